This is an optimization exercise on Yosys and OpenROAD, whose aim is small area, not a production implementation. Function was checked by simulation only, so behaviour that the tests miss may differ from the original. The runs stand in the order in which they began. Some may have run side by side, so a run need not build on the results above it, and the first need not be the original design. Not every run is shown, and edits may drop behaviour that the tests do not exercise. Power and IR drop assume default switching activity.

===== flow/run.sh =====
#!/bin/bash
# synth_recipe.tcl (not shown) runs the flow's synth.tcl, then flattens the netlist and writes it again
# the make line also repeats each setting of config.mk as NAME=value (left out here)
make -C /OpenROAD-flow-scripts/flow DESIGN_CONFIG=/design/flow/config.mk WORK_HOME=/design/flow/orfs CLKGATE_MAP_FILE= SYNTH_SCRIPT=/design/flow/synth_recipe.tcl finish

===== flow/config.mk =====
export PLATFORM = sky130hd
export DESIGN_NAME = Full_Connect
export DESIGN_NICKNAME = Full_Connect
export VERILOG_FILES = /design/flow/design.v
export SDC_FILE = /design/flow/constraint.sdc
export NUM_CORES = 4
export LEC_CHECK = 0
export CAP_MARGIN = 20
export CORE_MARGIN = 2
export CORE_UTILIZATION = 40
export SLEW_MARGIN = 20

===== flow/constraint.sdc =====
create_clock -name core_clock -period 6.0 [get_ports {clk}]
set_input_delay 1.2000 -clock core_clock [delete_from_list [all_inputs] [get_ports {clk}]]
set_output_delay 1.2000 -clock core_clock [all_outputs]
set_load 0.01 [all_outputs]

===== flow/design.v =====
`timescale 1ns / 1ps
module Vector_Mult#(
parameter BITWIDTH = 8,
parameter LENGTH = 16
    )
    (
    input clk,
    input rstn,
    input ena,
    input [LENGTH*BITWIDTH-1:0] in_data,
    input [LENGTH*BITWIDTH-1:0] in_weight,
    output reg [LENGTH*BITWIDTH*2-1:0] out_data
    );
wire signed [BITWIDTH:0] in_data_signed[LENGTH-1:0];
wire signed [BITWIDTH-1:0] in_weight_signed[LENGTH-1:0];
genvar l;
for ( l = 0; l < LENGTH; l = l + 1 ) begin
assign in_data_signed[l] = { 1'b0, in_data[l*BITWIDTH +: BITWIDTH] };
assign in_weight_signed[l] = in_weight[l*BITWIDTH +: BITWIDTH];
end
integer i;
always@( posedge clk or negedge rstn ) begin
if ( !rstn ) begin
	out_data <= '0;
end
else if ( !ena ) begin
	out_data <= '0;
end
else begin
	for ( i = 0; i < LENGTH; i = i + 1 ) begin
		out_data[i*2*BITWIDTH +: 2*BITWIDTH] <= in_data_signed[i] * in_weight_signed[i];
	end
end
end
endmodule
`timescale 1ns / 1ps
module Vector_Adder#(
parameter BITWIDTH_IN = 16,
parameter BITWIDTH_OUT = 24,
parameter LENGTH = 4
    )
    (
    input clk,
    input rstn,
    input ena,
    input [LENGTH*BITWIDTH_IN-1:0] in_data,
    output [LENGTH*BITWIDTH_OUT-1:0] out_data
    );
reg signed [BITWIDTH_OUT-1:0] c_reg [LENGTH-1:0];
wire signed [BITWIDTH_IN-1:0] in_signed [LENGTH-1:0];
genvar l;
for ( l = 0; l < LENGTH; l = l + 1 ) begin
assign in_signed[l] = in_data[l*BITWIDTH_IN +: BITWIDTH_IN];
assign out_data[l*BITWIDTH_OUT +: BITWIDTH_OUT] = c_reg[l];
end
integer i;
always@( posedge clk or negedge rstn ) begin
if ( !rstn ) begin
    for ( i = 0; i < LENGTH; i = i + 1 ) begin
        c_reg[i] <= '0;
    end
end
else if ( ena ) begin
    for ( i = 0; i < LENGTH; i = i + 1 ) begin
        c_reg[i] <= in_signed[i] + c_reg[i];
    end
end
else begin
    for ( i = 0; i < LENGTH; i = i + 1 ) begin
        c_reg[i] <= in_signed[i];
    end
end
end
endmodule
module Vector_ADD_BIAS#(
parameter BITWIDTH_BIAS = 8,
parameter BITWIDTH_DATA = 24,
parameter LENGTH = 4
)
(
    input clk,
    input rstn,
    input ena,
    input [ LENGTH*BITWIDTH_DATA - 1 : 0 ] data_in,
    input [ LENGTH*BITWIDTH_BIAS - 1 : 0 ] bias,
    output reg [ LENGTH*BITWIDTH_DATA - 1 : 0 ] result
);
wire signed [ BITWIDTH_DATA - 1 : 0 ] data_signed [ LENGTH - 1 : 0 ];
wire signed [ BITWIDTH_BIAS - 1 : 0 ] bias_signed [ LENGTH - 1 : 0 ];
genvar l;
for ( l = 0; l < LENGTH; l = l + 1 ) begin
assign data_signed[l] = data_in[l*BITWIDTH_DATA +: BITWIDTH_DATA];
assign bias_signed[l] = bias[l*BITWIDTH_BIAS +: BITWIDTH_BIAS];
end
integer i;
always@ ( posedge clk or negedge rstn ) begin
if ( !rstn ) begin
    result <= '0;
end
else if ( ena ) begin
for ( i = 0; i < LENGTH; i = i + 1 ) begin
    result[i*BITWIDTH_DATA +: BITWIDTH_DATA] <= bias_signed[i] + data_signed[i];
end
end
end
endmodule
module Vector_RELU#(
parameter BITWIDTH = 8,
parameter LENGTH = 1,
parameter THRESSHOLD = 0
)
(
    input clk,
    input rstn,
    input ena,
    input [LENGTH*BITWIDTH-1:0] in_data,
    output [LENGTH*BITWIDTH-1:0] out_data
 );
reg [BITWIDTH - 1:0] c_reg [LENGTH - 1:0];
wire signed [BITWIDTH - 1:0] in_signed [LENGTH - 1:0];
genvar l;
for ( l = 0; l < LENGTH; l = l + 1 ) begin
assign in_signed[l] = in_data[l*BITWIDTH +: BITWIDTH];
assign out_data[l*BITWIDTH +: BITWIDTH] = c_reg[l];
end
integer i;
always@( posedge clk or negedge rstn ) begin
if ( !rstn ) begin
    for ( i = 0; i < LENGTH; i = i + 1 ) begin
        c_reg[i] <= '0;
    end
end
else if ( ena ) begin
	for ( i = 0; i < LENGTH; i = i + 1 ) begin
		if ( in_signed[i] > THRESSHOLD ) begin
		  c_reg[i] <= in_signed[i];
		end
		else begin
		  c_reg[i] <= 0;
		end
	end
end
end
endmodule
module Rescale #(
parameter BITWIDTH_IN = 24,
parameter BITWIDTH_OUT =  8,
parameter SCALE1 = 199,
parameter SCALE2 = 156,
parameter SCALE3 = 164,
parameter BITWIDTH_SCALE = 8,
parameter BITWIDTH_RIGHT_SHIFT = 16
)
(
input clk,
input rstn,
input ena,
input [ 2-1 : 0 ] select,
input [ BITWIDTH_IN - 1 : 0 ] in_data,
output [ BITWIDTH_OUT - 1 : 0 ] result
);
localparam LO = BITWIDTH_RIGHT_SHIFT - 1;
localparam HI = BITWIDTH_RIGHT_SHIFT + BITWIDTH_OUT - 1;
localparam [ BITWIDTH_SCALE - 1 : 0 ] scale1 = SCALE1;
localparam [ BITWIDTH_SCALE - 1 : 0 ] scale2 = SCALE2;
localparam [ BITWIDTH_SCALE - 1 : 0 ] scale3 = SCALE3;
wire [ BITWIDTH_IN+BITWIDTH_SCALE - 1 : 0 ] product1 = in_data*scale1;
wire [ BITWIDTH_IN+BITWIDTH_SCALE - 1 : 0 ] product2 = in_data*scale2;
wire [ BITWIDTH_IN+BITWIDTH_SCALE - 1 : 0 ] product3 = in_data*scale3;
reg [ HI : LO ] product;
reg [ BITWIDTH_OUT - 1 : 0 ] product_round;
reg [ BITWIDTH_OUT - 1 : 0 ] product_right_shift;
always@( posedge clk or negedge rstn ) begin
if ( !rstn ) begin
    product <= '0;
    product_round <= '0;
    product_right_shift <= '0;
end
else if ( ena ) begin
    case ( select )
        2'b00: begin
            product <= product1[ HI : LO ];
        end
        2'b01: begin
            product <= product2[ HI : LO ];
        end
        2'b10: begin
            product <= product3[ HI : LO ];
        end
        default: begin
            product <= product;
        end
    endcase
    product_round <= product[ HI : LO + 1 ] + product[ LO ];
    product_right_shift <= product_round;
end
end
assign result = product_right_shift;
endmodule
module Full_Connect #
(
parameter BITWIDTH = 8,
parameter BITWIDTH_CAL = 24,
parameter NUM_PARA = 8
)
(
input clk,
input rstn,
input ena,
input ena_add,
input [1:0] select,
input [ NUM_PARA*BITWIDTH - 1 : 0 ] in_data,  
input [ NUM_PARA*BITWIDTH - 1 : 0 ] weight,  
input [ NUM_PARA*BITWIDTH - 1 : 0 ] bias,  
output [ NUM_PARA*BITWIDTH - 1 : 0 ] result  
);
genvar i;
wire [ NUM_PARA*2*BITWIDTH - 1 : 0 ] product;
Vector_Mult #( .BITWIDTH(BITWIDTH), .LENGTH( NUM_PARA ) ) vector_mult
( .clk(clk), .rstn(rstn), .ena(ena), .in_data(in_data), .in_weight(weight), .out_data(product) );
wire [ NUM_PARA*BITWIDTH_CAL - 1 : 0 ] sum;
Vector_Adder #( .BITWIDTH_IN( 16 ), .BITWIDTH_OUT( 24 ), .LENGTH( NUM_PARA ) ) vector_adder
( .clk(clk), .rstn(rstn), .ena( ena_add ), .in_data( product ), .out_data( sum ) );
wire [ NUM_PARA*BITWIDTH_CAL - 1 : 0 ] sum_bias;
Vector_ADD_BIAS #( .BITWIDTH_BIAS(8), .BITWIDTH_DATA( 24 ), .LENGTH( NUM_PARA ) ) vector_add_bias
( .clk(clk), .rstn(rstn), .ena(ena), .data_in( sum ), .bias( bias ), .result( sum_bias ) );
wire [ NUM_PARA*BITWIDTH_CAL - 1 : 0 ] sum_relu;
Vector_RELU # ( .BITWIDTH( BITWIDTH_CAL ), .LENGTH( NUM_PARA ), .THRESSHOLD(0) ) vector_relu
( .clk(clk), .rstn(rstn), .ena(ena), .in_data( sum_bias ), .out_data( sum_relu ) );
wire [ NUM_PARA*BITWIDTH - 1 : 0 ] sum_rescale;
generate
for ( i = 0; i < NUM_PARA; i = i + 1 ) begin : lane
Rescale #( .BITWIDTH_IN( 24 ), .BITWIDTH_OUT( 8 ), .SCALE1( 199 ), .SCALE2( 156 ), .SCALE3( 164 ), .BITWIDTH_SCALE( 8 ), .BITWIDTH_RIGHT_SHIFT(16) ) rescale
( .clk(clk), .rstn(rstn), .ena(ena), .select(select), .in_data( sum_relu[i*BITWIDTH_CAL +: BITWIDTH_CAL] ), .result( sum_rescale[i*BITWIDTH +: BITWIDTH] ) );
end
endgenerate
assign result = sum_rescale;
endmodule

==> qor.csv, run 1 <==
metric,value,unit
status,timing/DRC/antenna clean,
top_layer,met5,
path_clk_slew,0.07,ns
r2r_slack,0.54,ns
cp-end-kind,flip-flop,
slew_violations,0,
ys_types,87,
core_area,0.277,mm²
globalRoute.totalOverflow,0,
crit_cells,17,
pin_count,262,
synth_edf_count,0,
post_cts.repair.setup_buffers,0,
crit_top_cell,fa_1,
route.layer.met1.wl,143,mm
max_cap_viol_count,0,
finalWirelength,266,mm
clkSinkCount,904,
ys_seq_area_share,20.3,%
synth.avg_cell_area,9.40,µm²
cts_buffers,110,
async_flop_share,100,%
dieArea,0.282,mm²
cts-root-buf,clkbuf_16,
die_h,531,µm
io_buffers,261,
drc_errors,0,
ys_ff_latch,904,
syn2layout_area_growth,10.7,%
drive_gt1_share,5.87,%
path_buf_inv,2,
critPathLaunchType,flip-flop,
netlist_instances,11800,
via_per_inst,4.89,
cp_slowest_cell,dfrtp_1,
required,6.68,ns
fill_cells,27100,
critPathTopFamily,compound AO/OA/AOI/OAI gates,
final_net_count,15300,
crit_fanout,9,
yosys-top-cells-area,"dfrtp_1 20%, ha_1 20%, fa_1 20%",
antenna_found_initial,17,
slowest_delay,0.64,ns
final_area,0.123,mm²
met3_wirelength,10.5,mm
multiInputGateArea,0.0782,mm²
cts_buffer_depth,3,
row_count,193,
path_cells,ha_1 -> fa_1 -> inv_1 -> fa_1 -> fa_1 -> inv_1 -> ha_1 -> a21o_1 -> a21oi_1 -> o211ai_1 -> a2111oi_0 -> o21ai_0 -> a31o_2 -> a21o_1 -> a21oi_1 -> xnor2_1 -> a211oi_1,
num_vias,78200,
cts_tree,built,
die_x,531,µm
grt_util_all_layers,19.0,%
yosysTopAreaCellShare,20.3,%
hold_class,in -> async,
finalHoldViolations,0,
place.gp.congestion,0.853,
worstPathArrival,6.14,ns
final-setup-viol-count,0,
ant_nets,0,
wl_per_cell,16.6,µm
grt_max_degree,174,
start_util,40.2,%
netlist_area,0.111,mm²
synthFlopType,dfrtp_1,
finClkSkew,0.0339,ns
hpwl,218,mm
worst_pin_slew,1.05,ns
ys_warn_count,7,
synth_nets,14900,
wl_met2,109,mm
cts-resized-gates,0,
slew_headroom,29.5,%
r2r_cells,17,
drt_iter0_markers,3877,
period_share,91.1,%
rsz0062_at_grt,false,
fmax,183,MHz
holdWs,0.451,ns
cts_hold_buffers,0,
clk_latency,0.77,ns
critPathKind,reg -> reg,
firstDrtPassIters,6,
regArea,0.0226,mm²
htree_num_levels,3,
post-synth-top-area-cell,dfrtp_1,
min_period,5.46,ns
grt_pass1_wl,438,mm
placed_area,0.119,mm²
grt_pass1_vias,79700,
-- cell usage after synthesis, types with 29 or more instances --
master	number
inv_1	2626
ha_1	1795
fa_1	1096
dfrtp_1	904
nand2_1	565
xnor2_1	557
a21oi_1	543
nor2_1	535
o21ai_0	464
and2_1	386
mux2_2	309
a21o_1	253
xor2_1	243
clkbuf_1	152
nor3_1	135
nand3_1	130
o21bai_1	98
o21a_1	81
nand2b_1	76
nor2b_1	76
and3_1	63
a211oi_1	62
nor4_1	52
a31oi_1	51
a221oi_1	45
or3_1	43
o211ai_1	41
nand4_1	29
-- cell type report --
type                       count  area share, %
clock buffer                 150           2.57
clock inverter                54          0.568
tap                         3705           3.76
inverter                    2627           8.01
sequential                   904           18.4
timing repair buffer         414           3.18
antenna                        5         0.0102
multi-input combinational   8136           63.5
-- layer usage --
| layer | track usage [%] | up-vias |
|---|---|---|
| li1 | - | 39400 |
| met1 | 29.9 | 37700 |
| met2 | 28.0 | 985 |
| met3 | 2.56 | 207 |
| met4 | 2.70 | 20 |
| met5 | 0 | - |
-- logic make-up (layout without fill, tap and decap cells) --
logic type | count (synthesis) | count (layout) | share of synthesized area [%]
other cells | 0 | 5 | 0
xor+xnor | 800 | 800 | 6.30
buf+inv | 2801 | 3245 | 9.45
mux | 313 | 313 | 3.16
simple gates | 2182 | 2182 | 9.65
fa+ha+maj | 2891 | 2891 | 39.9
compound gates | 1950 | 1950 | 11.2
flops | 904 | 904 | 20.3
-- worst paths after layout --
kind / startpoint / endpoint
setup / recovery: vector_relu.c_reg[7][5]$_DFFE_PN0P_ / lane[7].rescale.product[23]$_DFFE_PN0P_
hold / removal: rstn / vector_relu.c_reg[0][1]$_DFFE_PN0P_
setup reg to reg: vector_relu.c_reg[7][5]$_DFFE_PN0P_ / lane[7].rescale.product[23]$_DFFE_PN0P_
hold reg to reg: lane[5].rescale.product[16]$_DFFE_PN0P_ / lane[5].rescale.product[16]$_DFFE_PN0P_
max in group asynchronous: rstn / vector_adder.c_reg[1][5]$_DFF_PN0_
min in group core_clock: lane[5].rescale.product[16]$_DFFE_PN0P_ / lane[5].rescale.product[16]$_DFFE_PN0P_
-- cell usage in the layout, fill, tap and decap left out, types with 26 or more instances in the layout --
cell type	instances
inv_1	2625
ha_1	1793
fa_1	1096
dfrtp_1	904
nand2_1	564
xnor2_1	557
a21oi_1	543
nor2_1	533
o21ai_0	464
and2_1	386
mux2_2	309
clkdlybuf4s50_1	258
a21o_1	253
xor2_1	243
buf_4	142
nor3_1	135
nand3_1	130
clkbuf_16	113
o21bai_1	98
o21a_1	81
nand2b_1	75
nor2b_1	74
and3_1	63
a211oi_1	62
nor4_1	52
a31oi_1	51
a221oi_1	45
or3_1	43
o211ai_1	41
nand4_1	29
o31ai_1	26
-- per-stage QoR --
| stage | cells | util [%] | TNS [ns] | worst slack [ns] |
|---|---|---|---|---|
| after floorplan | 11800 | - | 0 | 0.920 |
| after global placement | 15800 | 43.1 | 0 | 0.0747 |
| after detailed placement | 15800 | 43.1 | -0.0145 | -0.0145 |
| after CTS | 16000 | 44.5 | 0 | 0.500 |
| after global routing | 16000 | 44.5 | 0 | 0.108 |
| final | 16000 | 44.5 | 0 | 0.535 |
Power of run 1 is not shown: the default activity estimate is doubtful for this run.
==> run 2: changes to the inputs <==
==> flow/design.v (replaced) <==
module Fc_Lane (
    input clk,
    input rstn,
    input ena,
    input ena_add,
    input pv,
    input sel0,
    input sel1,
    input sel2,
    input hold_q,
    input [7:0] in_data,
    input [7:0] weight,
    input [7:0] bias,
    output [7:0] result
);
reg [7:0] d;
reg [7:0] w;
always @( posedge clk ) begin
    d <= in_data;
    w <= weight;
end
wire [7:0] dg = d & {8{pv}};
wire [7:0] bs = bias;
reg [23:0] acc;
reg [23:0] b;
reg [23:0] r;
reg [7:0] q;
reg [7:0] s1;
reg [7:0] s2;
wire [23:0] acc_n;
wire [23:0] b_n;
wire [7:0] q_n;
    wire pp0 = dg[0] & w[0];
    wire pp1 = dg[0] & w[1];
    wire pp2 = dg[0] & w[2];
    wire pp3 = dg[0] & w[3];
    wire pp4 = dg[0] & w[4];
    wire pp5 = dg[0] & w[5];
    wire pp6 = dg[0] & w[6];
    wire pn7 = ~(dg[0] & w[7]);
    wire pp8 = dg[1] & w[0];
    wire pp9 = dg[1] & w[1];
    wire pp10 = dg[1] & w[2];
    wire pp11 = dg[1] & w[3];
    wire pp12 = dg[1] & w[4];
    wire pp13 = dg[1] & w[5];
    wire pp14 = dg[1] & w[6];
    wire pn15 = ~(dg[1] & w[7]);
    wire pp16 = dg[2] & w[0];
    wire pp17 = dg[2] & w[1];
    wire pp18 = dg[2] & w[2];
    wire pp19 = dg[2] & w[3];
    wire pp20 = dg[2] & w[4];
    wire pp21 = dg[2] & w[5];
    wire pp22 = dg[2] & w[6];
    wire pn23 = ~(dg[2] & w[7]);
    wire pp24 = dg[3] & w[0];
    wire pp25 = dg[3] & w[1];
    wire pp26 = dg[3] & w[2];
    wire pp27 = dg[3] & w[3];
    wire pp28 = dg[3] & w[4];
    wire pp29 = dg[3] & w[5];
    wire pp30 = dg[3] & w[6];
    wire pn31 = ~(dg[3] & w[7]);
    wire pp32 = dg[4] & w[0];
    wire pp33 = dg[4] & w[1];
    wire pp34 = dg[4] & w[2];
    wire pp35 = dg[4] & w[3];
    wire pp36 = dg[4] & w[4];
    wire pp37 = dg[4] & w[5];
    wire pp38 = dg[4] & w[6];
    wire pn39 = ~(dg[4] & w[7]);
    wire pp40 = dg[5] & w[0];
    wire pp41 = dg[5] & w[1];
    wire pp42 = dg[5] & w[2];
    wire pp43 = dg[5] & w[3];
    wire pp44 = dg[5] & w[4];
    wire pp45 = dg[5] & w[5];
    wire pp46 = dg[5] & w[6];
    wire pn47 = ~(dg[5] & w[7]);
    wire pp48 = dg[6] & w[0];
    wire pp49 = dg[6] & w[1];
    wire pp50 = dg[6] & w[2];
    wire pp51 = dg[6] & w[3];
    wire pp52 = dg[6] & w[4];
    wire pp53 = dg[6] & w[5];
    wire pp54 = dg[6] & w[6];
    wire pn55 = ~(dg[6] & w[7]);
    wire pp56 = dg[7] & w[0];
    wire pp57 = dg[7] & w[1];
    wire pp58 = dg[7] & w[2];
    wire pp59 = dg[7] & w[3];
    wire pp60 = dg[7] & w[4];
    wire pp61 = dg[7] & w[5];
    wire pp62 = dg[7] & w[6];
    wire pn63 = ~(dg[7] & w[7]);
    wire ag64 = acc[0] & ena_add;
    wire ag65 = acc[1] & ena_add;
    wire ag66 = acc[2] & ena_add;
    wire ag67 = acc[3] & ena_add;
    wire ag68 = acc[4] & ena_add;
    wire ag69 = acc[5] & ena_add;
    wire ag70 = acc[6] & ena_add;
    wire ag71 = acc[7] & ena_add;
    wire ag72 = acc[8] & ena_add;
    wire ag73 = acc[9] & ena_add;
    wire ag74 = acc[10] & ena_add;
    wire ag75 = acc[11] & ena_add;
    wire ag76 = acc[12] & ena_add;
    wire ag77 = acc[13] & ena_add;
    wire ag78 = acc[14] & ena_add;
    wire ag79 = acc[15] & ena_add;
    wire ag80 = acc[16] & ena_add;
    wire ag81 = acc[17] & ena_add;
    wire ag82 = acc[18] & ena_add;
    wire ag83 = acc[19] & ena_add;
    wire ag84 = acc[20] & ena_add;
    wire ag85 = acc[21] & ena_add;
    wire ag86 = acc[22] & ena_add;
    wire ag87 = acc[23] & ena_add;
    wire s88 = 1'b1 ^ pn7;
    wire c89 = 1'b1 & pn7;
    wire s90 = pp12 ^ pp19;
    wire c91 = pp12 & pp19;
    wire s92 = pp13 ^ pp20 ^ pp27;
    wire c93 = (pp13 & pp20) | (pp27 & (pp13 ^ pp20));
    wire s94 = pp34 ^ pp41;
    wire c95 = pp34 & pp41;
    wire s96 = pp14 ^ pp21 ^ pp28;
    wire c97 = (pp14 & pp21) | (pp28 & (pp14 ^ pp21));
    wire s98 = pp35 ^ pp42 ^ pp49;
    wire c99 = (pp35 & pp42) | (pp49 & (pp35 ^ pp42));
    wire s100 = pp56 ^ s88;
    wire c101 = pp56 & s88;
    wire s102 = pn15 ^ pp22 ^ pp29;
    wire c103 = (pn15 & pp22) | (pp29 & (pn15 ^ pp22));
    wire s104 = pp36 ^ pp43 ^ pp50;
    wire c105 = (pp36 & pp43) | (pp50 & (pp36 ^ pp43));
    wire s106 = pp57 ^ c89 ^ ag72;
    wire c107 = (pp57 & c89) | (ag72 & (pp57 ^ c89));
    wire s108 = pn23 ^ pp30 ^ pp37;
    wire c109 = (pn23 & pp30) | (pp37 & (pn23 ^ pp30));
    wire s110 = pp44 ^ pp51 ^ pp58;
    wire c111 = (pp44 & pp51) | (pp58 & (pp44 ^ pp51));
    wire s112 = pn31 ^ pp38 ^ pp45;
    wire c113 = (pn31 & pp38) | (pp45 & (pn31 ^ pp38));
    wire s114 = pp10 ^ pp17;
    wire c115 = pp10 & pp17;
    wire s116 = pp11 ^ pp18 ^ pp25;
    wire c117 = (pp11 & pp18) | (pp25 & (pp11 ^ pp18));
    wire s118 = pp32 ^ pp4;
    wire c119 = pp32 & pp4;
    wire s120 = pp26 ^ pp33 ^ pp40;
    wire c121 = (pp26 & pp33) | (pp40 & (pp26 ^ pp33));
    wire s122 = pp5 ^ s90 ^ ag69;
    wire c123 = (pp5 & s90) | (ag69 & (pp5 ^ s90));
    wire s124 = pp48 ^ pp6 ^ c91;
    wire c125 = (pp48 & pp6) | (c91 & (pp48 ^ pp6));
    wire s126 = s94 ^ s92 ^ ag70;
    wire c127 = (s94 & s92) | (ag70 & (s94 ^ s92));
    wire s128 = c95 ^ c93 ^ s96;
    wire c129 = (c95 & c93) | (s96 & (c95 ^ c93));
    wire s130 = s98 ^ s100 ^ ag71;
    wire c131 = (s98 & s100) | (ag71 & (s98 ^ s100));
    wire s132 = c97 ^ c99 ^ s102;
    wire c133 = (c97 & c99) | (s102 & (c97 ^ c99));
    wire s134 = s104 ^ c101 ^ s106;
    wire c135 = (s104 & c101) | (s106 & (s104 ^ c101));
    wire s136 = c103 ^ c105 ^ s108;
    wire c137 = (c103 & c105) | (s108 & (c103 ^ c105));
    wire s138 = s110 ^ ag73 ^ c107;
    wire c139 = (s110 & ag73) | (c107 & (s110 ^ ag73));
    wire s140 = pp52 ^ pp59 ^ c109;
    wire c141 = (pp52 & pp59) | (c109 & (pp52 ^ pp59));
    wire s142 = c111 ^ s112 ^ ag74;
    wire c143 = (c111 & s112) | (ag74 & (c111 ^ s112));
    wire s144 = pn39 ^ pp46 ^ pp53;
    wire c145 = (pn39 & pp46) | (pp53 & (pn39 ^ pp46));
    wire s146 = pp60 ^ c113 ^ ag75;
    wire c147 = (pp60 & c113) | (ag75 & (pp60 ^ c113));
    wire s148 = pn47 ^ pp54 ^ pp61;
    wire c149 = (pn47 & pp54) | (pp61 & (pn47 ^ pp54));
    wire s150 = pp16 ^ pp2;
    wire c151 = pp16 & pp2;
    wire s152 = pp24 ^ pp3 ^ s114;
    wire c153 = (pp24 & pp3) | (s114 & (pp24 ^ pp3));
    wire s154 = c115 ^ s118 ^ s116;
    wire c155 = (c115 & s118) | (s116 & (c115 ^ s118));
    wire s156 = c119 ^ c117 ^ s120;
    wire c157 = (c119 & c117) | (s120 & (c119 ^ c117));
    wire s158 = c121 ^ s124 ^ c123;
    wire c159 = (c121 & s124) | (c123 & (c121 ^ s124));
    wire s160 = c125 ^ s128 ^ c127;
    wire c161 = (c125 & s128) | (c127 & (c125 ^ s128));
    wire s162 = c129 ^ s132 ^ c131;
    wire c163 = (c129 & s132) | (c131 & (c129 ^ s132));
    wire s164 = c133 ^ s136 ^ c135;
    wire c165 = (c133 & s136) | (c135 & (c133 ^ s136));
    wire s166 = c137 ^ s140 ^ s142;
    wire c167 = (c137 & s140) | (s142 & (c137 ^ s140));
    wire s168 = s144 ^ c141 ^ c143;
    wire c169 = (s144 & c141) | (c143 & (s144 ^ c141));
    wire s170 = c145 ^ s148 ^ ag76;
    wire c171 = (c145 & s148) | (ag76 & (c145 ^ s148));
    wire s172 = pn55 ^ pp62 ^ c149;
    wire c173 = (pn55 & pp62) | (c149 & (pn55 ^ pp62));
    wire s174 = pp1 ^ pp8;
    wire c175 = pp1 & pp8;
    wire s176 = pp9 ^ s150 ^ ag66;
    wire c177 = (pp9 & s150) | (ag66 & (pp9 ^ s150));
    wire s178 = c151 ^ s152 ^ ag67;
    wire c179 = (c151 & s152) | (ag67 & (c151 ^ s152));
    wire s180 = c153 ^ s154 ^ ag68;
    wire c181 = (c153 & s154) | (ag68 & (c153 ^ s154));
    wire s182 = c155 ^ s156 ^ s122;
    wire c183 = (c155 & s156) | (s122 & (c155 ^ s156));
    wire s184 = c157 ^ s126 ^ s158;
    wire c185 = (c157 & s126) | (s158 & (c157 ^ s126));
    wire s186 = s130 ^ c159 ^ s160;
    wire c187 = (s130 & c159) | (s160 & (s130 ^ c159));
    wire s188 = c161 ^ s162 ^ s134;
    wire c189 = (c161 & s162) | (s134 & (c161 ^ s162));
    wire s190 = c163 ^ s138 ^ s164;
    wire c191 = (c163 & s138) | (s164 & (c163 ^ s138));
    wire s192 = c139 ^ s166 ^ c165;
    wire c193 = (c139 & s166) | (c165 & (c139 ^ s166));
    wire s194 = s146 ^ c167 ^ s168;
    wire c195 = (s146 & c167) | (s168 & (s146 ^ c167));
    wire s196 = c147 ^ s170 ^ c169;
    wire c197 = (c147 & s170) | (c169 & (c147 ^ s170));
    wire s198 = s172 ^ ag77 ^ c171;
    wire c199 = (s172 & ag77) | (c171 & (s172 ^ ag77));
    wire s200 = pn63 ^ c173 ^ ag78;
    wire c201 = (pn63 & c173) | (ag78 & (pn63 ^ c173));
    wire s202 = 1'b1 ^ ag79;
    wire c203 = 1'b1 & ag79;
    wire s204 = 1'b1 ^ ag80;
    wire c205 = 1'b1 & ag80;
    wire s206 = 1'b1 ^ ag81;
    wire c207 = 1'b1 & ag81;
    wire s208 = 1'b1 ^ ag82;
    wire c209 = 1'b1 & ag82;
    wire s210 = 1'b1 ^ ag83;
    wire c211 = 1'b1 & ag83;
    wire s212 = 1'b1 ^ ag84;
    wire c213 = 1'b1 & ag84;
    wire s214 = 1'b1 ^ ag85;
    wire c215 = 1'b1 & ag85;
    wire s216 = 1'b1 ^ ag86;
    wire c217 = 1'b1 & ag86;
    wire s218 = 1'b1 ^ ag87;
    wire c219 = 1'b1 & ag87;
    wire s220 = pp0 ^ ag64;
    wire c221 = pp0 & ag64;
    wire s222 = s174 ^ ag65;
    wire c223 = s174 & ag65;
    wire s224 = c175 ^ s176;
    wire c225 = c175 & s176;
    wire s226 = c177 ^ s178;
    wire c227 = c177 & s178;
    wire s228 = c179 ^ s180;
    wire c229 = c179 & s180;
    wire s230 = c181 ^ s182;
    wire c231 = c181 & s182;
    wire s232 = c183 ^ s184;
    wire c233 = c183 & s184;
    wire s234 = c185 ^ s186;
    wire c235 = c185 & s186;
    wire s236 = c187 ^ s188;
    wire c237 = c187 & s188;
    wire s238 = c189 ^ s190;
    wire c239 = c189 & s190;
    wire s240 = c191 ^ s192;
    wire c241 = c191 & s192;
    wire s242 = c193 ^ s194;
    wire c243 = c193 & s194;
    wire s244 = c195 ^ s196;
    wire c245 = c195 & s196;
    wire s246 = c197 ^ s198;
    wire c247 = c197 & s198;
    wire s248 = c199 ^ s200;
    wire c249 = c199 & s200;
    wire s250 = c201 ^ s202;
    wire c251 = c201 & s202;
    wire s252 = c203 ^ s204;
    wire c253 = c203 & s204;
    wire s254 = c205 ^ s206;
    wire c255 = c205 & s206;
    wire s256 = c207 ^ s208;
    wire c257 = c207 & s208;
    wire s258 = c209 ^ s210;
    wire c259 = c209 & s210;
    wire s260 = c211 ^ s212;
    wire c261 = c211 & s212;
    wire s262 = c213 ^ s214;
    wire c263 = c213 & s214;
    wire s264 = c215 ^ s216;
    wire c265 = c215 & s216;
    wire s266 = c217 ^ s218;
    wire c267 = c217 & s218;
    wire g268 = c223 | (s222 & c221);
    wire p269 = s222 & s220;
    wire g270 = c227 | (s226 & c225);
    wire p271 = s226 & s224;
    wire g272 = c231 | (s230 & c229);
    wire p273 = s230 & s228;
    wire g274 = c235 | (s234 & c233);
    wire p275 = s234 & s232;
    wire g276 = c239 | (s238 & c237);
    wire p277 = s238 & s236;
    wire g278 = c243 | (s242 & c241);
    wire p279 = s242 & s240;
    wire g280 = c247 | (s246 & c245);
    wire p281 = s246 & s244;
    wire g282 = c251 | (s250 & c249);
    wire p283 = s250 & s248;
    wire g284 = c255 | (s254 & c253);
    wire p285 = s254 & s252;
    wire g286 = c259 | (s258 & c257);
    wire p287 = s258 & s256;
    wire g288 = c263 | (s262 & c261);
    wire p289 = s262 & s260;
    wire g290 = c267 | (s266 & c265);
    wire p291 = s266 & s264;
    wire g292 = c225 | (s224 & g268);
    wire p293 = s224 & p269;
    wire g294 = g270 | (p271 & g268);
    wire p295 = p271 & p269;
    wire g296 = c233 | (s232 & g272);
    wire p297 = s232 & p273;
    wire g298 = g274 | (p275 & g272);
    wire p299 = p275 & p273;
    wire g300 = c241 | (s240 & g276);
    wire p301 = s240 & p277;
    wire g302 = g278 | (p279 & g276);
    wire p303 = p279 & p277;
    wire g304 = c249 | (s248 & g280);
    wire p305 = s248 & p281;
    wire g306 = g282 | (p283 & g280);
    wire p307 = p283 & p281;
    wire g308 = c257 | (s256 & g284);
    wire p309 = s256 & p285;
    wire g310 = g286 | (p287 & g284);
    wire p311 = p287 & p285;
    wire g312 = c265 | (s264 & g288);
    wire p313 = s264 & p289;
    wire g314 = g290 | (p291 & g288);
    wire p315 = p291 & p289;
    wire g316 = c229 | (s228 & g294);
    wire p317 = s228 & p295;
    wire g318 = g272 | (p273 & g294);
    wire p319 = p273 & p295;
    wire g320 = g296 | (p297 & g294);
    wire p321 = p297 & p295;
    wire g322 = g298 | (p299 & g294);
    wire p323 = p299 & p295;
    wire g324 = c245 | (s244 & g302);
    wire p325 = s244 & p303;
    wire g326 = g280 | (p281 & g302);
    wire p327 = p281 & p303;
    wire g328 = g304 | (p305 & g302);
    wire p329 = p305 & p303;
    wire g330 = g306 | (p307 & g302);
    wire p331 = p307 & p303;
    wire g332 = c261 | (s260 & g310);
    wire p333 = s260 & p311;
    wire g334 = g288 | (p289 & g310);
    wire p335 = p289 & p311;
    wire g336 = g312 | (p313 & g310);
    wire p337 = p313 & p311;
    wire g338 = g314 | (p315 & g310);
    wire p339 = p315 & p311;
    wire g340 = c237 | (s236 & g322);
    wire p341 = s236 & p323;
    wire g342 = g276 | (p277 & g322);
    wire p343 = p277 & p323;
    wire g344 = g300 | (p301 & g322);
    wire p345 = p301 & p323;
    wire g346 = g302 | (p303 & g322);
    wire p347 = p303 & p323;
    wire g348 = g324 | (p325 & g322);
    wire p349 = p325 & p323;
    wire g350 = g326 | (p327 & g322);
    wire p351 = p327 & p323;
    wire g352 = g328 | (p329 & g322);
    wire p353 = p329 & p323;
    wire g354 = g330 | (p331 & g322);
    wire p355 = p331 & p323;
    wire g356 = c253 | (s252 & g354);
    wire p357 = s252 & p355;
    wire g358 = g284 | (p285 & g354);
    wire p359 = p285 & p355;
    wire g360 = g308 | (p309 & g354);
    wire p361 = p309 & p355;
    wire g362 = g310 | (p311 & g354);
    wire p363 = p311 & p355;
    wire g364 = g332 | (p333 & g354);
    wire p365 = p333 & p355;
    wire g366 = g334 | (p335 & g354);
    wire p367 = p335 & p355;
    wire g368 = g336 | (p337 & g354);
    wire p369 = p337 & p355;
    wire g370 = g338 | (p339 & g354);
    wire p371 = p339 & p355;
    wire s372 = s222 ^ c221;
    wire s373 = s224 ^ g268;
    wire s374 = s226 ^ g292;
    wire s375 = s228 ^ g294;
    wire s376 = s230 ^ g316;
    wire s377 = s232 ^ g318;
    wire s378 = s234 ^ g320;
    wire s379 = s236 ^ g322;
    wire s380 = s238 ^ g340;
    wire s381 = s240 ^ g342;
    wire s382 = s242 ^ g344;
    wire s383 = s244 ^ g346;
    wire s384 = s246 ^ g348;
    wire s385 = s248 ^ g350;
    wire s386 = s250 ^ g352;
    wire s387 = s252 ^ g354;
    wire s388 = s254 ^ g356;
    wire s389 = s256 ^ g358;
    wire s390 = s258 ^ g360;
    wire s391 = s260 ^ g362;
    wire s392 = s262 ^ g364;
    wire s393 = s264 ^ g366;
    wire s394 = s266 ^ g368;
    assign acc_n = {s394, s393, s392, s391, s390, s389, s388, s387, s386, s385, s384, s383, s382, s381, s380, s379, s378, s377, s376, s375, s374, s373, s372, s220};
    wire s395 = acc[0] ^ bs[0];
    wire c396 = acc[0] & bs[0];
    wire s397 = acc[1] ^ bs[1];
    wire c398 = acc[1] & bs[1];
    wire s399 = acc[2] ^ bs[2];
    wire c400 = acc[2] & bs[2];
    wire s401 = acc[3] ^ bs[3];
    wire c402 = acc[3] & bs[3];
    wire s403 = acc[4] ^ bs[4];
    wire c404 = acc[4] & bs[4];
    wire s405 = acc[5] ^ bs[5];
    wire c406 = acc[5] & bs[5];
    wire s407 = acc[6] ^ bs[6];
    wire c408 = acc[6] & bs[6];
    wire s409 = acc[7] ^ bs[7];
    wire c410 = acc[7] & bs[7];
    wire g411 = c398 | (s397 & c396);
    wire p412 = s397 & s395;
    wire g413 = c402 | (s401 & c400);
    wire p414 = s401 & s399;
    wire g415 = c406 | (s405 & c404);
    wire p416 = s405 & s403;
    wire g417 = c410 | (s409 & c408);
    wire p418 = s409 & s407;
    wire g419 = c400 | (s399 & g411);
    wire p420 = s399 & p412;
    wire g421 = g413 | (p414 & g411);
    wire p422 = p414 & p412;
    wire g423 = c408 | (s407 & g415);
    wire p424 = s407 & p416;
    wire g425 = g417 | (p418 & g415);
    wire p426 = p418 & p416;
    wire g427 = c404 | (s403 & g421);
    wire p428 = s403 & p422;
    wire g429 = g415 | (p416 & g421);
    wire p430 = p416 & p422;
    wire g431 = g423 | (p424 & g421);
    wire p432 = p424 & p422;
    wire g433 = g425 | (p426 & g421);
    wire p434 = p426 & p422;
    wire s435 = s397 ^ c396;
    wire s436 = s399 ^ g411;
    wire s437 = s401 ^ g419;
    wire s438 = s403 ^ g421;
    wire s439 = s405 ^ g427;
    wire s440 = s407 ^ g429;
    wire s441 = s409 ^ g431;
    wire inc442 = g433 & ~bs[7];
    wire dec443 = ~g433 & bs[7];
    wire s444 = acc[8] ^ (inc442 | dec443);
    wire s445 = acc[9] ^ ((inc442 & acc[8]) | (dec443 & ~acc[8]));
    wire on446 = acc[8] & acc[9];
    wire ze447 = ~acc[8] & ~acc[9];
    wire s448 = acc[10] ^ ((inc442 & on446) | (dec443 & ze447));
    wire on449 = on446 & acc[10];
    wire ze450 = ze447 & ~acc[10];
    wire s451 = acc[11] ^ ((inc442 & on449) | (dec443 & ze450));
    wire on452 = on449 & acc[11];
    wire ze453 = ze450 & ~acc[11];
    wire s454 = acc[12] ^ ((inc442 & on452) | (dec443 & ze453));
    wire on455 = on452 & acc[12];
    wire ze456 = ze453 & ~acc[12];
    wire s457 = acc[13] ^ ((inc442 & on455) | (dec443 & ze456));
    wire on458 = on455 & acc[13];
    wire ze459 = ze456 & ~acc[13];
    wire s460 = acc[14] ^ ((inc442 & on458) | (dec443 & ze459));
    wire on461 = on458 & acc[14];
    wire ze462 = ze459 & ~acc[14];
    wire s463 = acc[15] ^ ((inc442 & on461) | (dec443 & ze462));
    wire on464 = on461 & acc[15];
    wire ze465 = ze462 & ~acc[15];
    wire s466 = acc[16] ^ ((inc442 & on464) | (dec443 & ze465));
    wire on467 = on464 & acc[16];
    wire ze468 = ze465 & ~acc[16];
    wire s469 = acc[17] ^ ((inc442 & on467) | (dec443 & ze468));
    wire on470 = on467 & acc[17];
    wire ze471 = ze468 & ~acc[17];
    wire s472 = acc[18] ^ ((inc442 & on470) | (dec443 & ze471));
    wire on473 = on470 & acc[18];
    wire ze474 = ze471 & ~acc[18];
    wire s475 = acc[19] ^ ((inc442 & on473) | (dec443 & ze474));
    wire on476 = on473 & acc[19];
    wire ze477 = ze474 & ~acc[19];
    wire s478 = acc[20] ^ ((inc442 & on476) | (dec443 & ze477));
    wire on479 = on476 & acc[20];
    wire ze480 = ze477 & ~acc[20];
    wire s481 = acc[21] ^ ((inc442 & on479) | (dec443 & ze480));
    wire on482 = on479 & acc[21];
    wire ze483 = ze480 & ~acc[21];
    wire s484 = acc[22] ^ ((inc442 & on482) | (dec443 & ze483));
    wire on485 = on482 & acc[22];
    wire ze486 = ze483 & ~acc[22];
    wire s487 = acc[23] ^ ((inc442 & on485) | (dec443 & ze486));
    wire on488 = on485 & acc[23];
    wire ze489 = ze486 & ~acc[23];
    assign b_n = {s487, s484, s481, s478, s475, s472, s469, s466, s463, s460, s457, s454, s451, s448, s445, s444, s441, s440, s439, s438, s437, s436, s435, s395};
    wire m490 = sel0 & r[0];
    wire m491 = (sel0 & r[0]);
    wire m492 = sel0 & r[1];
    wire m493 = (sel0 & r[1]);
    wire m494 = sel0 & r[2];
    wire m495 = (sel0 & r[2]) | (sel1 & r[0]);
    wire m496 = sel0 & r[3];
    wire m497 = (sel1 & r[0]);
    wire m498 = (sel0 & r[3]) | (sel1 & r[1]);
    wire m499 = sel0 & r[4];
    wire m500 = (sel1 & r[1]) | (sel2 & r[0]);
    wire m501 = (sel0 & r[4]) | (sel1 & r[2]);
    wire m502 = sel0 & r[5];
    wire m503 = (sel0 & r[0]) | (sel1 & r[2]) | (sel2 & r[1]);
    wire m504 = (sel0 & r[5]) | (sel1 & r[3]);
    wire m505 = sel0 & r[6];
    wire m506 = (sel0 & r[1]) | (sel1 & r[3]) | (sel2 & r[2]);
    wire m507 = (sel0 & r[6]) | (sel1 & r[4]);
    wire m508 = sel0 & r[7];
    wire m509 = (sel0 & r[2]) | (sel1 & r[4]) | (sel2 & r[3]);
    wire m510 = (sel0 & r[7]) | (sel1 & r[5]);
    wire m511 = sel0 & r[8];
    wire m512 = (sel0 & r[3]) | (sel1 & r[5]) | (sel2 & r[4]);
    wire m513 = (sel0 & r[8]) | (sel1 & r[6]);
    wire m514 = sel0 & r[9];
    wire m515 = (sel0 & r[4]) | (sel1 & r[6]) | (sel2 & r[5]);
    wire m516 = (sel0 & r[9]) | (sel1 & r[7]);
    wire m517 = sel0 & r[10];
    wire m518 = (sel0 & r[5]) | (sel1 & r[7]) | (sel2 & r[6]);
    wire m519 = (sel0 & r[10]) | (sel1 & r[8]);
    wire m520 = sel0 & r[11];
    wire m521 = (sel0 & r[6]) | (sel1 & r[8]) | (sel2 & r[7]);
    wire m522 = (sel0 & r[11]) | (sel1 & r[9]);
    wire m523 = sel0 & r[12];
    wire m524 = (sel0 & r[7]) | (sel1 & r[9]) | (sel2 & r[8]);
    wire m525 = (sel0 & r[12]) | (sel1 & r[10]);
    wire m526 = sel0 & r[13];
    wire m527 = (sel0 & r[8]) | (sel1 & r[10]) | (sel2 & r[9]);
    wire m528 = (sel0 & r[13]) | (sel1 & r[11]);
    wire m529 = sel0 & r[14];
    wire m530 = (sel0 & r[9]) | (sel1 & r[11]) | (sel2 & r[10]);
    wire m531 = (sel0 & r[14]) | (sel1 & r[12]);
    wire m532 = sel0 & r[15];
    wire m533 = (sel0 & r[10]) | (sel1 & r[12]) | (sel2 & r[11]);
    wire m534 = (sel0 & r[15]) | (sel1 & r[13]);
    wire m535 = sel0 & r[16];
    wire m536 = (sel0 & r[11]) | (sel1 & r[13]) | (sel2 & r[12]);
    wire m537 = (sel0 & r[16]) | (sel1 & r[14]);
    wire m538 = sel0 & r[17];
    wire m539 = (sel0 & r[12]) | (sel1 & r[14]) | (sel2 & r[13]);
    wire m540 = (sel0 & r[17]) | (sel1 & r[15]);
    wire m541 = sel0 & r[18];
    wire m542 = (sel0 & r[13]) | (sel1 & r[15]) | (sel2 & r[14]);
    wire m543 = (sel0 & r[18]) | (sel1 & r[16]);
    wire m544 = sel0 & r[19];
    wire m545 = (sel0 & r[14]) | (sel1 & r[16]) | (sel2 & r[15]);
    wire m546 = (sel0 & r[19]) | (sel1 & r[17]);
    wire m547 = sel0 & r[20];
    wire m548 = (sel0 & r[15]) | (sel1 & r[17]) | (sel2 & r[16]);
    wire m549 = (sel0 & r[20]) | (sel1 & r[18]);
    wire m550 = sel0 & r[21];
    wire m551 = (sel0 & r[16]) | (sel1 & r[18]) | (sel2 & r[17]);
    wire m552 = (sel0 & r[21]) | (sel1 & r[19]);
    wire m553 = sel0 & r[22];
    wire m554 = (sel0 & r[17]) | (sel1 & r[19]) | (sel2 & r[18]);
    wire m555 = (sel0 & r[22]) | (sel1 & r[20]);
    wire s556 = r[0] ^ r[5];
    wire c557 = r[0] & r[5];
    wire s558 = r[1] ^ r[6] ^ m509;
    wire c559 = (r[1] & r[6]) | (m509 & (r[1] ^ r[6]));
    wire s560 = r[2] ^ r[7] ^ m512;
    wire c561 = (r[2] & r[7]) | (m512 & (r[2] ^ r[7]));
    wire s562 = r[3] ^ r[8] ^ m515;
    wire c563 = (r[3] & r[8]) | (m515 & (r[3] ^ r[8]));
    wire s564 = r[4] ^ r[9] ^ m518;
    wire c565 = (r[4] & r[9]) | (m518 & (r[4] ^ r[9]));
    wire s566 = r[10] ^ r[5] ^ m521;
    wire c567 = (r[10] & r[5]) | (m521 & (r[10] ^ r[5]));
    wire s568 = r[11] ^ r[6] ^ m524;
    wire c569 = (r[11] & r[6]) | (m524 & (r[11] ^ r[6]));
    wire s570 = r[12] ^ r[7] ^ m527;
    wire c571 = (r[12] & r[7]) | (m527 & (r[12] ^ r[7]));
    wire s572 = 1'b1 ^ r[13] ^ r[8];
    wire c573 = (1'b1 & r[13]) | (r[8] & (1'b1 ^ r[13]));
    wire s574 = m530 ^ m531;
    wire c575 = m530 & m531;
    wire s576 = r[14] ^ r[9] ^ m533;
    wire c577 = (r[14] & r[9]) | (m533 & (r[14] ^ r[9]));
    wire s578 = m534 ^ m535;
    wire c579 = m534 & m535;
    wire s580 = r[10] ^ r[15] ^ m536;
    wire c581 = (r[10] & r[15]) | (m536 & (r[10] ^ r[15]));
    wire s582 = m537 ^ m538;
    wire c583 = m537 & m538;
    wire s584 = r[11] ^ r[16] ^ m539;
    wire c585 = (r[11] & r[16]) | (m539 & (r[11] ^ r[16]));
    wire s586 = m540 ^ m541;
    wire c587 = m540 & m541;
    wire s588 = r[12] ^ r[17] ^ m542;
    wire c589 = (r[12] & r[17]) | (m542 & (r[12] ^ r[17]));
    wire s590 = m543 ^ m544;
    wire c591 = m543 & m544;
    wire s592 = r[13] ^ r[18] ^ m545;
    wire c593 = (r[13] & r[18]) | (m545 & (r[13] ^ r[18]));
    wire s594 = m546 ^ m547;
    wire c595 = m546 & m547;
    wire s596 = r[14] ^ r[19] ^ m548;
    wire c597 = (r[14] & r[19]) | (m548 & (r[14] ^ r[19]));
    wire s598 = m549 ^ m550;
    wire c599 = m549 & m550;
    wire s600 = r[15] ^ r[20] ^ m551;
    wire c601 = (r[15] & r[20]) | (m551 & (r[15] ^ r[20]));
    wire s602 = m552 ^ m553;
    wire c603 = m552 & m553;
    wire s604 = r[16] ^ r[21] ^ m554;
    wire c605 = (r[16] & r[21]) | (m554 & (r[16] ^ r[21]));
    wire s606 = r[2] ^ m497;
    wire c607 = r[2] & m497;
    wire s608 = r[3] ^ m500 ^ m501;
    wire c609 = (r[3] & m500) | (m501 & (r[3] ^ m500));
    wire s610 = r[4] ^ m503 ^ m504;
    wire c611 = (r[4] & m503) | (m504 & (r[4] ^ m503));
    wire s612 = s556 ^ m506 ^ m507;
    wire c613 = (s556 & m506) | (m507 & (s556 ^ m506));
    wire s614 = c557 ^ m510 ^ m511;
    wire c615 = (c557 & m510) | (m511 & (c557 ^ m510));
    wire s616 = m513 ^ m514 ^ c559;
    wire c617 = (m513 & m514) | (c559 & (m513 ^ m514));
    wire s618 = m516 ^ m517 ^ c561;
    wire c619 = (m516 & m517) | (c561 & (m516 ^ m517));
    wire s620 = m519 ^ m520 ^ c563;
    wire c621 = (m519 & m520) | (c563 & (m519 ^ m520));
    wire s622 = m522 ^ m523 ^ c565;
    wire c623 = (m522 & m523) | (c565 & (m522 ^ m523));
    wire s624 = m525 ^ m526 ^ c567;
    wire c625 = (m525 & m526) | (c567 & (m525 ^ m526));
    wire s626 = m528 ^ m529 ^ c569;
    wire c627 = (m528 & m529) | (c569 & (m528 ^ m529));
    wire s628 = s572 ^ m532 ^ s574;
    wire c629 = (s572 & m532) | (s574 & (s572 ^ m532));
    wire s630 = c573 ^ c575 ^ s578;
    wire c631 = (c573 & c575) | (s578 & (c573 ^ c575));
    wire s632 = c579 ^ s582 ^ c577;
    wire c633 = (c579 & s582) | (c577 & (c579 ^ s582));
    wire s634 = c583 ^ s586 ^ c581;
    wire c635 = (c583 & s586) | (c581 & (c583 ^ s586));
    wire s636 = c587 ^ s590 ^ c585;
    wire c637 = (c587 & s590) | (c585 & (c587 ^ s590));
    wire s638 = c591 ^ s594 ^ c589;
    wire c639 = (c591 & s594) | (c589 & (c591 ^ s594));
    wire s640 = c595 ^ s598 ^ c593;
    wire c641 = (c595 & s598) | (c593 & (c595 ^ s598));
    wire s642 = c599 ^ s602 ^ c597;
    wire c643 = (c599 & s602) | (c597 & (c599 ^ s602));
    wire s644 = m555 ^ c603 ^ c601;
    wire c645 = (m555 & c603) | (c601 & (m555 ^ c603));
    wire s646 = r[0] ^ m493;
    wire c647 = r[0] & m493;
    wire s648 = r[1] ^ m495 ^ m496;
    wire c649 = (r[1] & m495) | (m496 & (r[1] ^ m495));
    wire s650 = m498 ^ m499 ^ s606;
    wire c651 = (m498 & m499) | (s606 & (m498 ^ m499));
    wire s652 = m502 ^ c607 ^ s608;
    wire c653 = (m502 & c607) | (s608 & (m502 ^ c607));
    wire s654 = m505 ^ c609 ^ s610;
    wire c655 = (m505 & c609) | (s610 & (m505 ^ c609));
    wire s656 = m508 ^ c611 ^ s612;
    wire c657 = (m508 & c611) | (s612 & (m508 ^ c611));
    wire s658 = c613 ^ s558 ^ s614;
    wire c659 = (c613 & s558) | (s614 & (c613 ^ s558));
    wire s660 = c615 ^ s560 ^ s616;
    wire c661 = (c615 & s560) | (s616 & (c615 ^ s560));
    wire s662 = s562 ^ c617 ^ s618;
    wire c663 = (s562 & c617) | (s618 & (s562 ^ c617));
    wire s664 = s564 ^ c619 ^ s620;
    wire c665 = (s564 & c619) | (s620 & (s564 ^ c619));
    wire s666 = s566 ^ c621 ^ s622;
    wire c667 = (s566 & c621) | (s622 & (s566 ^ c621));
    wire s668 = s568 ^ c623 ^ s624;
    wire c669 = (s568 & c623) | (s624 & (s568 ^ c623));
    wire s670 = s570 ^ c625 ^ s626;
    wire c671 = (s570 & c625) | (s626 & (s570 ^ c625));
    wire s672 = c571 ^ s628 ^ c627;
    wire c673 = (c571 & s628) | (c627 & (c571 ^ s628));
    wire s674 = s576 ^ c629 ^ s630;
    wire c675 = (s576 & c629) | (s630 & (s576 ^ c629));
    wire s676 = s580 ^ c631 ^ s632;
    wire c677 = (s580 & c631) | (s632 & (s580 ^ c631));
    wire s678 = s584 ^ c633 ^ s634;
    wire c679 = (s584 & c633) | (s634 & (s584 ^ c633));
    wire s680 = s588 ^ c635 ^ s636;
    wire c681 = (s588 & c635) | (s636 & (s588 ^ c635));
    wire s682 = s592 ^ c637 ^ s638;
    wire c683 = (s592 & c637) | (s638 & (s592 ^ c637));
    wire s684 = s596 ^ c639 ^ s640;
    wire c685 = (s596 & c639) | (s640 & (s596 ^ c639));
    wire s686 = s600 ^ c641 ^ s642;
    wire c687 = (s600 & c641) | (s642 & (s600 ^ c641));
    wire s688 = s604 ^ c643 ^ s644;
    wire c689 = (s604 & c643) | (s644 & (s604 ^ c643));
    wire s690 = m491 ^ m492;
    wire c691 = m491 & m492;
    wire s692 = s646 ^ m494 ^ c691;
    wire c693 = (s646 & m494) | (c691 & (s646 ^ m494));
    wire s694 = c647 ^ s648 ^ c693;
    wire c695 = (c647 & s648) | (c693 & (c647 ^ s648));
    wire s696 = c649 ^ s650 ^ c695;
    wire c697 = (c649 & s650) | (c695 & (c649 ^ s650));
    wire s698 = c651 ^ s652 ^ c697;
    wire c699 = (c651 & s652) | (c697 & (c651 ^ s652));
    wire s700 = c653 ^ s654 ^ c699;
    wire c701 = (c653 & s654) | (c699 & (c653 ^ s654));
    wire s702 = c655 ^ s656 ^ c701;
    wire c703 = (c655 & s656) | (c701 & (c655 ^ s656));
    wire s704 = c657 ^ s658;
    wire c705 = c657 & s658;
    wire s706 = c659 ^ s660;
    wire c707 = c659 & s660;
    wire s708 = c661 ^ s662;
    wire c709 = c661 & s662;
    wire s710 = c663 ^ s664;
    wire c711 = c663 & s664;
    wire s712 = c665 ^ s666;
    wire c713 = c665 & s666;
    wire s714 = c667 ^ s668;
    wire c715 = c667 & s668;
    wire s716 = c669 ^ s670;
    wire c717 = c669 & s670;
    wire s718 = c671 ^ s672;
    wire c719 = c671 & s672;
    wire s720 = c673 ^ s674;
    wire c721 = c673 & s674;
    wire s722 = c675 ^ s676;
    wire c723 = c675 & s676;
    wire s724 = c677 ^ s678;
    wire c725 = c677 & s678;
    wire s726 = c679 ^ s680;
    wire c727 = c679 & s680;
    wire s728 = c681 ^ s682;
    wire c729 = c681 & s682;
    wire s730 = c683 ^ s684;
    wire c731 = c683 & s684;
    wire s732 = c685 ^ s686;
    wire c733 = c685 & s686;
    wire s734 = c687 ^ s688;
    wire c735 = c687 & s688;
    wire g736 = c705 | (s704 & c703);
    wire g737 = c707 | (s706 & g736);
    wire p738 = s706 & s704;
    wire g739 = c711 | (s710 & c709);
    wire p740 = s710 & s708;
    wire g741 = c715 | (s714 & c713);
    wire p742 = s714 & s712;
    wire g743 = c719 | (s718 & c717);
    wire p744 = s718 & s716;
    wire g745 = c723 | (s722 & c721);
    wire p746 = s722 & s720;
    wire g747 = c727 | (s726 & c725);
    wire p748 = s726 & s724;
    wire g749 = c731 | (s730 & c729);
    wire p750 = s730 & s728;
    wire g751 = c735 | (s734 & c733);
    wire p752 = s734 & s732;
    wire g753 = c709 | (s708 & g737);
    wire p754 = s708 & p738;
    wire g755 = g739 | (p740 & g737);
    wire p756 = p740 & p738;
    wire g757 = c717 | (s716 & g741);
    wire p758 = s716 & p742;
    wire g759 = g743 | (p744 & g741);
    wire p760 = p744 & p742;
    wire g761 = c725 | (s724 & g745);
    wire p762 = s724 & p746;
    wire g763 = g747 | (p748 & g745);
    wire p764 = p748 & p746;
    wire g765 = c733 | (s732 & g749);
    wire p766 = s732 & p750;
    wire g767 = g751 | (p752 & g749);
    wire p768 = p752 & p750;
    wire g769 = c713 | (s712 & g755);
    wire p770 = s712 & p756;
    wire g771 = g741 | (p742 & g755);
    wire p772 = p742 & p756;
    wire g773 = g757 | (p758 & g755);
    wire p774 = p758 & p756;
    wire g775 = g759 | (p760 & g755);
    wire p776 = p760 & p756;
    wire g777 = c729 | (s728 & g763);
    wire p778 = s728 & p764;
    wire g779 = g749 | (p750 & g763);
    wire p780 = p750 & p764;
    wire g781 = g765 | (p766 & g763);
    wire p782 = p766 & p764;
    wire g783 = g767 | (p768 & g763);
    wire p784 = p768 & p764;
    wire g785 = c721 | (s720 & g775);
    wire p786 = s720 & p776;
    wire g787 = g745 | (p746 & g775);
    wire p788 = p746 & p776;
    wire g789 = g761 | (p762 & g775);
    wire p790 = p762 & p776;
    wire g791 = g763 | (p764 & g775);
    wire p792 = p764 & p776;
    wire g793 = g777 | (p778 & g775);
    wire p794 = p778 & p776;
    wire g795 = g779 | (p780 & g775);
    wire p796 = p780 & p776;
    wire g797 = g781 | (p782 & g775);
    wire p798 = p782 & p776;
    wire g799 = g783 | (p784 & g775);
    wire p800 = p784 & p776;
    wire s801 = s704 ^ c703;
    wire s802 = s706 ^ g736;
    wire s803 = s708 ^ g737;
    wire s804 = s710 ^ g753;
    wire s805 = s712 ^ g755;
    wire s806 = s714 ^ g769;
    wire s807 = s716 ^ g771;
    wire s808 = s718 ^ g773;
    wire s809 = s720 ^ g775;
    wire s810 = s722 ^ g785;
    wire s811 = s724 ^ g787;
    wire s812 = s726 ^ g789;
    wire s813 = s728 ^ g791;
    wire s814 = s730 ^ g793;
    wire s815 = s732 ^ g795;
    wire s816 = s734 ^ g797;
    assign q_n = {s816, s815, s814, s813, s812, s811, s810, s809} & {8{~r[23]}};
always @( posedge clk or negedge rstn ) begin
    if ( !rstn ) acc <= '0;
    else acc <= acc_n;
end
always @( posedge clk or negedge rstn ) begin
    if ( !rstn ) begin
        b <= '0;
        r <= '0;
        q <= '0;
        s1 <= '0;
        s2 <= '0;
    end
    else if ( ena ) begin
        b <= b_n;
        r <= b;
        if ( !hold_q ) q <= q_n;
        s1 <= q;
        s2 <= s1;
    end
end
assign result = s2;
endmodule
module Full_Connect #
(
parameter BITWIDTH = 8,
parameter BITWIDTH_CAL = 24,
parameter NUM_PARA = 8
)
(
input clk,
input rstn,
input ena,
input ena_add,
input [1:0] select,
input [ NUM_PARA*BITWIDTH - 1 : 0 ] in_data,  
input [ NUM_PARA*BITWIDTH - 1 : 0 ] weight,  
input [ NUM_PARA*BITWIDTH - 1 : 0 ] bias,  
output [ NUM_PARA*BITWIDTH - 1 : 0 ] result  
);
reg pv;
always @( posedge clk or negedge rstn ) begin
    if ( !rstn ) pv <= 1'b0;
    else pv <= ena;
end
wire sel0 = ~select[1] & ~select[0];
wire sel1 = select[0];
wire sel2 = select[1];
wire hold_q = select[1] & select[0];
genvar i;
generate
for ( i = 0; i < NUM_PARA; i = i + 1 ) begin : lane
    Fc_Lane u (
        .clk(clk), .rstn(rstn), .ena(ena), .ena_add(ena_add), .pv(pv),
        .sel0(sel0), .sel1(sel1), .sel2(sel2), .hold_q(hold_q),
        .in_data(in_data[i*8 +: 8]), .weight(weight[i*8 +: 8]), .bias(bias[i*8 +: 8]),
        .result(result[i*8 +: 8])
    );
end
endgenerate
endmodule
==> flow/flow/run.sh (new file) <==
#!/bin/bash
# Own flow: the standard synthesis, then a netlist pass that removes
# inverters around full adders (flow/bubble.py), then the standard layout.
set -euo pipefail
R=orfs/results/sky130hd/Full_Connect/base
bash standard.sh synth > synth.log 2>&1
cp $R/1_2_yosys.v $R/1_2_yosys_std.v
python3 flow/bubble.py $R/1_2_yosys_std.v $R/1_2_yosys.v > bubble.log 2>&1
touch $R/1_2_yosys.v
bash standard.sh finish > finish.log 2>&1
==> flow/flow/bubble.py (new file) <==
#!/usr/bin/env python3
"""Remove inverters around full adders in a Yosys netlist of sky130hd cells.

A full adder is self-dual: FA(~a, ~b, ~c) = (~cout, ~sum). Synthesis leaves many
inverters between the fa_1 cells it extracts. This pass chooses, for every
fa_1, whether it computes its function on true or complemented signals, so as
to need as few inverters as possible, then rebuilds the inverters: at most one
per signal that some pin needs in the polarity its driver does not give.
The logic function of every register input and output port is unchanged.

usage: bubble.py IN.v OUT.v
"""
import re
import sys

INV = re.compile(r"^sky130_fd_sc_hd__inv_\d+$")
FA = "sky130_fd_sc_hd__fa_1"
OUT_PINS = {"X", "Y", "Q", "Q_N", "SUM", "COUT", "HI", "LO"}


def parse(text):
    m = re.search(r"^\s*(sky130_fd_sc_hd__\w+)\s", text, re.M)
    head = text[:m.start()]
    body = text[m.start():]
    end = body.rindex("endmodule")
    tail = body[end:]
    body = body[:end]
    cells = []
    for cm in re.finditer(r"(sky130_fd_sc_hd__\w+)\s+(\S+)\s*\((.*?)\);", body, re.S):
        pins = []
        for pm in re.finditer(r"\.(\w+)\(\s*((?:\\\S+\s)|[^()\s]+)\s*\)", cm.group(3)):
            pins.append([pm.group(1), pm.group(2).strip()])
        cells.append({"type": cm.group(1), "name": cm.group(2), "pins": pins})
    return head, cells, tail


def fmt_net(n):
    return n + " " if n.startswith("\\") else n


def main():
    text = open(sys.argv[1]).read()
    head, cells, tail = parse(text)
    outputs = set()
    for m in re.finditer(r"^\s*output\s+(\[(\d+):(\d+)\]\s*)?(\S+);", head, re.M):
        if m.group(1):
            for i in range(int(m.group(3)), int(m.group(2)) + 1):
                outputs.add("%s[%d]" % (m.group(4), i))
        else:
            outputs.add(m.group(4))

    inv_of = {}      # inverter output net -> input net
    for c in cells:
        if INV.match(c["type"]):
            p = dict(c["pins"])
            inv_of[p["Y"]] = p["A"]

    def root(n):
        par = 0
        seen = 0
        while n in inv_of:
            n = inv_of[n]
            par ^= 1
            seen += 1
            assert seen < 1000
        return n, par

    for o in outputs:
        assert o not in inv_of, "output port driven by an inverter: " + o

    fas = [c for c in cells if c["type"] == FA]
    others = [c for c in cells if not INV.match(c["type"])]
    fa_out_root = {}  # net -> fa index
    for i, c in enumerate(fas):
        for pin, net in c["pins"]:
            if pin in ("SUM", "COUT"):
                fa_out_root[net] = i

    # consumer pins: (cell, pin index, root, parity)
    cons = []
    for c in others:
        for k, (pin, net) in enumerate(c["pins"]):
            if pin in OUT_PINS:
                continue
            r, par = root(net)
            cons.append((c, k, r, par))
    flip = [0] * len(fas)
    fa_index = {id(c): i for i, c in enumerate(fas)}

    def phi(r):
        i = fa_out_root.get(r)
        return flip[i] if i is not None else 0

    # cnt[r] = [pins needing physical polarity 0, pins needing 1]
    cnt = {}
    pins_of_fa = [[] for _ in fas]
    for j, (c, k, r, par) in enumerate(cons):
        cnt.setdefault(r, [0, 0])
        i = fa_index.get(id(c))
        q = par ^ (flip[i] if i is not None else 0)
        cnt[r][q] += 1
        if i is not None:
            pins_of_fa[i].append(j)
    for o in outputs:
        cnt.setdefault(o, [0, 0])
        cnt[o][0] += 1   # ports need the true polarity from their driver

    def cost(r):
        c = cnt.get(r)
        if not c:
            return 0
        return 1 if c[1 - phi(r)] > 0 else 0

    def flip_delta(i):
        roots = set()
        for j in pins_of_fa[i]:
            roots.add(cons[j][2])
        for pin, net in fas[i]["pins"]:
            if pin in ("SUM", "COUT"):
                roots.add(net)
        before = sum(cost(r) for r in roots)
        apply_flip(i)
        after = sum(cost(r) for r in roots)
        apply_flip(i)
        return after - before

    def apply_flip(i):
        for j in pins_of_fa[i]:
            c, k, r, par = cons[j]
            q = par ^ flip[i]
            cnt[r][q] -= 1
            cnt[r][q ^ 1] += 1
        flip[i] ^= 1

    total0 = sum(cost(r) for r in cnt)
    import math
    import random
    rng = random.Random(1)
    cur = total0
    best = cur
    best_flip = list(flip)
    n_it = 400 * max(1, len(fas))
    for it in range(n_it):
        temp = 1.5 * (0.02 / 1.5) ** (it / n_it)
        i = rng.randrange(len(fas))
        d = flip_delta(i)
        if d <= 0 or rng.random() < math.exp(-d / temp):
            apply_flip(i)
            cur += d
            if cur < best:
                best = cur
                best_flip = list(flip)
    for i in range(len(fas)):
        if flip[i] != best_flip[i]:
            apply_flip(i)
    for it in range(50):
        changed = 0
        for i in range(len(fas)):
            if flip_delta(i) < 0:
                apply_flip(i)
                changed += 1
        if not changed:
            break
    total1 = sum(cost(r) for r in cnt)

    # rebuild
    new_inv = {}
    lines = []
    for j, (c, k, r, par) in enumerate(cons):
        i = fa_index.get(id(c))
        q = par ^ (flip[i] if i is not None else 0)
        if q != phi(r):
            if r not in new_inv:
                new_inv[r] = "_bpinv%d_" % len(new_inv)
            c["pins"][k][1] = new_inv[r]
        else:
            c["pins"][k][1] = r
    for o in outputs:
        assert phi(o) == 0
    out = [head]
    decl = "".join("  wire %s;\n" % n for n in new_inv.values())
    out.append(decl)
    for c in others:
        out.append("  %s %s (\n%s\n  );\n" % (c["type"], fmt_net(c["name"]) if c["name"].startswith("\\") else c["name"],
                   ",\n".join("    .%s(%s)" % (p, fmt_net(n)) for p, n in c["pins"])))
    for r, n in new_inv.items():
        out.append("  sky130_fd_sc_hd__inv_1 %s (\n    .A(%s),\n    .Y(%s)\n  );\n" % (n.replace("inv", "invc"), fmt_net(r), n))
    out.append(tail)
    open(sys.argv[2], "w").write("".join(out))
    ninv = sum(1 for c in cells if INV.match(c["type"]))
    print("bubble: %d fa, %d flipped; inverters %d -> %d (model %d -> %d)" % (
        len(fas), sum(flip), ninv, len(new_inv), total0, total1))


if __name__ == "__main__":
    main()
==> flow/standard.sh (new file) <==
#!/bin/bash
# synth_recipe.tcl (not shown) runs the flow's synth.tcl, then flattens the netlist and writes it again
# the make line also repeats each setting of config.mk as NAME=value (left out here)
make -C /OpenROAD-flow-scripts/flow DESIGN_CONFIG=/design/flow/config.mk WORK_HOME=/design/flow/orfs CLKGATE_MAP_FILE= SYNTH_SCRIPT=/design/flow/synth_recipe.tcl "${@:-finish}"
--- a/flow/config.mk
+++ b/flow/config.mk
@@ -8,4 +8,9 @@
 export CAP_MARGIN = 20
 export CORE_MARGIN = 2
-export CORE_UTILIZATION = 40
+export CORE_UTILIZATION = 60
+export CTS_BUF_LIST = sky130_fd_sc_hd__clkbuf_4 sky130_fd_sc_hd__clkbuf_8
+export CTS_CLUSTER_DIAMETER = 60
+export CTS_CLUSTER_SIZE = 30
+export PLACE_DENSITY = 0.7
+export SETUP_SLACK_MARGIN = 0.05
 export SLEW_MARGIN = 20
removed: flow/run.sh
==> run 2 against run 1 <==
  * Critical path depth unchanged
  * Cell count decreased by 45%
  * First-iteration DRC count increased by 5.1%
  * Largest cell class unchanged
  * Hold slack got worse by 0.072 ns
  * Design area decreased by 35%
  * Setup slack got worse by 0.15 ns
  * Fmax decreased by 2.8%
  * Global-route usage increased by 8.4 points
  * Sequential cell count decreased by 7
  * Non-clock buffer count decreased by 40
  * Critical path type unchanged
  * Wire length decreased by 37%
  * Clock-buffer cell count decreased by 51
==> qor.csv, run 2 <==
metric,value,unit,change
netlist_instances,6907,,-42%
place.gp.congestion,0.914,,+7.1%
antenna_found_initial,8,,-9
drc_errors,0,,unchanged
path_buf_inv,3,,+1
slew_violations,0,,unchanged
path_cells,buf_12 -> buf_4 -> and3_1 -> fa_1 -> inv_1 -> fa_1 -> fa_1 -> fa_1 -> ha_1 -> a21oi_1 -> nand2_1 -> a21oi_1 -> o21ai_0 -> a21oi_1 -> a221oi_1 -> a2111oi_0 -> xnor2_1,,
crit_top_cell,fa_1,,
rsz0062_at_grt,false,,
grt_max_degree,213,,+22%
drt_iter0_markers,4075,,+5.1%
ant_nets,0,,unchanged
grt_util_all_layers,27.5,%,+8.4 points
via_per_inst,5.76,,+18%
slowest_delay,0.55,ns,-0.09 ns
fmax,178,MHz,-2.8%
hold_class,in -> async,,
die_x,354,µm,-33%
dieArea,0.125,mm²,-56%
final_cell_mix,"880 x fa_1, 768 x dfrtp_1, 702 x inv_1",,
row_count,128,,-34%
cts_tree,built,,
core_area,0.122,mm²,-56%
crit_fanout,65,,+56
clk_latency,0.86,ns,+0.09 ns
netlist_area,0.0736,mm²,-34%
crit_cells,17,,unchanged
ys_warn_count,2,,-5
slew_headroom,35.5,%,+5.9 points
grt_pass1_wl,278,mm,-36%
hpwl,133,mm,-39%
firstDrtPassIters,5,,-1
finalWirelength,168,mm,-37%
synth.avg_cell_area,10.7,µm²,+13%
final_common_cell,fa_1,,
cts_buffer_depth,3,,unchanged
r2r_slack,0.38,ns,-0.15 ns
crit_start,pv$_DFF_PN0_,,
critPathTopFamily,adder cells,,
die_h,354,µm,-33%
r2r_cells,17,,unchanged
finClkSkew,0.0511,ns,+0.0172 ns
htree_num_levels,3,,unchanged
worstPathArrival,6.32,ns,+0.18 ns
clkSinkCount,897,,-0.77%
cts_buffers,92,,-16%
layoutNonFillerInstCount,8821,,-45%
cts-root-buf,clkbuf_8,,
critPathKind,reg -> reg,,
required,6.70,ns,+0.02 ns
tns,0,ns,unchanged
cp-end-kind,flip-flop,,
pin_count,262,,unchanged
critPathLaunchType,flip-flop,,
globalRoute.totalOverflow,0,,unchanged
synth_nets,8545,,-43%
num_vias,50800,,-35%
max_cap_viol_count,0,,unchanged
period_share,93.7,%,+2.6 points
worst_pin_slew,0.968,ns,-0.0839 ns
reg2reg_to,lane[0].u.acc[23]$_DFF_PN0_,,
min_period,5.62,ns,+0.155 ns
start_util,60.5,%,+20 points
grt_pass1_vias,52000,,-35%
finalHoldViolations,0,,unchanged
path_clk_slew,0.10,ns,+0.03 ns
r2r-start,pv$_DFF_PN0_,,
wl_per_cell,19.0,µm,+14%
cp_slowest_cell,a2111oi_0,,
dp.cells,8643,,-45%
final_net_count,8750,,-43%
io_buffers,261,,unchanged
drive_gt1_share,9.47,%,+3.6 points
crit_path_end,lane[0].u.acc[23]$_DFF_PN0_,,
syn2layout_area_growth,9.59,%,
status,timing/DRC/antenna clean,,
final-setup-viol-count,0,,unchanged
## run 2: stage by stage
| stage | hold slack (ns) | util [%] | instance area (µm²) | setup slack [ns] |
|---|---|---|---|---|
| after CTS | 0.334 | 66.2 | 80600 | 0.433 |
| after floorplan | 0.438 | - | 73600 | 0.0157 |
| after detailed placement | 0.462 | 64.4 | 78300 | -0.151 |
| after global routing | 0.395 | 66.3 | 80600 | 0.0956 |
| after global placement | 0.454 | 64.4 | 78300 | -0.100 |
| final | 0.379 | 66.3 | 80600 | 0.381 |
## run 2: layout make-up
type / count / area, µm²
Tap cell: 1625 / 2030
Clock inverter: 74 / 947
Antenna cell: 5 / 12.5
Multi-Input combinational cell: 5044 / 48100
Sequential cell: 897 / 21800
Timing Repair Buffer: 374 / 3710
Fill cell: 9629 / 41100
Clock buffer: 99 / 1340
Inverter: 703 / 2640
## run 2: how the worst min path moves through the flow
| stage | cells after the start | from | end | slack [ns] |
|---|---|---|---|---|
| 2_1_floorplan | 2 | lane[1].u.q[4]$_DFFE_PN0P_ | lane[1].u.q[4]$_DFFE_PN0P_ | 0.44 |
| 4_1_cts | 1 | rstn | lane[0].u.s2[2]$_DFFE_PN0P_ | 0.33 |
| 3_5_place_dp | 2 | lane[4].u.q[1]$_DFFE_PN0P_ | lane[4].u.q[1]$_DFFE_PN0P_ | 0.46 |
| 6_report | 1 | rstn | lane[0].u.s2[4]$_DFFE_PN0P_ | 0.38 |
| 5_1_grt | 1 | rstn | lane[0].u.s2[4]$_DFFE_PN0P_ | 0.39 |
| 3_3_place_gp | 2 | lane[4].u.q[1]$_DFFE_PN0P_ | lane[4].u.q[1]$_DFFE_PN0P_ | 0.45 |
## run 2: per-layer routing
layer	GRT usage [%]	wire, µm	up-vias
li1	-	-	23800
met1	43.9	83600	25500
met2	39.6	71000	1355
met3	4.22	10700	164
met4	5.75	2630	4
met5	0	22	-
## run 2: worst reg2reg max path: cells and delay by family (launching register included)
kind / cells / cell delay [ns]
buffers and inverters: 3 / 0.53
flip-flops: 1 / 0.53
adder cells (fa/ha/maj): 5 / 2.17
XOR/XNOR: 1 / 0.14
AO/OA/AOI/OAI: 6 / 1.81
AND/OR/NAND/NOR: 2 / 0.32
## run 2: repair_timing
action / 4_1_cts / 5_1_grt
hold buffers: 0 / 0
endpoints found under the hold margin: 0 / 0
resized for setup: 0 / 1
endpoints found under the setup margin: 0 / 1
buffers inserted: 0 / 0
Power of run 2 is not shown: the default activity estimate is doubtful for this run.
==> run 3: changes to the inputs <==
==> flow/flow/run.sh (replaced) <==
#!/bin/bash
# Own flow: the standard synthesis, then a netlist pass that removes
# inverters by choosing the polarity of full adders and of gates that have an
# inverted twin cell (flow/bubble.py), then the standard layout.
set -euo pipefail
R=orfs/results/sky130hd/Full_Connect/base
LIB=$FLOW_HOME/platforms/sky130hd/lib/sky130_fd_sc_hd__tt_025C_1v80.lib
bash standard.sh synth > synth.log 2>&1
cp $R/1_2_yosys.v $R/1_2_yosys_std.v
python3 flow/bubble.py $R/1_2_yosys_std.v $R/1_2_yosys.v $LIB > bubble.log 2>&1
touch $R/1_2_yosys.v
bash standard.sh finish > finish.log 2>&1
==> flow/flow/bubble.py (replaced) <==
#!/usr/bin/env python3
"""Remove inverters in a Yosys netlist of sky130hd cells by choosing polarities.

Two kinds of cells can give their output in either polarity:
- fa_1 is self-dual: FA(~a, ~b, ~c) = (~cout, ~sum), so a full adder can be
  computed on complemented inputs, giving complemented outputs, at no cost;
- a single-output gate that has a twin cell with the same inputs and the
  complemented function (nand2/and2, a21oi/a21o, xor2/xnor2, mux2/mux2i, ...)
  can be swapped for that twin, at the difference in area.
The pass picks a polarity for each such cell (simulated annealing on total
area), then rebuilds the inverters: at most one per signal that some pin needs
in the complement of the polarity its driver gives. Registers, ports and the
logic function at every register input and output port are unchanged.

usage: bubble.py IN.v OUT.v LIBERTY
"""
import itertools
import math
import random
import re
import sys

INV = re.compile(r"^sky130_fd_sc_hd__inv_\d+$")
FA = "sky130_fd_sc_hd__fa_1"
OUT_PINS = {"X", "Y", "Q", "Q_N", "SUM", "COUT", "HI", "LO"}
INV_AREA = 3.7536


def read_lib(path):
    t = open(path).read()
    cells = {}
    for m in re.finditer(r'\n    cell \("(sky130_fd_sc_hd__\w+)"\) \{(.*?)\n    \}', t, re.S):
        name, body = m.group(1), m.group(2)
        area = float(re.search(r"\barea : ([\d.]+)", body).group(1))
        ins = []
        outs = []
        for pn, pb in re.findall(r'\n        pin \("(\w+)"\) \{(.*?)\n        \}', body, re.S):
            d = re.search(r'direction : "(\w+)"', pb)
            f = re.search(r'\bfunction : "([^"]*)"', pb)
            if not d:
                continue
            if d.group(1) == "input":
                ins.append(pn)
            elif d.group(1) == "output":
                outs.append((pn, f.group(1) if f else None))
        seq = "ff (" in body or "latch (" in body
        cells[name] = {"area": area, "ins": sorted(ins), "outs": outs, "seq": seq,
                       "dont": "dont_use : true" in body}
    return cells


def truth(func, ins):
    e = func.replace("!", " not ").replace("&", " and ").replace("|", " or ").replace("^", " != ")
    tt = []
    for vals in itertools.product([False, True], repeat=len(ins)):
        env = dict(zip(ins, vals))
        tt.append(bool(eval(e, {}, env)))
    return tuple(tt)


def twins(cells):
    """cell -> (twin cell, twin output pin) with complemented function."""
    bykey = {}
    for n, c in cells.items():
        if c["seq"] or len(c["outs"]) != 1 or c["outs"][0][1] is None or not c["ins"]:
            continue
        if "lpflow" in n or "probe" in n or c["dont"]:
            continue
        if len(c["ins"]) > 6:
            continue
        c["tt"] = truth(c["outs"][0][1], c["ins"])
        bykey.setdefault((tuple(c["ins"]), c["tt"]), []).append(n)
    res = {}
    for n, c in cells.items():
        if "tt" not in c:
            continue
        comp = tuple(not v for v in c["tt"])
        cand = bykey.get((tuple(c["ins"]), comp), [])
        if cand:
            best = min(cand, key=lambda x: cells[x]["area"])
            res[n] = (best, cells[best]["outs"][0][0])
    return res


def parse(text):
    m = re.search(r"^\s*(sky130_fd_sc_hd__\w+)\s", text, re.M)
    head = text[:m.start()]
    body = text[m.start():]
    end = body.rindex("endmodule")
    tail = body[end:]
    body = body[:end]
    cells = []
    for cm in re.finditer(r"(sky130_fd_sc_hd__\w+)\s+(\S+)\s*\((.*?)\);", body, re.S):
        pins = []
        for pm in re.finditer(r"\.(\w+)\(\s*((?:\\\S+\s)|[^()\s]+)\s*\)", cm.group(3)):
            pins.append([pm.group(1), pm.group(2).strip()])
        cells.append({"type": cm.group(1), "name": cm.group(2), "pins": pins})
    return head, cells, tail


def fmt_net(n):
    return n + " " if n.startswith("\\") else n


def main():
    lib = read_lib(sys.argv[3])
    tw = twins(lib)
    text = open(sys.argv[1]).read()
    head, cells, tail = parse(text)
    outputs = set()
    for m in re.finditer(r"^\s*output\s+(\[(\d+):(\d+)\]\s*)?(\S+);", head, re.M):
        if m.group(1):
            for i in range(int(m.group(3)), int(m.group(2)) + 1):
                outputs.add("%s[%d]" % (m.group(4), i))
        else:
            outputs.add(m.group(4))

    inv_of = {}
    for c in cells:
        if INV.match(c["type"]):
            p = dict(c["pins"])
            inv_of[p["Y"]] = p["A"]

    def root(n):
        par = 0
        seen = 0
        while n in inv_of:
            n = inv_of[n]
            par ^= 1
            seen += 1
            assert seen < 1000
        return n, par

    for o in outputs:
        assert o not in inv_of, "output port driven by an inverter: " + o

    others = [c for c in cells if not INV.match(c["type"])]
    var = []          # list of cells
    var_cost = []     # area change when flipped
    out_var = {}      # output net -> var index
    for c in others:
        if c["type"] == FA:
            v = len(var)
            var.append(c)
            var_cost.append(0.0)
            for pin, net in c["pins"]:
                if pin in ("SUM", "COUT"):
                    out_var[net] = v
        elif c["type"] in tw:
            outs = [net for pin, net in c["pins"] if pin in OUT_PINS]
            if len(outs) != 1 or outs[0] in outputs:
                continue
            v = len(var)
            var.append(c)
            var_cost.append(lib[tw[c["type"]][0]]["area"] - lib[c["type"]]["area"])
            out_var[outs[0]] = v
    var_index = {id(c): i for i, c in enumerate(var)}
    is_fa = [c["type"] == FA for c in var]

    cons = []
    for c in others:
        for k, (pin, net) in enumerate(c["pins"]):
            if pin in OUT_PINS:
                continue
            r, par = root(net)
            cons.append((c, k, r, par))
    flip = [0] * len(var)

    def phi(r):
        i = out_var.get(r)
        return flip[i] if i is not None else 0

    cnt = {}
    pins_of_var = [[] for _ in var]
    for j, (c, k, r, par) in enumerate(cons):
        cnt.setdefault(r, [0, 0])
        cnt[r][par] += 1
        i = var_index.get(id(c))
        if i is not None and is_fa[i]:
            pins_of_var[i].append(j)
    for o in outputs:
        cnt.setdefault(o, [0, 0])
        cnt[o][0] += 1
    outs_of_var = [[] for _ in var]
    for net, i in out_var.items():
        outs_of_var[i].append(net)

    def cost(r):
        c = cnt.get(r)
        if not c:
            return 0.0
        return INV_AREA if c[1 - phi(r)] > 0 else 0.0

    def apply_flip(i):
        for j in pins_of_var[i]:
            c, k, r, par = cons[j]
            q = par ^ flip[i]
            cnt[r][q] -= 1
            cnt[r][q ^ 1] += 1
        flip[i] ^= 1

    def flip_delta(i):
        roots = set(outs_of_var[i])
        for j in pins_of_var[i]:
            roots.add(cons[j][2])
        before = sum(cost(r) for r in roots) + (var_cost[i] if flip[i] else 0.0)
        apply_flip(i)
        after = sum(cost(r) for r in roots) + (var_cost[i] if flip[i] else 0.0)
        apply_flip(i)
        return after - before

    def total():
        return sum(cost(r) for r in cnt) + sum(var_cost[i] for i in range(len(var)) if flip[i])

    total0 = total()
    rng = random.Random(1)
    cur = total0
    best = cur
    best_flip = list(flip)
    n_it = 300 * max(1, len(var))
    for it in range(n_it):
        temp = 5.0 * (0.05 / 5.0) ** (it / n_it)
        i = rng.randrange(len(var))
        d = flip_delta(i)
        if d <= 0 or rng.random() < math.exp(-d / temp):
            apply_flip(i)
            cur += d
            if cur < best - 1e-9:
                best = cur
                best_flip = list(flip)
    for i in range(len(var)):
        if flip[i] != best_flip[i]:
            apply_flip(i)
    for it in range(50):
        changed = 0
        for i in range(len(var)):
            if flip_delta(i) < -1e-9:
                apply_flip(i)
                changed += 1
        if not changed:
            break
    total1 = total()

    new_inv = {}
    for j, (c, k, r, par) in enumerate(cons):
        i = var_index.get(id(c))
        q = par ^ (flip[i] if (i is not None and is_fa[i]) else 0)
        if q != phi(r):
            if r not in new_inv:
                new_inv[r] = "_bpinv%d_" % len(new_inv)
            c["pins"][k][1] = new_inv[r]
        else:
            c["pins"][k][1] = r
    nswap = 0
    for i, c in enumerate(var):
        if flip[i] and not is_fa[i]:
            t, opin = tw[c["type"]]
            c["type"] = t
            for p in c["pins"]:
                if p[0] in OUT_PINS:
                    p[0] = opin
            nswap += 1
    for o in outputs:
        assert phi(o) == 0
    out = [head]
    out.append("".join("  wire %s;\n" % n for n in new_inv.values()))
    for c in others:
        out.append("  %s %s (\n%s\n  );\n" % (c["type"], fmt_net(c["name"]),
                   ",\n".join("    .%s(%s)" % (p, fmt_net(n)) for p, n in c["pins"])))
    for r, n in new_inv.items():
        out.append("  sky130_fd_sc_hd__inv_1 %s (\n    .A(%s),\n    .Y(%s)\n  );\n" % (
            n.replace("inv", "invc"), fmt_net(r), n))
    out.append(tail)
    open(sys.argv[2], "w").write("".join(out))
    ninv = sum(1 for c in cells if INV.match(c["type"]))
    nfa = sum(is_fa)
    print("bubble: %d fa (%d flipped), %d twin gates (%d swapped); inverters %d -> %d; area %+.1f" % (
        nfa, sum(f for f, a in zip(flip, is_fa) if a), len(var) - nfa, nswap, ninv, len(new_inv),
        total1 - total0 - 0.0))


if __name__ == "__main__":
    main()
==> run 3 against run 2 <==
  * Still clean on timing, DRC and antenna
  * Cell count is 3.0% lower
  * First-iteration DRC count is 2.1% lower
  * Design area is 0.44% lower
==> qor.csv, run 3 <==
metric,value,unit,change
grt_max_degree,163,,-23%
status,timing/DRC/antenna clean,,
synth_nets,8258,,-3.4%
path_clk_slew,0.12,ns,+0.02 ns
r2r_cells,18,,+1
drive_gt1_share,10.1,%,+0.65 points
finalHoldViolations,0,,unchanged
place.gp.congestion,0.892,,-2.4%
slowest_delay,0.61,ns,+0.06 ns
placed_area,0.0779,mm²,-0.56%
netlist_area,0.0729,mm²,-0.92%
grt_pass1_wl,274,mm,-1.6%
final_area,0.0803,mm²,-0.44%
finClkSkew,0.0394,ns,-0.0117 ns
tns,0,ns,unchanged
multiInputGateArea,0.0486,mm²,+0.88%
utilization,66.7,%,+0.49 points
drt_iter0_markers,3989,,-2.1%
dieArea,0.124,mm²,-0.91%
syn2layout_area_growth,10.1,%,
critPathLaunchType,flip-flop,,
hold_class,in -> async,,
slew_violations,0,,unchanged
crit_path_end,lane[1].u.acc[22]$_DFF_PN0_,,
io_buffers,261,,unchanged
clk_latency,0.82,ns,-0.04 ns
firstDrtPassIters,6,,+1
min_period,5.55,ns,-0.0727 ns
slew_headroom,36.3,%,+0.87 points
wl_per_cell,19.3,µm,+1.4%
worst_pin_slew,0.955,ns,-0.0131 ns
core_area,0.120,mm²,-1.2%
pin_count,262,,unchanged
worstPathArrival,6.30,ns,-0.02 ns
busiest_layer,met1,,
ant_nets,0,,unchanged
final_net_count,8497,,-2.9%
num_vias,49700,,-2.2%
ys_warn_count,2,,unchanged
cts_hold_buffers,0,,unchanged
grt_use_met1,42.5,%,-1.3 points
cts_tree,built,,
htree_num_levels,3,,unchanged
period_share,92.4,%,-1.2 points
final_common_cell,fa_1,,
start_util,60.6,%,+0.15 points
via_per_inst,5.81,,+0.85%
grt_pass1_vias,50800,,-2.2%
cts-root-buf,clkbuf_8,,
regArea,0.0218,mm²,unchanged
die_h,353,µm,-0.46%
cts_buffers,92,,unchanged
reg2reg_to,lane[1].u.acc[22]$_DFF_PN0_,,
final_cell_mix,"880 x fa_1, 768 x dfrtp_1, 560 x ha_1",,
holdWs,0.369,ns,-0.00993 ns
cp-end-kind,flip-flop,,
final-setup-viol-count,0,,unchanged
grtUsageMet3,4.51,%,+0.30 points
r2r_slack,0.45,ns,+0.07 ns
drc_errors,0,,unchanged
fill_cells,9370,,-2.7%
path_buf_inv,3,,unchanged
crit_cells,18,,+1
cp_slowest_cell,dfrtp_4,,
path_cells,buf_12 -> buf_4 -> nand3_1 -> fa_1 -> fa_1 -> fa_1 -> fa_1 -> ha_1 -> a21oi_1 -> o21bai_1 -> a211oi_1 -> a21oi_1 -> buf_4 -> a41o_1 -> o211ai_1 -> nand2b_1 -> a21oi_1 -> xnor2_1,,
clkSinkCount,897,,unchanged
r2r-start,pv$_DFF_PN0_,,
synth.avg_cell_area,11.0,µm²,+3.4%
antenna_found_initial,9,,+1
grt_util_all_layers,27.3,%,-0.20 points
globalRoute.totalOverflow,0,,unchanged
grt_util_met2,40.3,%,+0.71 points
die_x,353,µm,-0.46%
crit_top_cell,fa_1,,
rsz0062_at_grt,false,,
critPathKind,reg -> reg,,
crit_start,pv$_DFF_PN0_,,
row_count,127,,-0.78%
fmax,180,MHz,+1.3%
cts_buffer_depth,3,,unchanged
hpwl,131,mm,-1.5%
finalWirelength,165,mm,-1.6%
crit_fanout,51,,-22%
critPathTopFamily,adder cells,,
max_cap_viol_count,0,,unchanged
required,6.75,ns,+0.05 ns
netlist_instances,6620,,-4.2%
==> run 3: through the flow <==
| stage | std cells | worst slack (ns) |
|---|---|---|
| final | 8556 | 0.453 |
| after global routing | 8554 | 0.0658 |
| after CTS | 8549 | 0.312 |
| after detailed placement | 8376 | -0.284 |
| after global placement | 8376 | -0.383 |
| after floorplan | 6620 | 0.0750 |
==> run 3: repair_timing <==
item / CTS / global route
buffers inserted: 0 / 1
resized for setup: 0 / 4
setup endpoints to repair: 0 / 4
==> run 3: how the worst min path moves through the flow <==
| stage | start | to | slack, ns | depth (start not counted) |
|---|---|---|---|---|
| after floorplan | lane[1].u.q[4]$_DFFE_PN0P_ | lane[1].u.q[4]$_DFFE_PN0P_ | 0.44 | 2 |
| after global placement | lane[5].u.q[0]$_DFFE_PN0P_ | lane[5].u.q[0]$_DFFE_PN0P_ | 0.46 | 2 |
| after detailed placement | lane[1].u.b[19]$_DFFE_PN0P_ | lane[1].u.r[19]$_DFFE_PN0P_ | 0.47 | 2 |
| after CTS | rstn | lane[0].u.b[4]$_DFFE_PN0P_ | 0.34 | 1 |
| after global routing | rstn | lane[1].u.s2[3]$_DFFE_PN0P_ | 0.40 | 1 |
| final | rstn | lane[1].u.s2[3]$_DFFE_PN0P_ | 0.37 | 1 |
==> run 3: worst register-to-register path, stage by stage, from the launching register on <==
cell      delay (ns)
dfrtp_4         0.61
buf_12          0.27
buf_4           0.28
nand3_1         0.13
fa_1            0.59
fa_1            0.46
fa_1            0.49
fa_1            0.41
ha_1            0.35
a21oi_1         0.26
o21bai_1        0.10
a211oi_1        0.23
a21oi_1         0.13
buf_4           0.18
a41o_1          0.30
o211ai_1        0.24
nand2b_1        0.12
a21oi_1         0.19
xnor2_1         0.14
==> run 3: layer usage <==
metal	up-vias	part of all wire [%]
li1	23200	-
met1	25000	49
met2	1323	43
met3	165	6.2
met4	0	1.7
met5	-	0
==> run 3: layout make-up <==
type	count	area share [%]
Clock buffer	100	1.69
Inverter	419	1.96
Tap cell	1612	2.51
Antenna cell	6	0.0187
Multi-Input combinational cell	5044	60.5
Sequential cell	897	27.2
Timing Repair Buffer	405	4.93
Clock inverter	73	1.23
Power of run 3 is not shown: the default activity estimate is doubtful for this run.
==> run 4: changes to the inputs <==
==> flow/design.v (replaced) <==
module Fc_Lane (
    input clk,
    input rstn,
    input ena,
    input ena_add,
    input pv,
    input sel0,
    input sel1,
    input sel2,
    input hold_q,
    input [7:0] in_data,
    input [7:0] weight,
    input [7:0] bias,
    output [7:0] result
);
reg [7:0] d;
reg [7:0] w;
always @( posedge clk ) begin
    d <= in_data;
    w <= weight;
end
wire [7:0] dg = d & {8{pv}};
wire [7:0] bs = bias;
reg [23:0] acc;
reg [23:0] b;
reg [23:0] r;
reg [7:0] q;
reg [7:0] s1;
reg [7:0] s2;
wire [23:0] acc_n;
wire [23:0] b_n;
wire [7:0] q_n;
    wire pp0 = dg[0] & w[0];
    wire pp1 = dg[0] & w[1];
    wire pp2 = dg[0] & w[2];
    wire pp3 = dg[0] & w[3];
    wire pp4 = dg[0] & w[4];
    wire pp5 = dg[0] & w[5];
    wire pp6 = dg[0] & w[6];
    wire pn7 = ~(dg[0] & w[7]);
    wire pp8 = dg[1] & w[0];
    wire pp9 = dg[1] & w[1];
    wire pp10 = dg[1] & w[2];
    wire pp11 = dg[1] & w[3];
    wire pp12 = dg[1] & w[4];
    wire pp13 = dg[1] & w[5];
    wire pp14 = dg[1] & w[6];
    wire pn15 = ~(dg[1] & w[7]);
    wire pp16 = dg[2] & w[0];
    wire pp17 = dg[2] & w[1];
    wire pp18 = dg[2] & w[2];
    wire pp19 = dg[2] & w[3];
    wire pp20 = dg[2] & w[4];
    wire pp21 = dg[2] & w[5];
    wire pp22 = dg[2] & w[6];
    wire pn23 = ~(dg[2] & w[7]);
    wire pp24 = dg[3] & w[0];
    wire pp25 = dg[3] & w[1];
    wire pp26 = dg[3] & w[2];
    wire pp27 = dg[3] & w[3];
    wire pp28 = dg[3] & w[4];
    wire pp29 = dg[3] & w[5];
    wire pp30 = dg[3] & w[6];
    wire pn31 = ~(dg[3] & w[7]);
    wire pp32 = dg[4] & w[0];
    wire pp33 = dg[4] & w[1];
    wire pp34 = dg[4] & w[2];
    wire pp35 = dg[4] & w[3];
    wire pp36 = dg[4] & w[4];
    wire pp37 = dg[4] & w[5];
    wire pp38 = dg[4] & w[6];
    wire pn39 = ~(dg[4] & w[7]);
    wire pp40 = dg[5] & w[0];
    wire pp41 = dg[5] & w[1];
    wire pp42 = dg[5] & w[2];
    wire pp43 = dg[5] & w[3];
    wire pp44 = dg[5] & w[4];
    wire pp45 = dg[5] & w[5];
    wire pp46 = dg[5] & w[6];
    wire pn47 = ~(dg[5] & w[7]);
    wire pp48 = dg[6] & w[0];
    wire pp49 = dg[6] & w[1];
    wire pp50 = dg[6] & w[2];
    wire pp51 = dg[6] & w[3];
    wire pp52 = dg[6] & w[4];
    wire pp53 = dg[6] & w[5];
    wire pp54 = dg[6] & w[6];
    wire pn55 = ~(dg[6] & w[7]);
    wire pp56 = dg[7] & w[0];
    wire pp57 = dg[7] & w[1];
    wire pp58 = dg[7] & w[2];
    wire pp59 = dg[7] & w[3];
    wire pp60 = dg[7] & w[4];
    wire pp61 = dg[7] & w[5];
    wire pp62 = dg[7] & w[6];
    wire pn63 = ~(dg[7] & w[7]);
    wire ag64 = acc[0] & ena_add;
    wire ag65 = acc[1] & ena_add;
    wire ag66 = acc[2] & ena_add;
    wire ag67 = acc[3] & ena_add;
    wire ag68 = acc[4] & ena_add;
    wire ag69 = acc[5] & ena_add;
    wire ag70 = acc[6] & ena_add;
    wire ag71 = acc[7] & ena_add;
    wire ag72 = acc[8] & ena_add;
    wire ag73 = acc[9] & ena_add;
    wire ag74 = acc[10] & ena_add;
    wire ag75 = acc[11] & ena_add;
    wire ag76 = acc[12] & ena_add;
    wire ag77 = acc[13] & ena_add;
    wire ag78 = acc[14] & ena_add;
    wire ag79 = acc[15] & ena_add;
    wire ag80 = acc[16] & ena_add;
    wire ag81 = acc[17] & ena_add;
    wire ag82 = acc[18] & ena_add;
    wire ag83 = acc[19] & ena_add;
    wire ag84 = acc[20] & ena_add;
    wire ag85 = acc[21] & ena_add;
    wire ag86 = acc[22] & ena_add;
    wire ag87 = acc[23] & ena_add;
    wire s88 = 1'b1 ^ pn7;
    wire c89 = 1'b1 & pn7;
    wire s90 = pp12 ^ pp19;
    wire c91 = pp12 & pp19;
    wire s92 = pp13 ^ pp20 ^ pp27;
    wire c93 = (pp13 & pp20) | (pp27 & (pp13 ^ pp20));
    wire s94 = pp34 ^ pp41;
    wire c95 = pp34 & pp41;
    wire s96 = pp14 ^ pp21 ^ pp28;
    wire c97 = (pp14 & pp21) | (pp28 & (pp14 ^ pp21));
    wire s98 = pp35 ^ pp42 ^ pp49;
    wire c99 = (pp35 & pp42) | (pp49 & (pp35 ^ pp42));
    wire s100 = pp56 ^ s88;
    wire c101 = pp56 & s88;
    wire s102 = pn15 ^ pp22 ^ pp29;
    wire c103 = (pn15 & pp22) | (pp29 & (pn15 ^ pp22));
    wire s104 = pp36 ^ pp43 ^ pp50;
    wire c105 = (pp36 & pp43) | (pp50 & (pp36 ^ pp43));
    wire s106 = pp57 ^ c89 ^ ag72;
    wire c107 = (pp57 & c89) | (ag72 & (pp57 ^ c89));
    wire s108 = pn23 ^ pp30 ^ pp37;
    wire c109 = (pn23 & pp30) | (pp37 & (pn23 ^ pp30));
    wire s110 = pp44 ^ pp51 ^ pp58;
    wire c111 = (pp44 & pp51) | (pp58 & (pp44 ^ pp51));
    wire s112 = pn31 ^ pp38 ^ pp45;
    wire c113 = (pn31 & pp38) | (pp45 & (pn31 ^ pp38));
    wire s114 = pp10 ^ pp17;
    wire c115 = pp10 & pp17;
    wire s116 = pp11 ^ pp18 ^ pp25;
    wire c117 = (pp11 & pp18) | (pp25 & (pp11 ^ pp18));
    wire s118 = pp32 ^ pp4;
    wire c119 = pp32 & pp4;
    wire s120 = pp26 ^ pp33 ^ pp40;
    wire c121 = (pp26 & pp33) | (pp40 & (pp26 ^ pp33));
    wire s122 = pp5 ^ s90 ^ ag69;
    wire c123 = (pp5 & s90) | (ag69 & (pp5 ^ s90));
    wire s124 = pp48 ^ pp6 ^ c91;
    wire c125 = (pp48 & pp6) | (c91 & (pp48 ^ pp6));
    wire s126 = s94 ^ s92 ^ ag70;
    wire c127 = (s94 & s92) | (ag70 & (s94 ^ s92));
    wire s128 = c95 ^ c93 ^ s96;
    wire c129 = (c95 & c93) | (s96 & (c95 ^ c93));
    wire s130 = s98 ^ s100 ^ ag71;
    wire c131 = (s98 & s100) | (ag71 & (s98 ^ s100));
    wire s132 = c97 ^ c99 ^ s102;
    wire c133 = (c97 & c99) | (s102 & (c97 ^ c99));
    wire s134 = s104 ^ c101 ^ s106;
    wire c135 = (s104 & c101) | (s106 & (s104 ^ c101));
    wire s136 = c103 ^ c105 ^ s108;
    wire c137 = (c103 & c105) | (s108 & (c103 ^ c105));
    wire s138 = s110 ^ ag73 ^ c107;
    wire c139 = (s110 & ag73) | (c107 & (s110 ^ ag73));
    wire s140 = pp52 ^ pp59 ^ c109;
    wire c141 = (pp52 & pp59) | (c109 & (pp52 ^ pp59));
    wire s142 = c111 ^ s112 ^ ag74;
    wire c143 = (c111 & s112) | (ag74 & (c111 ^ s112));
    wire s144 = pn39 ^ pp46 ^ pp53;
    wire c145 = (pn39 & pp46) | (pp53 & (pn39 ^ pp46));
    wire s146 = pp60 ^ c113 ^ ag75;
    wire c147 = (pp60 & c113) | (ag75 & (pp60 ^ c113));
    wire s148 = pn47 ^ pp54 ^ pp61;
    wire c149 = (pn47 & pp54) | (pp61 & (pn47 ^ pp54));
    wire s150 = pp16 ^ pp2;
    wire c151 = pp16 & pp2;
    wire s152 = pp24 ^ pp3 ^ s114;
    wire c153 = (pp24 & pp3) | (s114 & (pp24 ^ pp3));
    wire s154 = c115 ^ s118 ^ s116;
    wire c155 = (c115 & s118) | (s116 & (c115 ^ s118));
    wire s156 = c119 ^ c117 ^ s120;
    wire c157 = (c119 & c117) | (s120 & (c119 ^ c117));
    wire s158 = c121 ^ s124 ^ c123;
    wire c159 = (c121 & s124) | (c123 & (c121 ^ s124));
    wire s160 = c125 ^ s128 ^ c127;
    wire c161 = (c125 & s128) | (c127 & (c125 ^ s128));
    wire s162 = c129 ^ s132 ^ c131;
    wire c163 = (c129 & s132) | (c131 & (c129 ^ s132));
    wire s164 = c133 ^ s136 ^ c135;
    wire c165 = (c133 & s136) | (c135 & (c133 ^ s136));
    wire s166 = c137 ^ s140 ^ s142;
    wire c167 = (c137 & s140) | (s142 & (c137 ^ s140));
    wire s168 = s144 ^ c141 ^ c143;
    wire c169 = (s144 & c141) | (c143 & (s144 ^ c141));
    wire s170 = c145 ^ s148 ^ ag76;
    wire c171 = (c145 & s148) | (ag76 & (c145 ^ s148));
    wire s172 = pn55 ^ pp62 ^ c149;
    wire c173 = (pn55 & pp62) | (c149 & (pn55 ^ pp62));
    wire s174 = pp1 ^ pp8;
    wire c175 = pp1 & pp8;
    wire s176 = pp9 ^ s150 ^ ag66;
    wire c177 = (pp9 & s150) | (ag66 & (pp9 ^ s150));
    wire s178 = c151 ^ s152 ^ ag67;
    wire c179 = (c151 & s152) | (ag67 & (c151 ^ s152));
    wire s180 = c153 ^ s154 ^ ag68;
    wire c181 = (c153 & s154) | (ag68 & (c153 ^ s154));
    wire s182 = c155 ^ s156 ^ s122;
    wire c183 = (c155 & s156) | (s122 & (c155 ^ s156));
    wire s184 = c157 ^ s126 ^ s158;
    wire c185 = (c157 & s126) | (s158 & (c157 ^ s126));
    wire s186 = s130 ^ c159 ^ s160;
    wire c187 = (s130 & c159) | (s160 & (s130 ^ c159));
    wire s188 = c161 ^ s162 ^ s134;
    wire c189 = (c161 & s162) | (s134 & (c161 ^ s162));
    wire s190 = c163 ^ s138 ^ s164;
    wire c191 = (c163 & s138) | (s164 & (c163 ^ s138));
    wire s192 = c139 ^ s166 ^ c165;
    wire c193 = (c139 & s166) | (c165 & (c139 ^ s166));
    wire s194 = s146 ^ c167 ^ s168;
    wire c195 = (s146 & c167) | (s168 & (s146 ^ c167));
    wire s196 = c147 ^ s170 ^ c169;
    wire c197 = (c147 & s170) | (c169 & (c147 ^ s170));
    wire s198 = s172 ^ ag77 ^ c171;
    wire c199 = (s172 & ag77) | (c171 & (s172 ^ ag77));
    wire s200 = pn63 ^ c173 ^ ag78;
    wire c201 = (pn63 & c173) | (ag78 & (pn63 ^ c173));
    wire s202 = 1'b1 ^ ag79;
    wire c203 = 1'b1 & ag79;
    wire s204 = 1'b1 ^ ag80;
    wire c205 = 1'b1 & ag80;
    wire s206 = 1'b1 ^ ag81;
    wire c207 = 1'b1 & ag81;
    wire s208 = 1'b1 ^ ag82;
    wire c209 = 1'b1 & ag82;
    wire s210 = 1'b1 ^ ag83;
    wire c211 = 1'b1 & ag83;
    wire s212 = 1'b1 ^ ag84;
    wire c213 = 1'b1 & ag84;
    wire s214 = 1'b1 ^ ag85;
    wire c215 = 1'b1 & ag85;
    wire s216 = 1'b1 ^ ag86;
    wire c217 = 1'b1 & ag86;
    wire s218 = 1'b1 ^ ag87;
    wire c219 = 1'b1 & ag87;
    wire s220 = pp0 ^ ag64;
    wire c221 = pp0 & ag64;
    wire s222 = s174 ^ ag65;
    wire c223 = s174 & ag65;
    wire s224 = c175 ^ s176;
    wire c225 = c175 & s176;
    wire s226 = c177 ^ s178;
    wire c227 = c177 & s178;
    wire s228 = c179 ^ s180;
    wire c229 = c179 & s180;
    wire s230 = c181 ^ s182;
    wire c231 = c181 & s182;
    wire s232 = c183 ^ s184;
    wire c233 = c183 & s184;
    wire s234 = c185 ^ s186;
    wire c235 = c185 & s186;
    wire s236 = c187 ^ s188;
    wire c237 = c187 & s188;
    wire s238 = c189 ^ s190;
    wire c239 = c189 & s190;
    wire s240 = c191 ^ s192;
    wire c241 = c191 & s192;
    wire s242 = c193 ^ s194;
    wire c243 = c193 & s194;
    wire s244 = c195 ^ s196;
    wire c245 = c195 & s196;
    wire s246 = c197 ^ s198;
    wire c247 = c197 & s198;
    wire s248 = c199 ^ s200;
    wire c249 = c199 & s200;
    wire s250 = c201 ^ s202;
    wire c251 = c201 & s202;
    wire s252 = c203 ^ s204;
    wire c253 = c203 & s204;
    wire s254 = c205 ^ s206;
    wire c255 = c205 & s206;
    wire s256 = c207 ^ s208;
    wire c257 = c207 & s208;
    wire s258 = c209 ^ s210;
    wire c259 = c209 & s210;
    wire s260 = c211 ^ s212;
    wire c261 = c211 & s212;
    wire s262 = c213 ^ s214;
    wire c263 = c213 & s214;
    wire s264 = c215 ^ s216;
    wire c265 = c215 & s216;
    wire s266 = c217 ^ s218;
    wire c267 = c217 & s218;
    wire g268 = c223 | (s222 & c221);
    wire p269 = s222 & s220;
    wire g270 = c227 | (s226 & c225);
    wire p271 = s226 & s224;
    wire g272 = c231 | (s230 & c229);
    wire p273 = s230 & s228;
    wire g274 = c235 | (s234 & c233);
    wire p275 = s234 & s232;
    wire g276 = c239 | (s238 & c237);
    wire p277 = s238 & s236;
    wire g278 = c243 | (s242 & c241);
    wire p279 = s242 & s240;
    wire g280 = c247 | (s246 & c245);
    wire p281 = s246 & s244;
    wire g282 = c251 | (s250 & c249);
    wire p283 = s250 & s248;
    wire g284 = c255 | (s254 & c253);
    wire p285 = s254 & s252;
    wire g286 = c259 | (s258 & c257);
    wire p287 = s258 & s256;
    wire g288 = c263 | (s262 & c261);
    wire p289 = s262 & s260;
    wire g290 = c267 | (s266 & c265);
    wire p291 = s266 & s264;
    wire g292 = g270 | (p271 & g268);
    wire p293 = p271 & p269;
    wire g294 = g274 | (p275 & g272);
    wire p295 = p275 & p273;
    wire g296 = g278 | (p279 & g276);
    wire p297 = p279 & p277;
    wire g298 = g282 | (p283 & g280);
    wire p299 = p283 & p281;
    wire g300 = g286 | (p287 & g284);
    wire p301 = p287 & p285;
    wire g302 = g290 | (p291 & g288);
    wire p303 = p291 & p289;
    wire g304 = g294 | (p295 & g292);
    wire p305 = p295 & p293;
    wire g306 = g298 | (p299 & g296);
    wire p307 = p299 & p297;
    wire g308 = g302 | (p303 & g300);
    wire p309 = p303 & p301;
    wire g310 = g306 | (p307 & g304);
    wire p311 = p307 & p305;
    wire g312 = g308 | (p309 & g310);
    wire p313 = p309 & p311;
    wire g314 = g296 | (p297 & g304);
    wire p315 = p297 & p305;
    wire g316 = g300 | (p301 & g310);
    wire p317 = p301 & p311;
    wire g318 = g272 | (p273 & g292);
    wire p319 = p273 & p293;
    wire g320 = g276 | (p277 & g304);
    wire p321 = p277 & p305;
    wire g322 = g280 | (p281 & g314);
    wire p323 = p281 & p315;
    wire g324 = g284 | (p285 & g310);
    wire p325 = p285 & p311;
    wire g326 = g288 | (p289 & g316);
    wire p327 = p289 & p317;
    wire g328 = c225 | (s224 & g268);
    wire p329 = s224 & p269;
    wire g330 = c229 | (s228 & g292);
    wire p331 = s228 & p293;
    wire g332 = c233 | (s232 & g318);
    wire p333 = s232 & p319;
    wire g334 = c237 | (s236 & g304);
    wire p335 = s236 & p305;
    wire g336 = c241 | (s240 & g320);
    wire p337 = s240 & p321;
    wire g338 = c245 | (s244 & g314);
    wire p339 = s244 & p315;
    wire g340 = c249 | (s248 & g322);
    wire p341 = s248 & p323;
    wire g342 = c253 | (s252 & g310);
    wire p343 = s252 & p311;
    wire g344 = c257 | (s256 & g324);
    wire p345 = s256 & p325;
    wire g346 = c261 | (s260 & g316);
    wire p347 = s260 & p317;
    wire g348 = c265 | (s264 & g326);
    wire p349 = s264 & p327;
    wire s350 = s222 ^ c221;
    wire s351 = s224 ^ g268;
    wire s352 = s226 ^ g328;
    wire s353 = s228 ^ g292;
    wire s354 = s230 ^ g330;
    wire s355 = s232 ^ g318;
    wire s356 = s234 ^ g332;
    wire s357 = s236 ^ g304;
    wire s358 = s238 ^ g334;
    wire s359 = s240 ^ g320;
    wire s360 = s242 ^ g336;
    wire s361 = s244 ^ g314;
    wire s362 = s246 ^ g338;
    wire s363 = s248 ^ g322;
    wire s364 = s250 ^ g340;
    wire s365 = s252 ^ g310;
    wire s366 = s254 ^ g342;
    wire s367 = s256 ^ g324;
    wire s368 = s258 ^ g344;
    wire s369 = s260 ^ g316;
    wire s370 = s262 ^ g346;
    wire s371 = s264 ^ g326;
    wire s372 = s266 ^ g348;
    assign acc_n = {s372, s371, s370, s369, s368, s367, s366, s365, s364, s363, s362, s361, s360, s359, s358, s357, s356, s355, s354, s353, s352, s351, s350, s220};
    wire s373 = acc[0] ^ bs[0];
    wire c374 = acc[0] & bs[0];
    wire s375 = acc[1] ^ bs[1];
    wire c376 = acc[1] & bs[1];
    wire s377 = acc[2] ^ bs[2];
    wire c378 = acc[2] & bs[2];
    wire s379 = acc[3] ^ bs[3];
    wire c380 = acc[3] & bs[3];
    wire s381 = acc[4] ^ bs[4];
    wire c382 = acc[4] & bs[4];
    wire s383 = acc[5] ^ bs[5];
    wire c384 = acc[5] & bs[5];
    wire s385 = acc[6] ^ bs[6];
    wire c386 = acc[6] & bs[6];
    wire s387 = acc[7] ^ bs[7];
    wire c388 = acc[7] & bs[7];
    wire g389 = c376 | (s375 & c374);
    wire p390 = s375 & s373;
    wire g391 = c380 | (s379 & c378);
    wire p392 = s379 & s377;
    wire g393 = c384 | (s383 & c382);
    wire p394 = s383 & s381;
    wire g395 = c388 | (s387 & c386);
    wire p396 = s387 & s385;
    wire g397 = c378 | (s377 & g389);
    wire p398 = s377 & p390;
    wire g399 = g391 | (p392 & g389);
    wire p400 = p392 & p390;
    wire g401 = c386 | (s385 & g393);
    wire p402 = s385 & p394;
    wire g403 = g395 | (p396 & g393);
    wire p404 = p396 & p394;
    wire g405 = c382 | (s381 & g399);
    wire p406 = s381 & p400;
    wire g407 = g393 | (p394 & g399);
    wire p408 = p394 & p400;
    wire g409 = g401 | (p402 & g399);
    wire p410 = p402 & p400;
    wire g411 = g403 | (p404 & g399);
    wire p412 = p404 & p400;
    wire s413 = s375 ^ c374;
    wire s414 = s377 ^ g389;
    wire s415 = s379 ^ g397;
    wire s416 = s381 ^ g399;
    wire s417 = s383 ^ g405;
    wire s418 = s385 ^ g407;
    wire s419 = s387 ^ g409;
    wire inc420 = g411 & ~bs[7];
    wire dec421 = ~g411 & bs[7];
    wire s422 = acc[8] ^ (inc420 | dec421);
    wire s423 = acc[9] ^ ((inc420 & acc[8]) | (dec421 & ~acc[8]));
    wire on424 = acc[8] & acc[9];
    wire ze425 = ~acc[8] & ~acc[9];
    wire s426 = acc[10] ^ ((inc420 & on424) | (dec421 & ze425));
    wire on427 = on424 & acc[10];
    wire ze428 = ze425 & ~acc[10];
    wire s429 = acc[11] ^ ((inc420 & on427) | (dec421 & ze428));
    wire on430 = on427 & acc[11];
    wire ze431 = ze428 & ~acc[11];
    wire s432 = acc[12] ^ ((inc420 & on430) | (dec421 & ze431));
    wire on433 = on430 & acc[12];
    wire ze434 = ze431 & ~acc[12];
    wire s435 = acc[13] ^ ((inc420 & on433) | (dec421 & ze434));
    wire on436 = on433 & acc[13];
    wire ze437 = ze434 & ~acc[13];
    wire s438 = acc[14] ^ ((inc420 & on436) | (dec421 & ze437));
    wire on439 = on436 & acc[14];
    wire ze440 = ze437 & ~acc[14];
    wire s441 = acc[15] ^ ((inc420 & on439) | (dec421 & ze440));
    wire on442 = on439 & acc[15];
    wire ze443 = ze440 & ~acc[15];
    wire s444 = acc[16] ^ ((inc420 & on442) | (dec421 & ze443));
    wire on445 = on442 & acc[16];
    wire ze446 = ze443 & ~acc[16];
    wire s447 = acc[17] ^ ((inc420 & on445) | (dec421 & ze446));
    wire on448 = on445 & acc[17];
    wire ze449 = ze446 & ~acc[17];
    wire s450 = acc[18] ^ ((inc420 & on448) | (dec421 & ze449));
    wire on451 = on448 & acc[18];
    wire ze452 = ze449 & ~acc[18];
    wire s453 = acc[19] ^ ((inc420 & on451) | (dec421 & ze452));
    wire on454 = on451 & acc[19];
    wire ze455 = ze452 & ~acc[19];
    wire s456 = acc[20] ^ ((inc420 & on454) | (dec421 & ze455));
    wire on457 = on454 & acc[20];
    wire ze458 = ze455 & ~acc[20];
    wire s459 = acc[21] ^ ((inc420 & on457) | (dec421 & ze458));
    wire on460 = on457 & acc[21];
    wire ze461 = ze458 & ~acc[21];
    wire s462 = acc[22] ^ ((inc420 & on460) | (dec421 & ze461));
    wire on463 = on460 & acc[22];
    wire ze464 = ze461 & ~acc[22];
    wire s465 = acc[23] ^ ((inc420 & on463) | (dec421 & ze464));
    wire on466 = on463 & acc[23];
    wire ze467 = ze464 & ~acc[23];
    assign b_n = {s465, s462, s459, s456, s453, s450, s447, s444, s441, s438, s435, s432, s429, s426, s423, s422, s419, s418, s417, s416, s415, s414, s413, s373};
    wire m468 = sel0 & r[0];
    wire m469 = (sel0 & r[0]);
    wire m470 = sel0 & r[1];
    wire m471 = (sel0 & r[1]);
    wire m472 = sel0 & r[2];
    wire m473 = (sel0 & r[2]) | (sel1 & r[0]);
    wire m474 = sel0 & r[3];
    wire m475 = (sel1 & r[0]);
    wire m476 = (sel0 & r[3]) | (sel1 & r[1]);
    wire m477 = sel0 & r[4];
    wire m478 = (sel1 & r[1]) | (sel2 & r[0]);
    wire m479 = (sel0 & r[4]) | (sel1 & r[2]);
    wire m480 = sel0 & r[5];
    wire m481 = (sel0 & r[0]) | (sel1 & r[2]) | (sel2 & r[1]);
    wire m482 = (sel0 & r[5]) | (sel1 & r[3]);
    wire m483 = sel0 & r[6];
    wire m484 = (sel0 & r[1]) | (sel1 & r[3]) | (sel2 & r[2]);
    wire m485 = (sel0 & r[6]) | (sel1 & r[4]);
    wire m486 = sel0 & r[7];
    wire m487 = (sel0 & r[2]) | (sel1 & r[4]) | (sel2 & r[3]);
    wire m488 = (sel0 & r[7]) | (sel1 & r[5]);
    wire m489 = sel0 & r[8];
    wire m490 = (sel0 & r[3]) | (sel1 & r[5]) | (sel2 & r[4]);
    wire m491 = (sel0 & r[8]) | (sel1 & r[6]);
    wire m492 = sel0 & r[9];
    wire m493 = (sel0 & r[4]) | (sel1 & r[6]) | (sel2 & r[5]);
    wire m494 = (sel0 & r[9]) | (sel1 & r[7]);
    wire m495 = sel0 & r[10];
    wire m496 = (sel0 & r[5]) | (sel1 & r[7]) | (sel2 & r[6]);
    wire m497 = (sel0 & r[10]) | (sel1 & r[8]);
    wire m498 = sel0 & r[11];
    wire m499 = (sel0 & r[6]) | (sel1 & r[8]) | (sel2 & r[7]);
    wire m500 = (sel0 & r[11]) | (sel1 & r[9]);
    wire m501 = sel0 & r[12];
    wire m502 = (sel0 & r[7]) | (sel1 & r[9]) | (sel2 & r[8]);
    wire m503 = (sel0 & r[12]) | (sel1 & r[10]);
    wire m504 = sel0 & r[13];
    wire m505 = (sel0 & r[8]) | (sel1 & r[10]) | (sel2 & r[9]);
    wire m506 = (sel0 & r[13]) | (sel1 & r[11]);
    wire m507 = sel0 & r[14];
    wire m508 = (sel0 & r[9]) | (sel1 & r[11]) | (sel2 & r[10]);
    wire m509 = (sel0 & r[14]) | (sel1 & r[12]);
    wire m510 = sel0 & r[15];
    wire m511 = (sel0 & r[10]) | (sel1 & r[12]) | (sel2 & r[11]);
    wire m512 = (sel0 & r[15]) | (sel1 & r[13]);
    wire m513 = sel0 & r[16];
    wire m514 = (sel0 & r[11]) | (sel1 & r[13]) | (sel2 & r[12]);
    wire m515 = (sel0 & r[16]) | (sel1 & r[14]);
    wire m516 = sel0 & r[17];
    wire m517 = (sel0 & r[12]) | (sel1 & r[14]) | (sel2 & r[13]);
    wire m518 = (sel0 & r[17]) | (sel1 & r[15]);
    wire m519 = sel0 & r[18];
    wire m520 = (sel0 & r[13]) | (sel1 & r[15]) | (sel2 & r[14]);
    wire m521 = (sel0 & r[18]) | (sel1 & r[16]);
    wire m522 = sel0 & r[19];
    wire m523 = (sel0 & r[14]) | (sel1 & r[16]) | (sel2 & r[15]);
    wire m524 = (sel0 & r[19]) | (sel1 & r[17]);
    wire m525 = sel0 & r[20];
    wire m526 = (sel0 & r[15]) | (sel1 & r[17]) | (sel2 & r[16]);
    wire m527 = (sel0 & r[20]) | (sel1 & r[18]);
    wire m528 = sel0 & r[21];
    wire m529 = (sel0 & r[16]) | (sel1 & r[18]) | (sel2 & r[17]);
    wire m530 = (sel0 & r[21]) | (sel1 & r[19]);
    wire m531 = sel0 & r[22];
    wire m532 = (sel0 & r[17]) | (sel1 & r[19]) | (sel2 & r[18]);
    wire m533 = (sel0 & r[22]) | (sel1 & r[20]);
    wire s534 = r[0] ^ r[5];
    wire c535 = r[0] & r[5];
    wire s536 = r[1] ^ r[6] ^ m487;
    wire c537 = (r[1] & r[6]) | (m487 & (r[1] ^ r[6]));
    wire s538 = r[2] ^ r[7] ^ m490;
    wire c539 = (r[2] & r[7]) | (m490 & (r[2] ^ r[7]));
    wire s540 = r[3] ^ r[8] ^ m493;
    wire c541 = (r[3] & r[8]) | (m493 & (r[3] ^ r[8]));
    wire s542 = r[4] ^ r[9] ^ m496;
    wire c543 = (r[4] & r[9]) | (m496 & (r[4] ^ r[9]));
    wire s544 = r[10] ^ r[5] ^ m499;
    wire c545 = (r[10] & r[5]) | (m499 & (r[10] ^ r[5]));
    wire s546 = r[11] ^ r[6] ^ m502;
    wire c547 = (r[11] & r[6]) | (m502 & (r[11] ^ r[6]));
    wire s548 = r[12] ^ r[7] ^ m505;
    wire c549 = (r[12] & r[7]) | (m505 & (r[12] ^ r[7]));
    wire s550 = 1'b1 ^ r[13] ^ r[8];
    wire c551 = (1'b1 & r[13]) | (r[8] & (1'b1 ^ r[13]));
    wire s552 = m508 ^ m509;
    wire c553 = m508 & m509;
    wire s554 = r[14] ^ r[9] ^ m511;
    wire c555 = (r[14] & r[9]) | (m511 & (r[14] ^ r[9]));
    wire s556 = m512 ^ m513;
    wire c557 = m512 & m513;
    wire s558 = r[10] ^ r[15] ^ m514;
    wire c559 = (r[10] & r[15]) | (m514 & (r[10] ^ r[15]));
    wire s560 = m515 ^ m516;
    wire c561 = m515 & m516;
    wire s562 = r[11] ^ r[16] ^ m517;
    wire c563 = (r[11] & r[16]) | (m517 & (r[11] ^ r[16]));
    wire s564 = m518 ^ m519;
    wire c565 = m518 & m519;
    wire s566 = r[12] ^ r[17] ^ m520;
    wire c567 = (r[12] & r[17]) | (m520 & (r[12] ^ r[17]));
    wire s568 = m521 ^ m522;
    wire c569 = m521 & m522;
    wire s570 = r[13] ^ r[18] ^ m523;
    wire c571 = (r[13] & r[18]) | (m523 & (r[13] ^ r[18]));
    wire s572 = m524 ^ m525;
    wire c573 = m524 & m525;
    wire s574 = r[14] ^ r[19] ^ m526;
    wire c575 = (r[14] & r[19]) | (m526 & (r[14] ^ r[19]));
    wire s576 = m527 ^ m528;
    wire c577 = m527 & m528;
    wire s578 = r[15] ^ r[20] ^ m529;
    wire c579 = (r[15] & r[20]) | (m529 & (r[15] ^ r[20]));
    wire s580 = m530 ^ m531;
    wire c581 = m530 & m531;
    wire s582 = r[16] ^ r[21] ^ m532;
    wire c583 = (r[16] & r[21]) | (m532 & (r[16] ^ r[21]));
    wire s584 = r[2] ^ m475;
    wire c585 = r[2] & m475;
    wire s586 = r[3] ^ m478 ^ m479;
    wire c587 = (r[3] & m478) | (m479 & (r[3] ^ m478));
    wire s588 = r[4] ^ m481 ^ m482;
    wire c589 = (r[4] & m481) | (m482 & (r[4] ^ m481));
    wire s590 = s534 ^ m484 ^ m485;
    wire c591 = (s534 & m484) | (m485 & (s534 ^ m484));
    wire s592 = c535 ^ m488 ^ m489;
    wire c593 = (c535 & m488) | (m489 & (c535 ^ m488));
    wire s594 = m491 ^ m492 ^ c537;
    wire c595 = (m491 & m492) | (c537 & (m491 ^ m492));
    wire s596 = m494 ^ m495 ^ c539;
    wire c597 = (m494 & m495) | (c539 & (m494 ^ m495));
    wire s598 = m497 ^ m498 ^ c541;
    wire c599 = (m497 & m498) | (c541 & (m497 ^ m498));
    wire s600 = m500 ^ m501 ^ c543;
    wire c601 = (m500 & m501) | (c543 & (m500 ^ m501));
    wire s602 = m503 ^ m504 ^ c545;
    wire c603 = (m503 & m504) | (c545 & (m503 ^ m504));
    wire s604 = m506 ^ m507 ^ c547;
    wire c605 = (m506 & m507) | (c547 & (m506 ^ m507));
    wire s606 = s550 ^ m510 ^ s552;
    wire c607 = (s550 & m510) | (s552 & (s550 ^ m510));
    wire s608 = c551 ^ c553 ^ s556;
    wire c609 = (c551 & c553) | (s556 & (c551 ^ c553));
    wire s610 = c557 ^ s560 ^ c555;
    wire c611 = (c557 & s560) | (c555 & (c557 ^ s560));
    wire s612 = c561 ^ s564 ^ c559;
    wire c613 = (c561 & s564) | (c559 & (c561 ^ s564));
    wire s614 = c565 ^ s568 ^ c563;
    wire c615 = (c565 & s568) | (c563 & (c565 ^ s568));
    wire s616 = c569 ^ s572 ^ c567;
    wire c617 = (c569 & s572) | (c567 & (c569 ^ s572));
    wire s618 = c573 ^ s576 ^ c571;
    wire c619 = (c573 & s576) | (c571 & (c573 ^ s576));
    wire s620 = c577 ^ s580 ^ c575;
    wire c621 = (c577 & s580) | (c575 & (c577 ^ s580));
    wire s622 = m533 ^ c581 ^ c579;
    wire c623 = (m533 & c581) | (c579 & (m533 ^ c581));
    wire s624 = r[0] ^ m471;
    wire c625 = r[0] & m471;
    wire s626 = r[1] ^ m473 ^ m474;
    wire c627 = (r[1] & m473) | (m474 & (r[1] ^ m473));
    wire s628 = m476 ^ m477 ^ s584;
    wire c629 = (m476 & m477) | (s584 & (m476 ^ m477));
    wire s630 = m480 ^ c585 ^ s586;
    wire c631 = (m480 & c585) | (s586 & (m480 ^ c585));
    wire s632 = m483 ^ c587 ^ s588;
    wire c633 = (m483 & c587) | (s588 & (m483 ^ c587));
    wire s634 = m486 ^ c589 ^ s590;
    wire c635 = (m486 & c589) | (s590 & (m486 ^ c589));
    wire s636 = c591 ^ s536 ^ s592;
    wire c637 = (c591 & s536) | (s592 & (c591 ^ s536));
    wire s638 = c593 ^ s538 ^ s594;
    wire c639 = (c593 & s538) | (s594 & (c593 ^ s538));
    wire s640 = s540 ^ c595 ^ s596;
    wire c641 = (s540 & c595) | (s596 & (s540 ^ c595));
    wire s642 = s542 ^ c597 ^ s598;
    wire c643 = (s542 & c597) | (s598 & (s542 ^ c597));
    wire s644 = s544 ^ c599 ^ s600;
    wire c645 = (s544 & c599) | (s600 & (s544 ^ c599));
    wire s646 = s546 ^ c601 ^ s602;
    wire c647 = (s546 & c601) | (s602 & (s546 ^ c601));
    wire s648 = s548 ^ c603 ^ s604;
    wire c649 = (s548 & c603) | (s604 & (s548 ^ c603));
    wire s650 = c549 ^ s606 ^ c605;
    wire c651 = (c549 & s606) | (c605 & (c549 ^ s606));
    wire s652 = s554 ^ c607 ^ s608;
    wire c653 = (s554 & c607) | (s608 & (s554 ^ c607));
    wire s654 = s558 ^ c609 ^ s610;
    wire c655 = (s558 & c609) | (s610 & (s558 ^ c609));
    wire s656 = s562 ^ c611 ^ s612;
    wire c657 = (s562 & c611) | (s612 & (s562 ^ c611));
    wire s658 = s566 ^ c613 ^ s614;
    wire c659 = (s566 & c613) | (s614 & (s566 ^ c613));
    wire s660 = s570 ^ c615 ^ s616;
    wire c661 = (s570 & c615) | (s616 & (s570 ^ c615));
    wire s662 = s574 ^ c617 ^ s618;
    wire c663 = (s574 & c617) | (s618 & (s574 ^ c617));
    wire s664 = s578 ^ c619 ^ s620;
    wire c665 = (s578 & c619) | (s620 & (s578 ^ c619));
    wire s666 = s582 ^ c621 ^ s622;
    wire c667 = (s582 & c621) | (s622 & (s582 ^ c621));
    wire s668 = m469 ^ m470;
    wire c669 = m469 & m470;
    wire s670 = s624 ^ m472 ^ c669;
    wire c671 = (s624 & m472) | (c669 & (s624 ^ m472));
    wire s672 = c625 ^ s626 ^ c671;
    wire c673 = (c625 & s626) | (c671 & (c625 ^ s626));
    wire s674 = c627 ^ s628 ^ c673;
    wire c675 = (c627 & s628) | (c673 & (c627 ^ s628));
    wire s676 = c629 ^ s630 ^ c675;
    wire c677 = (c629 & s630) | (c675 & (c629 ^ s630));
    wire s678 = c631 ^ s632 ^ c677;
    wire c679 = (c631 & s632) | (c677 & (c631 ^ s632));
    wire s680 = c633 ^ s634 ^ c679;
    wire c681 = (c633 & s634) | (c679 & (c633 ^ s634));
    wire s682 = c635 ^ s636;
    wire c683 = c635 & s636;
    wire s684 = c637 ^ s638;
    wire c685 = c637 & s638;
    wire s686 = c639 ^ s640;
    wire c687 = c639 & s640;
    wire s688 = c641 ^ s642;
    wire c689 = c641 & s642;
    wire s690 = c643 ^ s644;
    wire c691 = c643 & s644;
    wire s692 = c645 ^ s646;
    wire c693 = c645 & s646;
    wire s694 = c647 ^ s648;
    wire c695 = c647 & s648;
    wire s696 = c649 ^ s650;
    wire c697 = c649 & s650;
    wire s698 = c651 ^ s652;
    wire c699 = c651 & s652;
    wire s700 = c653 ^ s654;
    wire c701 = c653 & s654;
    wire s702 = c655 ^ s656;
    wire c703 = c655 & s656;
    wire s704 = c657 ^ s658;
    wire c705 = c657 & s658;
    wire s706 = c659 ^ s660;
    wire c707 = c659 & s660;
    wire s708 = c661 ^ s662;
    wire c709 = c661 & s662;
    wire s710 = c663 ^ s664;
    wire c711 = c663 & s664;
    wire s712 = c665 ^ s666;
    wire c713 = c665 & s666;
    wire g714 = c683 | (s682 & c681);
    wire g715 = c685 | (s684 & g714);
    wire p716 = s684 & s682;
    wire g717 = c689 | (s688 & c687);
    wire p718 = s688 & s686;
    wire g719 = c693 | (s692 & c691);
    wire p720 = s692 & s690;
    wire g721 = c697 | (s696 & c695);
    wire p722 = s696 & s694;
    wire g723 = c701 | (s700 & c699);
    wire p724 = s700 & s698;
    wire g725 = c705 | (s704 & c703);
    wire p726 = s704 & s702;
    wire g727 = c709 | (s708 & c707);
    wire p728 = s708 & s706;
    wire g729 = c713 | (s712 & c711);
    wire p730 = s712 & s710;
    wire g731 = g717 | (p718 & g715);
    wire p732 = p718 & p716;
    wire g733 = g721 | (p722 & g719);
    wire p734 = p722 & p720;
    wire g735 = g725 | (p726 & g723);
    wire p736 = p726 & p724;
    wire g737 = g729 | (p730 & g727);
    wire p738 = p730 & p728;
    wire g739 = g733 | (p734 & g731);
    wire p740 = p734 & p732;
    wire g741 = g737 | (p738 & g735);
    wire p742 = p738 & p736;
    wire g743 = g741 | (p742 & g739);
    wire p744 = p742 & p740;
    wire g745 = g735 | (p736 & g739);
    wire p746 = p736 & p740;
    wire g747 = g719 | (p720 & g731);
    wire p748 = p720 & p732;
    wire g749 = g723 | (p724 & g739);
    wire p750 = p724 & p740;
    wire g751 = g727 | (p728 & g745);
    wire p752 = p728 & p746;
    wire g753 = c687 | (s686 & g715);
    wire p754 = s686 & p716;
    wire g755 = c691 | (s690 & g731);
    wire p756 = s690 & p732;
    wire g757 = c695 | (s694 & g747);
    wire p758 = s694 & p748;
    wire g759 = c699 | (s698 & g739);
    wire p760 = s698 & p740;
    wire g761 = c703 | (s702 & g749);
    wire p762 = s702 & p750;
    wire g763 = c707 | (s706 & g745);
    wire p764 = s706 & p746;
    wire g765 = c711 | (s710 & g751);
    wire p766 = s710 & p752;
    wire s767 = s682 ^ c681;
    wire s768 = s684 ^ g714;
    wire s769 = s686 ^ g715;
    wire s770 = s688 ^ g753;
    wire s771 = s690 ^ g731;
    wire s772 = s692 ^ g755;
    wire s773 = s694 ^ g747;
    wire s774 = s696 ^ g757;
    wire s775 = s698 ^ g739;
    wire s776 = s700 ^ g759;
    wire s777 = s702 ^ g749;
    wire s778 = s704 ^ g761;
    wire s779 = s706 ^ g745;
    wire s780 = s708 ^ g763;
    wire s781 = s710 ^ g751;
    wire s782 = s712 ^ g765;
    assign q_n = {s782, s781, s780, s779, s778, s777, s776, s775} & {8{~r[23]}};
always @( posedge clk or negedge rstn ) begin
    if ( !rstn ) acc <= '0;
    else acc <= acc_n;
end
always @( posedge clk or negedge rstn ) begin
    if ( !rstn ) begin
        b <= '0;
        r <= '0;
        q <= '0;
        s1 <= '0;
        s2 <= '0;
    end
    else if ( ena ) begin
        b <= b_n;
        r <= b;
        if ( !hold_q ) q <= q_n;
        s1 <= q;
        s2 <= s1;
    end
end
assign result = s2;
endmodule
module Full_Connect #
(
parameter BITWIDTH = 8,
parameter BITWIDTH_CAL = 24,
parameter NUM_PARA = 8
)
(
input clk,
input rstn,
input ena,
input ena_add,
input [1:0] select,
input [ NUM_PARA*BITWIDTH - 1 : 0 ] in_data,  
input [ NUM_PARA*BITWIDTH - 1 : 0 ] weight,  
input [ NUM_PARA*BITWIDTH - 1 : 0 ] bias,  
output [ NUM_PARA*BITWIDTH - 1 : 0 ] result  
);
reg pv;
always @( posedge clk or negedge rstn ) begin
    if ( !rstn ) pv <= 1'b0;
    else pv <= ena;
end
wire sel0 = ~select[1] & ~select[0];
wire sel1 = select[0];
wire sel2 = select[1];
wire hold_q = select[1] & select[0];
genvar i;
generate
for ( i = 0; i < NUM_PARA; i = i + 1 ) begin : lane
    Fc_Lane u (
        .clk(clk), .rstn(rstn), .ena(ena), .ena_add(ena_add), .pv(pv),
        .sel0(sel0), .sel1(sel1), .sel2(sel2), .hold_q(hold_q),
        .in_data(in_data[i*8 +: 8]), .weight(weight[i*8 +: 8]), .bias(bias[i*8 +: 8]),
        .result(result[i*8 +: 8])
    );
end
endgenerate
endmodule
==> flow/flow/run.sh (replaced) <==
#!/bin/bash
# Own flow: the standard synthesis, then a netlist pass that removes
# inverters by choosing the polarity of full adders and of gates that have an
# inverted twin cell (flow/bubble.py), then the standard layout with
# smaller port buffers and a clock tree without dummy loads.
set -euo pipefail
R=orfs/results/sky130hd/Full_Connect/base
LIB=$FLOW_HOME/platforms/sky130hd/lib/sky130_fd_sc_hd__tt_025C_1v80.lib
bash standard.sh synth > synth.log 2>&1
cp $R/1_2_yosys.v $R/1_2_yosys_std.v
python3 flow/bubble.py $R/1_2_yosys_std.v $R/1_2_yosys.v $LIB > bubble.log 2>&1
touch $R/1_2_yosys.v
bash standard.sh finish \
  "BUFFER_PORTS_ARGS=-buffer_cell sky130_fd_sc_hd__buf_1" \
  "CTS_ARGS=-sink_clustering_enable -repair_clock_nets -sink_clustering_size 20 -sink_clustering_max_diameter 60 -buf_list sky130_fd_sc_hd__clkbuf_16 -dont_use_dummy_load" \
  > finish.log 2>&1
--- a/flow/config.mk
+++ b/flow/config.mk
@@ -6,10 +6,8 @@
 export NUM_CORES = 4
 export LEC_CHECK = 0
+export ABC_AREA = 1
 export CAP_MARGIN = 20
 export CORE_MARGIN = 2
 export CORE_UTILIZATION = 60
-export CTS_BUF_LIST = sky130_fd_sc_hd__clkbuf_4 sky130_fd_sc_hd__clkbuf_8
-export CTS_CLUSTER_DIAMETER = 60
-export CTS_CLUSTER_SIZE = 30
 export PLACE_DENSITY = 0.7
 export SETUP_SLACK_MARGIN = 0.05
==> run 4 against run 3 <==
  * Synthesized cell count increased by 15%
  * Clock skew is 0.0046 ns higher
  * Wire length increased by 6.5%
  * Via count increased by 4.0%
  * Hold slack improved by 0.082 ns
  * Sequential share of layout area increased by 0.82 points
==> qor.csv, run 4 <==
metric,value,unit,change
pin_count,262,,unchanged
place.gp.congestion,0.924,,+3.6%
row_count,127,,unchanged
cp-end-kind,flip-flop,,
final-setup-viol-count,0,,unchanged
holdWs,0.451,ns,+0.0824 ns
wl_per_cell,18.5,µm,-4.0%
period_share,94.4,%,+2.0 points
grt_pass1_wl,285,mm,+3.9%
setup_ws,0.336,ns,-0.118 ns
leakage,40.3,nW,
busiest_layer,met1,,
clk_latency,0.71,ns,-0.11 ns
grt_use_met1,45.2,%,+2.7 points
max_cap_viol_count,0,,unchanged
grt_pass1_vias,53000,,+4.4%
critPathKind,reg -> reg,,
netlist_area,0.0722,mm²,-0.98%
start_util,60.3,%,-0.28 points
drive_gt1_share,3.74,%,-6.4 points
slew_violations,0,,unchanged
die_h,351,µm,-0.49%
min_period,5.66,ns,+0.118 ns
rsz0062_at_grt,true,,
drt_iter0_markers,3883,,-2.7%
cts_buffers,90,,-2.2%
status,timing/DRC/antenna clean,,
required,6.56,ns,-0.19 ns
final_net_count,9572,,+13%
netlist_instances,7617,,+15%
cts_buffer_depth,3,,unchanged
synth_nets,9319,,+13%
place_ws,-0.0466,ns,+0.238 ns
worstPathArrival,6.22,ns,-0.08 ns
finalWirelength,176,mm,+6.5%
synth.avg_cell_area,9.48,µm²,-14%
via_per_inst,5.45,,-6.1%
firstDrtPassIters,5,,-1
path_clk_slew,0.07,ns,-0.05 ns
clkSinkCount,897,,unchanged
hold_class,reg -> reg,,
globalRoute.totalOverflow,0,,unchanged
finClkSkew,0.0440,ns,+0.00460 ns
r2r_slack,0.34,ns,-0.12 ns
slew_headroom,34.3,%,-2.1 points
io_buffers,261,,unchanged
num_vias,51700,,+4.0%
final_area,0.0779,mm²,-3.0%
placed_area,0.0756,mm²,-2.9%
drc_errors,0,,unchanged
antenna_found_initial,9,,unchanged
powerDensity,542,mW/mm²,
cts_tree,built,,
utilization,65.1,%,-1.6 points
ant_nets,0,,unchanged
grtUsageMet3,6.42,%,+1.9 points
final_cell_mix,"1,571 x nand2_1, 980 x inv_1, 960 x fa_1",,
grt_util_all_layers,29.5,%,+2.2 points
final_common_cell,nand2_1,,
cts-root-buf,clkbuf_16,,
crit_fanout,28,,-45%
worst_pin_slew,0.986,ns,+0.0308 ns
power.total,42.2,mW,
hpwl,140,mm,+6.8%
grt_util_met2,42.7,%,+2.3 points
htree_num_levels,3,,unchanged
grt_max_degree,225,,+38%
critPathLaunchType,flip-flop,,
dieArea,0.123,mm²,-0.97%
core_area,0.120,mm²,-0.53%
ys_warn_count,2,,unchanged
finalHoldViolations,0,,unchanged
cts_hold_buffers,0,,unchanged
syn2layout_area_growth,7.92,%,
fmax,177,MHz,-2.1%
ir_worst_vdd,317,µV,
die_x,351,µm,-0.49%
## run 4: critical path, stage by stage, from the launching register on
cell     delay (ns)
dfrtp_2        0.40
buf_12         0.20
nand2_1        0.22
nor2_1         0.19
fa_1           0.46
fa_1           0.48
fa_1           0.54
fa_1           0.42
ha_1           0.34
and2_0         0.18
nand2_1        0.08
nand2_1        0.06
a41oi_1        0.06
o21ai_0        0.25
nand3_1        0.11
nand2_1        0.11
nand3_1        0.07
nand2_1        0.11
nand3_1        0.08
nand2_1        0.23
a21o_1         0.22
a31oi_1        0.12
fa_1           0.40
xor2_1         0.17
## run 4: worst paths after layout
check                           depth (start not counted)                  startpoint                           to
worst max-delay path                                   23                pv$_DFF_PN0_  lane[7].u.acc[23]$_DFF_PN0_
worst min-delay path                                    2  lane[5].u.q[2]$_DFFE_PN0P_  lane[5].u.s1[2]$_DFFE_PN0P_
worst max register to register                         23                pv$_DFF_PN0_  lane[7].u.acc[23]$_DFF_PN0_
worst min register to register                          2  lane[5].u.q[2]$_DFFE_PN0P_  lane[5].u.s1[2]$_DFFE_PN0P_
max in group asynchronous                               3                        rstn  lane[1].u.r[10]$_DFFE_PN0P_
min in group asynchronous                               1                        rstn   lane[4].u.acc[4]$_DFF_PN0_
## run 4: repair_timing
action	CTS	global route
gates resized for setup	0	8
setup endpoints to repair	0	18
setup buffers	0	1
## run 4: through the flow
step	cells	TNS, ns
2_1_floorplan	7617	0
5_1_grt	9483	0
3_3_place_gp	9388	0
6_report	9484	0
4_1_cts	9478	0
3_5_place_dp	9388	-0.0887
## run 4: routing by layer
| metal | share of wire (%) | wire (µm) | vias up |
|---|---|---|---|
| met5 | 0.026 | 46 | - |
| met4 | 2.1 | 3730 | 6 |
| met3 | 7.7 | 13600 | 208 |
| met2 | 43 | 75000 | 1416 |
| met1 | 47 | 83500 | 25600 |
| li1 | - | - | 24500 |
## run 4: final cells by class
cell class | instances | area (µm²)
tap | 1612 | 2020
inverter | 985 | 3710
antenna | 4 | 10.0
clock buffer | 90 | 2250
timing repair buffer | 380 | 2230
fill | 9836 | 41700
sequential | 897 | 21800
multi-input combinational | 5516 | 45900
## run 4: report_power, final
group          switching (mW)  internal (mW)  leakage, nW  total (mW)
Combinational            14.8           12.0         28.7        26.8
Sequential               2.17           8.35         10.5        10.5
Clock                    2.27           2.61         1.11        4.88
Total                    19.2           23.0         40.3        42.2
==> run 5: changes to the inputs <==
--- a/flow/flow/run.sh
+++ b/flow/flow/run.sh
@@ -1,6 +1,6 @@
 #!/bin/bash
 # Own flow: the standard synthesis, then a netlist pass that removes
-# inverters by choosing the polarity of full adders and of gates that have an
-# inverted twin cell (flow/bubble.py), then the standard layout with
+# inverters by choosing the polarity of full adders and of gates that have
+# complemented-input or complemented-output variants (flow/bubble.py), then the standard layout with
 # smaller port buffers and a clock tree without dummy loads.
 set -euo pipefail
--- a/flow/flow/bubble.py
+++ b/flow/flow/bubble.py
@@ -59,6 +59,7 @@
 
 
-def twins(cells):
-    """cell -> (twin cell, twin output pin) with complemented function."""
+def variants(cells):
+    """cell -> {(pf, of): (cell, output pin)}: cells computing the same function
+    with all inputs complemented (pf) and/or the output complemented (of)."""
     bykey = {}
     for n, c in cells.items():
@@ -75,9 +76,20 @@
         if "tt" not in c:
             continue
-        comp = tuple(not v for v in c["tt"])
-        cand = bykey.get((tuple(c["ins"]), comp), [])
-        if cand:
-            best = min(cand, key=lambda x: cells[x]["area"])
-            res[n] = (best, cells[best]["outs"][0][0])
+        tt = c["tt"]
+        nin = len(c["ins"])
+        m = len(tt)
+        want = {
+            (0, 1): tuple(not v for v in tt),
+            (1, 1): tuple(not tt[m - 1 - i] for i in range(m)),
+            (1, 0): tuple(tt[m - 1 - i] for i in range(m)),
+        }
+        opts = {}
+        for st, t in want.items():
+            cand = bykey.get((tuple(c["ins"]), t), [])
+            if cand:
+                best = min(cand, key=lambda x: cells[x]["area"])
+                opts[st] = (best, cells[best]["outs"][0][0])
+        if opts:
+            res[n] = opts
     return res
 
@@ -105,5 +117,5 @@
 def main():
     lib = read_lib(sys.argv[3])
-    tw = twins(lib)
+    vt = variants(lib)
     text = open(sys.argv[1]).read()
     head, cells, tail = parse(text)
@@ -136,16 +148,18 @@
 
     others = [c for c in cells if not INV.match(c["type"])]
-    var = []          # list of cells
-    var_cost = []     # area change when flipped
-    out_var = {}      # output net -> var index
+    # variables: cells whose input and/or output polarity may change.
+    # state (pf, of): pf = inputs complemented, of = output complemented.
+    var = []
+    var_states = []   # list of {state: (cell type, out pin, area delta)}
+    out_var = {}
     for c in others:
         if c["type"] == FA:
             v = len(var)
             var.append(c)
-            var_cost.append(0.0)
+            var_states.append({(0, 0): (FA, None, 0.0), (1, 1): (FA, None, 0.0)})
             for pin, net in c["pins"]:
                 if pin in ("SUM", "COUT"):
                     out_var[net] = v
-        elif c["type"] in tw:
+        elif c["type"] in vt:
             outs = [net for pin, net in c["pins"] if pin in OUT_PINS]
             if len(outs) != 1 or outs[0] in outputs:
@@ -153,8 +167,11 @@
             v = len(var)
             var.append(c)
-            var_cost.append(lib[tw[c["type"]][0]]["area"] - lib[c["type"]]["area"])
+            st = {(0, 0): (c["type"], None, 0.0)}
+            for k, (t, opin) in vt[c["type"]].items():
+                st[k] = (t, opin, lib[t]["area"] - lib[c["type"]]["area"])
+            var_states.append(st)
             out_var[outs[0]] = v
     var_index = {id(c): i for i, c in enumerate(var)}
-    is_fa = [c["type"] == FA for c in var]
+    state = [(0, 0)] * len(var)
 
     cons = []
@@ -165,9 +182,8 @@
             r, par = root(net)
             cons.append((c, k, r, par))
-    flip = [0] * len(var)
 
     def phi(r):
         i = out_var.get(r)
-        return flip[i] if i is not None else 0
+        return state[i][1] if i is not None else 0
 
     cnt = {}
@@ -177,5 +193,5 @@
         cnt[r][par] += 1
         i = var_index.get(id(c))
-        if i is not None and is_fa[i]:
+        if i is not None:
             pins_of_var[i].append(j)
     for o in outputs:
@@ -192,24 +208,28 @@
         return INV_AREA if c[1 - phi(r)] > 0 else 0.0
 
-    def apply_flip(i):
-        for j in pins_of_var[i]:
-            c, k, r, par = cons[j]
-            q = par ^ flip[i]
-            cnt[r][q] -= 1
-            cnt[r][q ^ 1] += 1
-        flip[i] ^= 1
-
-    def flip_delta(i):
+    def set_state(i, st):
+        old = state[i]
+        if old[0] != st[0]:
+            for j in pins_of_var[i]:
+                c, k, r, par = cons[j]
+                q = par ^ old[0]
+                cnt[r][q] -= 1
+                cnt[r][q ^ 1] += 1
+        state[i] = st
+
+    def delta(i, st):
         roots = set(outs_of_var[i])
-        for j in pins_of_var[i]:
-            roots.add(cons[j][2])
-        before = sum(cost(r) for r in roots) + (var_cost[i] if flip[i] else 0.0)
-        apply_flip(i)
-        after = sum(cost(r) for r in roots) + (var_cost[i] if flip[i] else 0.0)
-        apply_flip(i)
+        if st[0] != state[i][0]:
+            for j in pins_of_var[i]:
+                roots.add(cons[j][2])
+        old = state[i]
+        before = sum(cost(r) for r in roots) + var_states[i][old][2]
+        set_state(i, st)
+        after = sum(cost(r) for r in roots) + var_states[i][st][2]
+        set_state(i, old)
         return after - before
 
     def total():
-        return sum(cost(r) for r in cnt) + sum(var_cost[i] for i in range(len(var)) if flip[i])
+        return sum(cost(r) for r in cnt) + sum(var_states[i][state[i]][2] for i in range(len(var)))
 
     total0 = total()
@@ -217,25 +237,29 @@
     cur = total0
     best = cur
-    best_flip = list(flip)
+    best_state = list(state)
     n_it = 300 * max(1, len(var))
+    choices = [list(st.keys()) for st in var_states]
     for it in range(n_it):
         temp = 5.0 * (0.05 / 5.0) ** (it / n_it)
         i = rng.randrange(len(var))
-        d = flip_delta(i)
+        opts = [x for x in choices[i] if x != state[i]]
+        st = opts[rng.randrange(len(opts))]
+        d = delta(i, st)
         if d <= 0 or rng.random() < math.exp(-d / temp):
-            apply_flip(i)
+            set_state(i, st)
             cur += d
             if cur < best - 1e-9:
                 best = cur
-                best_flip = list(flip)
+                best_state = list(state)
     for i in range(len(var)):
-        if flip[i] != best_flip[i]:
-            apply_flip(i)
+        if state[i] != best_state[i]:
+            set_state(i, best_state[i])
     for it in range(50):
         changed = 0
         for i in range(len(var)):
-            if flip_delta(i) < -1e-9:
-                apply_flip(i)
-                changed += 1
+            for st in choices[i]:
+                if st != state[i] and delta(i, st) < -1e-9:
+                    set_state(i, st)
+                    changed += 1
         if not changed:
             break
@@ -245,5 +269,5 @@
     for j, (c, k, r, par) in enumerate(cons):
         i = var_index.get(id(c))
-        q = par ^ (flip[i] if (i is not None and is_fa[i]) else 0)
+        q = par ^ (state[i][0] if i is not None else 0)
         if q != phi(r):
             if r not in new_inv:
@@ -254,6 +278,6 @@
     nswap = 0
     for i, c in enumerate(var):
-        if flip[i] and not is_fa[i]:
-            t, opin = tw[c["type"]]
+        t, opin, _ = var_states[i][state[i]]
+        if c["type"] != FA and state[i] != (0, 0):
             c["type"] = t
             for p in c["pins"]:
@@ -274,8 +298,8 @@
     open(sys.argv[2], "w").write("".join(out))
     ninv = sum(1 for c in cells if INV.match(c["type"]))
-    nfa = sum(is_fa)
-    print("bubble: %d fa (%d flipped), %d twin gates (%d swapped); inverters %d -> %d; area %+.1f" % (
-        nfa, sum(f for f, a in zip(flip, is_fa) if a), len(var) - nfa, nswap, ninv, len(new_inv),
-        total1 - total0 - 0.0))
+    nfa = sum(1 for c in var if c["type"] == FA)
+    print("bubble: %d fa (%d flipped), %d other cells (%d changed); inverters %d -> %d; area %+.1f" % (
+        nfa, sum(1 for i, c in enumerate(var) if c["type"] == FA and state[i] != (0, 0)),
+        len(var) - nfa, nswap, ninv, len(new_inv), total1 - total0))
 
 
--- a/flow/config.mk
+++ b/flow/config.mk
@@ -9,6 +9,6 @@
 export CAP_MARGIN = 20
 export CORE_MARGIN = 2
-export CORE_UTILIZATION = 60
-export PLACE_DENSITY = 0.7
+export CORE_UTILIZATION = 70
+export PLACE_DENSITY = 0.8
 export SETUP_SLACK_MARGIN = 0.05
 export SLEW_MARGIN = 20
==> run 5 against run 4 <==
  * Synthesized cell count is 3.0% lower
  * Register-to-register slack worse by 0.14 ns
  * Hold slack gained 0.0055 ns
  * Cell count is 0.16% lower
==> qor.csv, run 5 <==
metric,value,unit,change
final-setup-viol-count,0,,unchanged
crit_top_cell,nand2_1,,
ir_worst_vdd,496,µV,+57%
finClkSkew,0.0718,ns,+0.0278 ns
num_vias,57300,,+11%
die_x,323,µm,-7.9%
synth.avg_cell_area,9.67,µm²,+2.0%
slowest_delay,0.54,ns,about the same
syn2layout_area_growth,12.1,%,
cp-end-kind,flip-flop,,
ys_warn_count,2,,unchanged
htree_num_levels,3,,unchanged
cp_slowest_cell,fa_1,,
critPathLaunchType,flip-flop,,
antenna_found_initial,13,,+4
core_area,0.101,mm²,-15%
finalHoldViolations,0,,unchanged
final_area,0.0800,mm²,+2.7%
slew_violations,0,,unchanged
rsz0062_at_grt,true,,
min_period,5.81,ns,+0.143 ns
placed_area,0.0776,mm²,+2.6%
grt_util_all_layers,43.2,%,+14 points
layoutNonFillerInstCount,9469,,-0.16%
final_cell_mix,"1,091 x nand2_1, 1,036 x nor2_1, 957 x fa_1",,
cts-root-buf,clkbuf_16,,
holdWs,0.457,ns,+0.00551 ns
netlist_instances,7385,,-3.0%
drt_iter0_markers,5237,,+35%
cts_buffer_depth,3,,unchanged
ant_nets,0,,unchanged
final_net_count,9803,,+2.4%
worstPathArrival,6.35,ns,+0.13 ns
clkSinkCount,897,,unchanged
netlist_area,0.0714,mm²,-1.1%
crit_fanout,18,,-36%
clk_latency,0.71,ns,about the same
dieArea,0.105,mm²,-15%
place.gp.congestion,1.04,,+12%
globalRoute.totalOverflow,0,,unchanged
fmax,172,MHz,-2.5%
start_util,70.4,%,+10 points
required,6.54,ns,-0.02 ns
cts_hold_buffers,0,,unchanged
path_clk_slew,0.07,ns,about the same
dp.cells,9375,,-0.14%
status,timing/DRC/antenna clean,,
grt_pass1_vias,60000,,+13%
row_count,117,,-7.9%
holdPathStages,2,,unchanged
drc_errors,0,,unchanged
final_common_cell,nand2_1,,
path_cells,buf_12 -> nand2_1 -> nor2_1 -> fa_1 -> fa_1 -> fa_1 -> fa_1 -> ha_1 -> and2_0 -> nand2_1 -> nand2_1 -> a41oi_1 -> o21ai_2 -> nand3_1 -> nand2_1 -> nand3_1 -> nand2_1 -> nand3_1 -> nand2_1 -> inv_1 -> o21ai_1 -> a31oi_1 -> fa_1 -> xor2_1,,
synth_nets,9087,,-2.5%
r2r_cells,24,,+4.3%
max_cap_viol_count,0,,unchanged
period_share,96.8,%,+2.4 points
hold_class,reg -> reg,,
grt_max_degree,134,,-40%
die_h,323,µm,-7.9%
firstDrtPassIters,6,,+1
hpwl,175,mm,+25%
cts_tree,built,,
worst_pin_slew,1.18,ns,+0.195 ns
via_per_inst,6.05,,+11%
cts_buffers,86,,-4.4%
pin_count,262,,unchanged
critPathKind,reg -> reg,,
io_buffers,261,,unchanged
finalWirelength,220,mm,+25%
slew_headroom,21.2,%,-13 points
grt_pass1_wl,338,mm,+19%
powerDensity,578,mW/mm²,+6.6%
wl_per_cell,23.2,µm,+25%
power.total,46.2,mW,+9.5%
drive_gt1_share,7.93,%,+4.2 points
leakage,40.3,nW,about the same
==> run 5: stage by stage <==
step | TNS (ns) | worst slack (ns) | utilization, %
2_1_floorplan | -0.0239 | -0.0239 | -
3_3_place_gp | -3.91 | -0.421 | 76.5
3_5_place_dp | -8.06 | -0.539 | 76.5
4_1_cts | 0 | 0.107 | 78.6
5_1_grt | 0 | 0.0126 | 78.8
6_report | 0 | 0.193 | 78.8
==> run 5: critical path: cells and delay by family, from the launching register on <==
kind	cells	cell delay, ns
adders and majority gates	6	2.66
and+or+nand+nor	11	1.47
AOI/OAI and AO/OA	4	0.67
DFF	1	0.38
buffers and inverters	2	0.27
xor gates and xnor gates	1	0.18
==> run 5: worst paths after layout <==
kind                                              from                          end  slack, ns
min reg2reg                lane[2].u.b[13]$_DFFE_PN0P_  lane[2].u.r[13]$_DFFE_PN0P_       0.46
min                        lane[2].u.b[13]$_DFFE_PN0P_  lane[2].u.r[13]$_DFFE_PN0P_       0.46
max                                       pv$_DFF_PN0_  lane[1].u.acc[23]$_DFF_PN0_       0.19
max reg2reg                               pv$_DFF_PN0_  lane[1].u.acc[23]$_DFF_PN0_       0.19
max in group asynchronous                         rstn   lane[4].u.b[2]$_DFFE_PN0P_       3.98
min in group asynchronous                         rstn  lane[3].u.s2[3]$_DFFE_PN0P_       0.62
==> run 5: report_power, final <==
part	internal (mW)	switching (mW)	leakage, nW	total, mW
Sequential	8.35	2.13	10.6	10.5
Combinational	14.5	16.4	28.7	30.9
Clock	2.50	2.29	1.06	4.79
==> run 5: layer usage <==
layer  wire [µm]  GRT usage, %  up-vias  share of wire [%]
met3       24500          11.4      723                 11
met4       14400          22.1       22                6.5
met5         333          1.39        -               0.15
li1            -             -    24900                  -
met1       82600          56.8    28600                 38
met2       98000          66.5     3026                 45
==> run 5: layout make-up <==
type                    instances  area [µm²]
fillers                      6649       21500
flip-flops and latches        897       21800
inverters                     846        3220
diodes                          2        5.00
multi-input cells            5516       46000
clock buffers                  86        2150
repair buffers                754        5050
well taps                    1368        1710
==> run 5: timing repair <==
| item | in CTS | in global routing |
|---|---|---|
| setup buffers | 0 | 4 |
| pin swaps | 0 | 12 |
| gates resized for setup | 1 | 59 |
| cloned | 0 | 2 |
| setup endpoints to repair | 1 | 31 |
==> run 6: changes to the inputs <==
--- a/flow/flow/run.sh
+++ b/flow/flow/run.sh
@@ -1,6 +1,6 @@
 #!/bin/bash
 # Own flow: the standard synthesis, then a netlist pass that removes
-# inverters by choosing the polarity of full adders and of gates that have
-# complemented-input or complemented-output variants (flow/bubble.py), then the standard layout with
+# inverters by choosing the polarity of full adders and of gates that have an
+# inverted twin cell (flow/bubble.py), then the standard layout with
 # smaller port buffers and a clock tree without dummy loads.
 set -euo pipefail
@@ -14,3 +14,4 @@
   "BUFFER_PORTS_ARGS=-buffer_cell sky130_fd_sc_hd__buf_1" \
   "CTS_ARGS=-sink_clustering_enable -repair_clock_nets -sink_clustering_size 20 -sink_clustering_max_diameter 60 -buf_list sky130_fd_sc_hd__clkbuf_16 -dont_use_dummy_load" \
+  RECOVER_POWER=100 \
   > finish.log 2>&1
==> flow/flow/bubble.py: back to that of run 3 <==
==> run 6 against run 5 <==
  * Synthesized area increased by 1.1%
  * Design area decreased by 3.4%
  * Sequential cell count unchanged
  * Setup slack improved by 0.13 ns
  * Largest power group unchanged
  * Clock power about the same
  * Die area increased by 1.1%
  * Now fails the layout checks on max-capacitance violations, max-slew violations
  * Critical path type unchanged
  * Clock skew decreased by 0.019 ns
  * Core utilization decreased by 3.1 points
  * Via count decreased by 8.0%
  * Register-to-register slack improved by 0.13 ns
  * Clock-buffer cell count increased by 2
  * Critical endpoint is now lane[6].u.acc[22]$_DFF_PN0_
==> qor.csv, run 6 <==
metric,value,unit,change
status,failed layout checks,,
so.violations,"max-capacitance violations, max-slew violations",,
antenna_found_initial,13,,unchanged
netlist_instances,7617,,+3.1%
regArea,0.0218,mm²,unchanged
r2r-start,pv$_DFF_PN0_,,
core_area,0.102,mm²,+0.58%
min_period,5.67,ns,-0.135 ns
hold_class,reg -> reg,,
reg2reg_to,lane[6].u.acc[22]$_DFF_PN0_,,
cts_hold_buffers,0,,unchanged
worstPathArrival,6.27,ns,-0.08 ns
synth.avg_cell_area,9.48,µm²,-1.9%
whs_endpoint,lane[0].u.r[15]$_DFFE_PN0P_,,
finalWirelength,173,mm,-21%
row_count,117,,unchanged
max_cap_viol_count,12,,+12
cts_tree,built,,
layoutNonFillerInstCount,9222,,-2.6%
leakage,40.1,nW,-0.57%
die_h,325,µm,+0.56%
start_util,70.8,%,+0.40 points
crit_fanout,45,,+27
ys_warn_count,2,,unchanged
tns,0,ns,unchanged
place.gp.congestion,0.961,,-7.5%
critPathLaunchType,flip-flop,,
synth_nets,9319,,+2.6%
netlist_area,0.0722,mm²,+1.1%
io_buffers,261,,unchanged
cts-root-buf,clkbuf_16,,
num_vias,52700,,-8.0%
grt_util_all_layers,33.8,%,-9.4 points
holdPathStages,2,,unchanged
final_common_cell,nand2_1,,
clkSinkCount,897,,unchanged
syn2layout_area_growth,7.00,%,
path_clk_slew,0.08,ns,about the same
r2r_slack,0.33,ns,+0.13 ns
ant_nets,0,,unchanged
cp-end-kind,flip-flop,,
drive_gt1_share,3.25,%,-4.7 points
cts-resized-gates,0,,-1
multiInputGateArea,0.0459,mm²,-0.36%
powerDensity,548,mW/mm²,-5.2%
cts_buffers,88,,+2.3%
grt_max_degree,238,,+78%
grt_pass1_vias,54900,,-8.5%
htree_num_levels,3,,unchanged
min_from,lane[0].u.b[15]$_DFFE_PN0P_,,
post_cts.repair.setup_buffers,0,,unchanged
worst_pin_slew,3.40,ns,+2.22 ns
rsz0062_at_grt,true,,
grt_pass1_wl,284,mm,-16%
wl_per_cell,18.8,µm,-19%
ir_worst_vdd,415,µV,-16%
fmax,176,MHz,+2.4%
via_per_inst,5.72,,-5.5%
dieArea,0.106,mm²,+1.1%
finClkSkew,0.0528,ns,-0.0190 ns
slew_violations,1320,,"+1,320"
globalRoute.totalOverflow,0,,unchanged
period_share,94.5,%,-2.2 points
clk_latency,0.69,ns,-0.02 ns
final-setup-viol-count,0,,unchanged
critPathKind,reg -> reg,,
pin_count,262,,unchanged
firstDrtPassIters,6,,unchanged
hpwl,137,mm,-21%
final_net_count,9552,,-2.6%
slew_headroom,-127,%,-150 points
final_cell_mix,"1,560 x nand2_1, 980 x inv_1, 960 x fa_1",,
drc_errors,0,,unchanged
finalHoldViolations,0,,unchanged
drt_iter0_markers,4515,,-14%
r2r_cells,23,,-4.2%
cts_buffer_depth,3,,unchanged
die_x,325,µm,+0.56%
fill_cells,7300,,+9.8%
dp.cells,9128,,-2.6%
required,6.60,ns,+0.06 ns
-- run 6: worst max path at each step --
| stage | start | end | cells after the start |
|---|---|---|---|
| 6_report | pv$_DFF_PN0_ | lane[6].u.acc[22]$_DFF_PN0_ | 23 |
| 3_3_place_gp | select[0] | lane[4].u.q[7]$_DFFE_PN0P_ | 26 |
| 5_1_grt | pv$_DFF_PN0_ | lane[5].u.acc[23]$_DFF_PN0_ | 24 |
| 3_5_place_dp | ena_add | lane[7].u.acc[23]$_DFF_PN0_ | 21 |
| 2_1_floorplan | select[0] | lane[2].u.q[7]$_DFFE_PN0P_ | 27 |
| 4_1_cts | pv$_DFF_PN0_ | lane[7].u.acc[22]$_DFF_PN0_ | 23 |
-- run 6: cell type report --
cell class | instances | area share, %
Multi-Input combinational cell | 5516 | 59.4
Timing Repair Buffer | 362 | 2.49
Clock buffer | 88 | 2.85
Sequential cell | 897 | 28.2
Tap cell | 1368 | 2.22
Inverter | 985 | 4.80
Antenna cell | 6 | 0.0194
-- run 6: routing by layer --
layer | up-vias | wire length [µm] | track usage [%]
li1 | 24500 | - | -
met1 | 26100 | 75000 | 49.2
met2 | 1883 | 77000 | 51.2
met3 | 299 | 15900 | 8.35
met4 | 14 | 4850 | 8.88
met5 | - | 188 | 0.725
-- run 6: critical path, stage by stage (launching register included) --
cell      delay (ns)
dfrtp_2         0.39
buf_12          0.25
nand2_1         0.25
nor2_1          0.17
fa_1            0.44
fa_1            0.47
fa_1            0.54
fa_1            0.42
ha_1            0.33
and2_0          0.19
nand2_1         0.07
nand2_1         0.05
a41oi_1         0.25
o21ai_1         0.14
a31o_2          0.23
nand3_1         0.07
nand2_1         0.10
nand3_1         0.10
nand2_2         0.14
nand2_1         0.10
nand2_1         0.09
a21boi_0        0.25
fa_1            0.46
inv_1           0.06
-- run 6: where the power goes --
| group | internal, mW | leakage (nW) | switching [mW] |
|---|---|---|---|
| Combinational | 12.0 | 28.5 | 15.0 |
| Sequential | 8.36 | 10.5 | 2.15 |
| Clock | 2.56 | 1.08 | 2.21 |
| Total | 22.9 | 40.1 | 19.4 |
-- run 6: through the flow --
| stage | cell area [µm²] | power, mW | utilization (%) | hold slack, ns | worst slack [ns] |
|---|---|---|---|---|---|
| floorplan | 72200 | 30.1 | - | 0.435 | 0.0649 |
| global placement | 75200 | 35.8 | 73.7 | 0.444 | 0.100 |
| detailed placement | 75200 | 37.5 | 73.7 | 0.456 | -0.0756 |
| CTS | 77400 | 42.5 | 75.9 | 0.449 | 0.142 |
| global route | 77200 | 47.0 | 75.7 | 0.475 | 0.00591 |
| finish | 77300 | 42.3 | 75.7 | 0.440 | 0.328 |
==> run 7: changes to the inputs <==
--- a/flow/flow/run.sh
+++ b/flow/flow/run.sh
@@ -14,4 +14,3 @@
   "BUFFER_PORTS_ARGS=-buffer_cell sky130_fd_sc_hd__buf_1" \
   "CTS_ARGS=-sink_clustering_enable -repair_clock_nets -sink_clustering_size 20 -sink_clustering_max_diameter 60 -buf_list sky130_fd_sc_hd__clkbuf_16 -dont_use_dummy_load" \
-  RECOVER_POWER=100 \
   > finish.log 2>&1
==> run 7 against run 6 <==
  * Now clean on timing, DRC and antenna
  * Clock-buffer cell count is the same
  * First-iteration DRC count fell by 2.5%
  * Total power up 0.13%
  * Design area is 0.28% higher
  * Setup slack better by 0.0023 ns
  * Synthesized area unchanged
  * Fmax barely moved
  * Global-route usage unchanged
  * Critical path type unchanged
  * Critical endpoint unchanged
  * Largest cell class unchanged
  * Highest routed layer unchanged
==> qor.csv, run 7 <==
metric,value,unit,change
status,timing/DRC/antenna clean,,
r2r_slack,0.33,ns,about the same
ir_worst_vdd,414,µV,about the same
power.total,42.4,mW,+0.13%
swShare,45.8,%,about the same
setup_ws,0.330,ns,+0.00230 ns
pin_count,262,,unchanged
clkSinkCount,897,,unchanged
finClkSkew,0.0526,ns,-0.000167 ns
period_share,94.5,%,about the same
rsz0062_at_grt,true,,
cts_hold_buffers,0,,unchanged
firstDrtPassIters,7,,+1
via_per_inst,5.71,,about the same
synth_nets,9319,,unchanged
final_cell_mix,"1,559 x nand2_1, 980 x inv_1, 960 x fa_1",,
clk_latency,0.69,ns,about the same
finalHoldViolations,0,,unchanged
num_vias,52700,,-0.082%
globalRoute.totalOverflow,0,,unchanged
required,6.60,ns,about the same
grt_max_degree,238,,unchanged
core_area,0.102,mm²,unchanged
slowest_delay,0.54,ns,about the same
pwr-share-clk,11.3,%,about the same
max_cap_viol_count,0,,-12
synth.avg_cell_area,9.48,µm²,unchanged
hold_class,reg -> reg,,
cp_slowest_cell,fa_1,,
ys_warn_count,2,,unchanged
worst_pin_slew,1.19,ns,-2.22 ns
final-setup-viol-count,0,,unchanged
final_area,0.0775,mm²,+0.28%
fill_cells,7245,,-0.75%
placed_area,0.0752,mm²,unchanged
htree_num_levels,3,,unchanged
layoutNonFillerInstCount,9222,,unchanged
path_clk_slew,0.08,ns,about the same
place_ws,-0.0756,ns,unchanged
dieArea,0.106,mm²,unchanged
min_period,5.67,ns,-0.00230 ns
grt_util_all_layers,33.8,%,unchanged
powerDensity,547,mW/mm²,-0.15%
cts_buffer_depth,3,,unchanged
cts_tree,built,,
grt_pass1_vias,54900,,unchanged
cp-end-kind,flip-flop,,
final_common_cell,nand2_1,,
tns,0,ns,unchanged
hpwl,137,mm,unchanged
netlist_instances,7617,,unchanged
worstPathArrival,6.27,ns,about the same
netlist_area,0.0722,mm²,unchanged
leakage,40.2,nW,+0.27%
cts-root-buf,clkbuf_16,,
antenna_found_initial,13,,unchanged
slew_headroom,20.9,%,+150 points
die_x,325,µm,unchanged
critPathKind,reg -> reg,,
finalWirelength,173,mm,-0.12%
utilization,75.9,%,+0.21 points
drc_errors,0,,unchanged
fmax,176,MHz,about the same
drive_gt1_share,3.67,%,+0.42 points
syn2layout_area_growth,7.30,%,
power.internal,22.9,mW,+0.17%
pwr-share-comb,63.9,%,about the same
dp.cells,9128,,unchanged
start_util,70.8,%,unchanged
wl_per_cell,18.7,µm,-0.12%
p_switching,19.4,mW,about the same
crit_fanout,45,,unchanged
row_count,117,,unchanged
drt_iter0_markers,4401,,-2.5%
holdWs,0.450,ns,+0.0101 ns
critPathLaunchType,flip-flop,,
grt_pass1_wl,284,mm,unchanged
crit_top_cell,nand2_1,,
io_buffers,261,,unchanged
p_seq_share,24.8,%,about the same
cts_buffers,88,,unchanged
path_cells,buf_12 -> nand2_1 -> nor2_1 -> fa_1 -> fa_1 -> fa_1 -> fa_1 -> ha_1 -> and2_0 -> nand2_1 -> nand2_1 -> a41oi_1 -> o21ai_1 -> a31o_2 -> nand3_1 -> nand2_1 -> nand3_1 -> nand2_2 -> nand2_1 -> nand2_1 -> a21boi_0 -> fa_1 -> inv_1,,
ant_nets,0,,unchanged
final_net_count,9552,,unchanged
slew_violations,0,,-100%
die_h,325,µm,unchanged
place.gp.congestion,0.961,,unchanged
run 7: what timing repair did:
action,CTS,global route
setup buffers,0,0
gates resized for setup,0,24
endpoints found under the setup margin,0,28
run 7: worst paths after layout:
check / startpoint / to / depth (start not counted)
max in group asynchronous: rstn / lane[3].u.r[5]$_DFFE_PN0P_ / 2
setup reg to reg: pv$_DFF_PN0_ / lane[6].u.acc[22]$_DFF_PN0_ / 23
hold / removal: lane[0].u.b[15]$_DFFE_PN0P_ / lane[0].u.r[15]$_DFFE_PN0P_ / 2
setup / recovery: pv$_DFF_PN0_ / lane[6].u.acc[22]$_DFF_PN0_ / 23
hold reg to reg: lane[0].u.b[15]$_DFFE_PN0P_ / lane[0].u.r[15]$_DFFE_PN0P_ / 2
min in group asynchronous: rstn / lane[4].u.acc[5]$_DFF_PN0_ / 1
run 7: final cells by class:
| type | count | area (µm²) | share of cell area, % |
|---|---|---|---|
| Multi-Input combinational cell | 5516 | 45900 | 59.3 |
| Sequential cell | 897 | 21800 | 28.1 |
| Inverter | 985 | 3710 | 4.79 |
| Clock buffer | 88 | 2200 | 2.84 |
| Timing Repair Buffer | 362 | 2100 | 2.71 |
| Tap cell | 1368 | 1710 | 2.21 |
| Antenna cell | 6 | 15.0 | 0.0194 |
run 7: power groups by stage:
stage	clock [mW]	sequential, mW	combinational, mW
6_report	4.77	10.5	27.1
2_1_floorplan	0	9.83	20.3
3_5_place_dp	0	10.5	26.9
5_1_grt	5.07	10.8	31.2
4_1_cts	4.86	10.5	27.2
3_3_place_gp	0	10.4	25.4
run 7: worst max-delay path: cells and delay by family, from the launching register on:
kind / cells / cell delay, ns
fa+ha+maj: 6 / 2.68
simple gates: 11 / 1.32
compound gates: 4 / 0.86
flops: 1 / 0.39
buf+inv: 2 / 0.31
run 7: layer usage:
metal  global-route usage [%]  routed length (µm)  up-vias
li1                         -                   -    24400
met5                    0.725                 188        -
met2                     51.2               76900     1889
met1                     49.2               75300    26000
met4                     8.88                4760       14
met3                     8.35               15600      294
==> run 8: changes to the inputs <==
--- a/flow/config.mk
+++ b/flow/config.mk
@@ -9,6 +9,6 @@
 export CAP_MARGIN = 20
 export CORE_MARGIN = 2
-export CORE_UTILIZATION = 70
-export PLACE_DENSITY = 0.8
+export CORE_UTILIZATION = 78
+export PLACE_DENSITY = 0.88
 export SETUP_SLACK_MARGIN = 0.05
 export SLEW_MARGIN = 20
==> run 8 against run 7 <==
  * Sequential cell count unchanged
  * Via count grew 4.1%
  * Clock skew up 0.023 ns
  * Combinational power increased by 3%
  * Fmax shrank 2.8%
  * Global-route usage up 6.3 points
  * First-iteration DRC count up 40%
  * Clock-buffer cell count decreased by 4
  * Largest cell class unchanged
  * Clock power decreased by 3%
  * Largest power group unchanged
  * Synthesized area unchanged
  * Critical path depth shrank 4
==> qor.csv, run 8 <==
metric,value,unit,change
status,timing/DRC/antenna clean,,
critPathLaunchType,flip-flop,,
grt_util_all_layers,40.1,%,+6.3 points
ys_warn_count,2,,unchanged
fmax,171,MHz,-2.8%
multiInputGateArea,0.0459,mm²,about the same
crit_top_cell,fa_1,,
crit_fanout,25,,-44%
cts-root-buf,clkbuf_16,,
power.total,43.1,mW,+1.8%
setup_ws,0.165,ns,-0.165 ns
max_cap_viol_count,0,,unchanged
leakage,40.0,nW,-0.39%
antenna_found_initial,14,,+1
ir_worst_vdd,432,µV,+4.2%
via_per_inst,6.08,,+6.4%
final_area,0.0770,mm²,-0.67%
worstPathArrival,6.35,ns,+0.08 ns
fill_cells,5341,,-26%
ant_nets,0,,unchanged
start_util,78.8,%,+8.0 points
netlist_area,0.0722,mm²,unchanged
hpwl,143,mm,+3.9%
synth_nets,9319,,unchanged
slowest_delay,0.61,ns,+0.07 ns
die_h,308,µm,-5.2%
die_x,308,µm,-5.2%
clk_latency,0.69,ns,about the same
pwr-share-comb,64.6,%,+0.7 points
cts_buffer_depth,3,,unchanged
cp_slowest_cell,fa_1,,
required,6.51,ns,-0.09 ns
placed_area,0.0747,mm²,-0.62%
swShare,46.9,%,+1.1 points
rsz0062_at_grt,true,,
path_cells,buf_12 -> nand2_1 -> nor2_1 -> fa_1 -> inv_1 -> fa_1 -> fa_1 -> fa_1 -> ha_1 -> nand4_1 -> o21ai_2 -> nand3_1 -> o21ai_0 -> buf_4 -> nand4_1 -> o211ai_1 -> a31oi_1 -> fa_1 -> xor2_1,,
firstDrtPassIters,9,,+2
syn2layout_area_growth,6.59,%,
slew_violations,0,,unchanged
drive_gt1_share,3.45,%,-0.22 points
drt_iter0_markers,6168,,+40%
critPathKind,reg -> reg,,
io_buffers,261,,unchanged
globalRoute.totalOverflow,0,,unchanged
hold_class,reg -> reg,,
powerDensity,561,mW/mm²,+2.5%
path_clk_slew,0.08,ns,about the same
p_seq_share,24.6,%,-0.2 points
pwr-share-clk,10.8,%,-0.5 points
drc_errors,0,,unchanged
grt_pass1_vias,57000,,+3.9%
netlist_instances,7617,,unchanged
period_share,97.2,%,+2.7 points
cts_hold_buffers,0,,unchanged
finalHoldViolations,0,,unchanged
tns,0,ns,unchanged
row_count,111,,-5.1%
final_common_cell,nand2_1,,
place_ws,-0.252,ns,-0.176 ns
dieArea,0.0950,mm²,-10%
core_area,0.0917,mm²,-10%
finalWirelength,185,mm,+6.9%
final_net_count,9532,,-0.21%
r2r_slack,0.17,ns,-0.16 ns
cts_buffers,84,,-4.5%
p_switching,20.3,mW,+4.3%
finClkSkew,0.0753,ns,+0.0227 ns
power.internal,22.9,mW,-0.25%
worst_pin_slew,1.06,ns,-0.131 ns
grt_max_degree,228,,-4.2%
final_cell_mix,"1,561 x nand2_1, 980 x inv_1, 960 x fa_1",,
regArea,0.0218,mm²,about the same
htree_num_levels,3,,unchanged
min_period,5.83,ns,+0.165 ns
path_buf_inv,3,,+1
synth.avg_cell_area,9.48,µm²,unchanged
cts_tree,built,,
cp-end-kind,flip-flop,,
grt_pass1_wl,297,mm,+4.5%
clkSinkCount,897,,unchanged
num_vias,54900,,+4.1%
pin_count,262,,unchanged
slew_headroom,29.6,%,+8.7 points
final-setup-viol-count,0,,unchanged
place.gp.congestion,0.985,,+2.5%
wl_per_cell,20.5,µm,+9.3%
critPathTopFamily,adder cells,,
## run 8: tightest hold or removal path, stage by stage (launching register included)
cell	delay [ns]
dfrtp_1	0.34
nand2_1	0.05
o21ai_0	0.06
## run 8: path summary, 6_finish.rpt
| path | depth (start not counted) | to | from |
|---|---|---|---|
| setup / recovery | 19 | lane[0].u.acc[23]$_DFF_PN0_ | pv$_DFF_PN0_ |
| hold / removal | 2 | lane[4].u.s1[5]$_DFFE_PN0P_ | lane[4].u.q[5]$_DFFE_PN0P_ |
| setup reg to reg | 19 | lane[0].u.acc[23]$_DFF_PN0_ | pv$_DFF_PN0_ |
| hold reg to reg | 2 | lane[4].u.s1[5]$_DFFE_PN0P_ | lane[4].u.q[5]$_DFFE_PN0P_ |
| max in group asynchronous | 2 | lane[5].u.q[1]$_DFFE_PN0P_ | rstn |
| min in group asynchronous | 1 | lane[4].u.acc[2]$_DFF_PN0_ | rstn |
## run 8: power by group through the flow
stage	logic, mW	registers (mW)	clock network [mW]
2_1_floorplan	20.3	9.83	0
3_3_place_gp	25.1	10.5	0
3_5_place_dp	27.2	10.6	0
4_1_cts	27.6	10.5	4.69
5_1_grt	31.6	10.8	4.91
6_report	27.9	10.6	4.65
## run 8: timing repair
item | in CTS | in global routing
resized for setup | 1 | 27
cloned | 0 | 1
setup buffers | 0 | 1
hold endpoints to repair | 0 | 0
endpoints found under the setup margin | 1 | 26
## run 8: metal layers
layer / routed length (µm) / up-vias / share of wire (%) / global-route usage, %
met5: 54 / - / 0.029 / 0
met4: 6330 / 8 / 3.4 / 12.3
met3: 19400 / 476 / 10 / 9.81
met2: 83300 / 2785 / 45 / 61.1
met1: 75600 / 27200 / 41 / 57.8
li1: - / 24400 / - / -
## run 8: metrics by stage
step,instances,util [%],hold WS (ns)
floorplan,7617,-,0.435
global placement,8928,81.5,0.448
detailed placement,8928,81.5,0.458
CTS,9012,83.8,0.451
global route,9020,83.9,0.482
finish,9022,84.0,0.451
## run 8: area by class of cell
class                           instances  share of cell area [%]
Multi-Input combinational cell       5516                    59.7
Timing Repair Buffer                  346                    2.46
Inverter                              985                    4.82
Antenna cell                            8                  0.0260
Tap cell                             1186                    1.93
Clock buffer                           84                    2.73
Sequential cell                       897                    28.3
==> run 9: changes to the inputs <==
--- a/flow/flow/run.sh
+++ b/flow/flow/run.sh
@@ -13,4 +13,4 @@
 bash standard.sh finish \
   "BUFFER_PORTS_ARGS=-buffer_cell sky130_fd_sc_hd__buf_1" \
-  "CTS_ARGS=-sink_clustering_enable -repair_clock_nets -sink_clustering_size 20 -sink_clustering_max_diameter 60 -buf_list sky130_fd_sc_hd__clkbuf_16 -dont_use_dummy_load" \
+  "CTS_ARGS=-sink_clustering_enable -repair_clock_nets -sink_clustering_size 30 -sink_clustering_max_diameter 80 -buf_list sky130_fd_sc_hd__clkbuf_16 -dont_use_dummy_load" \
   > finish.log 2>&1
--- a/flow/config.mk
+++ b/flow/config.mk
@@ -9,6 +9,6 @@
 export CAP_MARGIN = 20
 export CORE_MARGIN = 2
-export CORE_UTILIZATION = 78
-export PLACE_DENSITY = 0.88
+export CORE_UTILIZATION = 70
+export PLACE_DENSITY = 0.8
 export SETUP_SLACK_MARGIN = 0.05
 export SLEW_MARGIN = 20
==> run 9 against run 8 <==
  * Still clean
  * Fmax up 1.3%
  * Design area down 0.56%
  * Sequential power is essentially flat
  * Hold slack lost 0.014 ns
  * Clock-buffer cell count fell by 34
  * Combinational power fell by 3%
  * Wire length shrank 7.4%
  * Critical path depth increased by 4
  * Core utilization fell by 9.0 points
  * Critical endpoint is now lane[7].u.acc[22]$_DFF_PN0_
  * Largest cell class unchanged
  * Highest routed layer unchanged
==> qor.csv, run 9 <==
metric,value,unit,change
status,timing/DRC/antenna clean,,
crit_fanout,45,,+80%
finalWirelength,171,mm,-7.4%
cts_tree,built,,
path_buf_inv,2,,-1
final-setup-viol-count,0,,unchanged
final_cell_mix,"1,556 x nand2_1, 980 x inv_1, 960 x fa_1",,
path_clk_slew,0.11,ns,+0.03 ns
synth.avg_cell_area,9.48,µm²,unchanged
critPathTopFamily,adder cells,,
pwr-share-clk,8.5,%,-2.3 points
num_vias,52500,,-4.3%
powerDensity,535,mW/mm²,-4.5%
placed_area,0.0752,mm²,+0.62%
cts_buffer_depth,3,,unchanged
die_h,325,µm,+5.5%
synth_nets,9319,,unchanged
dieArea,0.106,mm²,+11%
grt_pass1_vias,54300,,-4.7%
rsz0062_at_grt,true,,
critPathLaunchType,flip-flop,,
power.total,41.0,mW,-5.0%
firstDrtPassIters,6,,-3
htree_num_levels,2,,-1
cp-end-kind,flip-flop,,
ir_worst_vdd,361,µV,-16%
critPathKind,reg -> reg,,
globalRoute.totalOverflow,0,,unchanged
swShare,46.7,%,-0.22 points
hold_class,reg -> reg,,
r2r_cells,23,,+4
pin_count,262,,unchanged
wl_per_cell,18.6,µm,-9.0%
row_count,117,,+5.4%
netlist_area,0.0722,mm²,unchanged
leakage,39.7,nW,-0.78%
final_area,0.0765,mm²,-0.56%
die_x,325,µm,+5.5%
drive_gt1_share,3.24,%,-0.21 points
utilization,75.0,%,-9.0 points
cts_buffers,50,,-40%
r2r-start,pv$_DFF_PN0_,,
slew_violations,0,,unchanged
fmax,174,MHz,+1.3%
netlist_instances,7617,,unchanged
place.gp.congestion,0.961,,-2.4%
power.internal,21.8,mW,-4.6%
via_per_inst,5.72,,-6.0%
required,6.64,ns,+0.13 ns
cts-root-buf,clkbuf_16,,
slowest_delay,0.53,ns,-0.08 ns
ys_warn_count,2,,unchanged
io_buffers,261,,unchanged
path_cells,buf_12 -> nand2_1 -> nor2_1 -> fa_1 -> fa_1 -> fa_1 -> fa_1 -> ha_1 -> and2_0 -> nand2_1 -> nand2_1 -> a41oi_1 -> o21ai_1 -> nand3_1 -> nand2_1 -> nand3_1 -> nand2_1 -> nand3_1 -> nand2_2 -> a21o_1 -> a31oi_1 -> fa_1 -> inv_1,,
period_share,96.0,%,-1.2 points
final_net_count,9514,,-0.19%
clkSinkCount,897,,unchanged
drt_iter0_markers,4556,,-26%
slew_headroom,31.6,%,+2.0 points
syn2layout_area_growth,5.99,%,
max_cap_viol_count,0,,unchanged
r2r_slack,0.24,ns,+0.07 ns
final_common_cell,nand2_1,,
worstPathArrival,6.40,ns,+0.05 ns
grt_max_degree,238,,+4.4%
reg2reg_to,lane[7].u.acc[22]$_DFF_PN0_,,
tns,0,ns,unchanged
whs_endpoint,lane[5].u.q[7]$_DFFE_PN0P_,,
antenna_found_initial,8,,-6
finalHoldViolations,0,,unchanged
p_seq_share,25.6,%,+1.0 points
min_period,5.76,ns,-0.0739 ns
grt_pass1_wl,283,mm,-4.9%
min_from,lane[5].u.r[23]$_DFFE_PN0P_,,
grt_util_all_layers,33.4,%,-6.7 points
start_util,70.8,%,-8.0 points
drc_errors,0,,unchanged
finClkSkew,0.0545,ns,-0.0208 ns
p_switching,19.1,mW,-5.5%
ant_nets,0,,unchanged
holdPathStages,1,,-1
cp_slowest_cell,fa_1,,
pwr-share-comb,65.9,%,+1.3 points
hpwl,137,mm,-3.8%
clk_latency,0.70,ns,about the same
worst_pin_slew,1.03,ns,-0.0304 ns
holdWs,0.437,ns,-0.0141 ns
core_area,0.102,mm²,+11%
[run 9: how the worst max path moves through the flow]
| stage | startpoint | end | slack (ns) | cells after the start |
|---|---|---|---|---|
| 6_report | pv$_DFF_PN0_ | lane[7].u.acc[22]$_DFF_PN0_ | 0.24 | 23 |
| 5_1_grt | pv$_DFF_PN0_ | lane[7].u.acc[22]$_DFF_PN0_ | -0.04 | 23 |
| 4_1_cts | pv$_DFF_PN0_ | lane[7].u.acc[22]$_DFF_PN0_ | 0.15 | 23 |
| 3_5_place_dp | ena_add | lane[7].u.acc[23]$_DFF_PN0_ | -0.08 | 21 |
| 3_3_place_gp | select[0] | lane[4].u.q[7]$_DFFE_PN0P_ | 0.10 | 26 |
| 2_1_floorplan | select[0] | lane[2].u.q[7]$_DFFE_PN0P_ | 0.06 | 27 |
[run 9: metrics by stage]
stage,instances,worst slack [ns]
global placement,9128,0.100
global route,9181,-0.0391
floorplan,7617,0.0649
finish,9183,0.239
CTS,9178,0.146
detailed placement,9128,-0.0756
[run 9: repair_timing]
item	in CTS	in global routing
endpoints found under the setup margin	0	26
resized for setup	0	28
hold buffers	0	0
setup buffers	0	0
[run 9: worst reg2reg max path, stage by stage (launching register included)]
cell and delay, ns:
dfrtp_2 0.40, buf_12 0.25, nand2_1 0.30, nor2_1 0.22, fa_1 0.47, fa_1 0.47, fa_1 0.53, fa_1 0.42
ha_1 0.33, and2_0 0.16, nand2_1 0.08, nand2_1 0.06, a41oi_1 0.23, o21ai_1 0.12, nand3_1 0.08, nand2_1 0.09
nand3_1 0.08, nand2_1 0.09, nand3_1 0.11, nand2_2 0.20, a21o_1 0.26, a31oi_1 0.22, fa_1 0.47, inv_1 0.06
[run 9: area by class of cell]
type                    instances  area [µm²]
inverters                     985        3710
fillers                      7389       25500
clock buffers                  50        1250
flip-flops and latches        897       21800
well taps                    1368        1710
multi-input cells            5516       45900
diodes                          5        12.5
repair buffers                362        2100
[run 9: power by group through the flow]
| stage | registers, mW | clock network, mW | logic (mW) |
|---|---|---|---|
| after floorplan | 9.83 | 0 | 20.3 |
| after global placement | 10.4 | 0 | 25.4 |
| after detailed placement | 10.5 | 0 | 26.9 |
| after CTS | 10.4 | 3.55 | 27.1 |
| after global routing | 10.8 | 3.76 | 31.1 |
| final | 10.5 | 3.48 | 27.0 |
[run 9: metal layers]
layer / share of wire [%] / global-route usage [%] / routed length (µm) / up-vias
met5: 0.023 / 0 / 39 / -
met4: 2.1 / 7.06 / 3550 / 6
met3: 8.6 / 6.49 / 14700 / 242
met2: 45 / 50.9 / 76400 / 1873
met1: 45 / 50.4 / 76300 / 26000
li1: - / - / - / 24300
==> run 10: changes to the inputs <==
--- a/flow/flow/run.sh
+++ b/flow/flow/run.sh
@@ -13,4 +13,4 @@
 bash standard.sh finish \
   "BUFFER_PORTS_ARGS=-buffer_cell sky130_fd_sc_hd__buf_1" \
-  "CTS_ARGS=-sink_clustering_enable -repair_clock_nets -sink_clustering_size 30 -sink_clustering_max_diameter 80 -buf_list sky130_fd_sc_hd__clkbuf_16 -dont_use_dummy_load" \
+  "CTS_ARGS=-sink_clustering_enable -repair_clock_nets -sink_clustering_size 25 -sink_clustering_max_diameter 80 -buf_list sky130_fd_sc_hd__clkbuf_16 -dont_use_dummy_load" \
   > finish.log 2>&1
--- a/flow/config.mk
+++ b/flow/config.mk
@@ -9,6 +9,6 @@
 export CAP_MARGIN = 20
 export CORE_MARGIN = 2
-export CORE_UTILIZATION = 70
-export PLACE_DENSITY = 0.8
+export CORE_UTILIZATION = 78
+export PLACE_DENSITY = 0.88
 export SETUP_SLACK_MARGIN = 0.05
 export SLEW_MARGIN = 20
==> run 10 against run 9 <==
  * Still clean
  * Clock-buffer cell count is 1 higher
  * Total power is 1.7% higher
  * Core utilization is 8.1 points higher
  * Register-to-register slack hardly changed
  * Hold slack better by 0.029 ns
  * Sequential cell count stayed put
  * Global-route usage is 5.8 points higher
  * Critical path type unchanged
  * Critical endpoint is now lane[7].u.acc[23]$_DFF_PN0_
  * Highest routed layer unchanged
==> qor.csv, run 10 <==
metric,value,unit,change
ir_worst_vdd,426,µV,+18%
synth_nets,9319,,unchanged
die_x,308,µm,-5.2%
required,6.59,ns,-0.05 ns
grt_pass1_vias,56000,,+3.1%
clk_latency,0.69,ns,about the same
row_count,111,,-5.1%
final_net_count,9499,,-0.16%
start_util,78.8,%,+8.0 points
r2r_cells,24,,+4.3%
synth.avg_cell_area,9.48,µm²,unchanged
finalWirelength,180,mm,+5.5%
final_common_cell,nand2_1,,
grt_pass1_wl,292,mm,+3.4%
grt_use_met1,57.6,%,+7.2 points
ys_warn_count,2,,unchanged
finClkSkew,0.0543,ns,-0.000241 ns
drc_errors,0,,unchanged
via_per_inst,6.04,,+5.7%
num_vias,54300,,+3.4%
netlist_instances,7617,,unchanged
htree_num_levels,2,,unchanged
hold_class,reg -> reg,,
firstDrtPassIters,6,,unchanged
drive_gt1_share,3.13,%,-0.11 points
cts-root-buf,clkbuf_16,,
grt_util_all_layers,39.2,%,+5.8 points
die_h,308,µm,-5.2%
grtUsageMet3,9.48,%,+3.0 points
period_share,96.0,%,about the same
cts_hold_buffers,0,,unchanged
r2r-start,pv$_DFF_PN0_,,
place.gp.congestion,0.985,,+2.5%
crit_path_end,lane[7].u.acc[23]$_DFF_PN0_,,
crit_fanout,25,,-44%
slew_headroom,28.1,%,-3.5 points
clkSinkCount,897,,unchanged
ant_nets,0,,unchanged
path_clk_slew,0.10,ns,about the same
final-setup-viol-count,0,,unchanged
placed_area,0.0747,mm²,-0.62%
powerDensity,547,mW/mm²,+2.2%
syn2layout_area_growth,5.48,%,
worst_pin_slew,1.08,ns,+0.0531 ns
cts_buffer_depth,3,,unchanged
hpwl,143,mm,+3.9%
rsz0062_at_grt,true,,
final_cell_mix,"1,554 x nand2_1, 980 x inv_1, 960 x fa_1",,
crit_start,pv$_DFF_PN0_,,
wl_per_cell,20.1,µm,+7.8%
core_area,0.0917,mm²,-10%
worstPathArrival,6.35,ns,-0.05 ns
globalRoute.totalOverflow,0,,unchanged
power.total,41.7,mW,+1.7%
antenna_found_initial,13,,+5
min_period,5.76,ns,+0.00101 ns
critPathKind,reg -> reg,,
fill_cells,5526,,-25%
busiest_layer,met2,,
slew_violations,0,,unchanged
grt_max_degree,228,,-4.2%
cp-end-kind,flip-flop,,
r2r_slack,0.24,ns,about the same
fmax,174,MHz,about the same
status,timing/DRC/antenna clean,,
grt_util_met2,59.4,%,+8.5 points
pin_count,262,,unchanged
final_area,0.0762,mm²,-0.48%
max_cap_viol_count,0,,unchanged
reg2reg_to,lane[7].u.acc[23]$_DFF_PN0_,,
netlist_area,0.0722,mm²,unchanged
leakage,39.7,nW,-0.21%
drt_iter0_markers,5894,,+29%
dieArea,0.0950,mm²,-10%
cts_tree,built,,
cts_buffers,51,,+2.0%
critPathLaunchType,flip-flop,,
io_buffers,261,,unchanged
finalHoldViolations,0,,unchanged
-- run 10: stage by stage --
| stage | worst slack [ns] | instances | TNS (ns) | util, % | hold slack, ns |
|---|---|---|---|---|---|
| 2_1_floorplan | 0.0649 | 7617 | 0 | - | 0.435 |
| 3_3_place_gp | -0.0182 | 8928 | -0.0182 | 81.5 | 0.448 |
| 3_5_place_dp | -0.252 | 8928 | -1.08 | 81.5 | 0.458 |
| 4_1_cts | 0.102 | 8979 | 0 | 82.9 | 0.464 |
| 5_1_grt | 0.0141 | 8986 | 0 | 83.1 | 0.490 |
| 6_report | 0.238 | 8987 | 0 | 83.1 | 0.465 |
-- run 10: final cells by class --
cell class	instances	area [µm²]	share of cell area (%)
multi-input cells	5516	46000	60.4
diodes	6	15.0	0.0197
flip-flops and latches	897	21800	28.6
clock buffers	51	1280	1.68
repair buffers	346	1890	2.48
well taps	1186	1480	1.95
inverters	985	3710	4.87
-- run 10: layer usage --
| metal | wire (µm) | vias up | part of all wire [%] |
|---|---|---|---|
| li1 | - | 24300 | - |
| met1 | 74600 | 27000 | 41 |
| met2 | 81100 | 2568 | 45 |
| met3 | 19400 | 388 | 11 |
| met4 | 5240 | 6 | 2.9 |
| met5 | 39 | - | 0.022 |
-- run 10: report_power, final --
part           total, mW  switching, mW  internal, mW
clock               3.52           2.02          1.51
combinational       27.6           15.6          12.0
sequential          10.6           2.22          8.33
-- run 10: repair_timing --
item,CTS,global route
hold endpoints to repair,0,0
setup endpoints to repair,1,29
setup buffers,0,1
cloned,0,1
gates resized for setup,1,38
-- run 10: worst min path at each step --
stage,start,end,slack (ns),depth (start not counted)
2_1_floorplan,lane[5].u.r[23]$_DFFE_PN0P_,lane[5].u.q[7]$_DFFE_PN0P_,0.43,1
3_3_place_gp,lane[5].u.r[23]$_DFFE_PN0P_,lane[5].u.q[7]$_DFFE_PN0P_,0.45,1
3_5_place_dp,lane[3].u.s2[7]$_DFFE_PN0P_,lane[3].u.s2[7]$_DFFE_PN0P_,0.46,2
4_1_cts,lane[5].u.b[7]$_DFFE_PN0P_,lane[5].u.r[7]$_DFFE_PN0P_,0.46,2
5_1_grt,lane[5].u.r[23]$_DFFE_PN0P_,lane[5].u.q[7]$_DFFE_PN0P_,0.49,1
6_report,lane[5].u.b[7]$_DFFE_PN0P_,lane[5].u.r[7]$_DFFE_PN0P_,0.47,2
-- run 10: critical path, stage by stage, from the launching register on --
cell     delay, ns
dfrtp_4       0.52
buf_12        0.23
buf_4         0.20
nand2_2       0.12
nor2_1        0.15
fa_1          0.45
fa_1          0.48
fa_1          0.54
fa_1          0.42
ha_1          0.34
and2_0        0.20
nand2_1       0.08
nand2_1       0.07
a41oi_2       0.06
o21ai_2       0.25
nand3_1       0.10
nand2_1       0.12
nand3_1       0.09
nand2_1       0.13
nand3_1       0.10
nand2_2       0.15
a21o_1        0.17
a31oi_1       0.10
fa_1          0.38
xor2_1        0.17
==> run 11: changes to the inputs <==
==> flow/design.v: back to that of run 2 <==
==> run 11 against run 10 <==
  * Sequential cell count is the same
  * Core utilization down 0.15 points
  * Wire length grew 2.4%
  * Clock-buffer cell count down 1
  * Setup slack improved by 0.16 ns
  * Hold slack worse by 0.00069 ns
  * Cell count is 4.4% higher
  * Via count increased by 3.0%
  * First-iteration DRC count decreased by 9.5%
  * Global-route usage rose by 0.88 points
  * Highest routed layer unchanged
==> qor.csv, run 11 <==
metric,value,unit,change
r2r-start,pv$_DFF_PN0_,,
drt_iter0_markers,5336,,-9.5%
slew_violations,0,,unchanged
post_cts.repair.setup_buffers,0,,unchanged
slew_headroom,23.6,%,-4.4 points
worst_pin_slew,1.14,ns,+0.0653 ns
synth_nets,9604,,+3.1%
status,timing/DRC/antenna clean,,
path_clk_slew,0.10,ns,about the same
die_h,309,µm,+0.20%
clk_latency,0.69,ns,about the same
cts-root-buf,clkbuf_16,,
row_count,111,,unchanged
num_vias,55900,,+3.0%
cts-resized-gates,0,,-1
final_cell_mix,"1,823 x nand2_1, 947 x inv_1, 880 x fa_1",,
worstPathArrival,6.19,ns,-0.16 ns
htree_num_levels,2,,unchanged
min_from,lane[5].u.b[5]$_DFFE_PN0P_,,
critPathKind,reg -> reg,,
reg2reg_to,lane[1].u.acc[23]$_DFF_PN0_,,
via_per_inst,5.96,,-1.3%
dieArea,0.0954,mm²,+0.40%
firstDrtPassIters,6,,unchanged
r2r_cells,20,,-17%
period_share,93.3,%,-2.7 points
whs_endpoint,lane[5].u.r[5]$_DFFE_PN0P_,,
rsz0062_at_grt,false,,
netlist_instances,7966,,+4.6%
netlist_area,0.0725,mm²,+0.40%
cts_buffers,50,,-2.0%
drc_errors,0,,unchanged
fill_cells,5639,,+2.0%
cp-end-kind,flip-flop,,
start_util,78.8,%,+0.079 points
grt_pass1_vias,57800,,+3.2%
critPathLaunchType,flip-flop,,
cts_buffer_depth,3,,unchanged
core_area,0.0919,mm²,+0.30%
cts_tree,built,,
grt_max_degree,230,,+0.88%
holdPathStages,2,,unchanged
synth.avg_cell_area,9.10,µm²,-4.0%
final_net_count,9769,,+2.8%
cts_hold_buffers,0,,unchanged
fmax,179,MHz,+2.9%
ant_nets,0,,unchanged
crit_fanout,18,,-28%
min_period,5.60,ns,-0.163 ns
crit_start,pv$_DFF_PN0_,,
finalHoldViolations,0,,unchanged
grt_pass1_wl,299,mm,+2.3%
ys_warn_count,2,,unchanged
finClkSkew,0.0665,ns,+0.0122 ns
hpwl,145,mm,+1.7%
drive_gt1_share,2.23,%,-0.90 points
r2r_slack,0.40,ns,+0.16 ns
required,6.59,ns,about the same
grt_util_all_layers,40.1,%,+0.88 points
syn2layout_area_growth,5.19,%,
globalRoute.totalOverflow,0,,unchanged
final_common_cell,nand2_1,,
pin_count,262,,unchanged
place.gp.congestion,0.967,,-1.8%
die_x,309,µm,+0.20%
io_buffers,261,,unchanged
hold_class,reg -> reg,,
clkSinkCount,897,,unchanged
final-setup-viol-count,0,,unchanged
tns,0,ns,unchanged
finalWirelength,185,mm,+2.4%
max_cap_viol_count,0,,unchanged
antenna_found_initial,15,,+2
wl_per_cell,19.7,µm,-2.0%
[run 11: through the flow]
step                util [%]  std cells  hold slack [ns]  setup WS [ns]  instance area (µm²)
global placement        81.5       9322            0.453          0.221                75000
detailed placement      81.5       9322            0.457         0.0556                75000
floorplan                  -       7966            0.442         0.0702                72500
CTS                     82.9       9372            0.466          0.343                76200
finish                  82.9       9382            0.465          0.401                76200
global route            82.9       9381            0.496         0.0596                76200
[run 11: area by class of cell]
class                           count  area, µm²  share of cell area (%)
Sequential cell                   897      21800                    28.6
Clock buffer                       50       1250                    1.64
Inverter                          957       3600                    4.72
Timing Repair Buffer              328       1720                    2.26
Multi-Input combinational cell   5897      46300                    60.7
Tap cell                         1243       1560                    2.04
Antenna cell                       10       25.0                  0.0328
[run 11: routing by layer]
metal	vias to the layer above	routed length (µm)	global-route usage (%)
met4	8	8520	17.3
li1	25400	-	-
met3	503	18100	8.78
met5	-	59	0
met2	2594	84800	62.9
met1	27500	73200	54.7
[run 11: worst max-delay path, cell delays in order, from the launching register on]
cell and delay [ns]:
dfrtp_4 0.64, buf_4 0.25, nand2_1 0.22, nor2_1 0.10, fa_1 0.59, fa_1 0.46
fa_1 0.55, fa_1 0.42, ha_1 0.28, inv_1 0.06, o21bai_1 0.36, a21oi_1 0.21
o21ai_0 0.40, a21o_1 0.24, nand2_1 0.08, nand2_1 0.12, nand3_1 0.13, nand3_1 0.11
o21ai_0 0.10, o21ai_0 0.09, nand2_1 0.07
[run 11: worst max-delay path by stage]
| stage | to | slack [ns] | cells after the start |
|---|---|---|---|
| global placement | lane[2].u.b[23]$_DFFE_PN0P_ | 0.22 | 33 |
| floorplan | lane[4].u.q[7]$_DFFE_PN0P_ | 0.07 | 25 |
| CTS | lane[6].u.acc[23]$_DFF_PN0_ | 0.34 | 23 |
| finish | lane[1].u.acc[23]$_DFF_PN0_ | 0.40 | 20 |
| detailed placement | lane[2].u.b[22]$_DFFE_PN0P_ | 0.06 | 33 |
| global route | lane[3].u.acc[23]$_DFF_PN0_ | 0.06 | 23 |
Power of run 11 is not shown: the default activity estimate is doubtful for this run.
==> run 12: changes to the inputs <==
==> flow/design.v: back to that of run 4 <==
--- a/flow/config.mk
+++ b/flow/config.mk
@@ -11,4 +11,3 @@
 export CORE_UTILIZATION = 78
 export PLACE_DENSITY = 0.88
-export SETUP_SLACK_MARGIN = 0.05
 export SLEW_MARGIN = 20
==> run 12 against run 11 <==
  * Via count shrank 2.8%
  * First-iteration DRC count increased by 15%
  * Critical path depth unchanged
  * Sequential cell count stayed put
  * Design area down 0.24%
  * Core utilization grew 0.052 points
  * Clock-buffer cell count increased by 1
  * Register-to-register slack got worse by 0.14 ns
  * Global-route usage shrank 1.2 points
  * Clock skew shrank 0.015 ns
  * Synthesized cell count is 4.4% lower
  * Still clean on timing, DRC and antenna
  * Die area is 0.40% lower
==> qor.csv, run 12 <==
metric,value,unit,change
status,timing/DRC/antenna clean,,
final-setup-viol-count,0,,unchanged
hpwl,142,mm,-2.4%
critPathKind,reg -> reg,,
globalRoute.totalOverflow,0,,unchanged
final_cell_mix,"1,568 x nand2_1, 980 x inv_1, 960 x fa_1",,
dieArea,0.0950,mm²,-0.40%
slew_violations,0,,unchanged
cts_tree,built,,
die_h,308,µm,-0.20%
finalHoldViolations,0,,unchanged
drive_gt1_share,2.81,%,+0.58 points
finClkSkew,0.0518,ns,-0.0147 ns
synth_nets,9319,,-3.0%
worstPathArrival,6.27,ns,+0.08 ns
ant_nets,0,,unchanged
via_per_inst,6.06,,+1.5%
period_share,95.7,%,+2.4 points
pin_count,262,,unchanged
critPathLaunchType,flip-flop,,
syn2layout_area_growth,5.36,%,
grt_util_all_layers,38.9,%,-1.2 points
min_period,5.74,ns,+0.142 ns
num_vias,54400,,-2.8%
cts_buffers,51,,+2.0%
path_cells,buf_4 -> clkbuf_16 -> nand2_1 -> nor2_1 -> fa_1 -> inv_1 -> fa_1 -> fa_1 -> fa_1 -> ha_1 -> nand4_1 -> o21ai_0 -> nand3_1 -> o21ai_0 -> buf_4 -> nand4_1 -> o211ai_1 -> a31oi_1 -> fa_1 -> xor2_1,,
finalWirelength,179,mm,-2.8%
required,6.53,ns,-0.06 ns
grt_pass1_wl,290,mm,-3.2%
netlist_area,0.0722,mm²,-0.40%
worst_pin_slew,1.07,ns,-0.0716 ns
cp-end-kind,flip-flop,,
crit_top_cell,fa_1,,
path_clk_slew,0.10,ns,about the same
wl_per_cell,20.0,µm,+1.5%
max_cap_viol_count,0,,unchanged
clkSinkCount,897,,unchanged
drt_iter0_markers,6123,,+15%
drc_errors,0,,unchanged
final_net_count,9494,,-2.8%
htree_num_levels,2,,unchanged
critPathTopFamily,adder cells,,
synth.avg_cell_area,9.48,µm²,+4.2%
fill_cells,5546,,-1.6%
cts_buffer_depth,3,,unchanged
path_buf_inv,4,,+2
firstDrtPassIters,6,,unchanged
grt_max_degree,237,,+3.0%
clk_latency,0.68,ns,about the same
tns,0,ns,unchanged
leakage,39.6,nW,
core_area,0.0917,mm²,-0.30%
ys_warn_count,2,,unchanged
start_util,78.8,%,-0.079 points
final_area,0.0761,mm²,-0.24%
row_count,111,,unchanged
hold_class,reg -> reg,,
ir_worst_vdd,387,µV,
cp_slowest_cell,fa_1,,
grt_pass1_vias,55600,,-3.8%
die_x,308,µm,-0.20%
place.gp.congestion,0.970,,+0.26%
fmax,174,MHz,-2.5%
placed_area,0.0747,mm²,-0.33%
crit_fanout,28,,+10
cts_hold_buffers,0,,unchanged
final_common_cell,nand2_1,,
slew_headroom,28.5,%,+4.9 points
slowest_delay,0.55,ns,-0.09 ns
antenna_found_initial,10,,-5
netlist_instances,7617,,-4.4%
io_buffers,261,,unchanged
powerDensity,548,mW/mm²,
cts-root-buf,clkbuf_16,,
run 12: routing by layer:
metal | vias to the layer above | global-route usage, % | share of wire (%)
met1 | 27000 | 57.0 | 42
met5 | - | 0 | 0.022
met4 | 6 | 10.7 | 2.8
met2 | 2617 | 60.0 | 45
met3 | 399 | 8.27 | 10
li1 | 24300 | - | -
run 12: worst paths after layout:
path / cells past startpoint / slack [ns] / from / to
worst max-delay path: 20 / 0.26 / pv$_DFF_PN0_ / lane[0].u.acc[23]$_DFF_PN0_
worst min-delay path: 2 / 0.47 / lane[6].u.b[21]$_DFFE_PN0P_ / lane[6].u.r[21]$_DFFE_PN0P_
worst max register to register: 20 / 0.26 / pv$_DFF_PN0_ / lane[0].u.acc[23]$_DFF_PN0_
worst min register to register: 2 / 0.47 / lane[6].u.b[21]$_DFFE_PN0P_ / lane[6].u.r[21]$_DFFE_PN0P_
max in group asynchronous: 2 / 3.97 / rstn / lane[3].u.r[2]$_DFFE_PN0P_
min in group asynchronous: 1 / 0.67 / rstn / lane[4].u.r[12]$_DFFE_PN0P_
run 12: final cells by class:
class,instances,area (µm²),share of cell area (%)
clock buffers,51,1280,1.68
well taps,1186,1480,1.95
multi-input cells,5516,45900,60.3
repair buffers,341,1880,2.47
inverters,985,3710,4.88
flip-flops and latches,897,21800,28.7
diodes,7,17.5,0.0230
run 12: timing repair:
action | 4_1_cts | 5_1_grt
endpoints found under the setup margin | 0 | 21
resized for setup | 0 | 12
buffers inserted | 0 | 1
run 12: worst min-delay path: stages (launching register included):
cell	delay, ns
dfrtp_1	0.35
nand2_1	0.05
o21ai_0	0.06
run 12: per-stage QoR:
stage	cells	hold WS, ns	worst slack, ns	util [%]	power (mW)
after floorplan	7617	0.435	0.00375	-	30.1
after global placement	8923	0.444	0.184	81.5	35.7
after detailed placement	8923	0.457	-0.0630	81.5	37.8
after CTS	8974	0.465	0.140	82.9	41.5
after global routing	8982	0.485	-0.00354	83.0	46.0
final	8983	0.469	0.260	83.0	41.7
run 12: report_power, final:
part	internal, mW	leakage, nW	total [mW]	switching [mW]
clock	1.51	0.629	3.48	1.97
combinational	12.1	28.4	27.6	15.5
sequential	8.33	10.5	10.6	2.24
==> run 13: changes to the inputs <==
--- a/flow/flow/run.sh
+++ b/flow/flow/run.sh
@@ -13,4 +13,4 @@
 bash standard.sh finish \
   "BUFFER_PORTS_ARGS=-buffer_cell sky130_fd_sc_hd__buf_1" \
-  "CTS_ARGS=-sink_clustering_enable -repair_clock_nets -sink_clustering_size 25 -sink_clustering_max_diameter 80 -buf_list sky130_fd_sc_hd__clkbuf_16 -dont_use_dummy_load" \
+  "CTS_ARGS=-sink_clustering_enable -repair_clock_nets -sink_clustering_size 30 -sink_clustering_max_diameter 80 -buf_list sky130_fd_sc_hd__clkbuf_16 -dont_use_dummy_load" \
   > finish.log 2>&1
==> run 13 against run 12 <==
  * Total power fell by 0.33%
  * Critical endpoint is now lane[4].u.acc[23]$_DFF_PN0_
  * Sequential share of layout area barely moved
  * Clock-buffer cell count fell by 3
  * Fmax rose by 0.76%
  * Critical path depth rose by 1
  * Die area did not move
  * Still clean
  * Combinational power barely moved
  * Synthesized area did not move
==> qor.csv, run 13 <==
metric,value,unit,change
start_util,78.8,%,unchanged
ys_warn_count,2,,unchanged
clk_latency,0.70,ns,+0.02 ns
cp-end-kind,flip-flop,,
ant_nets,0,,unchanged
busiest_layer,met2,,
fill_cells,5585,,+0.70%
max_cap_viol_count,0,,unchanged
ir_worst_vdd,352,µV,-9.0%
hpwl,142,mm,unchanged
drive_gt1_share,2.79,%,-0.025 points
hold_class,reg -> reg,,
netlist_instances,7617,,unchanged
cts-root-buf,clkbuf_16,,
drc_errors,0,,unchanged
period_share,95.0,%,-0.72 points
place_ws,-0.0630,ns,unchanged
grt_pass1_wl,289,mm,-0.28%
min_period,5.70,ns,-0.0432 ns
finalHoldViolations,0,,unchanged
dieArea,0.0950,mm²,unchanged
grt_max_degree,237,,unchanged
via_per_inst,6.02,,-0.61%
grt_pass1_vias,55700,,+0.11%
cts_buffers,48,,-5.9%
worstPathArrival,6.25,ns,-0.02 ns
synth_nets,9319,,unchanged
syn2layout_area_growth,5.26,%,about the same
rsz0062_at_grt,false,,
critPathLaunchType,flip-flop,,
cts_buffer_depth,3,,unchanged
synth.avg_cell_area,9.48,µm²,unchanged
final_cell_mix,"1,567 x nand2_1, 980 x inv_1, 960 x fa_1",,
status,timing/DRC/antenna clean,,
powerDensity,547,mW/mm²,-0.24%
globalRoute.totalOverflow,0,,unchanged
wl_per_cell,19.9,µm,-0.40%
die_h,308,µm,unchanged
pin_count,262,,unchanged
leakage,39.6,nW,about the same
row_count,111,,unchanged
cts_tree,built,,
finalWirelength,179,mm,-0.43%
htree_num_levels,2,,unchanged
grtUsageMet3,8.63,%,+0.36 points
finClkSkew,0.0680,ns,+0.0163 ns
slew_violations,0,,unchanged
required,6.55,ns,+0.02 ns
die_x,308,µm,unchanged
netlist_area,0.0722,mm²,unchanged
grt_util_met2,59.5,%,-0.45 points
setup_ws,0.303,ns,+0.0432 ns
grt_use_met1,56.8,%,-0.23 points
io_buffers,261,,unchanged
drt_iter0_markers,6101,,-0.36%
core_area,0.0917,mm²,unchanged
place.gp.congestion,0.970,,unchanged
slew_headroom,26.4,%,-2.1 points
final_net_count,9491,,-0.032%
num_vias,54000,,-0.65%
antenna_found_initial,14,,+4
final_common_cell,nand2_1,,
firstDrtPassIters,8,,+2
fmax,176,MHz,+0.76%
clkSinkCount,897,,unchanged
path_clk_slew,0.09,ns,about the same
worst_pin_slew,1.10,ns,+0.0311 ns
utilization,82.9,%,about the same
critPathKind,reg -> reg,,
crit_fanout,28,,unchanged
grt_util_all_layers,38.8,%,-0.12 points
final-setup-viol-count,0,,unchanged
## run 13: cell count changes in the layout (fill, tap and decap cells not counted)
cell | previous run | this run
clkbuf_16 | 52 | 49
nand2_1 | 1568 | 1567
nand2_2 | 31 | 32
## run 13: final timing paths
check                                              endpoint  cells past startpoint  slack, ns                       start
worst min register to register  lane[0].u.s1[4]$_DFFE_PN0P_                      2       0.44  lane[0].u.q[4]$_DFFE_PN0P_
min in group asynchronous       lane[4].u.b[16]$_DFFE_PN0P_                      1       0.67                        rstn
worst min-delay path            lane[0].u.s1[4]$_DFFE_PN0P_                      2       0.44  lane[0].u.q[4]$_DFFE_PN0P_
max in group asynchronous                      pv$_DFF_PN0_                      2       3.98                        rstn
worst max-delay path            lane[4].u.acc[23]$_DFF_PN0_                     21       0.30                pv$_DFF_PN0_
worst max register to register  lane[4].u.acc[23]$_DFF_PN0_                     21       0.30                pv$_DFF_PN0_
## run 13: critical path: stages, from the launching register on
cell and delay, ns:
dfrtp_2 0.40, buf_4 0.17, clkbuf_16 0.24, nand2_1 0.20
inv_1 0.15, nand2_1 0.08, fa_1 0.47, fa_1 0.53
fa_1 0.55, fa_1 0.42, ha_1 0.37, a21oi_1 0.11
nor2_1 0.12, a211oi_1 0.06, o21ai_0 0.15, nand3_1 0.18
o21ai_0 0.32, nand4_1 0.13, o211ai_1 0.17, a31oi_1 0.16
fa_1 0.40, xor2_1 0.17
## run 13: metal layers
metal | routed length (µm) | share of wire [%]
met1 | 74600 | 42
met5 | 67 | 0.038
met4 | 5230 | 2.9
met3 | 18400 | 10
met2 | 80400 | 45
## run 13: cell type report
| cell class | count | area, µm² | share of cell area [%] |
|---|---|---|---|
| diodes | 7 | 17.5 | 0.0231 |
| clock buffers | 48 | 1200 | 1.58 |
| inverters | 985 | 3710 | 4.88 |
| multi-input cells | 5516 | 45900 | 60.4 |
| flip-flops and latches | 897 | 21800 | 28.7 |
| well taps | 1186 | 1480 | 1.95 |
| repair buffers | 341 | 1880 | 2.47 |
## run 13: through the flow
stage | area [µm²] | TNS [ns] | hold WS [ns] | total power, mW | instances
CTS | 75900 | 0 | 0.435 | 41.4 | 8971
global route | 76000 | 0 | 0.440 | 45.8 | 8980
floorplan | 72200 | 0 | 0.435 | 30.1 | 7617
finish | 76000 | 0 | 0.437 | 41.5 | 8980
global placement | 74700 | 0 | 0.444 | 35.7 | 8923
detailed placement | 74700 | -0.0755 | 0.457 | 37.8 | 8923
## run 13: where the power goes
| part | leakage [nW] | internal (mW) | switching (mW) |
|---|---|---|---|
| sequential | 10.5 | 8.33 | 2.24 |
| clock | 0.592 | 1.42 | 1.97 |
| combinational | 28.4 | 12.1 | 15.5 |
## run 13: timing repair
item / CTS / global route
resized for setup: 0 / 13
hold buffers: 0 / 0
endpoints found under the setup margin: 0 / 19
setup buffers: 0 / 1
hold endpoints to repair: 0 / 0
==> run 14: changes to the inputs <==
--- a/flow/flow/run.sh
+++ b/flow/flow/run.sh
@@ -13,4 +13,4 @@
 bash standard.sh finish \
   "BUFFER_PORTS_ARGS=-buffer_cell sky130_fd_sc_hd__buf_1" \
-  "CTS_ARGS=-sink_clustering_enable -repair_clock_nets -sink_clustering_size 30 -sink_clustering_max_diameter 80 -buf_list sky130_fd_sc_hd__clkbuf_16 -dont_use_dummy_load" \
+  "CTS_ARGS=-sink_clustering_enable -repair_clock_nets -sink_clustering_size 25 -sink_clustering_max_diameter 80 -buf_list sky130_fd_sc_hd__clkbuf_16 -dont_use_dummy_load" \
   > finish.log 2>&1
--- a/flow/config.mk
+++ b/flow/config.mk
@@ -9,5 +9,5 @@
 export CAP_MARGIN = 20
 export CORE_MARGIN = 2
-export CORE_UTILIZATION = 78
-export PLACE_DENSITY = 0.88
+export CORE_UTILIZATION = 85
+export PLACE_DENSITY = 0.93
 export SLEW_MARGIN = 20
==> run 14 against run 13 <==
  * Now fails the layout checks on negative setup slack
  * First-iteration DRC count up 22%
  * Sequential share of layout area hardly changed
  * Critical path depth increased by 2
  * Via count rose by 7.7%
  * Wire length increased by 13%
  * Largest cell class unchanged
==> qor.csv, run 14 <==
metric,value,unit,change
cts_buffers,49,,+2.1%
die_h,295,µm,-4.2%
final_common_cell,nand2_1,,
crit_fanout,27,,-3.6%
drive_gt1_share,3.13,%,+0.34 points
io_buffers,261,,unchanged
grt_pass1_vias,60800,,+9.2%
hold_class,reg -> reg,,
clkSinkCount,897,,unchanged
final-setup-viol-count,4,,+4
required,6.60,ns,+0.05 ns
num_vias,58200,,+7.7%
max_cap_viol_count,0,,unchanged
utilization,90.7,%,+7.8 points
finalHoldViolations,0,,unchanged
fill_cells,3562,,-36%
path_cells,buf_12 -> buf_4 -> nand2_1 -> nor2_1 -> fa_1 -> fa_1 -> fa_1 -> ha_1 -> and2_0 -> nand2_1 -> nand2_1 -> a41oi_1 -> o21ai_2 -> a31o_2 -> nand3_1 -> nand2_1 -> nand3_1 -> nand2_2 -> nand2_1 -> nand2_1 -> a21boi_0 -> fa_1 -> inv_1,,
worst_pin_slew,1.00,ns,-0.101 ns
setup_ws,-0.222,ns,-0.524 ns
period_share,104,%,+8.7 points
cts_hold_buffers,0,,unchanged
firstDrtPassIters,9,,+1
cp-end-kind,flip-flop,,
pin_count,262,,unchanged
via_per_inst,6.51,,+8.2%
dieArea,0.0873,mm²,-8.1%
clk_latency,0.68,ns,-0.02 ns
synth_nets,9319,,unchanged
critPathLaunchType,flip-flop,,
min_period,6.22,ns,+0.524 ns
finClkSkew,0.0692,ns,+0.00119 ns
grt_util_all_layers,47.4,%,+8.6 points
cp_slowest_cell,fa_1,,
final_cell_mix,"1,559 x nand2_1, 980 x inv_1, 960 x fa_1",,
layoutNonFillerInstCount,8938,,-0.47%
rsz0062_at_grt,true,,
worstPathArrival,6.82,ns,+0.57 ns
synth.avg_cell_area,9.48,µm²,unchanged
grt_pass1_wl,319,mm,+10%
holdWs,0.451,ns,+0.0147 ns
start_util,86.1,%,+7.4 points
slew_violations,0,,unchanged
syn2layout_area_growth,5.36,%,about the same
dp.cells,8877,,-0.52%
finalWirelength,202,mm,+13%
fmax,161,MHz,-8.4%
place_ws,-0.287,ns,-0.224 ns
netlist_instances,7617,,unchanged
cts_buffer_depth,3,,unchanged
path_buf_inv,3,,unchanged
row_count,106,,-4.5%
grt_max_degree,228,,-3.8%
path_clk_slew,0.10,ns,about the same
htree_num_levels,2,,unchanged
ant_nets,0,,unchanged
slew_headroom,33.1,%,+6.7 points
ys_warn_count,2,,unchanged
core_area,0.0838,mm²,-8.6%
final_net_count,9498,,+0.074%
netlist_area,0.0722,mm²,unchanged
slowest_delay,0.61,ns,+0.06 ns
critPathTopFamily,adder cells,,
antenna_found_initial,19,,+5
place.gp.congestion,0.994,,+2.4%
drt_iter0_markers,7418,,+22%
hpwl,150,mm,+5.8%
so.violations,negative setup slack,,
status,failed layout checks,,
cts-root-buf,clkbuf_16,,
wl_per_cell,22.6,µm,+14%
drc_errors,0,,unchanged
die_x,295,µm,-4.2%
cts_tree,built,,
critPathKind,reg -> reg,,
globalRoute.totalOverflow,0,,unchanged
crit_top_cell,nand2_1,,
==> run 14: metal layers <==
metal | vias to the layer above | global-route usage, % | share of wire, %
li1 | 24300 | - | -
met1 | 28200 | 62.3 | 35
met2 | 4515 | 73.9 | 45
met3 | 1159 | 13.1 | 13
met4 | 12 | 23.0 | 6.2
met5 | - | 0 | 0.056
==> run 14: final timing paths <==
check,depth (start not counted),from,end,slack [ns]
worst max-delay path,23,pv$_DFF_PN0_,lane[6].u.acc[22]$_DFF_PN0_,-0.22
worst min-delay path,2,lane[0].u.b[6]$_DFFE_PN0P_,lane[0].u.r[6]$_DFFE_PN0P_,0.45
worst max register to register,23,pv$_DFF_PN0_,lane[6].u.acc[22]$_DFF_PN0_,-0.22
worst min register to register,2,lane[0].u.b[6]$_DFFE_PN0P_,lane[0].u.r[6]$_DFFE_PN0P_,0.45
max in group asynchronous,2,rstn,lane[5].u.q[1]$_DFFE_PN0P_,4.15
min in group asynchronous,1,rstn,lane[4].u.acc[7]$_DFF_PN0_,0.56
==> run 14: what timing repair did <==
| item | 4_1_cts | 5_1_grt |
|---|---|---|
| gates resized for setup | 6 | 34 |
| hold endpoints to repair | 0 | 0 |
| cloned | 0 | 1 |
| endpoints found under the setup margin | 7 | 32 |
| buffers inserted | 0 | 1 |
==> run 14: cell type report <==
type                    instances  area, µm²  area share, %
repair buffers                347       1920           2.53
flip-flops and latches        897      21800           28.7
inverters                     985       3710           4.87
diodes                         10       25.0         0.0329
clock buffers                  49       1230           1.61
well taps                    1134       1420           1.87
multi-input cells            5516      46000           60.4
==> run 14: through the flow <==
step,setup TNS [ns],area [µm²]
floorplan,0,72200
global placement,0,74700
detailed placement,-1.83,74700
CTS,0,75900
global route,-0.873,76100
finish,-0.474,76100
==> run 14: worst min-delay path: stages, from the launching register on <==
cell and delay, ns:
dfrtp_1 0.35, nand2_1 0.05, o21ai_0 0.06
Power of run 14 is not shown: the default activity estimate is doubtful for this run.

afterwards: timing with drivers on the ports:
Ports are ideal in the flow. The routed layouts listed here were re-timed in OpenROAD. Step 1: set_driving_cell puts a clkbuf_16 on clk and a buf_2 on each other input, an assumption about the parent block. Step 2, shift: input delay + t, output delay - t, t = (earliest + latest rising clock arrival at the registers) / 2. This alone moves slack from input paths to output paths. Slacks: no drivers / after step 1 / after step 2; pairs: no drivers / after step 1.
| run | t (ns) | setup WS [ns] | pins driven straight from the clock port |
|---|---|---|---|
| run 1 | 0.843 | 0.535 / 0.535 / -0.008 | 1 |
| run 2 | 0.905 | 0.381 / 0.381 / -0.131 | 1 |
| run 3 | 0.879 | 0.453 / 0.453 / -0.290 | 1 |
| run 4 | 0.756 | 0.336 / 0.336 / -0.078 | 1 |
| run 5 | 0.750 | 0.193 / 0.193 / -0.447 | 1 |
| run 6 | 0.727 | 0.328 / 0.328 / -0.328 | 1 |
| run 7 | 0.730 | 0.330 / 0.330 / -0.014 | 1 |
| run 8 | 0.735 | 0.165 / 0.165 / -0.246 | 1 |
| run 9 | 0.748 | 0.239 / 0.239 / -0.044 | 1 |
| run 10 | 0.745 | 0.238 / 0.238 / -0.214 | 1 |
| run 11 | 0.731 | 0.401 / 0.401 / 0.038 | 1 |
| run 12 | 0.726 | 0.260 / 0.260 / -0.127 | 1 |
| run 13 | 0.733 | 0.303 / 0.303 / -0.064 | 1 |
| run 14 | 0.722 | -0.222 / -0.222 / -0.425 | 1 |
For run 3, which loses most, drivers alone change the setup slack by 0.000 ns; drivers and shift together by -0.743 ns.
